Context: an optimization exercise on an open-source flow, tuned for small area. The choices shown serve that exercise and are no tape-out recipe.
At most, simulation tests tie the RTL to the original design; equivalence was not proved.
Order is by start time. A run may have started before the one above it ended, and the first run may already hold edits.
The series may have gaps, and a smaller design here may also do less where the tests do not look.
Function not checked in runs 1, 6 and 15: the RTL went through the layout flow alone.
The clock port is modelled as an ideal driver; clocking choices that lean on that would not hold on a real chip.

==> flow/run.sh <==
#!/bin/bash
# synth_recipe.tcl (not shown) runs the flow's synth.tcl, then flattens the netlist and writes it again
# the make line also repeats each setting of config.mk as NAME=value (left out here)
make -C /OpenROAD-flow-scripts/flow DESIGN_CONFIG=/design/flow/config.mk WORK_HOME=/design/flow/orfs CLKGATE_MAP_FILE= SYNTH_SCRIPT=/design/flow/synth_recipe.tcl finish
==> flow/config.mk <==
export PLATFORM = sky130hd
export DESIGN_NAME = Rs232_Controller
export DESIGN_NICKNAME = Rs232_Controller
export VERILOG_FILES = /design/flow/design.v
export SDC_FILE = /design/flow/constraint.sdc
export NUM_CORES = 4
export LEC_CHECK = 0
export CAP_MARGIN = 20
export CORE_MARGIN = 2
export CORE_UTILIZATION = 40
export SLEW_MARGIN = 20
==> flow/constraint.sdc <==
create_clock -name core_clock -period 10.0 [get_ports {clk}]
set_input_delay 2.0000 -clock core_clock [delete_from_list [all_inputs] [get_ports {clk}]]
set_output_delay 2.0000 -clock core_clock [all_outputs]
set_load 0.01 [all_outputs]
==> flow/design.v <==
`timescale 1ns / 1ps
module Rs232_Tx_nbytes(clk,reset,tx_start_flag,data_in,tx_done_flag,Rs232_Txd);
  parameter n = 8;  
  parameter N = 8;  
  parameter mlb = 0;  
  parameter BAUD_RATE = 16'h28B0;  
  input clk;
  input reset;
  input [(N*n)-1:0] data_in;
  output reg tx_start_flag;
  output reg tx_done_flag;
  output wire Rs232_Txd;
  reg [15:0] clk_count;  
  reg [N-1:0] data_buffer;  
  reg [N-1:0] data[n-1:0];  
  reg start;  
  reg [3:0] state;  
  reg tx_data;  
  reg [n-1:0] byte_counter;  
  reg [n-1:0] count;  
  always @(posedge clk) begin
    if (reset == 1'b0)
      begin
        tx_data <= 1'b1;  
        state <= 4'b0000;  
        clk_count <= 0;  
        start <= 1'b1;  
        count <= n-1;  
        tx_start_flag <= 1'b0;
        tx_done_flag <= 1'b0;
        byte_counter <= n-1;  
      end
    else
      begin
        case(state)
          4'b0000:  
            begin
              if (start)
                begin
                  state <= 4'b0001;  
                  data[count] <= data_in[(count*N) +: N];  
                  if (count >= 0)
                    begin
                      count <= count-1;  
                    end
                end
              else
                begin
                  state <= 4'b0000;  
                end
            end
          4'b0001:  
            begin
              start <= 1'b0;  
              tx_data <= 0;  
               tx_start_flag <= 1'b1;
              if ((BAUD_RATE - 1) == clk_count)  
                begin
                  state <= 4'b0010;  
                  clk_count <= 0;
                  if (mlb == 0)  
                    begin
                      data_buffer <= N-1;  
                    end
                  else
                    begin
                      data_buffer <= 0;  
                    end
                end
              else
                begin
                  state <= 4'b0001;  
                  clk_count <= clk_count + 1;  
                end
            end
          4'b0010:  
            begin
              tx_start_flag <= 1'b0;
              tx_data <= data[byte_counter][data_buffer];  
              if ((BAUD_RATE - 1) == clk_count)  
                begin
                  if (mlb == 0)
                    begin
                      data_buffer <= data_buffer-1;  
                    end
                  else
                    begin
                      data_buffer <= data_buffer + 1;  
                    end
                  if (data_buffer == 0 && mlb == 0)  
                    begin
                      state <= 4'b0011;  
                    end
                  else if (data_buffer == N-1 && mlb == 1)  
                    begin
                      state <= 4'b0011;  
                    end
                  else
                    begin
                      state <= 4'b0010;  
                    end
                  clk_count <= 0;
                end
              else
                begin
                  state <= 4'b0010;  
                  clk_count <= clk_count + 1;  
                end
            end
          4'b0011:  
            begin
              tx_start_flag <= 0;
              tx_data <= 1'b1;  
              if ((BAUD_RATE - 1) == clk_count)  
                begin
                  state <= 4'b0100;  
                  clk_count <= 0;
                  end
              else
                begin
                  state <= 4'b0011;  
                  clk_count <= clk_count + 1;
                end
            end
          4'b0100:  
            begin
              state <= 4'b0000;  
              clk_count <= 0;
              start <= 1'b1;  
              byte_counter <= byte_counter - 1;  
              if (byte_counter == 0)
                begin
                  byte_counter <= n-1;  
                  state <= 4'b1101;
                end
            end
          4'b1101:  
            begin
            tx_done_flag <= 1'b1;
              clk_count <= 0;  
            end
          default:
            begin
              state <= 4'b1101;  
            end
        endcase  
      end
  end
  assign Rs232_Txd = tx_data;  
endmodule  
`timescale 1ns / 1ps
module Rs232_Rx_nbytes(clk,reset,Rs232_Rxd,data_out);
  parameter n = 8;  
  parameter N = 8;  
  parameter mlb=0;  
  parameter BAUD_RATE = 16'h28B0;    
  input clk;   
  input reset; 
  input Rs232_Rxd;   
  output reg [(N*n)-1:0] data_out;  
  reg [15:0] clk_count;               
  reg [N+1:0] shift_reg[n-1:0];       
  reg start_bit ;                     
  reg [3:0] state;                   
  reg [(N*n)-1:0] bit_counter;        
  reg [n-1:0] byte_counter;     
  reg [n-1:0] count;                  
  always @(posedge clk) 
    begin
         if (reset == 1'b0)      
              begin 
                 state <= 4'b0000;            
                 clk_count <= 0;              
                 start_bit <= 1;              
                 byte_counter <= n-1;         
                 if(mlb==0)                   
                    begin
                      count <= n-1;           
                    end
                 else                        
                    begin
                     count<=n;               
                 end
             end 
        else
             begin
               case (state)                 
          4'b0000:  
              begin
                 if (start_bit== 1)         
                   begin
                     state <= 4'b0001;   
                   end
                else 
                  begin
                     state <= 4'b0000;      
                  end
              end
        4'b0001:  
            begin
              if ((BAUD_RATE - 1) == clk_count)  
                 begin
                     state <=  4'b0010;      
                     clk_count <= 0;         
                    if(mlb==0)              
                        begin
                           bit_counter<=N+1;       
                        end
                    else begin
                         bit_counter<=0;           
                    end
                 end 
             else
                 begin
                    state <=4'b0001;    
                    clk_count <= clk_count + 1;
                 end
          end
         4'b0010:   
             begin
                 if ((BAUD_RATE - 1) == clk_count)                  
                    begin
                      shift_reg[byte_counter][bit_counter] <= Rs232_Rxd;  
                        if(mlb==0)
                            begin
                             bit_counter <= bit_counter -1;         
                            end
                        else begin
                             bit_counter <= bit_counter +1;         
                        end
                         if(mlb==0)
                            begin
                      data_out[(count*N) +: N]<= shift_reg[byte_counter][9:2];   
                      end
                      else begin
                        data_out[(count*N-1) -: N]<= shift_reg[byte_counter][7:0];   
                      end
                        if (bit_counter ==0 &&mlb==0)begin          
                            state <=  4'b0100;  
                          end 
                          else if( bit_counter==N+1 && mlb==1) begin   
                                state <=  4'b0100;  
                          end
                       else 
                         begin
                            state <=  4'b0010;  
                         end
                      clk_count <= 0;
                    end
                 else 
                    begin
                      state <= 4'b0010;  
                      clk_count <= clk_count + 1; 
                     end
           end
          4'b0100:  
                begin
                 if(count != 0)  
                     begin
                        if((count >= 0&& count<=n-1) &&mlb==0)      
                             begin
                                  byte_counter <= byte_counter - 1; 
                                  bit_counter<=N+1;                
                                  count <= count-1;                
                             end
                        else if((count >= 0&& count<=n) && mlb==1)
                             begin
                                  byte_counter <= byte_counter - 1; 
                                  bit_counter<=0;                   
                                  count <= count-1;                 
                             end
                         clk_count <= 0;
                         state<=4'b0010;  
                    end
                 else 
                     begin
                         byte_counter <= n-1;  
                         state <= 4'b1101;     
                    end
              end
         4'b0011:   
              begin
                 state <= 2'b0011;  
                 clk_count <= 0; 
             end
      endcase 
    end
  end
endmodule  
`timescale 1ns / 1ps
module Rs232_Controller(clk,reset,data_in,Rs232_Rxd,start_flag,data_out,done_flag,Rs232_Txd);
parameter N=8;
parameter n=8;
  input clk;   
  input reset; 
  input [(N*n)-1:0] data_in;  
  output start_flag;
  output [(N*n)-1:0] data_out; 
  output done_flag;
  input Rs232_Rxd;   
  output Rs232_Txd;  
 Rs232_Tx_nbytes tx(.clk(clk),
                    .reset(reset),
                    .tx_start_flag(start_flag),
                    .data_in(data_in),
                    .tx_done_flag(done_flag),
                    .Rs232_Txd(Rs232_Txd));
 Rs232_Rx_nbytes Rx(.clk(clk),
                    .reset(reset),
                    .Rs232_Rxd(Rs232_Rxd),
                    .data_out(data_out));
endmodule  
==> results of run 1 <==
## worst max path at each step
stage / from / to / slack, ns
after floorplan: reset / Rx.bit_counter[0]$_SDFFCE_PP1P_ / 1.05
after global placement: reset / Rx.shift_reg[5][6]$_DFFE_PP_ / 4.72
after detailed placement: reset / Rx.shift_reg[4][9]$_DFFE_PP_ / 4.66
after CTS: reset / Rx.shift_reg[4][9]$_DFFE_PP_ / 5.22
after global routing: reset / Rx.shift_reg[5][6]$_DFFE_PP_ / 5.05
final: reset / Rx.shift_reg[4][9]$_DFFE_PP_ / 5.25
## logic make-up (layout without fill, tap and decap cells)
kind of cell / Yosys count / in the layout / synth area share
AO/OA/AOI/OAI: 105 / 105 / 0.0404
XOR/XNOR: 94 / 94 / 0.0511
adder cells (fa/ha/maj): 9 / 9 / 0.00698
buffers and inverters: 84 / 234 / 0.0202
flip-flops: 338 / 338 / 0.584
multiplexers: 140 / 140 / 0.123
AND/OR/NAND/NOR: 541 / 541 / 0.175
## layer usage
metal	part of all wire	global-route usage
met1	0.46	0.230
met2	0.46	0.266
met3	0.060	0.0293
met4	0.017	0.0437
met5	0	0
## area by class of cell
cell class,count,area [um2],area share
Timing Repair Buffer,145,1420,0.0742
Tap cell,525,657,0.0343
Clock buffer,49,1020,0.0534
Multi-Input combinational cell,889,6420,0.335
Clock inverter,17,135,0.00706
Sequential cell,338,9410,0.491
Inverter,23,86.3,0.00451
## metrics by stage
step	hold WS [ns]	setup slack, ns
5_1_grt	0.517	5.05
6_report	0.485	5.25
2_1_floorplan	0.438	1.05
4_1_cts	0.489	5.22
3_3_place_gp	0.464	4.72
3_5_place_dp	0.483	4.66
## cell usage in the layout (no fill, tap or decap), types with 6 or more instances in the layout
cell | Yosys | layout
edfxtp_1 | 264 | 264
nor2_1 | 201 | 201
clkdlybuf4s50_1 | 0 | 133
dfxtp_1 | 74 | 74
mux2_2 | 73 | 73
nand2_1 | 66 | 65
xnor2_1 | 60 | 60
nor3_1 | 51 | 51
nand3_1 | 40 | 40
mux4_2 | 39 | 39
clkbuf_16 | 0 | 39
xor2_1 | 34 | 34
o21ai_0 | 30 | 30
mux2i_1 | 28 | 28
or3_1 | 28 | 28
a21oi_1 | 27 | 27
nor4_1 | 27 | 25
inv_1 | 23 | 22
or4_1 | 20 | 20
nand4_1 | 18 | 18
nor4_2 | 11 | 12
and2_1 | 12 | 12
buf_4 | 0 | 12
nor2b_1 | 11 | 11
and3_1 | 9 | 9
ha_1 | 9 | 9
clkbuf_1 | 48 | 9
nand2b_1 | 8 | 8
clkinv_1 | 0 | 8
nand3b_1 | 6 | 6
==> reports/metrics.cfg, run 1 <==
[min_path]
hold_path_end=Rx.clk_count[13]$_SDFFE_PN0P_
min_path_cells=1
hold_path.startpoint=Rx.clk_count[13]$_SDFFE_PN0P_
min_path_type=register to register

[placed_design]
dp_hpwl_mm=23.0
dpl_cell_area_mm2=0.0180
dp_cells=1920
numPortBuffers=133
place_congestion=0.772

[route]
dr.pass1.iters=6
vias=10707
totalWireLength_mm=34.7
viasPerCell=5.39
drt_iter0_markers=884
ant_nets=0
drc=0
routedWlPerCell_um=17.5

[cts]
hold_buffers=0
post_cts.repair.setup_buffers=0
clock_latency_ns=0.53
cts_buffer_depth=3
cts_sinks=338
numCtsBuffers=38
postCtsResizedCells=0
cts_tree=built
clkTransAtPathRegs_ns=0.06
cts-root-buf=clkbuf_16
htree_levels=2

[setup_path]
critPathMaxFanout=30
crit_arrival_ns=4.97
cp-start-kind=input pin
worstSetupPathType=input pin to register
worst-path-buf-inv=3
crit_path_top_delay_cell=or3_1
worstPathCellList=clkdlybuf4s50_1 > buf_4 > inv_1 > or3_1 > nor4_4 > nand3_1 > nor2_1
r2r-start=Rx.bit_counter[0]$_SDFFCE_PP1P_
cp_num_cells=7
worst-endpoint-required_ns=10.22
r2r.worst_path.cells=8
rr_endpoint=Rx.bit_counter[58]$_SDFFCE_PP0P_
cp-end-kind=register
slowest_delay_ns=0.73
critical-path-top-delay-family=simple AND/OR/NAND/NOR gates
rrSetupSlack_ns=6.02

[sta]
finalSetupTns_ns=0
hold_viol=0
slew_viol_final=0
grt_setup_unrepaired=no
slew_headroom=0.317
fin_crit_ns=4.75
tightest_slew_ns=1.02
period_share=0.475
fmax_mhz=210
finalSetupViolations=0
finClkSkew_ns=0.0183

[grt]
grt_start_max_net_pins=65
grt_use_total=0.165
grt_pass1_vias=10403
grt_pass1_wl_mm=55.7
antenna_found_initial=0
overflow=0

[synth]
synth_most_common_cell=edfxtp_1
ys_seq_area_frac=0.584
synth_nets=1387
yosysTopAreaCellShare=0.492
synth_cells=1311
synth_common_cells=edfxtp_1, nor2_1, dfxtp_1
synthTopCellsByArea=edfxtp_1, dfxtp_1, mux4_2
ys_ff_latch=338
syn_area_per_cell_um2=12.3
synth_edf_count=264
ys_async_sr_fraction=0
yosys_warnings=2
synth_top_cell_by_area=edfxtp_1
synthesis.area_mm2=0.0161
ys.flop_type=edfxtp_1
synth.distinct_cells=63

[floorplan]
ios=134
die_width_um=205
fp.dieH_um=205
std_cell_rows=73
initial_core_util=0.406
coreArea_mm2=0.0397
die_area_mm2=0.0419

[layout]
instances_no_fill=1986
fin_util=0.482
area_growth_pct=18.8
fillers=3565
antennaDiodeCount=0
fin_nets=1511
layout-drive-gt1-share=0.142
final_area_mm2=0.0191

[run]
drv_cap=0

[run_status]
outcome=finished clean

Power of run 1 is not shown: the default activity estimate is doubtful for this run.
==> run 2, diff against run 1 <==
==> flow/design.v (replaced) <==
`timescale 1ns / 1ps
module Rs232_Tx_nbytes(clk,reset,tx_start_flag,data_in,tx_done_flag,Rs232_Txd,rx_sample);
  parameter n = 8;  
  parameter N = 8;  
  parameter BAUD_RATE = 16'h28B0;  
  input clk;
  input reset;
  input [(N*n)-1:0] data_in;
  output tx_start_flag;
  output reg tx_done_flag;
  output Rs232_Txd;
  output rx_sample;
  reg [13:0] clk_count;
  reg [3:0] phase;
  reg [3:0] byte_count;
  reg [N-1:0] data;
  wire [2:0] sel = ~byte_count[2:0];
  wire stop      = phase[3] & phase[0];
  wire end_data  = clk_count[13] & clk_count[11] & clk_count[7] & clk_count[5] &
                   clk_count[3] & clk_count[2] & clk_count[1] & clk_count[0];   
  wire past_b    = clk_count[13] & clk_count[11] & clk_count[7] & clk_count[5] &
                   clk_count[4];                                                
  wire load      = stop & past_b & ~clk_count[0];                               
  wire end_stop  = past_b & clk_count[0];                                       
  wire bit_end   = stop ? end_stop : end_data;
  wire rx_window = clk_count[13] & clk_count[11] & clk_count[7] & clk_count[5];   
  always @(posedge clk) begin
    if (reset == 1'b0) begin
      clk_count    <= BAUD_RATE;
      phase        <= 4'b1111;
      byte_count   <= 4'd0;
      tx_done_flag <= 1'b0;
    end else begin
      if (bit_end) begin
        clk_count <= 14'd0;
        phase     <= stop ? 4'b1000 : phase - 4'd1;
      end else begin
        clk_count <= clk_count + 14'd1;
      end
      if (load) begin
        byte_count   <= byte_count + 4'd1;
        tx_done_flag <= tx_done_flag | byte_count[3];
      end
    end
  end
  always @(posedge clk)
    if (load)
      data <= data_in[sel*N +: N];
  assign Rs232_Txd     = tx_done_flag | (phase[3] ? phase[0] : data[phase[2:0]]);
  assign tx_start_flag = ~tx_done_flag & phase[3] & ~phase[0];
  assign rx_sample     = ~tx_done_flag & ~phase[3] & rx_window &
                         (clk_count[3:0] == ~byte_count);
endmodule
`timescale 1ns / 1ps
module Rs232_Rx_nbytes(clk,sample,Rs232_Rxd,data_out);
  parameter n = 8;  
  parameter N = 8;  
  input clk;
  input sample;
  input Rs232_Rxd;
  output reg [(N*n)-1:0] data_out;
  always @(posedge clk)
    if (sample)
      data_out <= {data_out[(N*n)-2:0], Rs232_Rxd};
endmodule
`timescale 1ns / 1ps
module Rs232_Controller(clk,reset,data_in,Rs232_Rxd,start_flag,data_out,done_flag,Rs232_Txd);
parameter N=8;
parameter n=8;
  input clk;   
  input reset; 
  input [(N*n)-1:0] data_in;  
  output start_flag;
  output [(N*n)-1:0] data_out; 
  output done_flag;
  input Rs232_Rxd;   
  output Rs232_Txd;  
  wire sample;  
 Rs232_Tx_nbytes tx(.clk(clk),
                    .reset(reset),
                    .tx_start_flag(start_flag),
                    .data_in(data_in),
                    .tx_done_flag(done_flag),
                    .Rs232_Txd(Rs232_Txd),
                    .rx_sample(sample));
 Rs232_Rx_nbytes Rx(.clk(clk),
                    .sample(sample),
                    .Rs232_Rxd(Rs232_Rxd),
                    .data_out(data_out));
endmodule  
==> run 2 against run 1 <==
Compared with the run above: routed wire length fell by 77%; utilization up 11 points; hold slack worse by 0.033 ns; setup slack improved by 0.71 ns; synthesized cell count fell by 82%; global-route usage decreased by 0.55 points; fmax grew 17%; critical path depth shrank 3; via count decreased by 77%; die area shrank 75%; register-to-register slack improved by 1.4 ns; first-iteration DRC count shrank 86%.
==> reports/metrics.cfg, run 2 <==
[sta]
grt_setup_unrepaired=no
fin_crit_ns=4.04
period_share=0.404
slew_viol_final=0
finClkSkew_ns=0.0128
finalSetupTns_ns=0
hold_viol=0
tightest_slew_ns=0.910
fmax_mhz=247
slew_headroom=0.392
finalSetupViolations=0

[setup_path]
worst-endpoint-required_ns=8.00
cp-end-kind=output port
worstSetupPathType=register to output port
critPathMaxFanout=8
cp-start-kind=register
slowest_delay_ns=0.54
crit_path_top_delay_cell=mux4_2
crit_arrival_ns=2.04
worstPathCellList=mux4_2 > nand2_1 > a31oi_1 > clkdlybuf4s50_1

[floorplan]
coreArea_mm2=0.00928
initial_core_util=0.416
die_width_um=102
die_area_mm2=0.0105
ios=134
std_cell_rows=35
fp.dieH_um=102

[placed_design]
place_congestion=0.831
numPortBuffers=133
dp_hpwl_mm=5.99

[synth]
synth_top_cell_by_area=edfxtp_1
synth_most_common_cell=edfxtp_1
synthAdderAreaFrac=0.00972
synth_edf_count=72
synth_simple_gate_area_frac=0.0813
synth_common_cells=edfxtp_1, dfxtp_1, mux4_2
syn_area_per_cell_um2=16.6
synth_nets=303
ys_seq_area_frac=0.679
ys.flop_type=edfxtp_1
ys_ff_latch=95
synthTopCellsByArea=edfxtp_1, dfxtp_1, mux4_2
ys_async_sr_fraction=0
synth-xor-area-share=0.0408
yosysTopAreaCellShare=0.560
synth_cells=233
synth_compound_area_frac=0.0285
yosys_warnings=2
muxShareOfSynthArea=0.131
synthesis.area_mm2=0.00386
synth_top_family_by_area=multiplexers
synth.distinct_cells=42

[route]
dr.pass1.iters=4
ant_nets=0
totalWireLength_mm=8.08
drc=0
vias=2452
routedWlPerCell_um=16.1
drt_iter0_markers=123
viasPerCell=4.87

[run_status]
outcome=finished clean

[layout]
mostFrequentLayoutCells=clkdlybuf4s50_1, edfxtp_1, dfxtp_1
antennaDiodeCount=0
layout-drive-gt1-share=0.142
top_register=Rx.data_out
final_common_cell=clkdlybuf4s50_1
fillers=785
area_growth_pct=41.5
top_regs=Rx.data_out x64, tx.clk_count x14, tx.data x8
largest_reg_flops=64
fin_nets=439

[grt]
grt_use_total=0.160
overflow=0
grt_start_max_net_pins=65
grt_pass1_vias=2461
grt_pass1_wl_mm=12.4
antenna_found_initial=0

[cts]
hold_buffers=0
clock_latency_ns=0.36
clkTransAtPathRegs_ns=0.09
cts-root-buf=clkbuf_8
cts_tree=built
postCtsResizedCells=0
post_cts.repair.setup_buffers=0
numCtsBuffers=9
htree_levels=3
cts_sinks=95
cts_buffer_depth=2

[min_path]
min_path_type=register to register

[run]
drv_cap=0

-- run 2: cell types whose count changed after synthesis, moves of 49 or more --
cell      before  now
nor2_1       201   15
mux2_2        73    8
edfxtp_1     264   72
dfxtp_1       74   23
nor3_1        51    2
nand2_1       66    4
-- run 2: final timing paths --
check	startpoint	to	slack (ns)	depth (start not counted)
worst max-delay path	tx.phase[0]$_SDFFE_PN1P_	Rs232_Txd	5.96	4
worst min-delay path	Rx.data_out[38]$_DFFE_PP_	Rx.data_out[39]$_DFFE_PP_	0.45	0
worst max register to register	tx.byte_count[1]$_SDFFE_PN0P_	Rx.data_out[12]$_DFFE_PP_	7.45	4
worst min register to register	Rx.data_out[38]$_DFFE_PP_	Rx.data_out[39]$_DFFE_PP_	0.45	0
-- run 2: critical path: cells and delay by family (launching register included) --
kind / cells / cell delay [ns]
flip-flops: 1 / 0.50
buffers and inverters: 1 / 0.49
AND/OR/NAND/NOR: 1 / 0.08
AO/OA/AOI/OAI: 1 / 0.08
multiplexers: 1 / 0.54
-- run 2: cell families (layout without fill, tap and decap cells) --
group	Yosys count	in the layout
AO/OA/AOI/OAI	16	16
flip-flops	95	95
buffers and inverters	18	159
adder cells (fa/ha/maj)	3	3
XOR/XNOR	18	18
AND/OR/NAND/NOR	56	56
multiplexers	27	27
-- run 2: through the flow --
stage | hold WS [ns] | setup slack (ns) | cells | utilization | instance area [um2]
2_1_floorplan | 0.484 | 6.90 | 233 | - | 3860
3_3_place_gp | 0.429 | 6.34 | 487 | 0.569 | 5290
3_5_place_dp | 0.434 | 6.33 | 487 | 0.569 | 5290
4_1_cts | 0.453 | 5.92 | 503 | 0.589 | 5470
5_1_grt | 0.469 | 5.85 | 503 | 0.589 | 5470
6_report | 0.452 | 5.96 | 503 | 0.589 | 5470
-- run 2: layer usage --
layer / global-route usage / vias up / wire length [um]
met5: 0 / - / 0
met4: 0.0646 / 0 / 112
met3: 0.0499 / 10 / 654
met2: 0.259 / 119 / 3930
met1: 0.200 / 1158 / 3390
li1: - / 1165 / -
-- run 2: final cells by class --
| cell class | count | area [um2] | share of cell area |
|---|---|---|---|
| Tap cell | 129 | 161 | 0.0295 |
| Sequential cell | 95 | 2620 | 0.480 |
| Timing Repair Buffer | 135 | 1350 | 0.246 |
| Multi-Input combinational cell | 120 | 1130 | 0.206 |
| Clock inverter | 6 | 52.6 | 0.00961 |
| Inverter | 8 | 30.0 | 0.00549 |
| Clock buffer | 10 | 128 | 0.0233 |
Power of run 2 is not shown: the default activity estimate is doubtful for this run.
==> run 3, diff against run 2 <==
--- a/flow/config.mk
+++ b/flow/config.mk
@@ -5,6 +5,7 @@
 export SDC_FILE = /design/flow/constraint.sdc
 export NUM_CORES = 4
 export LEC_CHECK = 0
+export ABC_AREA = 1
 export CAP_MARGIN = 20
 export CORE_MARGIN = 2
 export CORE_UTILIZATION = 40
==> run 3 against run 2 <==
Compared with the run above: synthesized area increased by 3.4%; die area increased by 3.2%; sequential share of layout area decreased by 1.2 points; fmax increased by 1.1%; utilization decreased by 1.2 points; cell count increased by 31%; critical path depth increased by 4; setup slack improved by 0.045 ns; cell area increased by 2.7%; largest cell class unchanged; register-to-register slack got worse by 0.06 ns; still clean; via count increased by 29%.
==> reports/metrics.cfg, run 3 <==
[run_status]
outcome=finished clean

[synth]
synth.distinct_cells=28
synthesis.area_mm2=0.00399
synth-xor-area-share=0.0110
synth_nets=460
synth_common_cells=nand2_1, edfxtp_1, nor2_1
ys_seq_area_frac=0.657
yosysTopAreaCellShare=0.542
synth_top_family_by_area=simple AND/OR/NAND/NOR gates
synth_cells=390
ys_ff_latch=95
synth_most_common_cell=nand2_1
muxShareOfSynthArea=0
synth_top_cell_by_area=edfxtp_1
synthAdderAreaFrac=0.00940
synth_simple_gate_area_frac=0.189
synth_edf_count=72
syn_area_per_cell_um2=10.2
synth_compound_area_frac=0.0887
synthTopCellsByArea=edfxtp_1, dfxtp_1, nand2_1
ys_async_sr_fraction=0
yosys_warnings=2
ys.flop_type=edfxtp_1

[cts]
numCtsBuffers=9
cts_tree=built
postCtsResizedCells=0
htree_levels=3
cts_sinks=95
hold_buffers=0
clock_latency_ns=0.36
clkTransAtPathRegs_ns=0.10
post_cts.repair.setup_buffers=0
cts-root-buf=clkbuf_8
cts_buffer_depth=2

[layout]
multi_input_area_mm2=0.00120
fin_nets=590
fillers=898
top_register=Rx.data_out
mostFrequentLayoutCells=clkdlybuf4s50_1, nand2_1, edfxtp_1
final_common_cell=clkdlybuf4s50_1
largest_reg_flops=64
ff_latch_area_mm2=0.00262
layout-drive-gt1-share=0.0552
antennaDiodeCount=0
area_growth_pct=40.6
top_regs=Rx.data_out x64, tx.clk_count x14, tx.data x8

[route]
drc=0
totalWireLength_mm=9.03
vias=3166
dr.pass1.iters=4
drt_iter0_markers=139
routedWlPerCell_um=13.7
ant_nets=0
viasPerCell=4.81

[setup_path]
critPathMaxFanout=8
rr_endpoint=Rx.data_out[44]$_DFFE_PP_
r2r.worst_path.cells=5
cp-start-kind=register
worstSetupEndpoint=Rs232_Txd
worst-endpoint-required_ns=8.00
crit_arrival_ns=2.00
worstSetupPathType=register to output port
r2r-start=tx.byte_count[0]$_SDFFE_PN0P_
rrSetupSlack_ns=7.39
cp-end-kind=output port
worstSetupStartpoint=tx.phase[0]$_SDFFE_PN1P_

[min_path]
min_path_type=register to register

[sta]
finalSetupTns_ns=0
finClkSkew_ns=0.00676
holdWs_ns=0.452
hold_viol=0
slew_viol_final=0
slew_headroom=0.481
fin_crit_ns=4.00
tightest_slew_ns=0.778
fmax_mhz=250
period_share=0.400
grt_setup_unrepaired=no
finalSetupViolations=0

[grt]
antenna_found_initial=0
grt_use_total=0.171
grt_pass1_vias=3023
gr-usage-met2=0.283
top_usage_layer=met2
overflow=0
grt_start_max_net_pins=65
grt_pass1_wl_mm=14.7
met1_usage=0.214
use_met3=0.0401

[floorplan]
coreArea_mm2=0.00973
fp.dieH_um=104
die_width_um=104
ios=134
initial_core_util=0.410
std_cell_rows=36
die_area_mm2=0.0108

[placed_design]
dp_hpwl_mm=6.80
place_congestion=0.828
numPortBuffers=133

[run]
drv_cap=0

## run 3: cell count changes after synthesis, sizes merged, moves of 3 or more
cell and change:
nand2 +82, nor2 +39, o21ai +32, mux4 -18, inv +17, nand3 +17
o22ai +16, xnor2 -13, mux2 -8, a21oi +6, clkbuf +6, and2 -5
and3 -3, nor2b -3
## run 3: worst min path at each step
stage	to	depth (start not counted)	slack, ns	from
detailed placement	Rx.data_out[28]$_DFFE_PP_	0	0.43	Rx.data_out[27]$_DFFE_PP_
floorplan	tx.byte_count[3]$_SDFFE_PN0P_	2	0.45	tx.byte_count[3]$_SDFFE_PN0P_
finish	Rx.data_out[47]$_DFFE_PP_	0	0.45	Rx.data_out[46]$_DFFE_PP_
CTS	Rx.data_out[32]$_DFFE_PP_	0	0.45	Rx.data_out[31]$_DFFE_PP_
global route	Rx.data_out[47]$_DFFE_PP_	0	0.47	Rx.data_out[46]$_DFFE_PP_
global placement	Rx.data_out[39]$_DFFE_PP_	0	0.43	Rx.data_out[38]$_DFFE_PP_
## run 3: per-stage QoR
stage / worst slack, ns / util / instance area (um2) / instances
6_report: 6.00 / 0.577 / 5610 / 658
5_1_grt: 5.81 / 0.577 / 5610 / 658
4_1_cts: 5.97 / 0.577 / 5610 / 658
3_5_place_dp: 6.38 / 0.558 / 5430 / 642
3_3_place_gp: 6.44 / 0.558 / 5430 / 642
2_1_floorplan: 2.44 / - / 3990 / 390
## run 3: layout make-up
type / instances / share of cell area
tap: 133 / 0.0296
timing repair buffer: 134 / 0.239
clock buffer: 9 / 0.0221
multi-input combinational: 253 / 0.213
inverter: 27 / 0.0181
sequential: 95 / 0.467
clock inverter: 7 / 0.0111
## run 3: cell families (layout without fill, tap and decap cells)
logic type               Yosys count  after routing
XOR/XNOR                           5              5
flip-flops                        95             95
buffers and inverters             42            177
AND/OR/NAND/NOR                  180            180
adder cells (fa/ha/maj)            3              3
AO/OA/AOI/OAI                     65             65
## run 3: worst max-delay path, cell delays in order, from the launching register on
cell and delay [ns]:
dfxtp_1 0.47, clkinv_1 0.25, nand2_1 0.12, nand3_1 0.07, nand3_1 0.09, nand3_1 0.08
nand2_1 0.07, inv_1 0.03, clkdlybuf4s50_1 0.46
## run 3: layer usage
metal / routed length [um] / up-vias
met2: 4180 / 112
li1: - / 1598
met5: 0 / -
met4: 175 / 0
met3: 607 / 13
met1: 4070 / 1443
Power of run 3 is not shown: the default activity estimate is doubtful for this run.
==> run 4, diff against run 3 <==
==> flow/flow/run.sh (new file) <==
#!/bin/bash
# Standard layout, with the smallest buffer (buf_1) on each input and output port.
set -euo pipefail
bash standard.sh "BUFFER_PORTS_ARGS=-buffer_cell sky130_fd_sc_hd__buf_1" finish > standard.log 2>&1
==> flow/standard.sh (new file) <==
#!/bin/bash
# synth_recipe.tcl (not shown) runs the flow's synth.tcl, then flattens the netlist and writes it again
# the make line also repeats each setting of config.mk as NAME=value (left out here)
make -C /OpenROAD-flow-scripts/flow DESIGN_CONFIG=/design/flow/config.mk WORK_HOME=/design/flow/orfs CLKGATE_MAP_FILE= SYNTH_SCRIPT=/design/flow/synth_recipe.tcl "${@:-finish}"
--- a/flow/config.mk
+++ b/flow/config.mk
@@ -5,7 +5,6 @@
 export SDC_FILE = /design/flow/constraint.sdc
 export NUM_CORES = 4
 export LEC_CHECK = 0
-export ABC_AREA = 1
 export CAP_MARGIN = 20
 export CORE_MARGIN = 2
 export CORE_UTILIZATION = 40
removed: flow/run.sh
==> run 4 against run 3 <==
Compared with the run above: first-iteration DRC count fell by 34%; synthesized cell count fell by 40%; fmax rose by 8.2%; die area fell by 3.1%; sequential cell count did not move; largest cell class unchanged.
==> reports/metrics.cfg, run 4 <==
[grt]
grt_pass1_vias=2280
antenna_found_initial=0
overflow=0
grt_pass1_wl_mm=11.2
grt_start_max_net_pins=65
grt_use_total=0.142

[min_path]
min_path_type=register to register
hold_path.startpoint=Rx.data_out[42]$_DFFE_PP_

[floorplan]
initial_core_util=0.416
coreArea_mm2=0.00928
std_cell_rows=35
die_area_mm2=0.0105
die_width_um=102
fp.dieH_um=102
ios=134

[layout]
final_common_cell=buf_1
area_growth_pct=20.3
fin_nets=438
mostFrequentLayoutCells=buf_1, edfxtp_1, dfxtp_1
largest_reg_flops=64
top_register=Rx.data_out
top_regs=Rx.data_out x64, tx.clk_count x14, tx.data x8
final_area_mm2=0.00465
fin_util=0.500
layout-drive-gt1-share=0.145
antennaDiodeCount=0

[synth]
synth_most_common_cell=edfxtp_1
synth_nets=303
syn_area_per_cell_um2=16.6
ys.flop_type=edfxtp_1
ys_ff_latch=95
synth_edf_count=72
synth_cells=233
yosysTopAreaCellShare=0.560
synthesis.area_mm2=0.00386
yosys_warnings=2
ys_seq_area_frac=0.679
synth_top_cell_by_area=edfxtp_1
synthTopCellsByArea=edfxtp_1, dfxtp_1, mux4_2
synth_common_cells=edfxtp_1, dfxtp_1, mux4_2
synth.distinct_cells=42
ys_async_sr_fraction=0

[setup_path]
cp-start-kind=register
critPathMaxFanout=8
worst-endpoint-required_ns=8.00
worstSetupPathType=register to output port
crit_arrival_ns=1.70
r2r-start=tx.byte_count[1]$_SDFFE_PN0P_
worstSetupStartpoint=tx.phase[0]$_SDFFE_PN1P_
cp-end-kind=output port

[run]
drv_cap=0

[placed_design]
place_congestion=0.761
numPortBuffers=133
dp_hpwl_mm=5.37
dpl_cell_area_mm2=0.00445

[sta]
hold_viol=0
fmax_mhz=271
fin_crit_ns=3.70
slew_headroom=0.460
finalSetupViolations=0
finalSetupTns_ns=0
slew_viol_final=0
period_share=0.370
finClkSkew_ns=0.0140
grt_setup_unrepaired=no
tightest_slew_ns=0.809
holdWs_ns=0.453

[route]
drc=0
vias=2414
ant_nets=0
viasPerCell=4.81
totalWireLength_mm=7.29
dr.pass1.iters=4
routedWlPerCell_um=14.5
drt_iter0_markers=92

[cts]
numCtsBuffers=9
htree_levels=3
cts-root-buf=clkbuf_8
hold_buffers=0
postCtsResizedCells=0
clkTransAtPathRegs_ns=0.10
cts_tree=built
post_cts.repair.setup_buffers=0
clock_latency_ns=0.35
cts_buffer_depth=2
cts_sinks=95

[run_status]
outcome=finished clean

## run 4: worst max-delay path, stage by stage, from the launching register on
cell	delay, ns
dfxtp_1	0.51
mux4_2	0.54
nand2_1	0.07
a31oi_1	0.09
buf_1	0.14
## run 4: layout make-up
cell class | count | area (um2)
Sequential cell | 95 | 2620
Inverter | 8 | 30.0
Clock inverter | 7 | 73.8
Multi-Input combinational cell | 120 | 1130
Fill cell | 846 | 4640
Timing Repair Buffer | 134 | 507
Tap cell | 129 | 161
Clock buffer | 9 | 124
## run 4: metal layers
metal	up-vias	global-route usage	part of all wire
li1	1160	-	-
met1	1134	0.179	0.43
met2	116	0.235	0.48
met3	4	0.0417	0.076
met4	0	0.0462	0.010
met5	-	0	0
## run 4: path summary, 6_finish.rpt
| path | slack [ns] | endpoint | cells after the start |
|---|---|---|---|
| min reg2reg | 0.45 | Rx.data_out[43]$_DFFE_PP_ | 0 |
| max reg2reg | 7.50 | Rx.data_out[43]$_DFFE_PP_ | 4 |
| max | 6.30 | Rs232_Txd | 4 |
| min | 0.45 | Rx.data_out[43]$_DFFE_PP_ | 0 |
## run 4: cells by family (layout without fill, tap and decap cells)
kind of cell,count (synthesis),in the layout,share of synthesized area
AOI/OAI and AO/OA,16,16,0.0285
xor gates and xnor gates,18,18,0.0408
adders and majority gates,3,3,0.00972
buffers and inverters,18,158,0.0298
DFF,95,95,0.679
muxes,27,27,0.131
and+or+nand+nor,56,56,0.0813
## run 4: metrics by stage
step	instances	setup WS, ns
final	502	6.30
after global routing	502	6.18
after CTS	502	6.28
after detailed placement	486	6.67
after global placement	486	6.69
after floorplan	233	6.90
Power of run 4 is not shown: the default activity estimate is doubtful for this run.
==> run 5, diff against run 4 <==
--- a/flow/config.mk
+++ b/flow/config.mk
@@ -5,7 +5,7 @@
 export SDC_FILE = /design/flow/constraint.sdc
 export NUM_CORES = 4
 export LEC_CHECK = 0
-export CAP_MARGIN = 20
+export CAP_MARGIN = 0
 export CORE_MARGIN = 2
 export CORE_UTILIZATION = 40
-export SLEW_MARGIN = 20
+export SLEW_MARGIN = 0
==> run 5 against run 4 <==
Compared with the run above: fmax stayed put; first-iteration DRC count unchanged; cell area about the same; clock-buffer cell count stayed put; hold slack unchanged; still clean on timing, DRC and antenna; highest routed layer unchanged; via count did not move.
==> reports/metrics.cfg, run 5 <==
[layout]
final_area_mm2=0.00464
top_regs=Rx.data_out x64, tx.clk_count x14, tx.data x8
fin_nets=438
mostFrequentLayoutCells=buf_1, edfxtp_1, dfxtp_1
final_common_cell=buf_1
layout-drive-gt1-share=0.142
antennaDiodeCount=0
largest_reg_flops=64
top_register=Rx.data_out
fin_util=0.500
area_growth_pct=20.2

[synth]
ys_async_sr_fraction=0
synth_common_cells=edfxtp_1, dfxtp_1, mux4_2
ys_ff_latch=95
ys_seq_area_frac=0.679
synth_nets=303
synth.distinct_cells=42
yosysTopAreaCellShare=0.560
ys.flop_type=edfxtp_1
synth_edf_count=72
synthesis.area_mm2=0.00386
synth_top_cell_by_area=edfxtp_1
synth_cells=233
synth_most_common_cell=edfxtp_1
synthTopCellsByArea=edfxtp_1, dfxtp_1, mux4_2
yosys_warnings=2
syn_area_per_cell_um2=16.6

[route]
dr.pass1.iters=4
drc=0
viasPerCell=4.81
vias=2414
totalWireLength_mm=7.29
drt_iter0_markers=92
routedWlPerCell_um=14.5
ant_nets=0

[sta]
holdWs_ns=0.453
finalSetupTns_ns=0
slew_viol_final=0
fin_crit_ns=3.70
slew_headroom=0.197
finalSetupViolations=0
tightest_slew_ns=1.20
period_share=0.370
finClkSkew_ns=0.0140
fmax_mhz=271
grt_setup_unrepaired=no
hold_viol=0

[grt]
overflow=0
grt_pass1_vias=2280
grt_pass1_wl_mm=11.2
antenna_found_initial=0
grt_use_total=0.142
grt_start_max_net_pins=65

[cts]
cts_sinks=95
clock_latency_ns=0.35
post_cts.repair.setup_buffers=0
cts-root-buf=clkbuf_8
clkTransAtPathRegs_ns=0.10
htree_levels=3
hold_buffers=0
numCtsBuffers=9
postCtsResizedCells=0
cts_buffer_depth=2
cts_tree=built

[setup_path]
r2r.worst_path.cells=3
critPathMaxFanout=8
rr_endpoint=Rx.data_out[43]$_DFFE_PP_
cp-start-kind=register
rrSetupSlack_ns=7.48
r2r-start=tx.byte_count[0]$_SDFFE_PN0P_
crit_arrival_ns=1.70
cp-end-kind=output port
worst-endpoint-required_ns=8.00
worstSetupPathType=register to output port

[min_path]
hold_path_end=Rx.data_out[43]$_DFFE_PP_
hold_path.startpoint=Rx.data_out[42]$_DFFE_PP_
min_path_type=register to register
min_path_cells=0

[run_status]
outcome=finished clean

[placed_design]
place_congestion=0.761
dpl_cell_area_mm2=0.00445
dp_hpwl_mm=5.37
numPortBuffers=133

[floorplan]
die_width_um=102
fp.dieH_um=102
die_area_mm2=0.0105
coreArea_mm2=0.00928
initial_core_util=0.416
ios=134
std_cell_rows=35

[run]
drv_cap=0

## run 5: changes by cell type in the layout (fill, tap and decap cells not counted)
cell,delta
dfxtp_1,+1
dfxtp_2,-1
## run 5: cell type report
type	instances	area, um2
multi-input combinational	120	1130
timing repair buffer	134	507
tap	129	161
clock buffer	9	124
sequential	95	2620
inverter	8	30.0
clock inverter	7	73.8
fill	847	4640
## run 5: kinds of logic after synthesis
logic type | Yosys count | share of synthesized area
adder cells (fa/ha/maj) | 3 | 0.00972
buffers and inverters | 18 | 0.0298
AO/OA/AOI/OAI | 16 | 0.0285
flip-flops | 95 | 0.679
multiplexers | 27 | 0.131
AND/OR/NAND/NOR | 56 | 0.0813
XOR/XNOR | 18 | 0.0408
## run 5: critical path: stages, from the launching register on
cell and delay [ns]:
dfxtp_1 0.51, mux4_2 0.54, nand2_1 0.07, a31oi_1 0.09, buf_1 0.14
## run 5: per-layer routing
metal	GRT usage	routed length, um
met1	0.179	3170
met5	0	0
met2	0.235	3500
met4	0.0462	76
met3	0.0417	551
## run 5: stage by stage
step,worst slack [ns],cells
after floorplan,6.90,233
after global placement,6.69,486
after detailed placement,6.67,486
after CTS,6.28,502
after global routing,6.18,502
final,6.30,502
## run 5: worst max-delay path by stage
stage,to,startpoint,slack [ns],cells after the start
after floorplan,Rs232_Txd,tx.phase[0]$_SDFFE_PN1P_,6.90,4
after global placement,Rs232_Txd,tx.phase[0]$_SDFFE_PN1P_,6.69,4
after global routing,Rs232_Txd,tx.phase[0]$_SDFFE_PN1P_,6.18,4
final,Rs232_Txd,tx.phase[0]$_SDFFE_PN1P_,6.30,4
after detailed placement,Rs232_Txd,tx.phase[0]$_SDFFE_PN1P_,6.67,4
after CTS,Rs232_Txd,tx.phase[0]$_SDFFE_PN1P_,6.28,4
Power of run 5 is not shown: the default activity estimate is doubtful for this run.
==> run 6, diff against run 5 <==
==> flow/design.v (replaced) <==
`timescale 1ns / 1ps
module Rs232_Tx_nbytes(clk,reset,tx_start_flag,tx_bit,tx_done_flag,Rs232_Txd,rx_sample,load,byte_sel);
  parameter n = 8;  
  parameter N = 8;  
  parameter BAUD_RATE = 16'h28B0;  
  input clk;
  input reset;
  input tx_bit;               
  output tx_start_flag;
  output reg tx_done_flag;
  output reg Rs232_Txd;
  output rx_sample;
  output load;
  output [2:0] byte_sel;
  reg [13:0] clk_count;
  reg [3:0] phase;
  reg [3:0] byte_count;
  wire stop      = phase[3] & phase[0];
  wire end_data  = clk_count[13] & clk_count[11] & clk_count[7] & clk_count[5] &
                   clk_count[3] & clk_count[2] & clk_count[1] & clk_count[0];   
  wire past_b    = clk_count[13] & clk_count[11] & clk_count[7] & clk_count[5] &
                   clk_count[4];                                                
  wire at_load   = stop & past_b & ~clk_count[0];                               
  wire end_stop  = past_b & clk_count[0];                                       
  wire bit_end   = stop ? end_stop : end_data;
  wire rx_window = clk_count[13] & clk_count[11] & clk_count[7] & clk_count[5];   
  always @(posedge clk) begin
    if (reset == 1'b0) begin
      clk_count    <= BAUD_RATE;
      phase        <= 4'b1111;
      byte_count   <= 4'd0;
      tx_done_flag <= 1'b0;
      Rs232_Txd    <= 1'b1;
    end else begin
      if (bit_end) begin
        clk_count <= 14'd0;
        phase     <= stop ? 4'b1000 : phase - 4'd1;
        Rs232_Txd <= tx_done_flag | (stop ? 1'b0 : (phase == 4'd0) ? 1'b1 : tx_bit);
      end else begin
        clk_count <= clk_count + 14'd1;
      end
      if (at_load) begin
        if (!byte_count[3])
          byte_count <= byte_count + 4'd1;
        tx_done_flag <= tx_done_flag | byte_count[3];
      end
    end
  end
  assign load          = at_load & ~byte_count[3];
  assign byte_sel      = ~byte_count[2:0];    
  assign tx_start_flag = ~tx_done_flag & phase[3] & ~phase[0];
  assign rx_sample     = ~tx_done_flag & ~phase[3] & rx_window &
                         (clk_count[3:0] == ~byte_count);
endmodule
`timescale 1ns / 1ps
module Rs232_Rx_nbytes(clk,sample,Rs232_Rxd,load,byte_sel,data_in,data_out);
  parameter n = 8;  
  parameter N = 8;  
  input clk;
  input sample;
  input Rs232_Rxd;
  input load;
  input [2:0] byte_sel;
  input [(N*n)-1:0] data_in;
  output reg [(N*n)-1:0] data_out;
  always @(posedge clk) begin
    if (sample)
      data_out <= {data_out[(N*n)-2:0], Rs232_Rxd};
    if (load)
      data_out[(N*n)-1 -: N] <= data_in[byte_sel*N +: N];
  end
endmodule
`timescale 1ns / 1ps
module Rs232_Controller(clk,reset,data_in,Rs232_Rxd,start_flag,data_out,done_flag,Rs232_Txd);
parameter N=8;
parameter n=8;
  input clk;   
  input reset; 
  input [(N*n)-1:0] data_in;  
  output start_flag;
  output [(N*n)-1:0] data_out; 
  output done_flag;
  input Rs232_Rxd;   
  output Rs232_Txd;  
  wire       sample;    
  wire       load;      
  wire [2:0] byte_sel;  
 Rs232_Tx_nbytes tx(.clk(clk),
                    .reset(reset),
                    .tx_start_flag(start_flag),
                    .tx_bit(data_out[(N*n)-1]),
                    .tx_done_flag(done_flag),
                    .Rs232_Txd(Rs232_Txd),
                    .rx_sample(sample),
                    .load(load),
                    .byte_sel(byte_sel));
 Rs232_Rx_nbytes Rx(.clk(clk),
                    .sample(sample),
                    .Rs232_Rxd(Rs232_Rxd),
                    .load(load),
                    .byte_sel(byte_sel),
                    .data_in(data_in),
                    .data_out(data_out));
endmodule  
--- a/flow/config.mk
+++ b/flow/config.mk
@@ -5,7 +5,7 @@
 export SDC_FILE = /design/flow/constraint.sdc
 export NUM_CORES = 4
 export LEC_CHECK = 0
-export CAP_MARGIN = 0
+export CAP_MARGIN = 20
 export CORE_MARGIN = 2
 export CORE_UTILIZATION = 40
-export SLEW_MARGIN = 0
+export SLEW_MARGIN = 20
==> run 6 against run 5 <==
Compared with the run above: sequential share of layout area down 2.9 points; cell count down 1.2%; clock skew fell by 0.00052 ns; hold slack got worse by 0.0022 ns; global-route usage up 1.1 points; via count rose by 6.0%; synthesized cell count increased by 5.6%; synthesized area shrank 4.2%; critical path type unchanged; largest cell class unchanged.
==> reports/metrics.cfg, run 6 <==
[synth]
synth_edf_count=64
synth_top_cell_by_area=edfxtp_1
synth_nets=317
ys_seq_area_frac=0.649
synthAdderAreaFrac=0.0135
synth_top_family_by_area=multiplexers
ys_async_sr_fraction=0
yosys_warnings=2
yosysTopAreaCellShare=0.519
ys_ff_latch=88
muxShareOfSynthArea=0.124
synth_cells=246
synth_simple_gate_area_frac=0.0967
synth.distinct_cells=38
synth_most_common_cell=edfxtp_1
synth_compound_area_frac=0.0494
synth-xor-area-share=0.0379
synthTopCellsByArea=edfxtp_1, dfxtp_1, mux4_2
syn_area_per_cell_um2=15.0
ys.flop_type=edfxtp_1
synth_common_cells=edfxtp_1, dfxtp_1, nor2_1
synthesis.area_mm2=0.00370

[layout]
final_common_cell=buf_1
antennaDiodeCount=0
area_growth_pct=21.2
instances_no_fill=496
mostFrequentLayoutCells=buf_1, edfxtp_1, dfxtp_1
top_register=Rx.data_out
fillers=853
top_regs=Rx.data_out x64, tx.clk_count x14
layout-drive-gt1-share=0.112
largest_reg_flops=64
fin_nets=451
fin_util=0.492

[floorplan]
die_width_um=100
fp.dieH_um=100
initial_core_util=0.406
std_cell_rows=35
ios=134
coreArea_mm2=0.00911
die_area_mm2=0.0100

[setup_path]
critical-path-top-delay-family=flip-flops
crit_path_top_delay_cell=dfxtp_1
crit_arrival_ns=1.27
worstPathCellList=inv_1 > and3_1 > buf_1
rrSetupSlack_ns=7.27
r2r.worst_path.cells=5
rr_endpoint=Rx.data_out[59]$_DFFE_PP_
worst-endpoint-required_ns=8.00
worstSetupPathType=register to output port
worst-path-buf-inv=2
cp-end-kind=output port
critPathMaxFanout=7
slowest_delay_ns=0.46
cp-start-kind=register
r2r-start=tx.byte_count[1]$_SDFFE_PN0N_

[cts]
cts_buffer_depth=2
cts-root-buf=clkbuf_8
postCtsResizedCells=0
clkTransAtPathRegs_ns=0.10
numCtsBuffers=9
post_cts.repair.setup_buffers=0
htree_levels=3
cts_sinks=88
clock_latency_ns=0.35
cts_tree=built
hold_buffers=0

[sta]
slew_headroom=0.443
grt_setup_unrepaired=no
finalSetupViolations=0
tightest_slew_ns=0.834
period_share=0.327
finalSetupTns_ns=0
fin_crit_ns=3.27
finClkSkew_ns=0.0135
slew_viol_final=0
fmax_mhz=306
hold_viol=0

[placed_design]
numPortBuffers=133
dp_cells=480
place_congestion=0.804
dp_hpwl_mm=5.38

[run]
drv_cap=0

[route]
drt_iter0_markers=95
viasPerCell=5.16
drc=0
dr.pass1.iters=4
ant_nets=0
routedWlPerCell_um=15.2
vias=2559
totalWireLength_mm=7.56

[min_path]
hold_path.startpoint=Rx.data_out[40]$_DFFE_PP_
min_path_cells=0
hold_path_end=Rx.data_out[41]$_DFFE_PP_
min_path_type=register to register

[grt]
antenna_found_initial=0
overflow=0
grt_start_max_net_pins=58
grt_pass1_vias=2524
grt_pass1_wl_mm=11.9
grt_use_total=0.152

[run_status]
outcome=finished clean

[run 6: changes by cell type in the layout (fill, tap and decap cells not counted), sizes merged, moves of 5 or more]
cell | before | now
a21oi | 1 | 13
xnor2 | 15 | 3
xor2 | 3 | 13
mux2i | 1 | 10
edfxtp | 72 | 64
mux2 | 8 | 0
nor2 | 15 | 20
[run 6: worst max path at each step]
stage	to	cells after the start	startpoint	slack, ns
floorplan	Rx.data_out[56]$_DFFE_PP_	5	tx.byte_count[1]$_SDFFE_PN0N_	2.95
global placement	Rx.data_out[57]$_DFFE_PP_	4	data_in[9]	6.95
detailed placement	Rx.data_out[62]$_DFFE_PP_	4	data_in[6]	6.91
CTS	start_flag	3	tx.phase[0]$_SDFFE_PN1P_	6.73
global route	start_flag	3	tx.phase[0]$_SDFFE_PN1P_	6.67
finish	start_flag	3	tx.phase[0]$_SDFFE_PN1P_	6.73
[run 6: routing by layer]
layer,part of all wire,track usage
met5,0,0
met2,0.45,0.245
met3,0.11,0.0550
met4,0.015,0.0643
met1,0.42,0.187
[run 6: kinds of logic after synthesis]
group,count (synthesis)
muxes,26
adders and majority gates,4
AOI/OAI and AO/OA,29
buffers and inverters,17
xor gates and xnor gates,16
and+or+nand+nor,66
DFF,88
[run 6: area by class of cell]
| type | instances | area (um2) | share of cell area |
|---|---|---|---|
| flip-flops and latches | 88 | 2400 | 0.536 |
| well taps | 111 | 139 | 0.0310 |
| multi-input cells | 141 | 1200 | 0.267 |
| clock inverters | 7 | 85.1 | 0.0190 |
| inverters | 4 | 15.0 | 0.00335 |
| repair buffers | 136 | 522 | 0.116 |
| clock buffers | 9 | 124 | 0.0276 |
[run 6: through the flow]
step | worst slack [ns] | area [um2] | hold slack [ns]
floorplan | 2.95 | 3700 | 0.458
global placement | 6.95 | 4280 | 0.433
detailed placement | 6.91 | 4280 | 0.431
CTS | 6.73 | 4480 | 0.457
global route | 6.67 | 4480 | 0.462
finish | 6.73 | 4480 | 0.450
Power of run 6 is not shown: the default activity estimate is doubtful for this run.
==> run 7, diff against run 6 <==
--- a/flow/design.v
+++ b/flow/design.v
@@ -7,7 +7,7 @@
   input reset;
   input tx_bit;               
   output tx_start_flag;
-  output reg tx_done_flag;
+  output tx_done_flag;
   output reg Rs232_Txd;
   output rx_sample;
   output load;
@@ -15,41 +15,37 @@
   reg [13:0] clk_count;
   reg [3:0] phase;
   reg [3:0] byte_count;
-  wire stop      = phase[3] & phase[0];
-  wire end_data  = clk_count[13] & clk_count[11] & clk_count[7] & clk_count[5] &
+  wire tail      = phase[3] & phase[1] & ~phase[0];                            
+  wire end_bit   = clk_count[13] & clk_count[11] & clk_count[7] & clk_count[5] &
                    clk_count[3] & clk_count[2] & clk_count[1] & clk_count[0];   
-  wire past_b    = clk_count[13] & clk_count[11] & clk_count[7] & clk_count[5] &
-                   clk_count[4];                                                
-  wire at_load   = stop & past_b & ~clk_count[0];                               
-  wire end_stop  = past_b & clk_count[0];                                       
-  wire bit_end   = stop ? end_stop : end_data;
+  wire bit_end   = tail ? clk_count[0] : end_bit;
+  wire at_load   = tail & ~clk_count[0];
   wire rx_window = clk_count[13] & clk_count[11] & clk_count[7] & clk_count[5];   
+  wire done      = byte_count[3] & byte_count[0];
   always @(posedge clk) begin
     if (reset == 1'b0) begin
-      clk_count    <= BAUD_RATE;
-      phase        <= 4'b1111;
+      clk_count    <= 14'd0;
+      phase        <= 4'b1110;
       byte_count   <= 4'd0;
-      tx_done_flag <= 1'b0;
       Rs232_Txd    <= 1'b1;
     end else begin
       if (bit_end) begin
         clk_count <= 14'd0;
-        phase     <= stop ? 4'b1000 : phase - 4'd1;
-        Rs232_Txd <= tx_done_flag | (stop ? 1'b0 : (phase == 4'd0) ? 1'b1 : tx_bit);
+        phase     <= tail ? 4'b1000 : phase - 4'd1;
+        Rs232_Txd <= done | (phase[3] ? phase[0] | (~phase[1] & tx_bit)
+                                        : (phase[2:0] == 3'd0) | tx_bit);
       end else begin
         clk_count <= clk_count + 14'd1;
       end
-      if (at_load) begin
-        if (!byte_count[3])
-          byte_count <= byte_count + 4'd1;
-        tx_done_flag <= tx_done_flag | byte_count[3];
-      end
+      if (at_load & ~done)
+        byte_count <= byte_count + 4'd1;
     end
   end
   assign load          = at_load & ~byte_count[3];
   assign byte_sel      = ~byte_count[2:0];    
-  assign tx_start_flag = ~tx_done_flag & phase[3] & ~phase[0];
-  assign rx_sample     = ~tx_done_flag & ~phase[3] & rx_window &
+  assign tx_done_flag  = done;
+  assign tx_start_flag = ~done & phase[3] & ~phase[1];
+  assign rx_sample     = ~done & ~phase[3] & rx_window &
                          (clk_count[3:0] == ~byte_count);
 endmodule
 `timescale 1ns / 1ps
@@ -63,11 +59,18 @@
   input [2:0] byte_sel;
   input [(N*n)-1:0] data_in;
   output reg [(N*n)-1:0] data_out;
+  reg [N-1:0] byte_in;
+  integer k;
+  always @(*) begin
+    byte_in = {N{1'b0}};
+    for (k = 0; k < n; k = k + 1)
+      byte_in = byte_in | (data_in[k*N +: N] & {N{byte_sel == k}});
+  end
   always @(posedge clk) begin
     if (sample)
       data_out <= {data_out[(N*n)-2:0], Rs232_Rxd};
     if (load)
-      data_out[(N*n)-1 -: N] <= data_in[byte_sel*N +: N];
+      data_out[(N*n)-1 -: N] <= byte_in;
   end
 endmodule
 `timescale 1ns / 1ps
==> run 7 against run 6 <==
Compared with the run above: via count is 4.4% higher; clock-buffer cell count did not move; non-clock buffer count shrank 1; global-route usage increased by 0.73 points; largest cell class unchanged; still clean; critical path depth unchanged; critical path type unchanged.
==> reports/metrics.cfg, run 7 <==
[route]
drc=0
viasPerCell=5.22
drt_iter0_markers=192
dr.pass1.iters=4
routedWlPerCell_um=15.6
vias=2671
ant_nets=0
totalWireLength_mm=7.97

[sta]
worst_slack_ns=6.57
slew_headroom=0.537
slew_viol_final=0
fmax_mhz=292
period_share=0.343
hold_viol=0
finalSetupTns_ns=0
finClkSkew_ns=0.0161
fin_crit_ns=3.43
tightest_slew_ns=0.694
grt_setup_unrepaired=no
finalSetupViolations=0

[synth]
ys_seq_area_frac=0.661
ys.flop_type=edfxtp_1
ys_ff_latch=87
synth_cells=268
synth_common_cells=edfxtp_1, nor2_1, dfxtp_1
syn_area_per_cell_um2=13.4
ys_async_sr_fraction=0
yosysTopAreaCellShare=0.533
synth_top_cell_by_area=edfxtp_1
synth.distinct_cells=43
yosys_warnings=2
synth_most_common_cell=edfxtp_1
synthesis.area_mm2=0.00360
synth_edf_count=64
synthTopCellsByArea=edfxtp_1, dfxtp_1, a222oi_1
synth_nets=344

[placed_design]
numPortBuffers=133
dp_worst_setup_slack_ns=6.72
dp_hpwl_mm=5.73
place_congestion=0.862
dpl_cell_area_mm2=0.00418

[grt]
grt_pass1_wl_mm=12.3
overflow=0
grt_start_max_net_pins=57
grt_pass1_vias=2512
antenna_found_initial=0
grt_use_total=0.160

[cts]
post_cts.repair.setup_buffers=0
hold_buffers=0
cts_buffer_depth=2
htree_levels=3
numCtsBuffers=9
postCtsResizedCells=0
clkTransAtPathRegs_ns=0.10
cts_sinks=87
cts-root-buf=clkbuf_8
clock_latency_ns=0.36
cts_tree=built

[layout]
largest_reg_flops=64
fin_util=0.504
ff_latch_area_mm2=0.00238
fin_nets=475
multi_input_area_mm2=0.00111
layout-drive-gt1-share=0.0767
fillers=808
antennaDiodeCount=0
final_common_cell=buf_1
final_area_mm2=0.00440
mostFrequentLayoutCells=buf_1, edfxtp_1, nor2_1
area_growth_pct=22.0
top_register=Rx.data_out
top_regs=Rx.data_out x64, tx.clk_count x14

[floorplan]
die_area_mm2=0.00978
fp.dieH_um=98.9
coreArea_mm2=0.00872
die_width_um=98.9
ios=134
std_cell_rows=34
initial_core_util=0.413

[setup_path]
worst-endpoint-required_ns=8.00
cp-end-kind=output port
cp-start-kind=register
crit_arrival_ns=1.43
critPathMaxFanout=9
worstSetupPathType=register to output port

[min_path]
min_path_type=register to register

[run]
drv_cap=0

[run_status]
outcome=finished clean

## run 7: cell count changes after synthesis, moves of 5 or more
cell / change
a222oi_1: +20
ha_1: +5
o21ai_0: -7
nand3_1: -5
xor2_1: -5
mux2i_1: -8
mux4_2: -16
nor3_1: +5
nand2_1: +14
## run 7: worst paths after layout
kind	startpoint	end	slack (ns)	cells past startpoint
setup / recovery	tx.byte_count[0]$_SDFFE_PN0P_	start_flag	6.57	3
hold / removal	Rx.data_out[51]$_DFFE_PP_	Rx.data_out[52]$_DFFE_PP_	0.45	0
setup reg to reg	tx.byte_count[2]$_SDFFE_PN0P_	Rx.data_out[63]$_DFFE_PP_	7.55	5
hold reg to reg	Rx.data_out[51]$_DFFE_PP_	Rx.data_out[52]$_DFFE_PP_	0.45	0
## run 7: final cells by class
type,instances,area share
tap,108,0.0307
multi-input combinational,156,0.252
timing repair buffer,135,0.117
sequential,87,0.542
clock buffer,9,0.0282
clock inverter,7,0.0213
inverter,10,0.00854
## run 7: worst max-delay path, stage by stage (launching register included)
cell,delay [ns]
dfxtp_1,0.42
and2_1,0.25
nor3b_1,0.19
buf_1,0.21
## run 7: per-stage QoR
step                      cells  hold WS, ns
final                       512        0.448
after global routing        512        0.468
after detailed placement    496        0.432
after global placement      496        0.429
after floorplan             268        0.460
after CTS                   512        0.453
## run 7: kinds of logic (layout without fill, tap and decap cells)
group / after synthesis / after routing / share of synthesized area
AO/OA/AOI/OAI: 48 / 48 / 0.106
XOR/XNOR: 15 / 15 / 0.0365
adder cells (fa/ha/maj): 9 / 9 / 0.0313
buffers and inverters: 25 / 161 / 0.0326
flip-flops: 87 / 87 / 0.661
multiplexers: 6 / 6 / 0.0201
AND/OR/NAND/NOR: 78 / 78 / 0.113
## run 7: routing by layer
layer  up-vias  global-route usage  wire [um]
met2       138               0.256       3640
met4         0              0.0706         77
met3         6              0.0482        810
li1       1297                   -          -
met1      1230               0.200       3440
met5         -                   0          0
Power of run 7 is not shown: the default activity estimate is doubtful for this run.
==> run 8, diff against run 7 <==
==> flow/flow/run.sh (replaced) <==
#!/bin/bash
# Standard layout, with the smallest buffer (buf_1) on each input and output port
# and clock tree synthesis without dummy loads.
set -euo pipefail
bash standard.sh "BUFFER_PORTS_ARGS=-buffer_cell sky130_fd_sc_hd__buf_1" \
  "CTS_ARGS=-sink_clustering_enable -repair_clock_nets -dont_use_dummy_load -sink_clustering_size 30 -sink_clustering_max_diameter 300" finish > standard.log 2>&1
==> run 8 against run 7 <==
Compared with the run above: synthesized area stayed put; setup slack better by 0.027 ns; cell area is 2.1% lower; critical path type unchanged; largest cell class unchanged.
==> reports/metrics.cfg, run 8 <==
[floorplan]
ios=134
die_width_um=98.9
initial_core_util=0.413
fp.dieH_um=98.9
coreArea_mm2=0.00872
std_cell_rows=34
die_area_mm2=0.00978

[cts]
numCtsBuffers=9
cts_buffer_depth=2
cts_tree=built
postCtsResizedCells=0
cts-root-buf=clkbuf_8
clkTransAtPathRegs_ns=0.09
htree_levels=3
post_cts.repair.setup_buffers=0
hold_buffers=0
clock_latency_ns=0.35
cts_sinks=87

[synth]
synthTopCellsByArea=edfxtp_1, dfxtp_1, a222oi_1
synthesis.area_mm2=0.00360
synth.distinct_cells=43
syn_area_per_cell_um2=13.4
ys_async_sr_fraction=0
synth_common_cells=edfxtp_1, nor2_1, dfxtp_1
synth_nets=344
synth_edf_count=64
yosysTopAreaCellShare=0.533
yosys_warnings=2
ys_seq_area_frac=0.661
synth_cells=268
synth_most_common_cell=edfxtp_1
ys.flop_type=edfxtp_1
synth_top_cell_by_area=edfxtp_1
ys_ff_latch=87

[min_path]
min_path_cells=0
hold_path_end=Rx.data_out[55]$_DFFE_PP_
hold_path.startpoint=Rx.data_out[54]$_DFFE_PP_
min_path_type=register to register

[route]
ant_nets=0
dr.pass1.iters=5
viasPerCell=5.27
drc=0
vias=2662
routedWlPerCell_um=15.7
drt_iter0_markers=187
totalWireLength_mm=7.95

[run_status]
outcome=finished clean

[setup_path]
worst-endpoint-required_ns=8.00
cp-start-kind=register
rr_endpoint=Rx.data_out[63]$_DFFE_PP_
worstSetupPathType=register to output port
r2r.worst_path.cells=5
critPathMaxFanout=9
crit_arrival_ns=1.40
r2r-start=tx.byte_count[2]$_SDFFE_PN0P_
cp-end-kind=output port
rrSetupSlack_ns=7.57
worstSetupStartpoint=tx.byte_count[0]$_SDFFE_PN0P_

[sta]
period_share=0.340
fin_crit_ns=3.40
finClkSkew_ns=0.0345
fmax_mhz=294
grt_setup_unrepaired=no
tightest_slew_ns=0.692
hold_viol=0
slew_viol_final=0
finalSetupViolations=0
finalSetupTns_ns=0
slew_headroom=0.539

[layout]
antennaDiodeCount=0
final_common_cell=buf_1
layout-drive-gt1-share=0.0605
area_growth_pct=19.4
top_regs=Rx.data_out x64, tx.clk_count x14
top_register=Rx.data_out
largest_reg_flops=64
mostFrequentLayoutCells=buf_1, edfxtp_1, nor2_1
fin_nets=475

[grt]
grt_pass1_vias=2508
grt_start_max_net_pins=57
grt_pass1_wl_mm=12.2
grt_use_total=0.159
overflow=0
antenna_found_initial=0

[placed_design]
dp_hpwl_mm=5.73
place_congestion=0.862
numPortBuffers=133

[run]
drv_cap=0

## run 8: cell counts after synthesis
Identical to the previous run, type by type.
## run 8: layout make-up
cell class | count | area, um2
multi-input combinational | 156 | 1110
timing repair buffer | 135 | 514
inverter | 10 | 37.5
tap | 108 | 135
clock buffer | 9 | 124
fill | 814 | 4420
sequential | 87 | 2380
## run 8: logic make-up (layout without fill, tap and decap cells)
| kind of cell | Yosys count | count (layout) | share of synthesized area |
|---|---|---|---|
| compound gates | 48 | 48 | 0.106 |
| xor+xnor | 15 | 15 | 0.0365 |
| fa+ha+maj | 9 | 9 | 0.0313 |
| buf+inv | 25 | 154 | 0.0326 |
| flops | 87 | 87 | 0.661 |
| mux | 6 | 6 | 0.0201 |
| simple gates | 78 | 78 | 0.113 |
## run 8: stage by stage
| stage | cell area [um2] | hold WS [ns] | util | std cells | worst slack [ns] |
|---|---|---|---|---|---|
| 3_5_place_dp | 4180 | 0.432 | 0.479 | 496 | 6.72 |
| 6_report | 4300 | 0.441 | 0.493 | 505 | 6.60 |
| 4_1_cts | 4300 | 0.453 | 0.493 | 505 | 6.59 |
| 2_1_floorplan | 3600 | 0.460 | - | 268 | 3.25 |
| 3_3_place_gp | 4180 | 0.429 | 0.479 | 496 | 6.76 |
| 5_1_grt | 4300 | 0.468 | 0.493 | 505 | 6.50 |
## run 8: worst max path at each step
| stage | to |
|---|---|
| after floorplan | Rx.data_out[0]$_DFFE_PP_ |
| after global placement | Rx.data_out[62]$_DFFE_PP_ |
| after detailed placement | Rx.data_out[63]$_DFFE_PP_ |
| after CTS | start_flag |
| after global routing | start_flag |
| final | start_flag |
## run 8: worst max-delay path, cell delays in order, from the launching register on
cell	delay, ns
dfxtp_1	0.41
and2_1	0.25
nor3b_1	0.19
buf_1	0.21
## run 8: routing by layer
layer / track usage / vias to the layer above / wire, um / share of wire
li1: - / 1288 / - / -
met4: 0.0695 / 0 / 170 / 0.021
met1: 0.198 / 1235 / 3440 / 0.43
met5: 0 / - / 0 / 0
met3: 0.0532 / 13 / 789 / 0.099
met2: 0.254 / 126 / 3550 / 0.45
Power of run 8 is not shown: the default activity estimate is doubtful for this run.
==> run 9, diff against run 8 <==
==> flow/flow/run.sh (replaced) <==
#!/bin/bash
# Standard layout, with the smallest buffer (buf_1) on each input and output port
# and clock tree synthesis without dummy loads.
set -euo pipefail
bash standard.sh "BUFFER_PORTS_ARGS=-buffer_cell sky130_fd_sc_hd__buf_1" \
  "CTS_ARGS=-sink_clustering_enable -repair_clock_nets -dont_use_dummy_load" finish > standard.log 2>&1
--- a/flow/config.mk
+++ b/flow/config.mk
@@ -7,5 +7,5 @@
 export LEC_CHECK = 0
 export CAP_MARGIN = 20
 export CORE_MARGIN = 2
-export CORE_UTILIZATION = 40
+export CORE_UTILIZATION = 60
 export SLEW_MARGIN = 20
==> run 9 against run 8 <==
Compared with the run above: register-to-register slack got worse by 0.04 ns; global-route usage is 7.7 points higher; setup slack gained 0.054 ns; sequential share of layout area increased by 0.54 points; sequential cell count did not move; synthesized cell count did not move; utilization increased by 24 points; synthesized area unchanged; clock-buffer cell count unchanged; clock skew shrank 0.0028 ns; fmax grew 1.6%; via count increased by 0.90%; largest cell class unchanged.
==> reports/metrics.cfg, run 9 <==
[route]
ant_nets=0
vias=2686
dr.pass1.iters=7
totalWireLength_mm=7.67
drt_iter0_markers=286
viasPerCell=5.69
routedWlPerCell_um=16.3
drc=0

[setup_path]
worstSetupPathType=register to output port
slowest_delay_ns=0.40
worst-path-buf-inv=1
worst-endpoint-required_ns=8.00
crit_arrival_ns=1.35
worstPathCellList=and2_1 > nor3b_1 > buf_1
critical-path-top-delay-family=simple AND/OR/NAND/NOR gates
crit_path_top_delay_cell=dfxtp_1
cp-end-kind=output port
cp-start-kind=register
critPathMaxFanout=9
rrSetupSlack_ns=7.53

[floorplan]
die_width_um=81.5
initial_core_util=0.616
std_cell_rows=28
die_area_mm2=0.00664
fp.dieH_um=81.5
coreArea_mm2=0.00585
ios=134

[layout]
fillers=415
fin_nets=475
layout-drive-gt1-share=0.0605
final_common_cell=buf_1
largest_reg_flops=64
mostFrequentLayoutCells=buf_1, edfxtp_1, nor2_1
top_register=Rx.data_out
top_regs=Rx.data_out x64, tx.clk_count x14
ff_latch_area_mm2=0.00238
area_growth_pct=18.3
multi_input_area_mm2=0.00111
antennaDiodeCount=0

[synth]
synth_most_common_cell=edfxtp_1
ys_ff_latch=87
synth_nets=344
ys_seq_area_frac=0.661
synth_top_cell_by_area=edfxtp_1
synth_edf_count=64
yosys_warnings=2
synth_common_cells=edfxtp_1, nor2_1, dfxtp_1
synthesis.area_mm2=0.00360
syn_area_per_cell_um2=13.4
synthTopCellsByArea=edfxtp_1, dfxtp_1, a222oi_1
synth_cells=268
ys_async_sr_fraction=0
synth.distinct_cells=43
ys.flop_type=edfxtp_1
yosysTopAreaCellShare=0.533

[grt]
grt_pass1_wl_mm=11.6
overflow=0
grt_use_total=0.237
grt_pass1_vias=2399
grt_start_max_net_pins=57
antenna_found_initial=0

[sta]
grt_setup_unrepaired=no
finClkSkew_ns=0.0317
period_share=0.335
hold_viol=0
fin_crit_ns=3.35
slew_headroom=0.564
slew_viol_final=0
finalSetupViolations=0
tightest_slew_ns=0.654
fmax_mhz=299
finalSetupTns_ns=0

[placed_design]
dp_hpwl_mm=5.22
place_congestion=0.843
numPortBuffers=133

[cts]
postCtsResizedCells=0
htree_levels=3
cts_tree=built
cts-root-buf=clkbuf_8
numCtsBuffers=9
clkTransAtPathRegs_ns=0.09
cts_sinks=87
cts_buffer_depth=2
post_cts.repair.setup_buffers=0
clock_latency_ns=0.35
hold_buffers=0

[run_status]
outcome=finished clean

[run]
drv_cap=0

[min_path]
min_path_type=register to register

## run 9: cell counts after synthesis
Identical to the previous run, type by type.
## run 9: cells by family (layout without fill, tap and decap cells)
| kind of cell | after synthesis | count (layout) | synth area share |
|---|---|---|---|
| DFF | 87 | 87 | 0.661 |
| muxes | 6 | 6 | 0.0201 |
| AOI/OAI and AO/OA | 48 | 48 | 0.106 |
| xor gates and xnor gates | 15 | 15 | 0.0365 |
| adders and majority gates | 9 | 9 | 0.0313 |
| buffers and inverters | 25 | 154 | 0.0326 |
| and+or+nand+nor | 78 | 78 | 0.113 |
## run 9: worst paths after layout
kind         cells past startpoint                   endpoint                           from
min reg2reg                      0  Rx.data_out[12]$_DFFE_PP_      Rx.data_out[11]$_DFFE_PP_
min                              0  Rx.data_out[12]$_DFFE_PP_      Rx.data_out[11]$_DFFE_PP_
max                              3                 start_flag  tx.byte_count[0]$_SDFFE_PN0P_
max reg2reg                      5  Rx.data_out[63]$_DFFE_PP_  tx.byte_count[2]$_SDFFE_PN0P_
## run 9: cell type report
| class | instances | area share |
|---|---|---|
| Tap cell | 75 | 0.0220 |
| Timing Repair Buffer | 135 | 0.121 |
| Sequential cell | 87 | 0.559 |
| Multi-Input combinational cell | 156 | 0.260 |
| Clock buffer | 9 | 0.0291 |
| Inverter | 10 | 0.00881 |
## run 9: metal layers
| layer | track usage | vias to the layer above | routed length (um) |
|---|---|---|---|
| li1 | - | 1288 | - |
| met4 | 0.0814 | 0 | 94 |
| met1 | 0.327 | 1282 | 3430 |
| met2 | 0.357 | 106 | 3600 |
| met3 | 0.0736 | 10 | 546 |
| met5 | 0 | - | 0 |
## run 9: per-stage QoR
step	hold slack, ns	instance area (um2)	std cells	worst slack [ns]	util
CTS	0.446	4260	472	6.64	0.728
floorplan	0.460	3600	268	3.25	-
global route	0.463	4260	472	6.53	0.728
detailed placement	0.429	4140	463	6.74	0.707
global placement	0.427	4140	463	6.77	0.707
finish	0.439	4260	472	6.65	0.728
Power of run 9 is not shown: the default activity estimate is doubtful for this run.
==> run 10, diff against run 9 <==
--- a/flow/config.mk
+++ b/flow/config.mk
@@ -7,5 +7,5 @@
 export LEC_CHECK = 0
 export CAP_MARGIN = 20
 export CORE_MARGIN = 2
-export CORE_UTILIZATION = 60
+export CORE_UTILIZATION = 80
 export SLEW_MARGIN = 20
==> run 10 against run 9 <==
Compared with the run above: the flow now stops in global routing; synthesized cell count did not move; synthesized area stayed put.
==> reports/metrics.cfg, run 10 <==
[run_status]
outcome=did not finish
lastStage=global routing
error_line=[ERROR GRT-0232] Routing congestion too high. Check the congestion heatmap in the GUI.

[grt]
overflow=15
grt_use_total=0.772
grt_start_max_net_pins=57
antenna_found_initial=3

[synth]
yosysTopAreaCellShare=0.533
muxShareOfSynthArea=0.0201
synth.distinct_cells=43
synth_top_family_by_area=simple AND/OR/NAND/NOR gates
ys_async_sr_fraction=0
synth_compound_area_frac=0.106
syn_area_per_cell_um2=13.4
synth_nets=344
yosys_warnings=2
synth_top_cell_by_area=edfxtp_1
synth-xor-area-share=0.0365
synth_edf_count=64
synth_simple_gate_area_frac=0.113
ys_seq_area_frac=0.661
ys_ff_latch=87
synth_cells=268
synthAdderAreaFrac=0.0313
synth_common_cells=edfxtp_1, nor2_1, dfxtp_1
synthesis.area_mm2=0.00360
synth_most_common_cell=edfxtp_1
synthTopCellsByArea=edfxtp_1, dfxtp_1, a222oi_1
ys.flop_type=edfxtp_1

[placed_design]
dpl_cell_area_mm2=0.00411
dp_cells=440
dp_hpwl_mm=8.59
place_congestion=0.909
numPortBuffers=133

[cts]
htree_levels=3
cts_sinks=87
post_cts.repair.setup_buffers=0
numCtsBuffers=9
cts-root-buf=clkbuf_8
postCtsResizedCells=0
cts_buffer_depth=2
hold_buffers=0

[floorplan]
die_width_um=71.1
std_cell_rows=24
ios=134
fp.dieH_um=71.1
initial_core_util=0.828

run 10: cell counts after synthesis:
Identical to the previous run, type by type.
run 10: through the flow:
stage	hold WS [ns]	setup slack, ns
CTS	0.466	6.57
floorplan	0.460	3.25
detailed placement	0.433	6.56
global placement	0.427	6.73
run 10: logic make-up after synthesis:
| logic type | Yosys count |
|---|---|
| muxes | 6 |
| adders and majority gates | 9 |
| xor gates and xnor gates | 15 |
| DFF | 87 |
| buffers and inverters | 25 |
| and+or+nand+nor | 78 |
| AOI/OAI and AO/OA | 48 |
run 10: how the worst max path moves through the flow:
stage / from / end / slack [ns]
after CTS: tx.byte_count[0]$_SDFFE_PN0P_ / start_flag / 6.57
after detailed placement: data_in[41] / Rx.data_out[57]$_DFFE_PP_ / 6.56
after global placement: data_in[31] / Rx.data_out[63]$_DFFE_PP_ / 6.73
after floorplan: tx.clk_count[0]$_SDFF_PP0_ / Rx.data_out[0]$_DFFE_PP_ / 3.25
run 10: per-layer routing:
layer / global-route usage / overflow
met2: 0.934 / 9
met1: 0.828 / 0
met4: 0.704 / 6
met5: 0.141 / 0
met3: 0.608 / 0
==> run 11, diff against run 10 <==
--- a/flow/config.mk
+++ b/flow/config.mk
@@ -7,5 +7,5 @@
 export LEC_CHECK = 0
 export CAP_MARGIN = 20
 export CORE_MARGIN = 2
-export CORE_UTILIZATION = 80
+export CORE_UTILIZATION = 40
 export SLEW_MARGIN = 20
==> run 11 against run 10 <==
Compared with the run above: now clean on timing, DRC and antenna; synthesized area stayed put; synthesized cell count stayed put.
==> reports/metrics.cfg, run 11 <==
[grt]
grt_start_max_net_pins=57
antenna_found_initial=0
grt_pass1_vias=2508
overflow=0
grt_pass1_wl_mm=12.2
grt_use_total=0.159

[sta]
period_share=0.340
finalSetupViolations=0
finClkSkew_ns=0.0345
finalSetupTns_ns=0
slew_headroom=0.539
slew_viol_final=0
hold_viol=0
grt_setup_unrepaired=no
fin_crit_ns=3.40
fmax_mhz=294
tightest_slew_ns=0.692

[cts]
clock_latency_ns=0.35
cts_buffer_depth=2
cts_sinks=87
hold_buffers=0
clkTransAtPathRegs_ns=0.09
post_cts.repair.setup_buffers=0
numCtsBuffers=9
htree_levels=3
cts-root-buf=clkbuf_8
cts_tree=built
postCtsResizedCells=0

[setup_path]
slowest_delay_ns=0.41
worst-endpoint-required_ns=8.00
crit_arrival_ns=1.40
worstSetupPathType=register to output port
cp-end-kind=output port
cp-start-kind=register
critPathMaxFanout=9
crit_path_top_delay_cell=dfxtp_1
worstPathCellList=and2_1 > nor3b_1 > buf_1

[route]
ant_nets=0
drt_iter0_markers=187
dr.pass1.iters=5
totalWireLength_mm=7.95
drc=0
viasPerCell=5.27
vias=2662
routedWlPerCell_um=15.7

[synth]
synth_nets=344
synthesis.area_mm2=0.00360
synth_edf_count=64
synth_cells=268
synth.distinct_cells=43
ys_seq_area_frac=0.661
ys_async_sr_fraction=0
synth_common_cells=edfxtp_1, nor2_1, dfxtp_1
ys_ff_latch=87
yosys_warnings=2
ys.flop_type=edfxtp_1
synthTopCellsByArea=edfxtp_1, dfxtp_1, a222oi_1
yosysTopAreaCellShare=0.533
synth_most_common_cell=edfxtp_1
syn_area_per_cell_um2=13.4
synth_top_cell_by_area=edfxtp_1

[run_status]
outcome=finished clean

[layout]
largest_reg_flops=64
area_growth_pct=19.4
fillers=814
layout-drive-gt1-share=0.0605
final_common_cell=buf_1
mostFrequentLayoutCells=buf_1, edfxtp_1, nor2_1
fin_nets=475
top_register=Rx.data_out
antennaDiodeCount=0
top_regs=Rx.data_out x64, tx.clk_count x14

[min_path]
min_path_type=register to register

[floorplan]
die_width_um=98.9
ios=134
coreArea_mm2=0.00872
initial_core_util=0.413
fp.dieH_um=98.9
die_area_mm2=0.00978
std_cell_rows=34

[placed_design]
dp_hpwl_mm=5.73
place_congestion=0.862
numPortBuffers=133

[run]
drv_cap=0

[run 11: cell counts after synthesis]
Identical to the previous run, type by type.
[run 11: final cells by class]
class,count,area [um2],area share
sequential,87,2380,0.554
inverter,10,37.5,0.00872
tap,108,135,0.0314
clock buffer,9,124,0.0288
multi-input combinational,156,1110,0.258
timing repair buffer,135,514,0.120
[run 11: routing by layer]
| metal | wire length, um | global-route usage |
|---|---|---|
| met5 | 0 | 0 |
| met4 | 170 | 0.0695 |
| met3 | 789 | 0.0532 |
| met2 | 3550 | 0.254 |
| met1 | 3440 | 0.198 |
[run 11: per-stage QoR]
stage | utilization | cell area, um2 | instances | worst slack [ns] | hold slack [ns]
5_1_grt | 0.493 | 4300 | 505 | 6.50 | 0.468
2_1_floorplan | - | 3600 | 268 | 3.25 | 0.460
6_report | 0.493 | 4300 | 505 | 6.60 | 0.441
4_1_cts | 0.493 | 4300 | 505 | 6.59 | 0.453
3_5_place_dp | 0.479 | 4180 | 496 | 6.72 | 0.432
3_3_place_gp | 0.479 | 4180 | 496 | 6.76 | 0.429
[run 11: path summary, 6_finish.rpt]
check | startpoint | slack [ns] | to | cells after the start
max | tx.byte_count[0]$_SDFFE_PN0P_ | 6.60 | start_flag | 3
min | Rx.data_out[54]$_DFFE_PP_ | 0.44 | Rx.data_out[55]$_DFFE_PP_ | 0
max reg2reg | tx.byte_count[2]$_SDFFE_PN0P_ | 7.57 | Rx.data_out[63]$_DFFE_PP_ | 5
min reg2reg | Rx.data_out[54]$_DFFE_PP_ | 0.44 | Rx.data_out[55]$_DFFE_PP_ | 0
[run 11: critical path, delay by kind of cell, from the launching register on]
family        cells  cell delay [ns]
flops             1             0.41
buf+inv           1             0.21
simple gates      2             0.44
[run 11: cells by family (layout without fill, tap and decap cells)]
kind of cell | after synthesis | after routing | synth area share
multiplexers | 6 | 6 | 0.0201
AND/OR/NAND/NOR | 78 | 78 | 0.113
adder cells (fa/ha/maj) | 9 | 9 | 0.0313
flip-flops | 87 | 87 | 0.661
AO/OA/AOI/OAI | 48 | 48 | 0.106
buffers and inverters | 25 | 154 | 0.0326
XOR/XNOR | 15 | 15 | 0.0365
Power of run 11 is not shown: the default activity estimate is doubtful for this run.
==> run 12, diff against run 11 <==
==> flow/flow/run.sh (replaced) <==
#!/bin/bash
# Standard layout with three changes:
#  - the combinational logic of the standard synthesis is mapped again for
#    area (resynth.tcl); the registers are kept exactly as synthesised, and
#    equiv.tcl proves the new netlist equal to the standard one;
#  - the smallest buffer (buf_1) on each input and output port;
#  - clock tree synthesis without dummy loads.
set -euo pipefail
ARGS=("BUFFER_PORTS_ARGS=-buffer_cell sky130_fd_sc_hd__buf_1"
      "CTS_ARGS=-sink_clustering_enable -repair_clock_nets -dont_use_dummy_load")
bash standard.sh "${ARGS[@]}" synth > standard_synth.log 2>&1

RES=orfs/results/$FLOW_PLATFORM/Rs232_Controller/base
export LIB=$FLOW_HOME/platforms/sky130hd/lib/sky130_fd_sc_hd__tt_025C_1v80.lib
export TOP=$FLOW_TOP
export IN=$PWD/std_1_2_yosys.v
export OUT=$PWD/resynth_1_2_yosys.v
export ABC_SCRIPT=$PWD/flow/resynth.abc
cp $RES/1_2_yosys.v "$IN"
export SEQ_CELLS="$(grep -oE 'sky130_fd_sc_hd__(e|s|se)?df[a-z0-9_]+|sky130_fd_sc_hd__s?dl[a-z]*[xr][a-z0-9_]*|sky130_fd_sc_hd__s?dlclkp[a-z0-9_]*' "$IN" | sort -u | tr '\n' ' ')"
export DONT_USE="$(sed -n '/^export DONT_USE_CELLS/,/^$/p' $FLOW_HOME/platforms/sky130hd/config.mk | grep -oE 'sky130_fd_sc_hd__[a-z0-9_]+' | sed 's/^/-dont_use /' | tr '\n' ' ')"
yosys -c flow/resynth.tcl > resynth.log 2>&1
yosys -c flow/check.tcl > check.log 2>&1
yosys -c flow/equiv.tcl > equiv.log 2>&1
cp "$OUT" $RES/1_2_yosys.v

bash standard.sh "${ARGS[@]}" finish > standard.log 2>&1
==> flow/flow/check.tcl (new file) <==
# Checks the resynthesised netlist with the library cells as black boxes:
# every cell a library cell, no undriven or multiply driven net.
yosys read_liberty -lib $::env(LIB)
yosys read_verilog $::env(OUT)
yosys hierarchy -check -top $::env(TOP)
yosys check -assert -mapped
==> flow/flow/equiv.tcl (new file) <==
# Proves the resynthesised netlist equal to the standard one. Both keep the
# same register instances, so the registers are cut out (each one's pins
# become ports named after it) and the combinational logic around them, every
# other cell read as its function in the library, is proven equal by SAT.
yosys read_liberty -ignore_miss_func $::env(LIB)
yosys blackbox {*}$::env(SEQ_CELLS)
yosys read_verilog $::env(IN)
yosys rename $::env(TOP) gold
yosys read_verilog $::env(OUT)
yosys rename $::env(TOP) gate
yosys hierarchy -check
foreach c $::env(SEQ_CELLS) {
  yosys expose -evert gold/t:$c gate/t:$c
}
yosys flatten
yosys opt_clean
yosys miter -equiv -make_assert -flatten gold gate miter
yosys hierarchy -top miter
yosys sat -verify -prove-asserts
==> flow/flow/resynth.abc (new file) <==
strash
balance
rewrite
refactor
balance
rewrite
rewrite -z
balance
refactor -z
rewrite -z
balance
balance
rewrite
refactor
balance
rewrite
rewrite -z
balance
refactor -z
rewrite -z
balance
dch -f
amap -m -F 100
topo
dnsize
==> flow/flow/resynth.tcl (new file) <==
# Area resynthesis of the combinational logic of the standard synthesis's
# netlist. The registers stay as the standard synthesis made them (same
# instances, names and cell types): their cells are black boxes here, while
# every other cell is read as its logic function, flattened into the top and
# mapped again by ABC with an area-oriented script.
# Environment: LIB, IN (standard netlist), OUT, SEQ_CELLS, ABC_SCRIPT, DONT_USE.
yosys read_liberty -ignore_miss_func $::env(LIB)
yosys blackbox {*}$::env(SEQ_CELLS)
yosys read_verilog $::env(IN)
yosys hierarchy -top $::env(TOP)
yosys flatten
yosys opt_clean -purge
yosys abc -script $::env(ABC_SCRIPT) -liberty $::env(LIB) {*}$::env(DONT_USE)
yosys opt_clean -purge
yosys splitnets
yosys opt_clean -purge
yosys hilomap -singleton -hicell sky130_fd_sc_hd__conb_1 HI -locell sky130_fd_sc_hd__conb_1 LO
yosys insbuf -buf sky130_fd_sc_hd__buf_4 A X
yosys hierarchy -top $::env(TOP)
yosys stat -liberty $::env(LIB)
yosys write_verilog -noattr -nohex -nodec $::env(OUT)
==> run 12 against run 11 <==
Compared with the run above: cell count decreased by 2.0%; clock-buffer cell count unchanged; via count decreased by 2.0%; non-clock buffer count unchanged; fmax decreased by 2.7%; sequential cell count unchanged; critical path depth increased by 1; sequential share of layout area increased by 3.6 points; largest cell class unchanged; synthesized area decreased by 7.6%; setup slack got worse by 0.094 ns; still clean on timing, DRC and antenna; first-iteration DRC count decreased by 3.2%; die area decreased by 7.3%.
==> reports/metrics.cfg, run 12 <==
[cts]
post_cts.repair.setup_buffers=0
cts-root-buf=clkbuf_8
numCtsBuffers=9
postCtsResizedCells=0
cts_tree=built
clkTransAtPathRegs_ns=0.09
cts_buffer_depth=2
cts_sinks=87
hold_buffers=0
clock_latency_ns=0.35
htree_levels=3

[min_path]
min_path_type=register to register

[setup_path]
critPathMaxFanout=7
worst-endpoint-required_ns=8.00
cp-end-kind=output port
worstSetupPathType=register to output port
cp-start-kind=register
crit_arrival_ns=1.49
rrSetupSlack_ns=7.26

[grt]
grt_use_total=0.157
grt_start_max_net_pins=58
overflow=0
antenna_found_initial=0
grt_pass1_wl_mm=10.6
grt_pass1_vias=2282

[route]
totalWireLength_mm=7.54
viasPerCell=5.27
routedWlPerCell_um=15.2
ant_nets=0
drc=0
drt_iter0_markers=181
vias=2610
dr.pass1.iters=4

[synth]
synth_cells=255
syn_area_per_cell_um2=13.1
synthesis.area_mm2=0.00333
synth_nets=322
yosys_warnings=2

[sta]
period_share=0.349
slew_headroom=0.274
slew_viol_final=0
finalSetupViolations=0
tightest_slew_ns=1.09
finalSetupTns_ns=0
fin_crit_ns=3.49
grt_setup_unrepaired=no
finClkSkew_ns=0.0311
hold_viol=0
fmax_mhz=286

[placed_design]
dp_cells=485
dp_hpwl_mm=5.42
numPortBuffers=133
place_congestion=0.741

[layout]
top_regs=Rx.data_out x64, tx.clk_count x14
top_register=Rx.data_out
layout-drive-gt1-share=0.0333
fin_nets=459
mostFrequentLayoutCells=buf_1, edfxtp_1, nor2_1
largest_reg_flops=64
fillers=738
final_common_cell=buf_1
area_growth_pct=21.3
instances_no_fill=495
antennaDiodeCount=0

[floorplan]
die_area_mm2=0.00907
std_cell_rows=33
initial_core_util=0.409
coreArea_mm2=0.00813
die_width_um=95.2
fp.dieH_um=95.2
ios=134

[run]
drv_cap=0

[run_status]
outcome=finished clean

## run 12: cell count changes in the layout (fill, tap and decap cells not counted), sizes merged, moves of 5 or more
| cell | before | now |
|---|---|---|
| nand3 | 6 | 15 |
| a211oi | 1 | 7 |
| xor2 | 8 | 0 |
| a32o | 0 | 8 |
| inv | 10 | 0 |
| nand2 | 21 | 26 |
| ha | 9 | 0 |
| xnor2 | 7 | 0 |
| clkinv | 0 | 22 |
## run 12: final cells by class
type | instances | area (um2) | share of cell area
flip-flops and latches | 87 | 2380 | 0.590
multi-input cells | 137 | 806 | 0.199
repair buffers | 135 | 514 | 0.127
well taps | 105 | 131 | 0.0325
clock buffers | 9 | 124 | 0.0307
inverters | 22 | 82.6 | 0.0204
## run 12: final timing paths
path	start	end	depth (start not counted)
min	Rx.data_out[11]$_DFFE_PP_	Rx.data_out[12]$_DFFE_PP_	0
min reg2reg	Rx.data_out[11]$_DFFE_PP_	Rx.data_out[12]$_DFFE_PP_	0
max reg2reg	tx.phase[3]$_SDFFE_PN1P_	Rx.data_out[62]$_DFFE_PP_	8
max	tx.byte_count[0]$_SDFFE_PN0P_	start_flag	4
## run 12: worst max-delay path: stages (launching register included)
cell and delay (ns):
dfxtp_1 0.41, clkinv_1 0.21, nor2_1 0.31, nor3_1 0.09, buf_1 0.13
## run 12: per-layer routing
metal / track usage / share of wire / vias to the layer above
li1: - / - / 1253
met5: 0 / 0 / -
met4: 0.0725 / 0.013 / 0
met2: 0.271 / 0.47 / 119
met3: 0.0474 / 0.092 / 10
met1: 0.177 / 0.42 / 1228
## run 12: metrics by stage
stage	util	cell area, um2	hold WS (ns)	worst slack [ns]
2_1_floorplan	-	3330	0.420	2.86
3_3_place_gp	0.480	3910	0.428	6.93
3_5_place_dp	0.480	3910	0.432	6.89
4_1_cts	0.495	4030	0.434	6.51
5_1_grt	0.497	4040	0.461	6.39
6_report	0.497	4040	0.435	6.51
Power of run 12 is not shown: the default activity estimate is doubtful for this run.
==> run 13, diff against run 12 <==
--- a/flow/flow/run.sh
+++ b/flow/flow/run.sh
@@ -4,10 +4,12 @@
 #    area (resynth.tcl); the registers are kept exactly as synthesised, and
 #    equiv.tcl proves the new netlist equal to the standard one;
 #  - the smallest buffer (buf_1) on each input and output port;
-#  - clock tree synthesis without dummy loads.
+#  - clock tree synthesis without dummy loads, and each leaf clock buffer
+#    downsized while its clock pins' slew stays under 100 ps (post_cts.tcl).
 set -euo pipefail
 ARGS=("BUFFER_PORTS_ARGS=-buffer_cell sky130_fd_sc_hd__buf_1"
-      "CTS_ARGS=-sink_clustering_enable -repair_clock_nets -dont_use_dummy_load")
+      "CTS_ARGS=-sink_clustering_enable -repair_clock_nets -dont_use_dummy_load"
+      "POST_CTS_TCL=$PWD/flow/post_cts.tcl" "CLK_LEAF_SLEW_NS=0.100")
 bash standard.sh "${ARGS[@]}" synth > standard_synth.log 2>&1
 
 RES=orfs/results/$FLOW_PLATFORM/Rs232_Controller/base
==> flow/flow/post_cts.tcl (new file) <==
# ORFS POST_CTS_TCL hook: downsize each leaf clock buffer (one that drives
# only flip-flop clock pins) to the smallest clkbuf whose worst slew at those
# clock pins, with placement parasitics, stays at or below CLK_LEAF_SLEW_NS.
set limit [expr {[info exists ::env(CLK_LEAF_SLEW_NS)] ? $::env(CLK_LEAF_SLEW_NS) : 0.100}]
set sizes {sky130_fd_sc_hd__clkbuf_1 sky130_fd_sc_hd__clkbuf_2 sky130_fd_sc_hd__clkbuf_4 sky130_fd_sc_hd__clkbuf_8}
proc leaf_worst_slew {sinks} {
  set w 0
  foreach p $sinks {
    set s [get_property $p slew_max]
    if {$s > $w} { set w $s }
  }
  return $w
}
estimate_parasitics -placement
foreach inst [get_cells -hierarchical *] {
  set ref [get_property $inst ref_name]
  if {![string match sky130_fd_sc_hd__clkbuf_* $ref]} { continue }
  set out [get_pins -of_objects $inst -filter "direction == output"]
  set net [get_nets -of_objects $out]
  set sinks {}
  set leaf 1
  foreach p [get_pins -of_objects $net -filter "direction == input"] {
    if {[get_property $p name] ne "CLK"} { set leaf 0; break }
    lappend sinks $p
  }
  if {!$leaf || [llength $sinks] == 0} { continue }
  set orig_slew [leaf_worst_slew $sinks]
  foreach cell $sizes {
    if {$cell eq $ref} { break }
    replace_cell $inst [get_lib_cells */$cell]
    estimate_parasitics -placement
    set s [leaf_worst_slew $sinks]
    if {$s <= $limit} {
      puts "post_cts: [get_name $inst] $ref -> $cell, worst clock slew [format %.1f [expr {$s * 1e3}]] ps ([llength $sinks] sinks)"
      set ref $cell
      break
    }
    replace_cell $inst [get_lib_cells */$ref]
    estimate_parasitics -placement
  }
}
--- a/flow/config.mk
+++ b/flow/config.mk
@@ -7,5 +7,5 @@
 export LEC_CHECK = 0
 export CAP_MARGIN = 20
 export CORE_MARGIN = 2
-export CORE_UTILIZATION = 40
+export CORE_UTILIZATION = 60
 export SLEW_MARGIN = 20
==> run 13 against run 12 <==
Compared with the run above: hold slack better by 0.012 ns; still clean; critical path type unchanged; fmax is 1.3% lower; clock-buffer cell count stayed put; setup slack worse by 0.044 ns; routed wire length is 1.8% lower; non-clock buffer count stayed put; highest routed layer unchanged.
==> reports/metrics.cfg, run 13 <==
[grt]
overflow=0
grt_start_max_net_pins=57
grt_use_total=0.239
grt_pass1_vias=2326
grt_pass1_wl_mm=11.1
antenna_found_initial=0

[floorplan]
die_width_um=78.5
ios=134
fp.dieH_um=78.5
coreArea_mm2=0.00544
std_cell_rows=27
initial_core_util=0.612
die_area_mm2=0.00616

[cts]
cts_sinks=87
clkTransAtPathRegs_ns=0.08
cts_tree=built
clock_latency_ns=0.35

[setup_path]
slowest_delay_ns=0.42
cp-start-kind=register
r2r.worst_path.cells=8
crit_arrival_ns=1.54
worstPathCellList=clkinv_1 > nor2_1 > nor3_1 > buf_1
cp-end-kind=output port
worstSetupPathType=register to output port
crit_path_top_delay_cell=dfxtp_1
worst-path-buf-inv=2
worst-endpoint-required_ns=8.00
cp_num_cells=4
critical-path-top-delay-family=flip-flops
critPathMaxFanout=7

[placed_design]
place_congestion=0.807
numPortBuffers=133
dp_hpwl_mm=5.22

[layout]
final_common_cell=buf_1
fin_nets=459
antennaDiodeCount=0
area_growth_pct=19.8
largest_reg_flops=64
layout-drive-gt1-share=0.0359
top_regs=Rx.data_out x64, tx.clk_count x14
top_register=Rx.data_out
mostFrequentLayoutCells=buf_1, edfxtp_1, nor2_1, nand2_1, dfxtp_1

[sta]
slew_headroom=0.288
period_share=0.354
hold_viol=0
finClkSkew_ns=0.0268
finalSetupTns_ns=0
finalSetupViolations=0
slew_viol_final=0
fmax_mhz=283
grt_setup_unrepaired=no
tightest_slew_ns=1.06
fin_crit_ns=3.54

[min_path]
min_path_type=register to register
min_path_cells=0

[route]
routedWlPerCell_um=16.0
drc=0
dr.pass1.iters=5
drt_iter0_markers=178
ant_nets=0
vias=2620
viasPerCell=5.67
totalWireLength_mm=7.40

[synth]
synth_nets=322
synth_cells=255
yosys_warnings=2
synthesis.area_mm2=0.00333
syn_area_per_cell_um2=13.1

[run]
drv_cap=0

[run_status]
outcome=finished clean

run 13: cell count changes in the layout (fill, tap and decap cells not counted):
cell,before,now
nor2_1,27,26
clkbuf_4,0,2
clkbuf_8,9,7
nor2_2,1,2
run 13: layout make-up:
cell class,instances,area [um2]
Tap cell,72,90.1
Multi-Input combinational cell,137,808
Sequential cell,87,2380
Clock buffer,9,111
Fill cell,401,1450
Inverter,22,82.6
Timing Repair Buffer,135,514
run 13: per-layer routing:
layer,share of wire,up-vias,track usage
met5,0,-,0
met3,0.087,12,0.0598
met4,0.015,0,0.102
li1,-,1257,-
met1,0.42,1212,0.309
met2,0.47,139,0.389
run 13: metrics by stage:
step | setup slack [ns] | instance area (um2) | hold slack, ns | util | instances
6_report | 6.46 | 3990 | 0.448 | 0.733 | 462
5_1_grt | 6.33 | 3990 | 0.457 | 0.733 | 462
3_5_place_dp | 6.89 | 3870 | 0.434 | 0.712 | 453
3_3_place_gp | 6.90 | 3870 | 0.427 | 0.712 | 453
2_1_floorplan | 2.86 | 3330 | 0.420 | - | 255
run 13: final timing paths:
check                                      from                   endpoint  slack, ns
hold / removal        Rx.data_out[20]$_DFFE_PP_  Rx.data_out[21]$_DFFE_PP_       0.45
setup / recovery  tx.byte_count[0]$_SDFFE_PN0P_                 start_flag       6.46
hold reg to reg       Rx.data_out[20]$_DFFE_PP_  Rx.data_out[21]$_DFFE_PP_       0.45
setup reg to reg       tx.phase[3]$_SDFFE_PN1P_  Rx.data_out[62]$_DFFE_PP_       7.35
Power of run 13 is not shown: the default activity estimate is doubtful for this run.
==> run 14, diff against run 13 <==
--- a/flow/config.mk
+++ b/flow/config.mk
@@ -7,5 +7,5 @@
 export LEC_CHECK = 0
 export CAP_MARGIN = 20
 export CORE_MARGIN = 2
-export CORE_UTILIZATION = 60
+export CORE_UTILIZATION = 40
 export SLEW_MARGIN = 20
==> run 14 against run 13 <==
Compared with the run above: still clean; clock skew down 0.0086 ns; cell area up 0.97%; setup slack better by 0.067 ns; critical path depth unchanged; global-route usage down 8.2 points; clock-buffer cell count unchanged; synthesized cell count unchanged; via count down 0.99%; first-iteration DRC count down 2.8%; synthesized area unchanged; highest routed layer unchanged.
==> reports/metrics.cfg, run 14 <==
[synth]
syn_area_per_cell_um2=13.1
synth_cells=255
synth_nets=322
yosys_warnings=2
synthesis.area_mm2=0.00333

[grt]
antenna_found_initial=0
overflow=0
grt_pass1_wl_mm=10.6
grt_pass1_vias=2281
grt_use_total=0.157
grt_start_max_net_pins=58

[setup_path]
worst-endpoint-required_ns=8.00
crit_arrival_ns=1.47
crit_path_top_delay_cell=dfxtp_1
cp-end-kind=output port
critPathMaxFanout=7
slowest_delay_ns=0.41
worst-path-buf-inv=2
critical-path-top-delay-family=flip-flops
cp-start-kind=register
worstSetupPathType=register to output port
worstPathCellList=clkinv_1 > nor2_1 > nor3_1 > buf_1

[sta]
fmax_mhz=288
finClkSkew_ns=0.0183
grt_setup_unrepaired=no
fin_crit_ns=3.47
hold_viol=0
tightest_slew_ns=1.09
finalSetupTns_ns=0
slew_viol_final=0
finalSetupViolations=0
slew_headroom=0.273
period_share=0.347

[cts]
clkTransAtPathRegs_ns=0.09
clock_latency_ns=0.34
cts_tree=built
cts_sinks=87

[route]
dr.pass1.iters=4
route.met3.wl_um=699
routedWlPerCell_um=15.1
wl_met1_mm=3.13
vias=2594
ant_nets=0
met2_length_mm=3.57
drt_iter0_markers=173
totalWireLength_mm=7.50
top_layer=met4
viasPerCell=5.24
drc=0

[placed_design]
place_congestion=0.741
numPortBuffers=133
dp_hpwl_mm=5.42

[layout]
area_growth_pct=21.0
ff_latch_area_mm2=0.00238
antennaDiodeCount=0
top_register=Rx.data_out
final_common_cell=buf_1
top_regs=Rx.data_out x64, tx.clk_count x14
multi_input_area_um2=806
fillers=740
largest_reg_flops=64
layout-drive-gt1-share=0.0333
mostFrequentLayoutCells=buf_1, edfxtp_1, nor2_1
fin_nets=459

[floorplan]
coreArea_mm2=0.00813
ios=134
initial_core_util=0.409
die_width_um=95.2
fp.dieH_um=95.2
std_cell_rows=33
die_area_mm2=0.00907

[min_path]
min_path_type=register to register

[run]
drv_cap=0

[run_status]
outcome=finished clean

-- run 14: area by class of cell --
| type | instances | area share |
|---|---|---|
| Inverter | 22 | 0.0205 |
| Sequential cell | 87 | 0.591 |
| Multi-Input combinational cell | 137 | 0.200 |
| Timing Repair Buffer | 135 | 0.128 |
| Tap cell | 105 | 0.0326 |
| Clock buffer | 9 | 0.0276 |
-- run 14: stage by stage --
step	util	instance area, um2	worst slack [ns]	hold WS [ns]	instances
5_1_grt	0.495	4030	6.40	0.458	495
3_3_place_gp	0.480	3910	6.93	0.428	485
2_1_floorplan	-	3330	2.86	0.420	255
3_5_place_dp	0.480	3910	6.89	0.432	485
6_report	0.495	4030	6.53	0.436	495
-- run 14: path summary, 6_finish.rpt --
| check | startpoint | end | slack [ns] | cells past startpoint |
|---|---|---|---|---|
| setup / recovery | tx.byte_count[0]$_SDFFE_PN0P_ | start_flag | 6.53 | 4 |
| hold / removal | Rx.data_out[11]$_DFFE_PP_ | Rx.data_out[12]$_DFFE_PP_ | 0.44 | 0 |
| setup reg to reg | tx.phase[3]$_SDFFE_PN1P_ | Rx.data_out[62]$_DFFE_PP_ | 7.26 | 8 |
| hold reg to reg | Rx.data_out[11]$_DFFE_PP_ | Rx.data_out[12]$_DFFE_PP_ | 0.44 | 0 |
-- run 14: metal layers --
metal,vias up,track usage
li1,1252,-
met1,1211,0.178
met2,121,0.271
met3,10,0.0474
met4,0,0.0725
met5,-,0
Power of run 14 is not shown: the default activity estimate is doubtful for this run.
==> run 15, diff against run 14 <==
--- a/flow/design.v
+++ b/flow/design.v
@@ -66,12 +66,14 @@
     for (k = 0; k < n; k = k + 1)
       byte_in = byte_in | (data_in[k*N +: N] & {N{byte_sel == k}});
   end
-  always @(posedge clk) begin
-    if (sample)
-      data_out <= {data_out[(N*n)-2:0], Rs232_Rxd};
-    if (load)
-      data_out[(N*n)-1 -: N] <= byte_in;
-  end
+  wire hold = ~sample & ~load;
+  wire [(N*n)-1:0] shifted = {data_out[(N*n)-2:0], Rs232_Rxd};
+  wire [(N*n)-1:0] next =
+    (data_out & {(N*n){hold}}) |
+    (shifted & {(N*n){sample}}) |
+    ({byte_in, {(N*n)-N{1'b0}}} & {(N*n){load}});
+  always @(posedge clk)
+    data_out <= next;
 endmodule
 `timescale 1ns / 1ps
 module Rs232_Controller(clk,reset,data_in,Rs232_Rxd,start_flag,data_out,done_flag,Rs232_Txd);
--- a/flow/flow/run.sh
+++ b/flow/flow/run.sh
@@ -1,7 +1,8 @@
 #!/bin/bash
 # Standard layout with three changes:
 #  - the combinational logic of the standard synthesis is mapped again for
-#    area (resynth.tcl); the registers are kept exactly as synthesised, and
+#    area (resynth.tcl, with each flow/resynth_*.abc script, keeping the
+#    smallest); the registers are kept exactly as synthesised, and
 #    equiv.tcl proves the new netlist equal to the standard one;
 #  - the smallest buffer (buf_1) on each input and output port;
 #  - clock tree synthesis without dummy loads, and each leaf clock buffer
@@ -17,11 +18,22 @@
 export TOP=$FLOW_TOP
 export IN=$PWD/std_1_2_yosys.v
 export OUT=$PWD/resynth_1_2_yosys.v
-export ABC_SCRIPT=$PWD/flow/resynth.abc
 cp $RES/1_2_yosys.v "$IN"
 export SEQ_CELLS="$(grep -oE 'sky130_fd_sc_hd__(e|s|se)?df[a-z0-9_]+|sky130_fd_sc_hd__s?dl[a-z]*[xr][a-z0-9_]*|sky130_fd_sc_hd__s?dlclkp[a-z0-9_]*' "$IN" | sort -u | tr '\n' ' ')"
 export DONT_USE="$(sed -n '/^export DONT_USE_CELLS/,/^$/p' $FLOW_HOME/platforms/sky130hd/config.mk | grep -oE 'sky130_fd_sc_hd__[a-z0-9_]+' | sed 's/^/-dont_use /' | tr '\n' ' ')"
-yosys -c flow/resynth.tcl > resynth.log 2>&1
+# Map with each ABC script and keep the smallest result.
+best=""; best_area=""
+for abc in flow/resynth_*.abc; do
+  tag=$(basename "$abc" .abc)
+  ABC_SCRIPT=$PWD/$abc OUT=$PWD/$tag.v yosys -c flow/resynth.tcl > $tag.log 2>&1
+  area=$(grep "Chip area" $tag.log | tail -1 | awk '{print $NF}')
+  echo "$tag $area" >> resynth_areas.txt
+  if [[ -z "$best" ]] || awk -v a="$area" -v b="$best_area" 'BEGIN{exit !(a < b)}'; then
+    best=$tag; best_area=$area
+  fi
+done
+echo "chosen $best $best_area" >> resynth_areas.txt
+cp $best.v "$OUT"
 yosys -c flow/check.tcl > check.log 2>&1
 yosys -c flow/equiv.tcl > equiv.log 2>&1
 cp "$OUT" $RES/1_2_yosys.v
==> flow/flow/resynth_a.abc (new file) <==
strash
balance
rewrite
refactor
balance
rewrite
rewrite -z
balance
refactor -z
rewrite -z
balance
balance
rewrite
refactor
balance
rewrite
rewrite -z
balance
refactor -z
rewrite -z
balance
dch -f
amap -m -F 100
topo
dnsize
==> flow/flow/resynth_c.abc (new file) <==
strash
balance
rewrite
refactor
balance
rewrite
rewrite -z
balance
refactor -z
rewrite -z
balance
balance
rewrite
refactor
balance
rewrite
rewrite -z
balance
refactor -z
rewrite -z
balance
&get -n
&dch -f
&nf -R 1000
&put
==> flow/flow/resynth_e.abc (new file) <==
strash
balance
rewrite
refactor
balance
rewrite
rewrite -z
balance
refactor -z
rewrite -z
balance
balance
rewrite
refactor
balance
rewrite
rewrite -z
balance
refactor -z
rewrite -z
balance
dch -f
amap -m -F 100
topo
dnsize
strash
balance
rewrite
refactor
balance
rewrite
rewrite -z
balance
refactor -z
rewrite -z
balance
dch -f
amap -m -F 100
topo
dnsize
==> flow/flow/resynth_k.abc (new file) <==
strash
balance
rewrite
refactor
balance
rewrite
rewrite -z
balance
refactor -z
rewrite -z
balance
dc2
balance
rewrite
refactor
balance
rewrite
rewrite -z
balance
refactor -z
rewrite -z
balance
dch -f
amap -m -F 100
topo
dnsize
removed: flow/flow/resynth.abc
==> run 15 against run 14 <==
Compared with the run above: clock skew grew 0.0054 ns; clock-buffer cell count is the same; register-to-register slack gained 0.06 ns; die area grew 8.8%; critical path type unchanged; sequential share of layout area shrank 15 points; sequential cell count is the same; cell area shrank 2.3%; cell count grew 12%; setup slack gained 0.16 ns; highest routed layer unchanged; routed wire length grew 8.6%; synthesized area grew 9.2%; fmax grew 4.7%.
==> reports/metrics.cfg, run 15 <==
[setup_path]
crit_path_top_delay_cell=dfxtp_1
cpMostUsedCell=nand2_1
worstSetupPathType=register to output port
critPathMaxFanout=10
worst-endpoint-required_ns=8.00
rr_endpoint=Rx.data_out[59]$_DFF_P_
crit_arrival_ns=1.32
slowest_delay_ns=0.51
rrSetupSlack_ns=7.32
cp-end-kind=output port
r2r.worst_path.cells=6
cp-start-kind=register
r2r-start=tx.byte_count[2]$_SDFFE_PN0P_
worstPathCellList=nand2_1 > nand2_1 > nor2_1 > buf_1

[route]
dr.pass1.iters=6
drt_iter0_markers=165
totalWireLength_mm=8.15
drc=0
routedWlPerCell_um=14.8
viasPerCell=5.46
vias=3014
ant_nets=0

[layout]
top_regs=Rx.data_out x64, tx.clk_count x14
final_common_cell=buf_1
area_growth_pct=8.22
layout-drive-gt1-share=0.0338
fin_nets=513
top_register=Rx.data_out
antennaDiodeCount=0
mostFrequentLayoutCells=buf_1, dfxtp_1, a22o_1
fillers=900
largest_reg_flops=64

[floorplan]
die_width_um=99.3
initial_core_util=0.415
fp.dieH_um=99.3
die_area_mm2=0.00987
std_cell_rows=34
coreArea_mm2=0.00876
ios=134

[synth]
yosys_warnings=2
synthesis.area_mm2=0.00364
synth_nets=430
syn_area_per_cell_um2=10.0
synth_cells=363

[sta]
period_share=0.332
slew_headroom=0.232
hold_viol=0
fmax_mhz=302
finalSetupViolations=0
slew_viol_final=0
tightest_slew_ns=1.15
grt_setup_unrepaired=no
finClkSkew_ns=0.0237
finalSetupTns_ns=0
fin_crit_ns=3.32

[cts]
clkTransAtPathRegs_ns=0.09
cts_sinks=87
clock_latency_ns=0.34
cts_tree=built

[min_path]
hold_path_end=tx.clk_count[13]$_SDFF_PP0_
hold_path.startpoint=tx.clk_count[13]$_SDFF_PP0_
min_path_type=register to register
min_path_cells=2

[grt]
grt_use_total=0.166
grt_pass1_wl_mm=13.4
overflow=0
antenna_found_initial=0
grt_pass1_vias=2758
grt_start_max_net_pins=66

[placed_design]
place_congestion=0.917
dp_hpwl_mm=5.81
numPortBuffers=133

[run_status]
outcome=finished clean

[run]
drv_cap=0

## run 15: changes by cell type in the layout (fill, tap and decap cells not counted), moves of 7 or more
cell      delta
a211oi_1     -7
dfxtp_1     +64
nor2_1      -12
a32o_1       -8
a21oi_1     +17
a221o_1      +8
clkinv_1    -20
edfxtp_1    -64
a22o_1      +56
## run 15: worst max-delay path by stage
stage | from | endpoint | cells past startpoint
floorplan | tx.byte_count[2]$_SDFFE_PN0P_ | Rx.data_out[56]$_DFF_P_ | 4
global placement | data_in[4] | Rx.data_out[60]$_DFF_P_ | 6
detailed placement | reset | tx.Rs232_Txd$_SDFFE_PN1P_ | 3
global route | tx.byte_count[0]$_SDFFE_PN0P_ | start_flag | 4
finish | tx.byte_count[0]$_SDFFE_PN0P_ | start_flag | 4
## run 15: per-layer routing
layer / part of all wire / vias to the layer above / track usage
met5: 0 / - / 0
met4: 0.014 / 0 / 0.0485
met3: 0.049 / 9 / 0.0492
met2: 0.47 / 73 / 0.247
met1: 0.47 / 1444 / 0.233
li1: - / 1488 / -
## run 15: critical path, delay by kind of cell (launching register included)
kind / cells / cell delay [ns]
buffers and inverters: 1 / 0.12
AND/OR/NAND/NOR: 3 / 0.35
flip-flops: 1 / 0.51
## run 15: per-stage QoR
step	worst slack [ns]	utilization	instance area, um2	std cells	hold slack (ns)
after floorplan	4.80	-	3640	363	0.437
after global placement	6.87	0.437	3830	543	0.467
after detailed placement	6.79	0.437	3830	543	0.470
after global routing	6.56	0.449	3940	552	0.517
final	6.68	0.449	3940	552	0.493
## run 15: area by class of cell
type / count / area (um2) / share of cell area
flip-flops and latches: 87 / 1740 / 0.443
inverters: 2 / 7.51 / 0.00191
clock buffers: 9 / 105 / 0.0267
repair buffers: 136 / 522 / 0.133
multi-input cells: 210 / 1420 / 0.362
well taps: 108 / 135 / 0.0343
Power of run 15 is not shown: the default activity estimate is doubtful for this run.
==> run 16, diff against run 15 <==
--- a/flow/design.v
+++ b/flow/design.v
@@ -49,10 +49,11 @@
                          (clk_count[3:0] == ~byte_count);
 endmodule
 `timescale 1ns / 1ps
-module Rs232_Rx_nbytes(clk,sample,Rs232_Rxd,load,byte_sel,data_in,data_out);
+module Rs232_Rx_nbytes(clk,reset,sample,Rs232_Rxd,load,byte_sel,data_in,data_out);
   parameter n = 8;  
   parameter N = 8;  
   input clk;
+  input reset;
   input sample;
   input Rs232_Rxd;
   input load;
@@ -66,10 +67,10 @@
     for (k = 0; k < n; k = k + 1)
       byte_in = byte_in | (data_in[k*N +: N] & {N{byte_sel == k}});
   end
-  wire hold = ~sample & ~load;
+  wire [(N*n)-1:0] hold = {{N{~sample & ~load & reset}}, {(N*n)-N{~sample & reset}}};
   wire [(N*n)-1:0] shifted = {data_out[(N*n)-2:0], Rs232_Rxd};
   wire [(N*n)-1:0] next =
-    (data_out & {(N*n){hold}}) |
+    (data_out & hold) |
     (shifted & {(N*n){sample}}) |
     ({byte_in, {(N*n)-N{1'b0}}} & {(N*n){load}});
   always @(posedge clk)
@@ -100,6 +101,7 @@
                     .load(load),
                     .byte_sel(byte_sel));
  Rs232_Rx_nbytes Rx(.clk(clk),
+                    .reset(reset),
                     .sample(sample),
                     .Rs232_Rxd(Rs232_Rxd),
                     .load(load),
==> run 16 against run 15 <==
Compared with the run above: first-iteration DRC count is 28% higher; sequential share of layout area down 0.35 points; cell area rose by 0.79%; critical path depth unchanged; die area is 0.36% higher; clock skew down 0.00090 ns; clock-buffer cell count stayed put; synthesized area up 0.38%; register-to-register slack better by 0.02 ns; via count up 1.9%; largest cell class unchanged; highest routed layer unchanged.
==> reports/metrics.cfg, run 16 <==
[layout]
antennaDiodeCount=0
top_register=Rx.data_out
largest_reg_flops=64
mostFrequentLayoutCells=buf_1, dfxtp_1, a22o_1
area_growth_pct=8.67
final_area_mm2=0.00397
final_common_cell=buf_1
fin_nets=520
top_regs=Rx.data_out x64, tx.clk_count x14
fillers=912
layout-drive-gt1-share=0.0333
multi_input_area_mm2=0.00144
ff_latch_area_mm2=0.00174

[setup_path]
worst-path-buf-inv=1
worst-endpoint-required_ns=8.00
crit_arrival_ns=1.34
cp-start-kind=register
critPathMaxFanout=12
cpMostUsedCell=nand2_1
worstPathCellList=nand2_1 > nand2_1 > nor2_1 > buf_1
rrSetupSlack_ns=7.34
cp-end-kind=output port
r2r-start=tx.byte_count[2]$_SDFFE_PN0P_
rr_endpoint=Rx.data_out[62]$_DFF_P_
slowest_delay_ns=0.56
critical-path-top-delay-family=flip-flops
worstSetupPathType=register to output port
r2r.worst_path.cells=6
crit_path_top_delay_cell=dfxtp_1

[placed_design]
dp_hpwl_mm=5.83
dp_worst_setup_slack_ns=6.35
numPortBuffers=133
dpl_cell_area_mm2=0.00385
place_congestion=0.852

[sta]
hold_viol=0
tightest_slew_ns=1.06
worst_slack_ns=6.66
grt_setup_unrepaired=no
slew_viol_final=0
finalSetupViolations=0
finalSetupTns_ns=0
period_share=0.334
finClkSkew_ns=0.0228
fmax_mhz=299
holdWs_ns=0.461
slew_headroom=0.291
fin_crit_ns=3.34

[grt]
grt_pass1_wl_mm=12.9
antenna_found_initial=0
grt_pass1_vias=2744
overflow=0
grt_start_max_net_pins=66
grt_use_total=0.161

[route]
routedWlPerCell_um=14.7
drc=0
drt_iter0_markers=212
ant_nets=0
vias=3071
viasPerCell=5.49
totalWireLength_mm=8.21
dr.pass1.iters=5

[floorplan]
initial_core_util=0.414
fp.dieH_um=99.5
die_area_mm2=0.00990
ios=134
coreArea_mm2=0.00881
std_cell_rows=34
die_width_um=99.5

[cts]
clock_latency_ns=0.35
cts_tree=built
clkTransAtPathRegs_ns=0.07
cts_sinks=87

[min_path]
hold_path_end=tx.clk_count[12]$_SDFF_PP0_
min_path_cells=1
min_path_type=register to register
hold_path.startpoint=tx.clk_count[12]$_SDFF_PP0_

[synth]
synthesis.area_mm2=0.00365
synth_nets=437
yosys_warnings=2
syn_area_per_cell_um2=9.86
synth_cells=370

[run]
drv_cap=0

[run_status]
outcome=finished clean

==> run 16: cell types whose count changed in the layout (fill, tap and decap cells not counted), moves of 3 or more <==
cell / previous run / this run
a21oi_1: 23 / 26
a22oi_1: 4 / 7
nand2_1: 26 / 23
nor3_1: 9 / 12
o21ai_0: 5 / 14
==> run 16: final cells by class <==
class                   instances  share of cell area
clock buffers                   9              0.0297
inverters                       3             0.00284
multi-input cells             216               0.363
flip-flops and latches         87               0.439
well taps                     108              0.0341
repair buffers                136               0.132
==> run 16: how the worst max path moves through the flow <==
| stage | start | end | depth (start not counted) |
|---|---|---|---|
| finish | tx.byte_count[0]$_SDFFE_PN0P_ | start_flag | 4 |
| floorplan | reset | Rx.data_out[0]$_DFF_P_ | 3 |
| global placement | reset | Rx.data_out[62]$_DFF_P_ | 5 |
| detailed placement | reset | Rx.data_out[62]$_DFF_P_ | 5 |
| global route | reset | Rx.data_out[58]$_DFF_P_ | 5 |
==> run 16: routing by layer <==
metal / track usage / part of all wire / routed length (um)
met5: 0 / 0 / 0
met4: 0.0780 / 0.028 / 227
met2: 0.246 / 0.47 / 3890
met3: 0.0387 / 0.047 / 382
met1: 0.213 / 0.45 / 3710
==> run 16: stage by stage <==
stage                util  instances
floorplan               -        370
global placement    0.437        550
detailed placement  0.437        550
global route        0.450        559
finish              0.450        559
Power of run 16 is not shown: the default activity estimate is doubtful for this run.
==> run 17, diff against run 16 <==
--- a/flow/flow/run.sh
+++ b/flow/flow/run.sh
@@ -5,8 +5,9 @@
 #    smallest); the registers are kept exactly as synthesised, and
 #    equiv.tcl proves the new netlist equal to the standard one;
 #  - the smallest buffer (buf_1) on each input and output port;
-#  - clock tree synthesis without dummy loads, and each leaf clock buffer
-#    downsized while its clock pins' slew stays under 100 ps (post_cts.tcl).
+#  - clock tree synthesis without dummy loads, then each clock buffer
+#    downsized while every flip-flop clock pin's slew stays under 100 ps
+#    (post_cts.tcl).
 set -euo pipefail
 ARGS=("BUFFER_PORTS_ARGS=-buffer_cell sky130_fd_sc_hd__buf_1"
       "CTS_ARGS=-sink_clustering_enable -repair_clock_nets -dont_use_dummy_load"
==> flow/flow/post_cts.tcl (replaced) <==
# ORFS POST_CTS_TCL hook: downsize the clock tree's buffers. Each clkbuf,
# leaves (those driving only flip-flop clock pins) first, takes the smallest
# size at which the worst slew over all flip-flop clock pins, with placement
# parasitics, stays at or below CLK_LEAF_SLEW_NS.
set limit [expr {[info exists ::env(CLK_LEAF_SLEW_NS)] ? $::env(CLK_LEAF_SLEW_NS) : 0.100}]
set sizes {sky130_fd_sc_hd__clkbuf_1 sky130_fd_sc_hd__clkbuf_2 sky130_fd_sc_hd__clkbuf_4 sky130_fd_sc_hd__clkbuf_8 sky130_fd_sc_hd__clkbuf_16}
set ::post_cts_clk_pins {}
foreach p [get_pins -hierarchical */CLK] { lappend ::post_cts_clk_pins $p }
proc worst_clk_slew {} {
  set w 0
  foreach p $::post_cts_clk_pins {
    set s [get_property $p slew_max]
    if {$s > $w} { set w $s }
  }
  return $w
}
set leaves {}
set others {}
foreach inst [get_cells -hierarchical *] {
  if {![string match sky130_fd_sc_hd__clkbuf_* [get_property $inst ref_name]]} { continue }
  set out [get_pins -of_objects $inst -filter "direction == output"]
  set leaf 1
  foreach p [get_pins -of_objects [get_nets -of_objects $out] -filter "direction == input"] {
    if {[get_property $p name] ne "CLK"} { set leaf 0; break }
  }
  if {$leaf} { lappend leaves $inst } else { lappend others $inst }
}
estimate_parasitics -placement
puts "post_cts: worst clock pin slew [format %.1f [expr {[worst_clk_slew] * 1e3}]] ps before"
foreach inst [concat $leaves $others] {
  set ref [get_property $inst ref_name]
  foreach cell $sizes {
    if {$cell eq $ref} { break }
    replace_cell $inst [get_lib_cells */$cell]
    estimate_parasitics -placement
    if {[worst_clk_slew] <= $limit} {
      puts "post_cts: [get_name $inst] $ref -> $cell"
      set ref $cell
      break
    }
    replace_cell $inst [get_lib_cells */$ref]
    estimate_parasitics -placement
  }
}
puts "post_cts: worst clock pin slew [format %.1f [expr {[worst_clk_slew] * 1e3}]] ps after"
==> flow/flow/resynth_p.abc (new file) <==
strash
balance
rewrite
refactor
balance
rewrite
rewrite -z
balance
refactor -z
rewrite -z
balance
balance
rewrite
refactor
balance
rewrite
rewrite -z
balance
refactor -z
rewrite -z
balance
&get -n
&dc2
&dch -f
&nf -R 1000
&put
==> flow/flow/resynth_q.abc (new file) <==
strash
balance
rewrite
refactor
balance
rewrite
rewrite -z
balance
refactor -z
rewrite -z
balance
balance
rewrite
refactor
balance
rewrite
rewrite -z
balance
refactor -z
rewrite -z
balance
&get -n
&dc2
&dch
&nf -R 1000
&put
==> run 17 against run 16 <==
Compared with the run above: still clean; non-clock buffer count unchanged; first-iteration DRC count decreased by 39%; utilization about the same; hold slack improved by 0.020 ns; setup slack got worse by 0.18 ns; clock-buffer cell count unchanged; global-route usage about the same; register-to-register slack got worse by 0.28 ns; critical endpoint is now Rx.data_out[62]$_DFF_P_; highest routed layer unchanged.
==> reports/metrics.cfg, run 17 <==
[layout]
top_register=Rx.data_out
area_growth_pct=9.08
top_regs=Rx.data_out x64, tx.clk_count x14
layout-drive-gt1-share=0.0340
largest_reg_flops=64
antennaDiodeCount=0
fillers=861
final_common_cell=buf_1
fin_util=0.451
mostFrequentLayoutCells=buf_1, dfxtp_1, a22o_1
fin_nets=510

[floorplan]
die_area_mm2=0.00983
ios=134
std_cell_rows=34
coreArea_mm2=0.00876
die_width_um=99.2
initial_core_util=0.413
fp.dieH_um=99.2

[grt]
met1_usage=0.199
grt_pass1_vias=2726
use_met3=0.0408
grt_start_max_net_pins=65
antenna_found_initial=0
overflow=0
gr-usage-met2=0.265
grt_use_total=0.161
grt_pass1_wl_mm=12.8
top_usage_layer=met2

[sta]
slew_viol_final=0
tightest_slew_ns=1.09
fin_crit_ns=3.52
slew_headroom=0.269
worst_slack_ns=6.48
finalSetupViolations=0
finalSetupTns_ns=0
grt_setup_unrepaired=no
period_share=0.352
finClkSkew_ns=0.0281
fmax_mhz=284
hold_viol=0

[cts]
clkTransAtPathRegs_ns=0.07
clock_latency_ns=0.34
cts_tree=built
cts_sinks=87

[min_path]
hold_path.startpoint=tx.clk_count[13]$_SDFF_PP0_
min_path_cells=2
min_path_type=register to register
hold_path_end=tx.clk_count[13]$_SDFF_PP0_

[route]
dr.pass1.iters=7
routedWlPerCell_um=14.4
viasPerCell=5.37
ant_nets=0
totalWireLength_mm=7.93
vias=2950
drc=0
drt_iter0_markers=130

[setup_path]
crit_arrival_ns=3.79
r2r-start=tx.byte_count[2]$_SDFFE_PN0P_
critPathMaxFanout=57
rr_endpoint=Rx.data_out[62]$_DFF_P_
worstSetupPathType=input pin to register
cp-end-kind=register
worst-endpoint-required_ns=10.27
rrSetupSlack_ns=7.06
cp-start-kind=input pin
r2r.worst_path.cells=7

[run]
drv_cap=0

[run_status]
outcome=finished clean

[placed_design]
place_congestion=0.857
dp_hpwl_mm=5.70
dp_worst_setup_slack_ns=6.14
numPortBuffers=133

[synth]
synthesis.area_mm2=0.00362
yosys_warnings=2
synth_nets=427
syn_area_per_cell_um2=10.1
synth_cells=360

[run 17: worst max path at each step]
stage	endpoint	startpoint	cells after the start	slack (ns)
2_1_floorplan	Rx.data_out[56]$_DFF_P_	tx.byte_count[2]$_SDFFE_PN0P_	6	2.78
6_report	Rx.data_out[62]$_DFF_P_	reset	5	6.48
3_5_place_dp	Rx.data_out[62]$_DFF_P_	reset	5	6.14
5_1_grt	Rx.data_out[61]$_DFF_P_	reset	5	6.32
3_3_place_gp	Rx.data_out[56]$_DFF_P_	reset	5	6.19
[run 17: metrics by stage]
step	cells	cell area, um2	hold slack, ns
2_1_floorplan	360	3630	0.437
3_3_place_gp	540	3820	0.459
3_5_place_dp	540	3820	0.465
5_1_grt	549	3950	0.503
6_report	549	3950	0.481
[run 17: per-layer routing]
layer | vias to the layer above | wire, um
met4 | 0 | 136
met1 | 1344 | 3540
met5 | - | 0
met3 | 11 | 612
li1 | 1468 | -
met2 | 127 | 3650
[run 17: final cells by class]
class | count | area (um2) | share of cell area
clock buffers | 9 | 124 | 0.0313
multi-input cells | 206 | 1420 | 0.359
well taps | 108 | 135 | 0.0342
repair buffers | 136 | 522 | 0.132
flip-flops and latches | 87 | 1740 | 0.441
inverters | 3 | 11.3 | 0.00285
[run 17: worst max-delay path: stages]
cell	delay, ns
buf_1	0.32
nor2b_4	0.21
buf_4	0.46
nor2b_1	0.53
a221o_1	0.23
Power of run 17 is not shown: the default activity estimate is doubtful for this run.
==> run 18, diff against run 17 <==
--- a/flow/flow/run.sh
+++ b/flow/flow/run.sh
@@ -6,12 +6,12 @@
 #    equiv.tcl proves the new netlist equal to the standard one;
 #  - the smallest buffer (buf_1) on each input and output port;
 #  - clock tree synthesis without dummy loads, then each clock buffer
-#    downsized while every flip-flop clock pin's slew stays under 100 ps
+#    downsized while every flip-flop clock pin's slew stays under 110 ps
 #    (post_cts.tcl).
 set -euo pipefail
 ARGS=("BUFFER_PORTS_ARGS=-buffer_cell sky130_fd_sc_hd__buf_1"
       "CTS_ARGS=-sink_clustering_enable -repair_clock_nets -dont_use_dummy_load"
-      "POST_CTS_TCL=$PWD/flow/post_cts.tcl" "CLK_LEAF_SLEW_NS=0.100")
+      "POST_CTS_TCL=$PWD/flow/post_cts.tcl" "CLK_LEAF_SLEW_NS=0.110")
 bash standard.sh "${ARGS[@]}" synth > standard_synth.log 2>&1
 
 RES=orfs/results/$FLOW_PLATFORM/Rs232_Controller/base
==> run 18 against run 17 <==
Compared with the run above: hold slack hardly changed; still clean; routed wire length is the same; largest cell class unchanged; synthesized cell count stayed put; highest routed layer unchanged; critical endpoint is now start_flag; non-clock buffer count stayed put; clock skew rose by 0.014 ns.
==> reports/metrics.cfg, run 18 <==
[route]
routedWlPerCell_um=14.4
drc=0
drt_iter0_markers=122
dr.pass1.iters=5
vias=2951
ant_nets=0
viasPerCell=5.38
totalWireLength_mm=7.93

[layout]
area_growth_pct=8.08
instances_no_fill=549
top_register=Rx.data_out
final_common_cell=buf_1
layout-drive-gt1-share=0.0340
antennaDiodeCount=0
fin_nets=510
largest_reg_flops=64
top_regs=Rx.data_out x64, tx.clk_count x14
fillers=867
mostFrequentLayoutCells=buf_1, dfxtp_1, a22o_1

[placed_design]
numPortBuffers=133
place_congestion=0.857
dp_cells=540
dp_hpwl_mm=5.70

[setup_path]
cp-end-kind=output port
rrSetupSlack_ns=7.10
rr_endpoint=Rx.data_out[56]$_DFF_P_
crit_arrival_ns=1.45
worst-endpoint-required_ns=8.00
r2r-start=tx.byte_count[2]$_SDFFE_PN0P_
worstSetupStartpoint=tx.byte_count[0]$_SDFFE_PN0P_
worstSetupEndpoint=start_flag
r2r.worst_path.cells=7
cp-start-kind=register
worstSetupPathType=register to output port
critPathMaxFanout=9

[floorplan]
die_width_um=99.2
ios=134
initial_core_util=0.413
std_cell_rows=34
coreArea_mm2=0.00876
fp.dieH_um=99.2
die_area_mm2=0.00983

[sta]
finalSetupViolations=0
slew_viol_final=0
hold_viol=0
fin_crit_ns=3.45
period_share=0.345
finalSetupTns_ns=0
holdWs_ns=0.481
finClkSkew_ns=0.0418
grt_setup_unrepaired=no
slew_headroom=0.272
tightest_slew_ns=1.09
fmax_mhz=290

[cts]
cts_tree=built
clkTransAtPathRegs_ns=0.07
cts_sinks=87
clock_latency_ns=0.48

[synth]
synth_cells=360
synth_nets=427
syn_area_per_cell_um2=10.1
synthesis.area_mm2=0.00362
yosys_warnings=2

[grt]
grt_use_total=0.161
grt_pass1_wl_mm=12.8
antenna_found_initial=0
overflow=0
grt_pass1_vias=2727
grt_start_max_net_pins=65

[min_path]
min_path_cells=2
min_path_type=register to register

[run_status]
outcome=finished clean

[run]
drv_cap=0

[run 18: critical path: stages (launching register included)]
cell	delay, ns
dfxtp_1	0.53
nand2_1	0.18
nand2_1	0.11
nor2_1	0.04
buf_1	0.13
[run 18: metal layers]
metal  GRT usage  vias to the layer above  share of wire
met1       0.200                     1345           0.45
met4      0.0706                        0          0.017
li1            -                     1468              -
met5           0                        -              0
met2       0.264                      126           0.46
met3      0.0408                       12          0.077
[run 18: layout make-up]
| class | count | area, um2 | share of cell area |
|---|---|---|---|
| Sequential cell | 87 | 1740 | 0.445 |
| Multi-Input combinational cell | 206 | 1420 | 0.362 |
| Timing Repair Buffer | 136 | 522 | 0.133 |
| Tap cell | 108 | 135 | 0.0345 |
| Clock buffer | 9 | 87.6 | 0.0224 |
| Inverter | 3 | 11.3 | 0.00288 |
[run 18: metrics by stage]
stage	utilization	cell area (um2)	worst slack (ns)
2_1_floorplan	-	3630	2.78
3_3_place_gp	0.436	3820	6.19
3_5_place_dp	0.436	3820	6.14
5_1_grt	0.447	3920	6.39
6_report	0.447	3920	6.55
[run 18: how the worst min path moves through the flow]
stage,end,start,slack (ns)
2_1_floorplan,tx.clk_count[13]$_SDFF_PP0_,tx.clk_count[13]$_SDFF_PP0_,0.44
3_3_place_gp,tx.clk_count[13]$_SDFF_PP0_,tx.clk_count[13]$_SDFF_PP0_,0.46
3_5_place_dp,tx.clk_count[13]$_SDFF_PP0_,tx.clk_count[13]$_SDFF_PP0_,0.47
5_1_grt,tx.clk_count[8]$_SDFF_PP0_,tx.clk_count[8]$_SDFF_PP0_,0.51
6_report,tx.clk_count[13]$_SDFF_PP0_,tx.clk_count[13]$_SDFF_PP0_,0.48
Power of run 18 is not shown: the default activity estimate is doubtful for this run.
==> run 19, diff against run 18 <==
--- a/flow/config.mk
+++ b/flow/config.mk
@@ -5,7 +5,7 @@
 export SDC_FILE = /design/flow/constraint.sdc
 export NUM_CORES = 4
 export LEC_CHECK = 0
-export CAP_MARGIN = 20
+export CAP_MARGIN = 0
 export CORE_MARGIN = 2
 export CORE_UTILIZATION = 40
-export SLEW_MARGIN = 20
+export SLEW_MARGIN = 0
==> run 19 against run 18 <==
Compared with the run above: clock skew barely moved; clock-buffer cell count did not move; still clean on timing, DRC and antenna; setup slack improved by 0.018 ns; critical path type unchanged; cell count unchanged.
==> reports/metrics.cfg, run 19 <==
[grt]
overflow=0
grt_pass1_wl_mm=12.8
top_usage_layer=met2
grt_pass1_vias=2727
gr-usage-met2=0.264
grt_start_max_net_pins=65
use_met3=0.0408
met1_usage=0.200
antenna_found_initial=0
grt_use_total=0.161

[layout]
layout-drive-gt1-share=0.0317
top_register=Rx.data_out
fillers=868
area_growth_pct=8.01
multi_input_area_mm2=0.00142
top_regs=Rx.data_out x64, tx.clk_count x14
antennaDiodeCount=0
final_common_cell=buf_1
ff_latch_area_mm2=0.00174
fin_nets=510
largest_reg_flops=64
mostFrequentLayoutCells=buf_1, dfxtp_1, a22o_1

[cts]
clkTransAtPathRegs_ns=0.07
cts_sinks=87
clock_latency_ns=0.48
cts_tree=built

[setup_path]
cp-start-kind=register
worst-endpoint-required_ns=8.00
crit_arrival_ns=1.43
worst-path-buf-inv=1
slowest_delay_ns=0.52
worstPathCellList=nand2_1 > nand2_1 > nor2_1 > buf_1
critical-path-top-delay-family=flip-flops
critPathMaxFanout=9
cpMostUsedCell=nand2_1
worstSetupPathType=register to output port
cp-end-kind=output port
crit_path_top_delay_cell=dfxtp_1

[min_path]
min_path_type=register to register

[route]
dr.pass1.iters=5
drt_iter0_markers=118
vias=2944
totalWireLength_mm=7.94
ant_nets=0
routedWlPerCell_um=14.5
viasPerCell=5.36
drc=0

[floorplan]
coreArea_mm2=0.00876
initial_core_util=0.413
fp.dieH_um=99.2
std_cell_rows=34
die_width_um=99.2
ios=134
die_area_mm2=0.00983

[sta]
finalSetupViolations=0
fmax_mhz=292
slew_headroom=0.275
finClkSkew_ns=0.0418
slew_viol_final=0
hold_viol=0
finalSetupTns_ns=0
tightest_slew_ns=1.08
fin_crit_ns=3.43
grt_setup_unrepaired=no
period_share=0.343

[synth]
synth_nets=427
synth_cells=360
syn_area_per_cell_um2=10.1
yosys_warnings=2
synthesis.area_mm2=0.00362

[run_status]
outcome=finished clean

[placed_design]
numPortBuffers=133
place_congestion=0.857
dp_hpwl_mm=5.70

[run]
drv_cap=0

run 19: changes by cell type in the layout (fill, tap and decap cells not counted):
cell	before	now
nor2b_2	1	0
nor2b_1	3	4
run 19: area by class of cell:
| type | count | share of cell area |
|---|---|---|
| Sequential cell | 87 | 0.445 |
| Multi-Input combinational cell | 206 | 0.362 |
| Timing Repair Buffer | 136 | 0.133 |
| Tap cell | 108 | 0.0345 |
| Clock buffer | 9 | 0.0224 |
| Inverter | 3 | 0.00288 |
run 19: path summary, 6_finish.rpt:
check,start,endpoint,slack (ns),cells past startpoint
hold reg to reg,tx.clk_count[13]$_SDFF_PP0_,tx.clk_count[13]$_SDFF_PP0_,0.48,2
hold / removal,tx.clk_count[13]$_SDFF_PP0_,tx.clk_count[13]$_SDFF_PP0_,0.48,2
setup reg to reg,tx.byte_count[2]$_SDFFE_PN0P_,Rx.data_out[56]$_DFF_P_,7.11,7
setup / recovery,tx.byte_count[0]$_SDFFE_PN0P_,start_flag,6.57,4
run 19: per-layer routing:
layer / vias up / wire, um
li1: 1468 / -
met1: 1335 / 3550
met5: - / 0
met4: 0 / 135
met2: 129 / 3610
met3: 12 / 644
run 19: through the flow:
step	hold slack (ns)	utilization	setup slack, ns	std cells	instance area (um2)
6_report	0.482	0.446	6.57	549	3910
3_5_place_dp	0.465	0.436	6.14	540	3820
5_1_grt	0.509	0.446	6.41	549	3910
3_3_place_gp	0.459	0.436	6.19	540	3820
2_1_floorplan	0.437	-	2.78	360	3630
run 19: worst min-delay path, stage by stage (launching register included):
cell and delay (ns):
dfxtp_1 0.33, a21oi_1 0.04, nor2_1 0.07
Power of run 19 is not shown: the default activity estimate is doubtful for this run.
==> run 20, diff against run 19 <==
--- a/flow/config.mk
+++ b/flow/config.mk
@@ -5,7 +5,7 @@
 export SDC_FILE = /design/flow/constraint.sdc
 export NUM_CORES = 4
 export LEC_CHECK = 0
-export CAP_MARGIN = 0
+export CAP_MARGIN = 20
 export CORE_MARGIN = 2
-export CORE_UTILIZATION = 40
-export SLEW_MARGIN = 0
+export CORE_UTILIZATION = 65
+export SLEW_MARGIN = 20
==> run 20 against run 19 <==
Compared with the run above: setup slack got worse by 0.057 ns; synthesized area unchanged; non-clock buffer count unchanged; register-to-register slack got worse by 0.05 ns; cell area decreased by 1.1%; critical path depth unchanged; critical path type unchanged; largest cell class unchanged.
==> reports/metrics.cfg, run 20 <==
[placed_design]
place_congestion=0.796
numPortBuffers=133
dp_hpwl_mm=5.19

[layout]
area_growth_pct=6.80
fin_nets=510
mostFrequentLayoutCells=buf_1, dfxtp_1, a22o_1
antennaDiodeCount=0
top_regs=Rx.data_out x64, tx.clk_count x14
largest_reg_flops=64
top_register=Rx.data_out
layout-drive-gt1-share=0.0363
final_common_cell=buf_1

[setup_path]
r2r.worst_path.cells=7
cp-end-kind=output port
critPathMaxFanout=9
cp-start-kind=register
rrSetupSlack_ns=7.06
crit_arrival_ns=1.48
worst-endpoint-required_ns=8.00
worstSetupPathType=register to output port
r2r-start=tx.byte_count[2]$_SDFFE_PN0P_
rr_endpoint=Rx.data_out[60]$_DFF_P_

[min_path]
hold_path_end=tx.clk_count[4]$_SDFF_PP0_
min_path_type=register to register
min_path_cells=2
hold_path.startpoint=tx.clk_count[4]$_SDFF_PP0_

[route]
dr.pass1.iters=5
routedWlPerCell_um=14.6
met2_length_mm=3.54
drc=0
top_layer=met4
wl_met1_mm=3.34
totalWireLength_mm=7.50
vias=2941
drt_iter0_markers=199
viasPerCell=5.73
route.met3.wl_um=571
ant_nets=0

[sta]
hold_viol=0
finalSetupTns_ns=0
tightest_slew_ns=0.997
fin_crit_ns=3.48
slew_viol_final=0
finClkSkew_ns=0.0358
slew_headroom=0.333
fmax_mhz=287
period_share=0.348
grt_setup_unrepaired=no
finalSetupViolations=0

[run_status]
outcome=finished clean

[cts]
cts_sinks=87
clock_latency_ns=0.48
clkTransAtPathRegs_ns=0.09
cts_tree=built

[grt]
grt_start_max_net_pins=65
grt_pass1_vias=2622
overflow=0
antenna_found_initial=0
grt_use_total=0.246
grt_pass1_wl_mm=12.2

[floorplan]
std_cell_rows=27
die_area_mm2=0.00619
die_width_um=78.7
initial_core_util=0.666
fp.dieH_um=78.7
ios=134
coreArea_mm2=0.00544

[synth]
synth_nets=427
syn_area_per_cell_um2=10.1
synth_cells=360
yosys_warnings=2
synthesis.area_mm2=0.00362

[run]
drv_cap=0

## run 20: worst max-delay path by stage
| stage | from | endpoint | slack (ns) | depth (start not counted) |
|---|---|---|---|---|
| detailed placement | reset | Rx.data_out[61]$_DFF_P_ | 6.22 | 5 |
| global placement | reset | Rx.data_out[61]$_DFF_P_ | 6.24 | 5 |
| global route | tx.byte_count[0]$_SDFFE_PN0P_ | done_flag | 6.39 | 3 |
| floorplan | tx.byte_count[2]$_SDFFE_PN0P_ | Rx.data_out[56]$_DFF_P_ | 2.78 | 6 |
| finish | tx.byte_count[0]$_SDFFE_PN0P_ | start_flag | 6.52 | 4 |
## run 20: per-stage QoR
| stage | util | hold slack, ns | cells | setup WS [ns] | instance area [um2] |
|---|---|---|---|---|---|
| after floorplan | - | 0.437 | 360 | 2.78 | 3630 |
| after global placement | 0.695 | 0.462 | 504 | 6.24 | 3780 |
| after detailed placement | 0.695 | 0.468 | 504 | 6.22 | 3780 |
| after global routing | 0.711 | 0.502 | 513 | 6.39 | 3870 |
| final | 0.711 | 0.487 | 513 | 6.52 | 3870 |
## run 20: worst max-delay path, stage by stage, from the launching register on
cell     delay [ns]
dfxtp_1        0.55
nand2_1        0.18
nand2_1        0.11
nor2_1         0.04
buf_1          0.13
## run 20: area by class of cell
type | instances | area, um2
clock buffer | 9 | 83.8
fill | 443 | 1570
inverter | 3 | 11.3
multi-input combinational | 206 | 1420
sequential | 87 | 1740
tap | 72 | 90.1
timing repair buffer | 136 | 522
## run 20: routing by layer
metal,GRT usage,up-vias
met1,0.333,1337
met4,0.100,0
met3,0.0425,7
met5,0,-
li1,-,1470
met2,0.391,127
Power of run 20 is not shown: the default activity estimate is doubtful for this run.
==> run 21, diff against run 20 <==
--- a/flow/config.mk
+++ b/flow/config.mk
@@ -7,5 +7,5 @@
 export LEC_CHECK = 0
 export CAP_MARGIN = 20
 export CORE_MARGIN = 2
-export CORE_UTILIZATION = 65
+export CORE_UTILIZATION = 55
 export SLEW_MARGIN = 20
==> run 21 against run 20 <==
Compared with the run above: clock skew fell by 0.0057 ns; sequential cell count did not move; global-route usage fell by 3.7 points; cell area rose by 0.13%; hold slack got worse by 0.013 ns; largest cell class unchanged; critical path depth rose by 1.
==> reports/metrics.cfg, run 21 <==
[floorplan]
die_area_mm2=0.00725
std_cell_rows=29
coreArea_mm2=0.00635
initial_core_util=0.570
ios=134
fp.dieH_um=85.2
die_width_um=85.2

[setup_path]
cp-start-kind=input pin
worstSetupPathType=input pin to register
critPathMaxFanout=57
cp-end-kind=register
crit_arrival_ns=3.84
worst-endpoint-required_ns=10.39

[layout]
fillers=590
final_area_mm2=0.00387
layout-drive-gt1-share=0.0318
top_register=Rx.data_out
largest_reg_flops=64
top_regs=Rx.data_out x64, tx.clk_count x14
fin_nets=509
final_common_cell=buf_1
area_growth_pct=6.94
antennaDiodeCount=0
mostFrequentLayoutCells=buf_1, dfxtp_1, a22o_1

[sta]
hold_viol=0
finalSetupViolations=0
fmax_mhz=290
tightest_slew_ns=1.15
slew_headroom=0.232
grt_setup_unrepaired=no
worst_slack_ns=6.55
finalSetupTns_ns=0
finClkSkew_ns=0.0302
fin_crit_ns=3.45
slew_viol_final=0
period_share=0.345

[route]
vias=2916
dr.pass1.iters=5
drc=0
routedWlPerCell_um=14.7
totalWireLength_mm=7.61
ant_nets=0
drt_iter0_markers=151
viasPerCell=5.64

[placed_design]
dp_hpwl_mm=5.25
dp_worst_setup_slack_ns=6.14
dpl_cell_area_mm2=0.00378
numPortBuffers=133
place_congestion=0.814

[synth]
synthesis.area_mm2=0.00362
yosys_warnings=2
synth_cells=360
syn_area_per_cell_um2=10.1
synth_nets=427

[run_status]
outcome=finished clean

[cts]
clkTransAtPathRegs_ns=0.08
cts_sinks=87
cts_tree=built
clock_latency_ns=0.47

[grt]
grt_use_total=0.209
overflow=0
grt_start_max_net_pins=65
grt_pass1_wl_mm=12.5
antenna_found_initial=0
grt_pass1_vias=2782

[run]
drv_cap=0

[min_path]
min_path_type=register to register

run 21: layout make-up:
| cell class | count | area [um2] | area share |
|---|---|---|---|
| tap | 77 | 96.3 | 0.0249 |
| multi-input combinational | 206 | 1420 | 0.367 |
| clock buffer | 9 | 90.1 | 0.0233 |
| timing repair buffer | 135 | 514 | 0.133 |
| sequential | 87 | 1740 | 0.450 |
| inverter | 3 | 11.3 | 0.00291 |
run 21: worst paths after layout:
path | cells after the start | end | slack, ns | from
worst min-delay path | 2 | tx.clk_count[13]$_SDFF_PP0_ | 0.47 | tx.clk_count[13]$_SDFF_PP0_
worst min register to register | 2 | tx.clk_count[13]$_SDFF_PP0_ | 0.47 | tx.clk_count[13]$_SDFF_PP0_
worst max register to register | 7 | Rx.data_out[63]$_DFF_P_ | 7.02 | tx.byte_count[2]$_SDFFE_PN0P_
worst max-delay path | 5 | Rx.data_out[63]$_DFF_P_ | 6.55 | reset
run 21: metal layers:
| metal | up-vias | GRT usage | wire length [um] |
|---|---|---|---|
| li1 | 1465 | - | - |
| met4 | 0 | 0.0880 | 122 |
| met2 | 82 | 0.339 | 3550 |
| met3 | 10 | 0.0477 | 435 |
| met1 | 1359 | 0.269 | 3510 |
| met5 | - | 0 | 0 |
run 21: critical path: stages:
cell     delay (ns)
buf_1          0.32
nor2b_4        0.22
buf_4          0.47
nor2b_1        0.58
a221o_1        0.24
run 21: through the flow:
| step | utilization | hold WS [ns] | instances |
|---|---|---|---|
| finish | 0.610 | 0.473 | 517 |
| global route | 0.610 | 0.519 | 517 |
| detailed placement | 0.595 | 0.462 | 508 |
| global placement | 0.595 | 0.461 | 508 |
| floorplan | - | 0.437 | 360 |
Power of run 21 is not shown: the default activity estimate is doubtful for this run.
==> run 22, diff against run 21 <==
--- a/flow/flow/run.sh
+++ b/flow/flow/run.sh
@@ -11,7 +11,8 @@
 set -euo pipefail
 ARGS=("BUFFER_PORTS_ARGS=-buffer_cell sky130_fd_sc_hd__buf_1"
       "CTS_ARGS=-sink_clustering_enable -repair_clock_nets -dont_use_dummy_load"
-      "POST_CTS_TCL=$PWD/flow/post_cts.tcl" "CLK_LEAF_SLEW_NS=0.110")
+      "POST_CTS_TCL=$PWD/flow/post_cts.tcl" "CLK_LEAF_SLEW_NS=0.110"
+      "RECOVER_POWER=100")
 bash standard.sh "${ARGS[@]}" synth > standard_synth.log 2>&1
 
 RES=orfs/results/$FLOW_PLATFORM/Rs232_Controller/base
--- a/flow/config.mk
+++ b/flow/config.mk
@@ -7,5 +7,5 @@
 export LEC_CHECK = 0
 export CAP_MARGIN = 20
 export CORE_MARGIN = 2
-export CORE_UTILIZATION = 55
+export CORE_UTILIZATION = 40
 export SLEW_MARGIN = 20
==> run 22 against run 21 <==
Compared with the run above: now fails the layout checks on max-capacitance violations, max-slew violations; setup slack worse by 1.2 ns; first-iteration DRC count is 19% lower; clock-buffer cell count stayed put; die area is 36% higher; hold slack better by 0.0080 ns; utilization is 17 points lower; routed wire length is 4.2% higher; critical path type is now register to register; highest routed layer unchanged.
==> reports/metrics.cfg, run 22 <==
[run_status]
outcome=complete, but fails checks
checkFailReasons=max-capacitance violations, max-slew violations

[grt]
grt_pass1_vias=2727
overflow=0
grt_pass1_wl_mm=12.8
grt_start_max_net_pins=65
antenna_found_initial=0
grt_use_total=0.161

[route]
drt_iter0_markers=122
ant_nets=0
viasPerCell=5.40
drc=0
routedWlPerCell_um=14.4
dr.pass1.iters=4
totalWireLength_mm=7.93
vias=2964

[setup_path]
worst-endpoint-required_ns=10.40
crit_arrival_ns=5.01
critPathMaxFanout=64
cp-end-kind=register
slowest_delay_ns=1.96
cp-start-kind=register
worstPathCellList=xnor2_1 > or4_1 > a2111oi_0 > clkbuf_1 > a22o_1
crit_path_top_delay_cell=clkbuf_1
worstSetupPathType=register to register

[placed_design]
numPortBuffers=133
dp_hpwl_mm=5.70
dpl_cell_area_mm2=0.00382
place_congestion=0.857
dp_cells=540

[synth]
synthesis.area_mm2=0.00362
synth_nets=427
syn_area_per_cell_um2=10.1
synth_cells=360
yosys_warnings=2

[cts]
cts_sinks=87
clkTransAtPathRegs_ns=0.08
cts_tree=built
clock_latency_ns=0.48

[layout]
antennaDiodeCount=0
fin_nets=510
instances_no_fill=549
mostFrequentLayoutCells=buf_1, dfxtp_1, a22o_1
top_regs=Rx.data_out x64, tx.clk_count x14
top_register=Rx.data_out
final_area_mm2=0.00389
final_common_cell=buf_1
area_growth_pct=7.46
largest_reg_flops=64
layout-drive-gt1-share=0.0295

[sta]
hold_viol=0
period_share=0.461
finClkSkew_ns=0.0424
grt_setup_unrepaired=no
fin_crit_ns=4.61
fmax_mhz=217
finalSetupViolations=0
slew_headroom=-0.792
slew_viol_final=65
finalSetupTns_ns=0
tightest_slew_ns=2.69

[min_path]
min_path_type=register to register

[floorplan]
coreArea_mm2=0.00876
fp.dieH_um=99.2
die_width_um=99.2
ios=134
die_area_mm2=0.00983
std_cell_rows=34
initial_core_util=0.413

[run]
drv_cap=1

-- run 22: critical path, delay by kind of cell, from the launching register on --
| kind | cells | cell delay (ns) |
|---|---|---|
| compound gates | 2 | 1.19 |
| simple gates | 1 | 0.49 |
| xor+xnor | 1 | 0.14 |
| flops | 1 | 0.74 |
| buf+inv | 1 | 1.96 |
-- run 22: through the flow --
stage / worst slack, ns / utilization / hold slack [ns]
global route: 4.92 / 0.444 / 0.509
global placement: 6.19 / 0.436 / 0.459
floorplan: 2.78 / - / 0.437
finish: 5.39 / 0.444 / 0.481
detailed placement: 6.14 / 0.436 / 0.465
-- run 22: area by class of cell --
| type | count | area (um2) |
|---|---|---|
| tap | 108 | 135 |
| inverter | 3 | 11.3 |
| fill | 871 | 4870 |
| timing repair buffer | 136 | 518 |
| multi-input combinational | 206 | 1400 |
| clock buffer | 9 | 87.6 |
| sequential | 87 | 1740 |
-- run 22: per-layer routing --
layer / share of wire / vias up / global-route usage
li1: - / 1468 / -
met1: 0.45 / 1354 / 0.200
met2: 0.46 / 130 / 0.264
met3: 0.079 / 12 / 0.0408
met4: 0.017 / 0 / 0.0706
met5: 0 / - / 0
-- run 22: worst paths after layout --
path                                  from  slack [ns]  depth (start not counted)                           to
max reg2reg  tx.byte_count[2]$_SDFFE_PN0P_        5.39                          5      Rx.data_out[52]$_DFF_P_
min reg2reg    tx.clk_count[13]$_SDFF_PP0_        0.48                          2  tx.clk_count[13]$_SDFF_PP0_
max          tx.byte_count[2]$_SDFFE_PN0P_        5.39                          5      Rx.data_out[52]$_DFF_P_
min            tx.clk_count[13]$_SDFF_PP0_        0.48                          2  tx.clk_count[13]$_SDFF_PP0_
Power of run 22 is not shown: the default activity estimate is doubtful for this run.

what the ideal ports hide:
In the flow no input, the clock included, has a driving cell. The finished layouts below were timed again as built, in two steps. Step 1 sets driving cells, clkbuf_16 on the clock port and buf_2 on the other inputs (assumed; they add their load-dependent delay and slew). Step 2 times the ports against the registers' clock, not the clock port: input delays grow and output delays shrink by t, the midpoint of the rising clock arrivals with the driver on. a / b / c = ideal / step 1 / step 2; a / b = the first two.
| run | t, ns | slack for setup (ns) | latest minus earliest clock arrival (ns) | slew at the worst register clock pin (ns) |
|---|---|---|---|---|
| run 1 | 0.572 | 5.249 / 5.279 / 4.707 | 0.020 / 0.020 | 0.06 / 0.06 |
| run 2 | 0.382 | 5.957 / 5.925 / 6.306 | 0.014 / 0.013 | 0.10 / 0.10 |
| run 3 | 0.385 | 6.002 / 5.972 / 6.356 | 0.007 / 0.007 | 0.10 / 0.10 |
| run 4 | 0.377 | 6.305 / 6.273 / 6.650 | 0.014 / 0.014 | 0.10 / 0.10 |
| run 5 | 0.377 | 6.305 / 6.273 / 6.650 | 0.014 / 0.014 | 0.10 / 0.10 |
| run 6 | 0.372 | 6.734 / 6.705 / 6.937 | 0.016 / 0.015 | 0.10 / 0.10 |
| run 7 | 0.379 | 6.572 / 6.542 / 6.710 | 0.016 / 0.016 | 0.10 / 0.10 |
| run 8 | 0.366 | 6.599 / 6.569 / 6.702 | 0.035 / 0.036 | 0.09 / 0.09 |
| run 9 | 0.362 | 6.653 / 6.623 / 6.699 | 0.033 / 0.033 | 0.09 / 0.09 |
| run 11 | 0.366 | 6.599 / 6.569 / 6.702 | 0.035 / 0.036 | 0.09 / 0.09 |
| run 12 | 0.365 | 6.506 / 6.476 / 6.842 | 0.031 / 0.031 | 0.09 / 0.09 |
| run 13 | 0.370 | 6.461 / 6.430 / 6.800 | 0.027 / 0.027 | 0.09 / 0.09 |
| run 14 | 0.363 | 6.528 / 6.499 / 6.862 | 0.020 / 0.020 | 0.09 / 0.09 |
| run 15 | 0.360 | 6.684 / 6.654 / 6.804 | 0.024 / 0.024 | 0.09 / 0.09 |
| run 16 | 0.366 | 6.655 / 6.624 / 6.336 | 0.022 / 0.023 | 0.09 / 0.09 |
| run 17 | 0.360 | 6.480 / 6.489 / 6.129 | 0.044 / 0.044 | 0.10 / 0.10 |
| run 18 | 0.487 | 6.553 / 6.525 / 6.148 | 0.042 / 0.042 | 0.10 / 0.10 |
| run 19 | 0.487 | 6.572 / 6.543 / 6.154 | 0.042 / 0.042 | 0.10 / 0.10 |
| run 20 | 0.488 | 6.515 / 6.489 / 6.147 | 0.036 / 0.036 | 0.11 / 0.11 |
| run 21 | 0.484 | 6.554 / 6.537 / 6.076 | 0.030 / 0.031 | 0.10 / 0.10 |
| run 22 | 0.488 | 5.387 / 5.387 / 5.387 | 0.042 / 0.043 | 0.10 / 0.10 |
For run 1, which loses most, drivers alone change the setup slack by +0.030 ns; drivers and shift together by -0.542 ns.
